From an optimization exercise on the open Yosys and OpenROAD flow, aimed at small area and a short achievable clock period; shortcuts taken in it are not production practice.
In this exercise RTL edits were held to simulation tests only and were not proved equivalent to the original.
Order is by start time. A run may have started before the one above it ended, and the first run may already hold edits.
Some runs may be left out. An edit can pass the tests and still lose a function that they never use.

### design/flow/run.sh
#!/bin/bash
# synth_recipe.tcl (not shown) runs the flow's synth.tcl, then flattens the netlist and writes it again
# the make line also repeats each setting of config.mk as NAME=value (left out here)
make -C /OpenROAD-flow-scripts/flow DESIGN_CONFIG=/design/flow/config.mk WORK_HOME=/design/flow/orfs CLKGATE_MAP_FILE= SYNTH_SCRIPT=/design/flow/synth_recipe.tcl finish
### design/flow/config.mk
export PLATFORM = sky130hd
export DESIGN_NAME = mips
export DESIGN_NICKNAME = mips
export VERILOG_FILES = /design/flow/design.v
export SDC_FILE = /design/flow/constraint.sdc
export NUM_CORES = 4
export LEC_CHECK = 0
export CAP_MARGIN = 20
export CORE_MARGIN = 2
export CORE_UTILIZATION = 40
export SETUP_SLACK_MARGIN = 5
export SLEW_MARGIN = 20
### design/flow/constraint.sdc
create_clock -name core_clock -period 200.0 [get_ports {clk}]
set_input_delay 40.0000 -clock core_clock [delete_from_list [all_inputs] [get_ports {clk}]]
set_output_delay 40.0000 -clock core_clock [all_outputs]
set_load 0.01 [all_outputs]
### design/flow/design.v
`timescale 1ns / 1ps
`timescale 1ns / 1ps
 `timescale 1ns / 1ps
module ALU(
    input wire [31:0] SrcA,
    input wire [31:0] SrcB,
    input wire [3:0] ALUOp,
    output reg [31:0] ALURes,
    output reg overflow
    );
    integer i;
    reg [32:0] temp;
    always @(*)begin
      overflow = 1'b0;
      temp = 33'b0;
        case (ALUOp)
            4'b10:begin
                temp = {SrcA[31],SrcA} + {SrcB[31], SrcB};
                if (temp[32] != temp[31])begin  
                  overflow = 1'b1;
                  ALURes = 32'b0;
                end
                else begin
                  overflow = 1'b0;
                  ALURes = SrcA+SrcB;
                end
            end
            4'b110:begin
                temp = {SrcA[31], SrcA} - {SrcB[31], SrcB};
                if (temp[32] != temp[31])begin  
                  overflow = 1'b1;
                  ALURes = 32'b0;
                end
                else begin
                  overflow = 1'b0;
                  ALURes = SrcA-SrcB;
                end
            end
            4'b1:ALURes = SrcA | SrcB;
            4'b0:ALURes = SrcA & SrcB;
            4'b11:ALURes = SrcB << 16;  
            4'b101:ALURes = ($signed(SrcA) < $signed(SrcB)) ? $signed(32'b1) : $signed(32'b0);
            4'b111:ALURes = ($unsigned(SrcA) < $unsigned(SrcB)) ? $unsigned(32'b1) : $unsigned(32'b0);
            default:ALURes = 32'b0;
        endcase
    end
endmodule
`timescale 1ns / 1ps
module BRIDGE(
    input wire [31:0] PR_addr,
    input wire [31:0] PR_WD,
    input wire [3:0] PR_byteen,
    output wire [31:0] PR_RD,
    output wire [31:0] DEV_addr,
    input wire [31:0] DM_RD,
    input wire [31:0] TC0_RD,
    input wire [31:0] TC1_RD,
    output wire [3:0] DM_byteen,
    output wire TC0_enable,
    output wire TC1_enable,
    output wire [3:0] INT_byteen
);
    assign DEV_addr = PR_addr;
    assign DM_byteen = (PR_addr >= 32'h0000_0000 && PR_addr <= 32'h0000_2FFF) ? PR_byteen : 4'b0;
    assign TC0_enable = (PR_addr >= 32'h0000_7F00 && PR_addr <= 32'h0000_7f0B) ?  (|PR_byteen) : 1'b0;
    assign TC1_enable = (PR_addr >= 32'h0000_7F10 && PR_addr <= 32'h0000_7f1B) ?  (|PR_byteen) : 1'b0;
    assign INT_byteen = (PR_addr >= 32'h0000_7F20 && PR_addr <= 32'h0000_7f23) ? PR_byteen : 4'b0;
    assign PR_RD = (PR_addr >= 32'h0000_0000 && PR_addr <= 32'h0000_2FFF) ? DM_RD :
                   (PR_addr >= 32'h0000_7F00 && PR_addr <= 32'h0000_7f0B) ? TC0_RD :
                   (PR_addr >= 32'h0000_7F10 && PR_addr <= 32'h0000_7f1B) ? TC1_RD :
                    32'b0;
endmodule
`timescale 1ns / 1ps
 `timescale 1ns / 1ps
module CMP(
    input wire [31:0] A,
    input wire [31:0] B,
    input wire [3:0] CMPControl,
    output zero
    );
    reg [31:0] a_cnt;
    reg [31:0] b_cnt;
    integer i;
    always @(*)begin
        a_cnt = 0;
        b_cnt = 0;
        for (i=0;i<32;i=i+1)begin
            if (A[i] == 1)begin
                a_cnt = a_cnt + 1;
            end
            else begin
                a_cnt = a_cnt;
            end
            if (B[i] == 1)begin
                b_cnt = b_cnt + 1;
            end
            else begin
                b_cnt = b_cnt;
            end
        end
    end
    assign zero = (CMPControl == 4'b0000)  ? (A == B) :
                  (CMPControl == 4'b0001) ? (A >= 32'b0):
                  (CMPControl == 4'b0010) ? (A > 32'b0) :
                  (CMPControl == 4'b0011) ? (A <= 32'b0) :
                  (CMPControl == 4'b0100) ? (A < 32'b0) :
                  (CMPControl == 4'b0101)  ? (A != B) :
                  (CMPControl == 4'b1000) ? (a_cnt == b_cnt) : 
                  1'b0;
endmodule
module CP0(
    input wire clk,  
    input wire reset,  
    input wire enable,  
    input wire [4:0] CP0_addr,  
    input wire [31:0] CP0_in,  
    output wire [31:0] CP0_out,  
    input wire [31:0] VPC,  
    input wire BD_in,  
    input wire [4:0] ExcCode_in,  
    input wire [5:0] HW_Int,  
    input wire EXL_clr,  
    output wire [31:0] EPC_out,  
    output wire Req,  
    output wire [31:0] macroscopic_pc
);
    reg [31:0] SR;  
    reg [31:0] Cause;  
    reg [31:0] EPC;  
    always @(posedge clk)begin
        if (reset)begin
            SR <= 32'b0;
            Cause <= 32'b0;
            EPC <= 32'b0;
        end
        else begin
            Cause[15:10] <= HW_Int & SR[15:10];
            if (EXL_clr)begin
                SR[1] <= 1'b0;
            end
            if (Req)begin
                SR[1] <= 1'b1;
                Cause[31] <= BD_in;
                Cause[6:2] <= (IntReq) ? 5'd0 : ExcCode_in;
                EPC <= (BD_in == 1) ? (VPC - 32'D4) : VPC;
            end
            else if (enable)begin
                if (CP0_addr == 5'd12)begin
                    SR <= CP0_in;
                end
                else if (CP0_addr == 5'd14)begin
                    EPC <= CP0_in;
                end
                else begin
                end
            end
        end
    end
    wire ExcReq;
    wire IntReq;
    assign ExcReq = (SR[1] == 1'b0 && ExcCode_in != 5'b0) ? 1 : 0;
    assign IntReq = (SR[1] == 1'b0 && SR[0] == 1'b1 && (|(SR[15:10] & HW_Int))) ? 1 : 0;
    assign Req = (ExcReq || IntReq) ? 1 : 0;
    assign CP0_out = (CP0_addr == 5'd12) ? SR :
                     (CP0_addr == 5'd13) ? Cause :
                     (CP0_addr == 5'd14) ? EPC :
                     32'b0;
    assign EPC_out = EPC;
    assign macroscopic_pc = VPC;
endmodule
`timescale 1ns / 1ps
 `timescale 1ns / 1ps
module CTRL(
    input wire [31:0] instr,
    input wire zero,
    output wire Branch,
    output wire Jal,
    output Jr,
    output Eret,
    output ExtControl,
    output Sel_ID_WD,
    output [4:0] ID_A3,
    output [1:0] ID_A1_USE,
    output [1:0] ID_A2_USE,
    output [3:0] CMPControl,
    output ID_MD,
    output [3:0] ID_OP,
    output ri,
    output SYSCALL,
    output [3:0] ALUOp,
    output ALU_A_Sel,
    output ALU_B_Sel,
    output WD_Sel,
    output [1:0] EX_NEW,
    output [2:0] MULT_DIV_OP,
    output MULT_DIV_START,
    output MFLO,
    output MFHI,
    output MTHI,
    output MTLO,
    output MTC0,
    output wire LOAD,
    output wire STORE,
    output MEM_WE,  
    output MEM_Sel,  
    output CP0_Sel,  
    output [1:0] MEM_A2_NEW,
    output [1:0] MEM_PART,
    output [2:0] MEM_EXT_Control,
    output [4:0] mfc0_rd,
    output CP0_enable,
    output EXL_clr
    );
    wire [5:0] op;
    wire [5:0] funct;
    wire [4:0] rs;
    wire [4:0] rt;
    wire [4:0] rd;
    assign op = instr[31:26];
    assign funct = instr[5:0];
    assign rs = instr[25:21];
    assign rt = instr[20:16];
    assign rd = instr[15:11];
    wire R;
    wire COPO;
    wire add, sub, and_, or_, slt, sltu, nop;
    wire ori, lui, addi, andi;
    wire beq, bgez, bgtz, blez, bltz, bne, bnumeq;
    wire lw, sw, lh, sh, lb, sb;
    wire jal;
    wire jr;
    wire mult, multu, div, divu, mfhi, mflo, mthi, mtlo;
    wire mfc0, mtc0, eret, syscall; 
    assign R =   (op == 6'b0) ? 1 : 0;
    assign add = (R && funct == 6'b100000) ? 1 : 0;
    assign sub = (R && funct == 6'b100010) ? 1 : 0;
    assign jr =  (R && funct == 6'b001000) ? 1 : 0;
    assign nop = (R && funct == 6'b000000) ? 1 : 0;
    assign and_ = (R && funct == 6'b100100) ? 1 : 0;
    assign or_ = (R && funct == 6'b100101) ? 1 : 0;
    assign slt = (R && funct == 6'b101010) ? 1 : 0;
    assign sltu = (R && funct == 6'b101011) ? 1 : 0;
    assign ori = (op == 6'b001101) ? 1 : 0;
    assign lui = (op == 6'b001111) ? 1 : 0;
    assign addi = (op == 6'b001000) ? 1 : 0;
    assign andi = (op == 6'b001100) ? 1 : 0;
    assign mult = (R && funct == 6'b011000) ? 1 : 0;
    assign multu = (R && funct == 6'b011001) ? 1 : 0;
    assign div = (R && funct == 6'b011010) ? 1 : 0;
    assign divu = (R && funct == 6'b011011) ? 1 : 0;
    assign mfhi = (R && funct == 6'b010000) ? 1 : 0;
    assign mflo = (R && funct == 6'b010010) ? 1 : 0;
    assign mthi = (R && funct == 6'b010001) ? 1 : 0;
    assign mtlo = (R && funct == 6'b010011) ? 1 : 0;
    assign beq = (op == 6'b000100) ? 1 : 0;
    assign bgez = (op == 6'b000001 && rt == 5'b00001) ? 1 : 0;
    assign bgtz = (op == 6'b000111) ? 1 : 0;
    assign blez = (op == 6'b000110) ? 1 : 0;
    assign bltz = (op == 6'b000001 && rt == 5'b00000) ? 1 : 0;
    assign bne  = (op == 6'b000101) ? 1 : 0;
    assign bnumeq = (op == 6'b110110) ? 1 : 0;
    assign jal = (op == 6'b000011) ? 1 : 0;
    assign lw =  (op == 6'b100011) ? 1 : 0;
    assign sw =  (op == 6'b101011) ? 1 : 0;
    assign lh = (op == 6'b100001) ? 1 : 0;
    assign sh = (op == 6'b101001) ? 1 : 0;
    assign lb = (op == 6'b100000) ? 1 : 0;
    assign sb = (op == 6'b101000) ? 1 : 0;
    assign COPO = (op == 6'b010000) ? 1 : 0;
    assign eret = (COPO && funct == 6'b011000) ? 1 : 0;
    assign mfc0 = (COPO && rs == 5'b00000) ? 1 : 0;
    assign mtc0 = (COPO && rs == 5'b00100) ? 1 : 0;
    assign syscall = (R && funct == 6'b001100) ? 1 : 0;
    wire cal_r, cal_i, branch, cal_jal, cal_jr, load, store, cal_md, load_md, store_md;
    assign cal_r    = (add | sub | and_ | or_ | slt | sltu);
    assign cal_i    = (ori | lui | addi | andi);
    assign branch   = (beq | bne | bgez | bgtz | blez | bltz | bnumeq);
    assign cal_jal  = jal;
    assign cal_jr   = jr;
    assign load     = (lw | lh | lb);
    assign store    = (sw | sh | sb);
    assign cal_md   = (mult | multu | div | divu);
    assign load_md  = (mfhi | mflo);
    assign store_md = (mthi | mtlo);
    assign Branch = ((beq || bgez || bgtz || blez ||  bltz || bne || bnumeq) & zero)  ? 1 : 0;
    assign Sel_ID_WD = (jal) ? 1'b1 : 1'b0;
    assign Jal = jal ? 1 : 0;
    assign Jr = jr ? 1 : 0;
    assign Eret = eret ? 1 : 0;
    assign ExtControl = (lw || sw || beq || bnumeq || lui || bgez || bgtz || blez ||  
                        bltz || bne || lb || sb || lh || sh || addi) ? 1'b0 :
                        (ori || andi) ? 1'b1 :
                        1'b0;
    assign ID_A3 = (jal) ? 31 : 
                   (add || sub || and_ || or_ || slt || sltu || mflo || mfhi) ? rd : 
                   (lui || ori || lw || lb || lh || addi || andi || mfc0)? rt :
                   0;  
    assign ID_A1_USE = (branch || cal_jr) ? 2'd0 :  
                       (cal_r || cal_i || cal_md || store_md || load || store) ? 2'd1 :  
                       (load_md || cal_jal || eret || mfc0 || mtc0 || syscall) ? 2'd3 :   
                       2'd3; 
    assign ID_A2_USE = (branch) ? 2'd0 :  
                       (cal_r || cal_md) ? 2'd1 :  
                       (store || mtc0) ? 2'd2 :  
                       (cal_jal || cal_i || cal_jr || load_md || load || store_md || eret || mfc0 || syscall) ? 2'd3 :  
                       2'd3;
    assign CMPControl = (beq) ? 4'b0000 :
                        (bgez) ? 4'b0001 :
                        (bgtz) ? 4'b0010 :
                        (blez) ? 4'b0011 :
                        (bltz) ? 4'b0100 :
                        (bne) ? 4'b0101 : 
                        (bnumeq) ? 4'b1000:
                        4'b0;
    assign ID_MD = (mult || multu || div || divu || mfhi || mflo || mthi || mtlo) ? 1 : 0;
    assign ID_OP = (branch) ? 4'b0001 :
                   (jal) ? 4'b0010 :
                   (jr) ? 4'b0011 :
                   4'b0000;
    assign ri = ~(cal_r | cal_i | branch | cal_jal | cal_jr | load | store | cal_md | load_md | store_md | nop | COPO | syscall);
    assign SYSCALL = (syscall) ? 1 : 0;
    assign ALUOp = (add || lw || sw || lb || sb || lh || sh || addi) ? 4'b10 :  
                    (ori || or_) ? 4'b1 :  
                    (sub) ? 4'b110 :  
                    (lui) ? 4'b11 :  
                    (and_ || andi) ? 4'b0 :  
                    (slt) ? 4'b101 :  
                    (sltu) ? 4'b111 :  
                    4'b0;
    assign ALU_A_Sel = 0;
    assign ALU_B_Sel = (ori || lw || sw || lui || lb || sb || lh || sh || addi || andi) ? 1'b1 :
                       (add || sub || and_ || or_ || slt || sltu || mtc0) ?  1'b0 :
                        1'b0;
    assign WD_Sel = (jal) ? 1 : 0;
    assign EX_NEW = (cal_r || cal_i || load_md) ? 2'd1: 
                    (load || mfc0) ? 2'd2 :  
                    (store || cal_jal || cal_jr || cal_md || store_md || branch || syscall || mtc0 || eret) ? 2'd0 :  
                    2'd0;
    assign MULT_DIV_OP = (mult) ? 3'b0 :  
                         (div) ? 3'b1 :  
                         (multu) ? 3'b10 :  
                         (divu) ? 3'b11 :  
                         3'b0;
    assign MULT_DIV_START = (mult || div || multu || divu) ? 1 : 0;
    assign MTHI = (mthi == 1) ? 1 : 0;
    assign MTLO = (mtlo == 1) ? 1 : 0;
    assign MFHI = (mfhi == 1) ? 1 : 0;
    assign MFLO = (mflo == 1) ? 1 : 0;
    assign MTC0 = (mtc0 == 1) ? 1 : 0;
    assign LOAD = (load == 1) ? 1 : 0;
    assign STORE = (store == 1) ? 1 : 0;
    assign MEM_WE = (sw || sh || sb) ? 1 : 0;
    assign MEM_Sel = (lw || lh || lb) ? 1 : 0;
    assign MEM_A2_NEW = (load || mfc0) ? 2'd1 :   
                        (store || cal_r || cal_i || cal_jal || cal_jr || cal_md || load_md || store_md || branch || syscall || mtc0) ? 2'd0 :
                        2'd0;
    assign MEM_PART = (sw || lw) ? 2'b00 :
                      (sh || lh) ? 2'b01 :
                      (sb || lb) ? 2'b10 : 
                      2'b11;
    assign MEM_EXT_Control = (lw) ? 3'b000 :
                             (lh) ? 3'b100 :
                             (lb) ? 3'b010 :
                             3'b0;
    assign CP0_Sel = (mfc0) ? 1 : 0;
    assign mfc0_rd = (mfc0 || mtc0) ? rd : 5'b0;
    assign CP0_enable = (mtc0) ? 1 : 0;
    assign EXL_clr = (eret) ? 1 : 0;
endmodule
`timescale 1ns / 1ps
module EXT(
    input wire [15:0] imm16,
    input wire ExtControl,
    output wire [31:0] imm32
    );
    assign imm32 = (ExtControl == 1'b0) ? {{16{imm16[15]}}, imm16} :
                                          {{16{1'b0}}, imm16};
endmodule
`timescale 1ns / 1ps
 `timescale 1ns / 1ps
module EX(
    input wire clk,
    input wire reset,
    input wire req,
    input wire [31:0] EX_instr,
    input wire [31:0] EX_imm32,
    input wire [31:0] EX_WD,
    input wire [31:0] EX_RD1_forward,
    input wire [31:0] EX_RD2_forward,
    input wire [4:0] EX_ExcCode,
    output wire [31:0] EX_MEM_RES,
    output wire [31:0] EX_MEM_WD,
    output wire [31:0] EX_MEM_RD2,
    output wire [1:0] EX_NEW,
    output wire MULT_DIV_BUSY,
    output wire MULT_DIV_START,
    output wire [4:0] EX_MEM_ExcCode,
    output wire EX_MTC0
    );
    wire [3:0] ALUOp;
    wire ALU_A_Sel;
    wire ALU_B_Sel;
    wire WD_Sel;
    wire [2:0] MULT_DIV_OP;
    wire MTHI;
    wire MTLO;
    wire MFHI;
    wire MFLO;  
    wire MTC0;  
    wire LOAD;
    wire STORE;
    wire [1:0] MEM_PART;
    assign EX_MTC0 = MTC0;
    CTRL ex_control(
        .instr(EX_instr),
        .ALUOp(ALUOp),
        .ALU_A_Sel(ALU_A_Sel),
        .ALU_B_Sel(ALU_B_Sel),
        .WD_Sel(WD_Sel),
        .EX_NEW(EX_NEW),
        .MULT_DIV_OP(MULT_DIV_OP),
        .MULT_DIV_START(MULT_DIV_START),
        .MTHI(MTHI),       
        .MTLO(MTLO),
        .MFHI(MFHI),
        .MFLO(MFLO),
        .MTC0(MTC0),
        .LOAD(LOAD),
        .STORE(STORE),
        .MEM_PART(MEM_PART)
    );
    wire [31:0] SrcA;
    wire [31:0] SrcB;
    wire [31:0] ALURes;
    wire overflow;
    assign SrcA = (ALU_A_Sel == 1) ? EX_RD2_forward :   
                                    EX_RD1_forward;
    assign SrcB = (ALU_B_Sel == 1) ? EX_imm32 : 
                                    EX_RD2_forward;
    ALU alu(
        .SrcA(SrcA),
        .SrcB(SrcB),
        .ALUOp(ALUOp),
        .ALURes(ALURes),
        .overflow(overflow)
    );
    assign EX_MEM_RES = ALURes;
    assign EX_MEM_WD =  (MFHI == 1) ? HI :
                        (MFLO == 1) ? LO :
                        (WD_Sel == 1) ? EX_WD :
                        (MTC0 == 1) ? SrcB :
                        ALURes;
    assign EX_MEM_RD2 = EX_RD2_forward;
    wire busy;
    wire [31:0] HI;
    wire [31:0] LO;
    MULT_DIV mult_div(
        .clk(clk),
        .reset(reset),
        .req(req),
        .A(EX_RD1_forward),
        .B(EX_RD2_forward),
        .start(MULT_DIV_START),
        .MULT_DIV_OP(MULT_DIV_OP),
        .busy(busy),
        .HI(HI),
        .LO(LO),
        .MTHI(MTHI),
        .MTLO(MTLO) 
    );
    assign MULT_DIV_BUSY = busy;
    wire [31:0] addr = ALURes;
    wire NOT_ALIGN = (MEM_PART == 2'b00 && addr[1:0] != 2'b00)
                    || (MEM_PART == 2'b01 && addr[0] != 1'b0);
    wire AdEL =  
                (LOAD && NOT_ALIGN) || 
                (LOAD && (MEM_PART == 2'b01 || MEM_PART == 2'b10) && 
                    ((addr >= 32'h7f00 && addr <= 32'h7f0b) || (addr >= 32'h7f10 && addr <= 32'h7f1b))) ||
                (LOAD && !((addr >= 32'h0000 && addr <= 32'h2fff)
                        || (addr >= 32'h7f00 && addr <= 32'h7f0b) 
                        || (addr >= 32'h7f10 && addr <= 32'h7f1b)
                        || (addr >= 32'h7f20 && addr <= 32'h7f23)) )     ||
                (overflow && LOAD)           
                ? 1 : 0;
    wire AdES =  
                (STORE && NOT_ALIGN) ||
                (STORE && (MEM_PART == 2'b01 || MEM_PART == 2'b10) 
                    && ((addr >= 32'h7f00 && addr <= 32'h7f0b) || (addr >= 32'h7f10 && addr <= 32'h7f1b))) ||
                (STORE && (addr  == 32'h7f08 || addr == 32'h7f18)) ||
                (STORE && !((addr >= 32'h0000 && addr <= 32'h2fff) 
                         || (addr >= 32'h7f00 && addr <= 32'h7f0b) 
                         || (addr >= 32'h7f10 && addr <= 32'h7f1b)
                         || (addr >= 32'h7f20 && addr <= 32'h7f23)))  ||
                (overflow && STORE)
                ? 1 : 0;
    assign EX_MEM_ExcCode = (EX_ExcCode != 5'b0) ? EX_ExcCode :
                            AdEL ? 5'd4 :
                            AdES ? 5'd5 :
                            (overflow) ? 5'd12 :
                            5'd0;
endmodule
`timescale 1ns / 1ps
module EX_MEM(
    input wire clk,
    input wire reset,
    input wire req,
    input wire [31:0] EX_PC,
    input wire [31:0] EX_instr,
    input wire [4:0] EX_A3,
    input wire [31:0] EX_WD,
    input wire [31:0] EX_RES,
    input wire [31:0] EX_RD2,
    input wire EX_BD,
    input wire [4:0] EX_MEM_ExcCode,
    output reg [31:0] MEM_PC,
    output reg [31:0] MEM_instr,
    output reg [4:0] MEM_A3,
    output reg [31:0] MEM_WD,
    output reg [31:0] MEM_RES,
    output reg [31:0] MEM_RD2,
    output reg MEM_BD,
    output reg [4:0] MEM_ExcCode
    );
    always @(posedge clk)begin
        if (reset || req)begin
            MEM_PC <= (req == 1'b1) ?    32'h0000_4180 : 
                                        32'h3000;
            MEM_instr <= 32'b0;
            MEM_A3 <= 5'b0;
            MEM_WD <= 32'b0;
            MEM_RES <= 32'b0;
            MEM_RD2 <= 32'b0;
            MEM_BD <= 1'b0;
            MEM_ExcCode <= 5'b0;
        end
        else begin
            MEM_PC <= EX_PC;
            MEM_instr <= EX_instr;
            MEM_A3 <= EX_A3;
            MEM_WD <= EX_WD;
            MEM_RES <= EX_RES;
            MEM_RD2 <= EX_RD2;
            MEM_BD <= EX_BD;
            MEM_ExcCode <= EX_MEM_ExcCode;
        end
    end
endmodule
`timescale 1ns / 1ps
module GRF(
    input clk,
    input reset,
    input [4:0] A1,
    input [4:0] A2,
    input [4:0] A3,
    input [31:0] WD,
    input [31:0] PC,
    output [31:0] RD1,
    output [31:0] RD2
    );
    reg [31:0] grf[31:0];
    integer i;
    always @(posedge clk)begin
      if (reset)begin
        for (i = 0; i < 32; i=i+1)begin
          grf[i] <= 32'b0;
        end
      end
      else if (A3 != 5'b0)begin
        grf[A3] <= WD;
      end
    end
    assign RD1 = (A1 == A3 && A1 != 0 && !reset) ? WD : grf[A1]; 
    assign RD2 = (A2 == A3 && A2 != 0 && !reset) ? WD : grf[A2];
endmodule
`timescale 1ns / 1ps
module HAZARD_CTRL(
    input wire [31:0] ID_instr,
    input wire [4:0] ID_A1,
    input wire [4:0] ID_A2,
    input wire [31:0] ID_RD1,
    input wire [31:0] ID_RD2,
    input wire [1:0] ID_A1_USE,
    input wire [1:0] ID_A2_USE,
    input wire ID_MD,
    input wire ID_Eret,  
    input wire [31:0] EX_instr,
    input wire [4:0] EX_A1,
    input wire [4:0] EX_A2,
    input wire [31:0] EX_RD1,
    input wire [31:0] EX_RD2,
    input wire [1:0] EX_NEW,
    input wire [4:0] EX_A3,
    input wire [31:0] EX_WD,
    input wire MULT_DIV_BUSY,
    input wire MULT_DIV_START,
    input wire EX_MTC0,  
    input wire [31:0] MEM_instr,
    input wire [4:0] MEM_A2,
    input wire [31:0] MEM_RD2,
    input wire [1:0] MEM_A2_NEW,
    input wire [4:0] MEM_A3,
    input wire [31:0] MEM_WD,
    input wire MEM_MTC0,  
    input wire [4:0] WB_A3,
    input wire [31:0] WB_WD,
    output wire [31:0] ID_RD1_forward,
    output wire [31:0] ID_RD2_forward,
    output wire [31:0] EX_RD1_forward,
    output wire [31:0] EX_RD2_forward,
    output wire [31:0] MEM_RD2_forward,
    output wire Enable_PC,
    output wire Enable_IF_ID,
    output wire Enable_ID_EX,
    output wire Flush_ID_EX
    );
    wire STALL;
    assign STALL =  (ID_A1 == EX_A3 && ID_A1_USE < EX_NEW && EX_A3 != 0)  
                 || (ID_A2 == EX_A3 && ID_A2_USE < EX_NEW && EX_A3 != 0)
                 || (ID_A1 == MEM_A3 && ID_A1_USE < MEM_A2_NEW && MEM_A3 != 0)
                 || (ID_A2 == MEM_A3 && ID_A2_USE < MEM_A2_NEW && MEM_A3 != 0)
                 || (ID_MD && (MULT_DIV_BUSY || MULT_DIV_START))
                 || (ID_Eret && ((EX_MTC0 && EX_instr[15:11] == 5'D14) || (MEM_MTC0 && MEM_instr[15:11] == 5'd14))); 
    assign Enable_PC = !STALL;
    assign Enable_IF_ID = !STALL;
    assign Flush_ID_EX = STALL;
    assign Enable_ID_EX = 1'b1;
    reg [31:0] REG_A3;
    reg [31:0] REG_WD;
    assign ID_RD1_forward = (ID_A1 == 5'b0) ? 0 :
                            (ID_A1 == MEM_A3) ? MEM_WD :
                            (ID_A1 == WB_A3) ? WB_WD :
                            ID_RD1;
    assign ID_RD2_forward = (ID_A2 == 5'b0) ? 0:
                            (ID_A2 == MEM_A3) ? MEM_WD :
                            (ID_A2 == WB_A3) ? WB_WD :
                            ID_RD2;
    assign EX_RD1_forward = (EX_A1 == 5'b0) ? 0:
                            (EX_A1 == MEM_A3) ? MEM_WD :
                            (EX_A1 == WB_A3) ? WB_WD :
                            EX_RD1;
    assign EX_RD2_forward = (EX_A2 == 5'b0 ) ? 0:
                            (EX_A2 == MEM_A3) ? MEM_WD :
                            (EX_A2 == WB_A3) ? WB_WD : 
                            EX_RD2;
    assign MEM_RD2_forward = (MEM_A2 == 5'b0 ) ? 0 :
                            (MEM_A2 == WB_A3) ? WB_WD :
                            MEM_RD2;
endmodule
`timescale 1ns / 1ps
 `timescale 1ns / 1ps
module ID(
    input wire clk,
    input wire reset,
    input wire [31:0] IF_PC,  
    input wire [31:0] ID_PC,  
    input wire [31:0] ID_instr,  
    input wire [31:0] ID_RD1_forward,  
    input wire [31:0] ID_RD2_forward,  
    input wire [4:0] ID_ExcCode,  
    input wire [31:0] WB_WD,  
    input wire [4:0] WB_A3,  
    input wire [31:0] WB_PC,  
    input wire [31:0] EPC_out,  
    output wire [31:0] ID_EX_instr,
    output wire [31:0] ID_RD1,  
    output wire [31:0] ID_RD2,  
    output wire [31:0] ID_IMM32,   
    output wire [4:0] ID_A3,  
    output wire [31:0] ID_WD,  
    output wire [31:0] ID_NPC,  
    output wire [1:0] ID_A1_USE,  
    output wire [1:0] ID_A2_USE,  
    output wire ID_MD,  
    output wire [4:0] ID_EX_ExcCode,  
    output wire [3:0] ID_OP,
    output wire IF_ID_FLUSH,
    output wire ID_Eret  
    );
    wire [15:0] imm16;
    wire ExtControl;
    wire [31:0] imm32;
    assign imm16 = ID_instr[15:0];
    EXT ext(
        .imm16(imm16),
        .ExtControl(ExtControl),
        .imm32(imm32)
    );
    wire [31:0] A;
    wire [31:0] B;
    assign A = ID_RD1_forward;
    assign B = ID_RD2_forward;
    wire zero;
    wire [3:0] CMPControl;
    CMP cmp(
        .A(A),
        .B(B),
        .CMPControl(CMPControl),
        .zero(zero)
    );
    wire [25:0]ID_imm26;
    wire Branch;
    wire Jal;
    wire Jr;
    wire Eret;
    assign ID_Eret = Eret;
    assign ID_imm26 = ID_instr[25:0];
    NPC npc(
        .IF_PC(IF_PC),
        .ID_PC(ID_PC),
        .ID_imm26(ID_imm26),
        .imm32(imm32),
        .Jr_Reg_Data(ID_RD1_forward),  
        .EPC_out(EPC_out),
        .Branch(Branch),  
        .Jal(Jal),
        .Jr(Jr),
        .Eret(Eret),
        .NPC(ID_NPC)  
    );
    wire Sel_ID_WD;
    wire SYSCALL;
    wire ri;
    CTRL ID_CTRL(
        .instr(ID_instr),
        .Branch(Branch),
        .zero(zero),
        .Jal(Jal),
        .Jr(Jr),
        .Eret(Eret),
        .ExtControl(ExtControl),
        .Sel_ID_WD(Sel_ID_WD),
        .ID_A3(ID_A3),
        .ID_A1_USE(ID_A1_USE),
        .ID_A2_USE(ID_A2_USE),
        .CMPControl(CMPControl),
        .ID_MD(ID_MD),
        .ID_OP(ID_OP),
        .ri(ri),
        .SYSCALL(SYSCALL)
    );
    wire [4:0] A1;
    wire [4:0] A2;
    wire [4:0] A3;
    wire [31:0] WD;
    wire [31:0] PC;
    wire [31:0] RD1;
    wire [31:0] RD2;
    assign A1 = ID_instr[25:21];
    assign A2 = ID_instr[20:16];
    assign A3 = WB_A3;
    assign WD = WB_WD;
    assign PC = WB_PC;
    GRF grf(
        .clk(clk),
        .reset(reset),
        .A1(A1),
        .A2(A2),
        .A3(A3),
        .WD(WD),
        .PC(PC),
        .RD1(RD1),
        .RD2(RD2)
    );
    wire[31:0] PC_PLUS_EIGHT;
    assign ID_EX_instr = (ID_ExcCode == 5'b0) ? ID_instr : 32'b0;
    assign PC_PLUS_EIGHT = ID_PC + 32'd8;
    assign ID_RD1 = RD1;
    assign ID_RD2 = RD2;
    assign ID_IMM32 = imm32;
    assign ID_WD = Sel_ID_WD ? PC_PLUS_EIGHT : 32'b0;
    assign ID_EX_ExcCode =  (ID_ExcCode != 5'd0) ? ID_ExcCode : 
                            (ri) ? 5'd10 :
                            (SYSCALL) ? 5'd8 :
                            5'd0; 
    assign IF_ID_FLUSH = (Eret) ? 1 : 0;
endmodule
`timescale 1ns / 1ps
  module ID_EX(
    input wire clk,
    input wire reset,
    input wire enable,
    input wire req,
    input wire flush,  
    input wire [31:0] ID_PC,
    input wire [31:0] ID_instr,
    input wire [31:0] ID_RD1,
    input wire [31:0] ID_RD2,
    input wire [31:0] ID_imm32,
    input wire [4:0] ID_A3,
    input wire [31:0] ID_WD,
    input wire ID_BD,
    input wire [4:0] ID_EX_ExcCode,
    output reg [31:0] EX_PC,
    output reg [31:0] EX_instr,
    output reg [31:0] EX_RD1,
    output reg [31:0] EX_RD2,
    output reg [31:0] EX_imm32,
    output reg [4:0] EX_A3,
    output reg [31:0] EX_WD,
    output reg EX_BD,
    output reg [4:0] EX_ExcCode
    );
    always @(posedge clk)begin
      if (reset)begin
        EX_PC <= 32'h3000;
        EX_instr <= 32'b0;
        EX_RD1 <= 32'b0;
        EX_RD2 <= 32'b0;
        EX_imm32 <= 32'b0;
        EX_A3 <= 5'b0;
        EX_WD <= 32'b0;
        EX_BD <= 1'b0;
        EX_ExcCode <= 5'b0;
      end
      else if (req) begin
        EX_PC <= 32'h0000_4180;
        EX_instr <= 32'b0;
        EX_RD1 <= 32'b0;
        EX_RD2 <= 32'b0;
        EX_imm32 <= 32'b0;
        EX_A3 <= 5'b0;
        EX_WD <= 32'b0;
        EX_BD <= 1'b0;
        EX_ExcCode <= 5'b0;
      end
      else if (enable) begin
        if (flush)begin
          EX_PC <= ID_PC;
          EX_instr <= 32'b0;
          EX_RD1 <= 32'b0;
          EX_RD2 <= 32'b0;
          EX_imm32 <= 32'b0;
          EX_A3 <= 5'b0;
          EX_WD <= 32'b0;
          EX_BD <= ID_BD;
          EX_ExcCode <= 5'b0;    
        end
        else begin
          EX_PC <= ID_PC;
          EX_instr <= ID_instr;
          EX_RD1 <= ID_RD1;
          EX_RD2 <= ID_RD2;
          EX_imm32 <= ID_imm32;
          EX_A3 <= ID_A3;
          EX_WD <= ID_WD;
          EX_BD <= ID_BD;
          EX_ExcCode <= ID_EX_ExcCode;
        end
      end
    end
endmodule
`timescale 1ns / 1ps
 `timescale 1ns / 1ps
module IF(
    input wire clk,  
    input wire reset,    
    input wire req,  
    input wire enablePC,  
    input wire [31:0] NPC,  
    input wire [3:0] ID_OP,  
    output wire [31:0] IF_PC,  
    output wire IF_BD,  
    output wire [4:0] IF_ExcCode  
    );
    PC pc(
        .clk(clk),
        .reset(reset),
        .req(req),
        .enable(enablePC),
        .NPC(NPC),  
        .PC(IF_PC)  
    );
    assign IF_BD = (ID_OP != 4'b0000) ? 1 : 0;
    assign IF_ExcCode = (IF_PC[1:0] != 2'b00 || (IF_PC > 32'h6ffc || IF_PC < 32'h3000)) ? 5'd4 : 5'd0;
endmodule
`timescale 1ns / 1ps
module IF_ID(
    input wire clk,
    input wire reset,
    input wire enable,  
    input wire req,  
    input wire flush,  
    input wire [31:0] IF_PC,  
    input wire [31:0] IF_instr,  
    input wire [4:0] IF_ExcCode,  
    input wire IF_BD,  
    output reg [31:0] ID_PC,  
    output reg [31:0] ID_instr,  
    output reg [4:0] ID_ExcCode,  
    output reg ID_BD  
    );
    always @(posedge clk)begin
        if (reset)begin
            ID_PC <= 32'h3000;
            ID_instr <= 32'h0;
            ID_ExcCode <= 5'b0;
            ID_BD <= 1'b0;
        end
        else if (req)begin
            ID_PC <= 32'h4180;  
            ID_instr <= 32'b0;  
            ID_ExcCode <= 5'b0;
            ID_BD <= 1'b0;
        end
        else if (enable)begin
            if (flush)begin
                ID_PC <= ID_PC;
                ID_instr <= 32'h0;
                ID_ExcCode <= 5'b0;
                ID_BD <= 1'b0;
            end
            else begin
                ID_PC <= IF_PC;
                ID_instr <= IF_instr;
                ID_ExcCode <= IF_ExcCode;
                ID_BD <= IF_BD;
            end
        end
    end
endmodule
`timescale 1ns / 1ps
 `timescale 1ns / 1ps
module MEM(
    input wire clk,
    input wire reset,
    input wire req,
    input wire [31:0] MEM_PC,  
    input wire [31:0] MEM_instr,  
    input wire [31:0] MEM_WD,  
    input wire [31:0] MEM_RES,  
    input wire [31:0] MEM_RD2_forward,  
    input wire [4:0] MEM_A3,  
    input wire [31:0] RD,  
    input wire [4:0] MEM_ExcCode,
    input wire [31:0] CP0_out,  
    output [4:0] MEM_WB_A3,  
    output wire [31:0] MEM_WB_WD, 
    output wire [1:0] MEM_A2_NEW,  
    output wire [3:0] MEM_BYTE_EN,  
    output wire [31:0] MEM_WRITE_DATA,  
    output wire [31:0] MEM_DATA_ADDR,  
    output wire [31:0] MEM_INST_ADDR,  
    output wire [4:0] MEM_WB_ExcCode,
    output wire CP0_enable,
    output wire [4:0] mfc0_rd,
    output wire EXL_clr,
    output wire MEM_MTC0
    );
    wire WE;
    wire MEM_Sel;
    wire [1:0] MEM_PART;
    wire [2:0] MEM_EXT_Control;
    wire CP0_Sel;
    CTRL mem_ctrl(
        .instr(MEM_instr),
        .MEM_WE(WE),  
        .MEM_Sel(MEM_Sel),
        .MEM_A2_NEW(MEM_A2_NEW),
        .MEM_PART(MEM_PART),
        .MEM_EXT_Control(MEM_EXT_Control),
        .CP0_Sel(CP0_Sel),
        .mfc0_rd(mfc0_rd),
        .CP0_enable(CP0_enable),
        .EXL_clr(EXL_clr),
        .MTC0(MEM_MTC0)
    );
    assign MEM_WB_A3 = (req || CP0_enable) ? 5'd0 : MEM_A3;
    wire [31:0] LOAD_DATA;
    MEM_EXT mem_ext(
        .A(addr[1:0]),
        .Din(RD),
        .Op(MEM_EXT_Control),
        .Dout(LOAD_DATA)
    );
    assign MEM_WB_WD =  (CP0_Sel == 1) ? CP0_out :
                        (MEM_Sel == 1) ? LOAD_DATA : 
                        MEM_WD;  
    wire half;
    wire [1:0] byte_sel;
    wire [31:0] addr;
    assign addr = MEM_RES;    
    assign half = addr[1];
    assign byte_sel = addr[1:0];
    assign MEM_BYTE_EN =    (req) ? 4'b0000 :
                            (WE == 0) ? 4'b0000 :
                            (MEM_PART == 2'b00) ? 4'b1111 :
                            (MEM_PART == 2'b01 && half == 0) ? 4'b0011 :
                            (MEM_PART == 2'b01 && half == 1) ? 4'b1100 :
                            (MEM_PART == 2'b10 && byte_sel == 2'b00) ? 4'b0001 : 
                            (MEM_PART == 2'b10 && byte_sel == 2'b01) ? 4'b0010 : 
                            (MEM_PART == 2'b10 && byte_sel == 2'b10) ? 4'b0100 : 
                            (MEM_PART == 2'b10 && byte_sel == 2'b11) ? 4'b1000 :
                            4'b0000;
    assign MEM_WRITE_DATA = (WE== 0) ? 32'b0 :
                            (MEM_PART == 2'b00) ? MEM_RD2_forward:
                            (MEM_PART == 2'b01 && half == 0) ? MEM_RD2_forward :
                            (MEM_PART == 2'b01 && half == 1) ? {MEM_RD2_forward[15:0], 16'b0} :
                            (MEM_PART == 2'b10 && byte_sel == 2'b00) ? MEM_RD2_forward : 
                            (MEM_PART == 2'b10 && byte_sel == 2'b01) ? {16'b0, MEM_RD2_forward[7:0], 8'b0} : 
                            (MEM_PART == 2'b10 && byte_sel == 2'b10) ? {8'b0, MEM_RD2_forward[7:0], 16'b0} : 
                            (MEM_PART == 2'b10 && byte_sel == 2'b11) ? {MEM_RD2_forward[7:0], 24'b0} :
                            32'b0;
    assign MEM_DATA_ADDR = MEM_RES;
    assign MEM_INST_ADDR = MEM_PC;
    assign MEM_WB_ExcCode = MEM_ExcCode;
endmodule
`timescale 1ns / 1ps
 `timescale 1ns / 1ps
module MEM_EXT(
    input wire [1:0] A,
    input wire [31:0] Din,
    input wire [2:0] Op,
    output wire [31:0] Dout
);
    wire [1:0] byte_sel;
    wire half;
    assign byte_sel = A;
    assign half = A[1];
    assign Dout = (Op == 3'b000) ? Din :
                  (Op == 3'b001) ? {24'b0, Din[8*byte_sel+:8]} :
                  (Op == 3'b010) ? {{24{Din[8*byte_sel+7]}}, Din[8*byte_sel+:8]}:
                  (Op == 3'b011) ? {16'b0, Din[16*half+:16]} :
                  (Op == 3'b100) ? {{16{Din[16*half+15]}}, Din[16*half+:16]} :
                  32'b0;
endmodule
`timescale 1ns / 1ps
module MEM_WB(
    input wire clk,
    input wire reset,
    input wire req,
    input wire [31:0] MEM_PC,
    input wire [31:0] MEM_instr,
    input wire [4:0] MEM_A3,
    input wire [31:0] MEM_WD,
    output reg [31:0] WB_PC,
    output reg [31:0] WB_instr,
    output reg [4:0] WB_A3,
    output reg [31:0] WB_WD
    );
    always @(posedge clk)begin
        if (reset || req)begin
            WB_PC <= (req == 1) ? 32'h4180 : 32'h3000;
            WB_instr <= 32'b0;
            WB_A3 <= 5'b0;
            WB_WD <= 32'b0;
        end
        else begin
            WB_PC <= MEM_PC;
            WB_instr <= MEM_instr;
            WB_A3 <= MEM_A3;
            WB_WD <= MEM_WD;
        end
    end
endmodule
`timescale 1ns / 1ps
 `timescale 1ns / 1ps
module MULT_DIV(
    input wire clk,
    input wire reset,
    input wire req,
    input wire [31:0] A,
    input wire [31:0] B,
    input wire start,
    input wire [2:0] MULT_DIV_OP,  
    input wire MTHI,   
    input wire MTLO,       
    output reg busy,
    output reg [31:0] HI,
    output reg [31:0] LO
    );
    reg[31:0] hi;
    reg[31:0] lo;
    integer cnt;
    wire is_signed = (MULT_DIV_OP == 3'b0) || (MULT_DIV_OP == 3'b1);
    wire signed [32:0] mul_a = {is_signed & A[31], A};
    wire signed [32:0] mul_b = {is_signed & B[31], B};
    wire signed [65:0] mul_p = mul_a * mul_b;
    wire a_neg = is_signed & A[31];
    wire b_neg = is_signed & B[31];
    wire [31:0] div_n = a_neg ? (~A + 32'd1) : A;
    wire [31:0] div_d = b_neg ? (~B + 32'd1) : B;
    reg [32:0] div_r;
    reg [31:0] div_q;
    integer k;
    always @(*) begin
        div_r = 33'b0;
        div_q = div_n;
        for (k = 0; k < 32; k = k + 1) begin
            div_r = {div_r[31:0], div_q[31]};
            div_q = {div_q[30:0], 1'b0};
            if (div_r >= {1'b0, div_d}) begin
                div_r = div_r - {1'b0, div_d};
                div_q[0] = 1'b1;
            end
        end
    end
    wire [31:0] div_lo = (B == 32'b0) ? 32'hffffffff :
                         (a_neg ^ b_neg) ? (~div_q + 32'd1) : div_q;
    wire [31:0] div_hi = (B == 32'b0) ? A :
                         a_neg ? (~div_r[31:0] + 32'd1) : div_r[31:0];
    always @(posedge clk)begin
        if (reset)begin
            hi <= 32'b0;
            lo <= 32'b0;
            cnt <= 0;
            busy <= 0;
            HI <= 32'b0;
            LO <= 32'b0;
        end
        else if (cnt==0)begin
            if (MTHI == 1 && req == 0)begin
              HI <= A;
            end
            else if (MTLO == 1 && req == 0)begin
              LO <= A;
            end
            else if (start == 1 && req == 0)begin
                busy <= 1;
                if (MULT_DIV_OP == 3'b0 || MULT_DIV_OP == 3'b10)begin
                    {hi, lo} <= mul_p[63:0];
                    cnt <= 5;
                end
                else if (MULT_DIV_OP == 3'b1 || MULT_DIV_OP == 3'b11)begin
                    hi <= div_hi;
                    lo <= div_lo;
                    cnt <= 10;
                end
            end
        end
        else if (cnt == 1)begin
            HI <= hi;
            LO <= lo;
            cnt <= 0;
            busy <= 0;
        end
        else begin
            cnt <= cnt - 1;
        end
    end
endmodule
`timescale 1ns / 1ps
module NPC(
    input wire [31:0] IF_PC,
    input wire [31:0] ID_PC,
    input wire [25:0] ID_imm26,
    input wire [31:0] imm32,
    input wire [31:0] Jr_Reg_Data,
    input wire [31:0] EPC_out,
    input wire Branch,
    input wire Jal,
    input wire Jr,
    input wire Eret,
    output wire [31:0] NPC
    );
    wire [31:0] PC_PLUS_FOUR;
    assign PC_PLUS_FOUR = ID_PC + 4;
    assign NPC = (Branch == 1) ? PC_PLUS_FOUR + (imm32 << 2) :
                 (Jal == 1) ? {PC_PLUS_FOUR[31:28], ID_imm26, 2'b0} :
                 (Jr == 1) ? Jr_Reg_Data :
                 (Eret == 1) ? EPC_out : 
                 IF_PC + 4;
endmodule
`timescale 1ns / 1ps
module PC(
    input wire clk,
    input wire reset,
    input wire enable,
    input wire req,
    input wire [31:0] NPC,
    output wire [31:0] PC
    );
    reg [31:0] reg_pc;
    always @(posedge clk)begin
		if (reset) begin
			reg_pc<=32'h3000 ; 
		end
		else if (req)begin
			reg_pc <= 32'h4180;  
		end
		else if (enable) begin
			reg_pc<=NPC;
		end
    end
    assign PC = reg_pc;
endmodule
`timescale 1ns / 1ps
module TC(
    input wire clk,
    input wire reset,
    input wire [31:2] Addr,
    input wire WE,
    input wire [31:0] Din,
    output wire [31:0] Dout,
    output wire IRQ
    );
	reg [1:0] state;
	reg [31:0] mem [2:0];
	reg _IRQ;
	assign IRQ = mem[0][3] & _IRQ;
	assign Dout = mem[Addr[3:2]];
	wire [31:0] load = Addr[3:2] == 0 ? {28'h0, Din[3:0]} : Din;
	integer i;
	always @(posedge clk) begin
		if(reset) begin
			state <= 0; 
			for(i = 0; i < 3; i = i+1) mem[i] <= 0;
			_IRQ <= 0;
		end
		else if(WE) begin
			mem[Addr[3:2]] <= load;
		end
		else begin
			case(state)
				2'b00 : if(mem[0][0]) begin
					state <= 2'b01;
					_IRQ <= 1'b0;
				end
				2'b01 : begin
					mem[2] <= mem[1];
					state <= 2'b10;
				end
				2'b10  : 
					if(mem[0][0]) begin
						if(mem[2] > 1) mem[2] <= mem[2]-1;
						else begin
							mem[2] <= 0;
							state <= 2'b11;
							_IRQ <= 1'b1;
						end
					end
					else state <= 2'b00;
				default : begin
					if(mem[0][2:1] == 2'b00) mem[0][0] <= 1'b0;
					else _IRQ <= 1'b0;
					state <= 2'b00;
				end
			endcase
		end
	end
endmodule
module CPU(
    input wire clk,
    input wire reset,
    input wire [5:0] HW_Int,
    output wire [31:0] i_inst_addr,
    input wire [31:0] i_inst_rdata,
    output wire [31:0] m_data_addr,
    input wire [31:0] m_data_rdata,
    output wire [31:0] m_data_wdata,
    output wire [3:0] m_data_byteen,
    output wire [31:0] m_inst_addr,
    output wire w_grf_we,
    output wire [4:0] w_grf_addr,
    output wire [31:0] w_grf_wdata,
    output wire [31:0] w_inst_addr,  
    output wire [31:0] macroscopic_pc
);
    wire MEM_BD;
    wire EXL_clr;
    wire Enable_PC;
    wire [31:0] IF_instr;
    wire [31:0] IF_PC;
    wire [31:0] ID_NPC;  
    assign i_inst_addr = IF_PC;  
    assign IF_instr = i_inst_rdata;  
    wire IF_BD;
    wire [4:0] IF_ExcCode;
    wire [3:0] ID_OP;
    wire req;
    IF uvv1(
        .clk(clk),  
        .reset(reset),  
        .req(req),
        .enablePC(Enable_PC),  
        .NPC(ID_NPC),  
        .ID_OP(ID_OP),
        .IF_PC(IF_PC),  
        .IF_BD(IF_BD),
        .IF_ExcCode(IF_ExcCode)
    );
    wire [31:0] ID_PC;
    wire [31:0] ID_instr;
    wire Enable_IF_ID;
    wire ID_BD;
    wire [4:0] ID_ExcCode;
    wire IF_ID_FLUSH;
    IF_ID uvv2(
        .clk(clk),  
        .reset(reset),  
        .req(req),  
        .flush(IF_ID_FLUSH),
        .enable(Enable_IF_ID),  
        .IF_PC(IF_PC),   
        .IF_instr(IF_instr),  
        .IF_BD(IF_BD),
        .IF_ExcCode(IF_ExcCode),
        .ID_PC(ID_PC),  
        .ID_instr(ID_instr),  
        .ID_BD(ID_BD),
        .ID_ExcCode(ID_ExcCode)
    );
    wire [31:0] ID_RD1_forward;
    wire [31:0] ID_RD2_forward;
    wire [31:0] WB_WD;
    wire [4:0] WB_A3;
    wire [31:0] WB_PC;
    wire [31:0] ID_EX_instr;
    wire [31:0] ID_RD1;
    wire [31:0] ID_RD2;
    wire [31:0] ID_IMM32;
    wire [4:0] ID_A3; 
    wire [31:0] ID_WD;  
    wire [1:0] ID_A1_USE; 
    wire [1:0] ID_A2_USE; 
    wire ID_MD;
    wire [4:0] ID_EX_ExcCode;
    wire [31:0] EPC_out;
    wire ID_Eret;
    ID uvv3(
        .clk(clk),
        .reset(reset),
        .IF_PC(IF_PC),  
        .ID_PC(ID_PC),  
        .ID_instr(ID_instr),  
        .ID_RD1_forward(ID_RD1_forward),  
        .ID_RD2_forward(ID_RD2_forward),  
        .ID_ExcCode(ID_ExcCode),
        .WB_WD(WB_WD),  
        .WB_A3(WB_A3),  
        .WB_PC(WB_PC),  
        .EPC_out(EPC_out),
        .ID_EX_instr(ID_EX_instr),
        .ID_RD1(ID_RD1),  
        .ID_RD2(ID_RD2),  
        .ID_IMM32(ID_IMM32),  
        .ID_A3(ID_A3),  
        .ID_WD(ID_WD),  
        .ID_NPC(ID_NPC),  
        .ID_A1_USE(ID_A1_USE),  
        .ID_A2_USE(ID_A2_USE),  
        .ID_MD(ID_MD),
        .ID_EX_ExcCode(ID_EX_ExcCode),
        .ID_OP(ID_OP),
        .IF_ID_FLUSH(IF_ID_FLUSH),
        .ID_Eret(ID_Eret)
    );
    wire Enable_ID_EX;
    wire Flush_ID_EX;  
    wire [31:0] EX_PC;
    wire [31:0] EX_instr;
    wire [31:0] EX_RD1;
    wire [31:0] EX_RD2;
    wire [31:0] EX_imm32;
    wire [4:0] EX_A3;
    wire [31:0] EX_WD;
    wire EX_BD;
    wire [4:0] EX_ExcCode;
    ID_EX uvv4(
        .clk(clk),
        .reset(reset),
        .enable(Enable_ID_EX),
        .req(req),
        .flush(Flush_ID_EX),  
        .ID_PC(ID_PC),
        .ID_instr(ID_EX_instr),
        .ID_RD1(ID_RD1_forward),
        .ID_RD2(ID_RD2_forward),
        .ID_imm32(ID_IMM32),
        .ID_A3(ID_A3),
        .ID_WD(ID_WD),
        .ID_BD(ID_BD),
        .ID_EX_ExcCode(ID_EX_ExcCode),
        .EX_PC(EX_PC),
        .EX_instr(EX_instr),
        .EX_RD1(EX_RD1),
        .EX_RD2(EX_RD2),
        .EX_imm32(EX_imm32),
        .EX_A3(EX_A3),
        .EX_WD(EX_WD),
        .EX_BD(EX_BD),
        .EX_ExcCode(EX_ExcCode)
    );
    wire [31:0] EX_RD1_forward;
    wire [31:0] EX_RD2_forward;
    wire [31:0] EX_MEM_RES;
    wire [31:0] EX_MEM_WD;
    wire [31:0] EX_MEM_RD2;
    wire [1:0] EX_NEW;
    wire MULT_DIV_BUSY;
    wire MULT_DIV_START;
    wire [4:0] EX_MEM_ExcCode;
    wire EX_MTC0;
    EX uvv5(
        .clk(clk),
        .reset(reset),
        .req(req),
        .EX_instr(EX_instr),  
        .EX_imm32(EX_imm32),  
        .EX_WD(EX_WD),  
        .EX_RD1_forward(EX_RD1_forward),  
        .EX_RD2_forward(EX_RD2_forward),  
        .EX_ExcCode(EX_ExcCode),
        .EX_MEM_RES(EX_MEM_RES),  
        .EX_MEM_WD(EX_MEM_WD),  
        .EX_MEM_RD2(EX_MEM_RD2),  
        .EX_NEW(EX_NEW),  
        .MULT_DIV_BUSY(MULT_DIV_BUSY),
        .MULT_DIV_START(MULT_DIV_START),
        .EX_MEM_ExcCode(EX_MEM_ExcCode),
        .EX_MTC0(EX_MTC0)
    );
    wire [31:0] MEM_PC;
    wire [31:0] MEM_instr;
    wire [4:0] MEM_A3;
    wire [31:0] MEM_WD;
    wire [31:0] MEM_RES;
    wire [31:0] MEM_RD2;
    wire [4:0] MEM_ExcCode;
    EX_MEM uvv6(
        .clk(clk),
        .reset(reset),
        .req(req),
        .EX_PC(EX_PC),  
        .EX_instr(EX_instr),
        .EX_A3(EX_A3),
        .EX_RES(EX_MEM_RES),
        .EX_RD2(EX_MEM_RD2),
        .EX_WD(EX_MEM_WD),
        .EX_BD(EX_BD),
        .EX_MEM_ExcCode(EX_MEM_ExcCode),
        .MEM_PC(MEM_PC),
        .MEM_instr(MEM_instr),
        .MEM_A3(MEM_A3),
        .MEM_WD(MEM_WD),
        .MEM_RES(MEM_RES),
        .MEM_RD2(MEM_RD2),
        .MEM_BD(MEM_BD),
        .MEM_ExcCode(MEM_ExcCode)
    );
    wire [31:0] MEM_RD2_forward;
    wire [4:0] MEM_WB_A3;
    wire [31:0] MEM_WB_WD;
    wire [1:0] MEM_A2_NEW;
    wire [3:0] MEM_BYTE_EN;
    wire [4:0] MEM_WB_ExcCode;
    wire CP0_enable;
    wire [4:0] mfc0_rd;
    wire [31:0] CP0_out;
    wire MEM_MTC0;
    MEM uvv7(
        .clk(clk),
        .reset(reset),
        .req(req),
        .MEM_PC(MEM_PC),
        .MEM_instr(MEM_instr),
        .MEM_RES(MEM_RES),
        .MEM_RD2_forward(MEM_RD2_forward),
        .MEM_A3(MEM_A3),
        .RD(m_data_rdata),
        .MEM_ExcCode(MEM_ExcCode),
        .MEM_WD(MEM_WD),
        .CP0_out(CP0_out),
        .MEM_WB_A3(MEM_WB_A3),
        .MEM_WB_WD(MEM_WB_WD),
        .MEM_A2_NEW(MEM_A2_NEW),
        .MEM_BYTE_EN(m_data_byteen),
        .MEM_WRITE_DATA(m_data_wdata),
        .MEM_DATA_ADDR(m_data_addr),
        .MEM_INST_ADDR(m_inst_addr),
        .MEM_WB_ExcCode(MEM_WB_ExcCode),
        .mfc0_rd(mfc0_rd),
        .CP0_enable(CP0_enable),
        .EXL_clr(EXL_clr),
        .MEM_MTC0(MEM_MTC0)
    );
    wire [31:0] WB_instr;
    assign w_grf_we = 1;
    assign w_grf_addr = WB_A3;
    assign w_grf_wdata = WB_WD;
    assign w_inst_addr = WB_PC;
    MEM_WB uvv8(
        .clk(clk),
        .reset(reset),
        .req(req),
        .MEM_PC(MEM_PC),
        .MEM_instr(MEM_instr),
        .MEM_A3(MEM_WB_A3),
        .MEM_WD(MEM_WB_WD),
        .WB_PC(WB_PC),
        .WB_instr(WB_instr),
        .WB_A3(WB_A3),
        .WB_WD(WB_WD)
    );
    wire [4:0] ID_A1;
    wire [4:0] ID_A2;
    assign ID_A1 = ID_instr[25:21];
    assign ID_A2 = ID_instr[20:16];
    wire [4:0] EX_A1;
    wire [4:0] EX_A2;
    assign EX_A1 = EX_instr[25:21];
    assign EX_A2 = EX_instr[20:16];
    wire [4:0] MEM_A2;
    assign MEM_A2 = MEM_instr[20:16];
    HAZARD_CTRL uvv9(
        .ID_instr(ID_instr),
        .ID_A1(ID_A1),
        .ID_A2(ID_A2),
        .ID_RD1(ID_RD1),
        .ID_RD2(ID_RD2),
        .ID_A1_USE(ID_A1_USE),
        .ID_A2_USE(ID_A2_USE),
        .ID_MD(ID_MD),
        .ID_Eret(ID_Eret),
        .EX_instr(EX_instr),
        .EX_A1(EX_A1),
        .EX_A2(EX_A2),
        .EX_RD1(EX_RD1),
        .EX_RD2(EX_RD2),
        .EX_NEW(EX_NEW),
        .EX_A3(EX_A3),
        .EX_WD(EX_WD),
        .MULT_DIV_BUSY(MULT_DIV_BUSY),
        .MULT_DIV_START(MULT_DIV_START),
        .EX_MTC0(EX_MTC0),
        .MEM_instr(MEM_instr),
        .MEM_A2(MEM_A2),
        .MEM_RD2(MEM_RD2),
        .MEM_A2_NEW(MEM_A2_NEW),
        .MEM_A3(MEM_A3),
        .MEM_WD(MEM_WD),
        .MEM_MTC0(MEM_MTC0),
        .WB_A3(WB_A3),
        .WB_WD(WB_WD),
        .ID_RD1_forward(ID_RD1_forward),
        .ID_RD2_forward(ID_RD2_forward),
        .EX_RD1_forward(EX_RD1_forward),
        .EX_RD2_forward(EX_RD2_forward),
        .MEM_RD2_forward(MEM_RD2_forward),
        .Enable_PC(Enable_PC),
        .Enable_IF_ID(Enable_IF_ID),
        .Enable_ID_EX(Enable_ID_EX),
        .Flush_ID_EX(Flush_ID_EX)
    );
    CP0 cp0(
        .clk(clk),
        .reset(reset),
        .enable(CP0_enable),
        .CP0_addr(mfc0_rd),
        .CP0_in(MEM_RD2_forward),
        .CP0_out(CP0_out),  
        .VPC(MEM_PC),
        .BD_in(MEM_BD),
        .ExcCode_in(MEM_WB_ExcCode),
        .HW_Int(HW_Int),
        .EXL_clr(ID_Eret),
        .EPC_out(EPC_out),
        .Req(req),
        .macroscopic_pc(macroscopic_pc)
    );
endmodule
`timescale 1ns / 1ps
`default_nettype none
module mips(
    input wire clk,  
    input wire reset,  
    input wire interrupt,  
    output wire [31:0] macroscopic_pc,  
    output wire [31:0] i_inst_addr,  
    input wire [31:0] i_inst_rdata,  
    output wire [31:0] m_data_addr,  
    input wire [31:0] m_data_rdata,  
    output wire [31:0] m_data_wdata,  
    output wire [3 :0] m_data_byteen,  
    output wire [31:0] m_int_addr,  
    output wire [3:0] m_int_byteen,  
    output wire [31:0] m_inst_addr,  
    output wire w_grf_we,  
    output wire [4:0] w_grf_addr,  
    output wire [31:0] w_grf_wdata,  
    output wire [31:0] w_inst_addr  
    );
    wire [5:0] HW_Int;
    wire IRQ0;
    wire IRQ1;
    assign HW_Int = {3'b0, interrupt, IRQ1, IRQ0}; 
    wire [3:0] tmp_m_data_byteen;
    wire [31:0] PR_RD;
    CPU cpu(
        .clk(clk),
        .reset(reset),
        .HW_Int(HW_Int),
        .i_inst_addr(i_inst_addr),
        .i_inst_rdata(i_inst_rdata),
        .m_data_addr(m_data_addr),
        .m_data_rdata(PR_RD),
        .m_data_wdata(m_data_wdata),
        .m_data_byteen(tmp_m_data_byteen),
        .m_inst_addr(m_inst_addr),
        .w_grf_we(w_grf_we),
        .w_grf_addr(w_grf_addr),
        .w_grf_wdata(w_grf_wdata),
        .w_inst_addr(w_inst_addr),
        .macroscopic_pc(macroscopic_pc)
    );
    wire [31:0] DEV_addr;
    wire TC0_enable;
    wire TC1_enable;
    wire [31:0] TC0_RD;
    wire [31:0] TC1_RD;
    BRIDGE bridge(
        .PR_addr(m_data_addr),
        .PR_WD(m_data_wdata),
        .PR_byteen(tmp_m_data_byteen),
        .DEV_addr(DEV_addr),
        .DM_RD(m_data_rdata),
        .TC0_RD(TC0_RD),
        .TC1_RD(TC1_RD),
        .DM_byteen(m_data_byteen),
        .TC0_enable(TC0_enable),
        .TC1_enable(TC1_enable),
        .INT_byteen(m_int_byteen),
        .PR_RD(PR_RD)
    );
    TC tc0(
        .clk(clk),
        .reset(reset),
        .Addr(DEV_addr[31:2]),
        .WE(TC0_enable),
        .Din(m_data_wdata),
        .Dout(TC0_RD),
        .IRQ(IRQ0)
    );
    TC tc1(
        .clk(clk),
        .reset(reset),
        .Addr(DEV_addr[31:2]),
        .WE(TC1_enable),
        .Din(m_data_wdata),
        .Dout(TC1_RD),
        .IRQ(IRQ1)
    );
    assign m_int_addr = DEV_addr;
endmodule
==> results of run 1 <==
==> stage by stage <==
stage / hold slack, ps / utilization [%] / setup slack [ps]
final: 441.4 / 44.56 / 21870
after CTS: 439.2 / 44.30 / 8838
after detailed placement: 410.9 / 42.87 / 10050
after floorplan: 399.6 / - / 26590
after global routing: 455.3 / 44.53 / 4624
after global placement: 416.1 / 42.86 / 11420
==> logic make-up (layout without fill, tap and decap cells) <==
group | Yosys count | in the layout | synth area share (%)
flip-flops | 2037 | 2037 | 25.03
XOR/XNOR | 1330 | 1330 | 5.537
buffers and inverters | 3325 | 3441 | 6.061
AO/OA/AOI/OAI | 4547 | 4548 | 13.79
other | 2 | 217 | 0.003507
adder cells (fa/ha/maj) | 2573 | 2573 | 19.10
multiplexers | 1732 | 1732 | 12.56
AND/OR/NAND/NOR | 8198 | 8200 | 17.92
==> synthesized netlist by cell type, drive strengths merged (140+ instances only) <==
cell type	number	share of area, %
a211oi	278	0.99
dfxtp	757	7.1
nand4	267	0.78
nor2	2428	4.3
mux4	704	7.4
nand2b	170	0.50
inv	1951	3.4
nor2b	215	0.63
xor2	443	1.8
fa	1159	11
and2	1062	3.1
nor3	449	1.1
ha	1414	8.3
clkbuf	972	1.7
mux2	594	3.1
nand2	2557	4.5
o21ai	1109	2.6
nand3	308	0.72
o21bai	140	0.49
a21boi	305	1.1
mux2i	434	2.0
buf	395	0.92
xnor2	872	3.6
a21oi	1152	2.7
a21o	431	1.5
and3	244	0.71
edfxtp	1280	18
==> area by class of cell <==
type	count	area, µm²	share of cell area [%]
Multi-Input combinational cell	18536	150700	63.46
Sequential cell	2037	53680	22.61
Timing Repair Buffer	1068	9111	3.838
Tap cell	7020	8783	3.700
Inverter	1957	7377	3.107
Clock buffer	291	6256	2.635
Clock inverter	125	1386	0.5839
Antenna cell	64	160.2	0.06746
==> repair_timing <==
action,4_1_cts,5_1_grt
resized for setup,0,222
hold endpoints to repair,0,0
setup buffers,0,51
setup endpoints to repair,0,64
==> routing by layer <==
layer	up-vias	global-route usage [%]
met5	-	0
met4	50	25.25
met3	3215	7.714
met2	10957	54.03
met1	93414	41.23
li1	83238	-
==> run_results.csv, run 1 <==
group,metric,value,unit
outcome,status,"complete, no violations",
routing,routed_wirelength,960900,µm
clock_network,root_buffer,"clkbuf_16",
routing,drtAntennaViolNets,0,
synth,synth-main-ff-cell,"edfxtp_1",
final_layout,num-fill-cells,51417,
final_layout,num-nets-final,26466,
setup_path,critical_path_depth,889,
setup_path,crit_family,"compound AO/OA/AOI/OAI gates",
global_route,grt_use_total,34.31,%
placement,placed_cell_area,228400,µm²
clock_network,h-tree-depth,4,
synth,ys_seq_area_share,25.03,%
final_layout,regMostFlops,"cpu.uvv3.grf.grf",
final_layout,areaGrowthSynthToFinish,10.86,%
timing,max_freq,0.005614,GHz
clock_network,cts_tree,"yes",
timing,setup_viol,0,
routing,drt_iter0_markers,22324,
global_route,grt_pass1_vias,184354,
placement,routabilityCongestion,1.028,
routing,drc,0,
routing,via_count,190874,
routing,wl_met1,351800,µm
flow_run,drv_cap,0,
worst_hold_path,hold_path_class,"reg -> reg",
setup_path,arrival,178970,ps
floorplanning,start_util,40.19,%
timing,skew,84.85,ps
synth,syn-cell-area,214100,µm²
clock_network,clock_path_buffers,4,
timing,finalCriticalPeriod,178130,ps
final_layout,final_common_cell,"nand2_1",
final_layout,reg_top3,"cpu.uvv3.grf.grf (1024), tc0.mem (128), tc1.mem (128)",
final_layout,drive_gt1_share,12.26,%
setup_path,worst-setup-path-type,"reg -> reg",
setup_path,rrSetupSlack,21870,ps
routing,met3_length,94950,µm
synth,synth_warnings,11,
setup_path,timing.rr.end,"cpu.uvv5.mult_div.lo[28]$_SDFFE_PP0P_",
synth,ys_async_sr_fraction,0,%
synth,syn-instance-count,23744,
setup_path,crit_end,"cpu.uvv5.mult_div.lo[28]$_SDFFE_PP0P_",
setup_path,slowest_stage,"nor4_4",
worst_hold_path,min_to,"cpu.uvv6.MEM_PC[8]$_DFF_P_",
floorplanning,fp-row-count,268,
clock_network,clock_latency,990,ps
timing,hold_viol_final,0,
floorplanning,die_x,735.7,µm
timing,finalCritPeriodShare,89.07,%
setup_path,cp_max_fo,42,
synth,synth-edff-count,1280,
global_route,grt_pass1_wl,1347000,µm
placement,place_inst,30562,
routing,via_per_inst,6.138,
clock_network,clk_pin_slew,70,ps
routing,top_layer,"met5",
global_route,grt.overflow.total,0,
synth,synth-seq-cells,2037,
clock_network,cts_sinks,2037,
setup_path,worstPathRequired,200830,ps
setup_path,path_buf_inv,57,
synth,ys_types,131,
final_layout,final_cells,31098,
setup_path,endpoint_kind,"flop",
placement,port_buffers,335,
timing,fin_tns_setup,0,ps
worst_hold_path,worstHoldStart,"cpu.uvv4.EX_PC[8]$_SDFF_PP0_",
synth,synth.avg_cell_area,9.019,µm²
final_layout,final_area,237400,µm²
timing,worst-slew-pin-transition,1385,ps
setup_path,critPathLaunch,"cpu.uvv6.MEM_A3[1]$_SDFF_PN0_",
global_route,grt_max_degree,80,
floorplanning,ios,337,
final_layout,largest_reg_flops,1024,
timing,rsz0062_at_grt,"false",
floorplanning,coreArea,532800,µm²
timing,maxSlewViolCount,0,
timing,relSlewSlack,7.413,%
routing,dr.pass1.iters,7,
setup_path,r2r-start,"cpu.uvv6.MEM_A3[1]$_SDFF_PN0_",
worst_hold_path,min_delay_path_depth,1,
routing,routedWlPerCell,30.90,µm
setup_path,worstRegToRegCells,894,
routing,met2_wirelength,427900,µm
placement,dpl.hpwl,711300,µm
global_route,antenna_found_initial,93,
clock_network,cts_inserted_buffers,226,
final_layout,final_cell_mix,"nand2_1, nor2_1, inv_1",
floorplanning,die_h,735.7,µm
setup_path,cpMostUsedCell,"o21ai_0",
clock_network,cts_hold_buf,0,
setup_path,worst_setup_path_start_kind,"flop",
setup_path,max_stage_delay,690,ps
floorplanning,die_area,541200,µm²
Power of run 1 is not shown: the default activity estimate is doubtful for this run.
==> run 2, diff against run 1 <==
--- a/design/flow/design.v
+++ b/design/flow/design.v
@@ -1,6 +1,22 @@
 `timescale 1ns / 1ps
 `timescale 1ns / 1ps
  `timescale 1ns / 1ps
+module RCA #(parameter W = 32) (
+    input wire [W-1:0] a,
+    input wire [W-1:0] b,
+    input wire ci,
+    output wire [W-1:0] s,
+    output wire co
+    );
+    assign {co, s} = a + b + ci;
+endmodule
+module INC #(parameter W = 32) (
+    input wire [W-1:0] a,
+    input wire ci,
+    output wire [W-1:0] s
+    );
+    assign s = a + ci;
+endmodule
 module ALU(
     input wire [31:0] SrcA,
     input wire [31:0] SrcB,
@@ -8,40 +24,27 @@
     output reg [31:0] ALURes,
     output reg overflow
     );
-    integer i;
-    reg [32:0] temp;
-    always @(*)begin
-      overflow = 1'b0;
-      temp = 33'b0;
+    wire inv = (ALUOp == 4'b110) || (ALUOp == 4'b101) || (ALUOp == 4'b111);
+    wire [31:0] bx = SrcB ^ {32{inv}};
+    wire [31:0] sum;
+    wire co;
+    RCA #(32) add(.a(SrcA), .b(bx), .ci(inv), .s(sum), .co(co));
+    wire ov = (SrcA[31] == bx[31]) && (sum[31] != SrcA[31]);
+    wire lt = sum[31] ^ ov;    
+    wire ltu = ~co;            
+    always @(*) begin
+        overflow = 1'b0;
         case (ALUOp)
-            4'b10:begin
-                temp = {SrcA[31],SrcA} + {SrcB[31], SrcB};
-                if (temp[32] != temp[31])begin  
-                  overflow = 1'b1;
-                  ALURes = 32'b0;
-                end
-                else begin
-                  overflow = 1'b0;
-                  ALURes = SrcA+SrcB;
-                end
+            4'b10, 4'b110: begin
+                overflow = ov;
+                ALURes = ov ? 32'b0 : sum;
             end
-            4'b110:begin
-                temp = {SrcA[31], SrcA} - {SrcB[31], SrcB};
-                if (temp[32] != temp[31])begin  
-                  overflow = 1'b1;
-                  ALURes = 32'b0;
-                end
-                else begin
-                  overflow = 1'b0;
-                  ALURes = SrcA-SrcB;
-                end
-            end
-            4'b1:ALURes = SrcA | SrcB;
-            4'b0:ALURes = SrcA & SrcB;
-            4'b11:ALURes = SrcB << 16;  
-            4'b101:ALURes = ($signed(SrcA) < $signed(SrcB)) ? $signed(32'b1) : $signed(32'b0);
-            4'b111:ALURes = ($unsigned(SrcA) < $unsigned(SrcB)) ? $unsigned(32'b1) : $unsigned(32'b0);
-            default:ALURes = 32'b0;
+            4'b1:   ALURes = SrcA | SrcB;
+            4'b0:  ALURes = SrcA & SrcB;
+            4'b11:  ALURes = {SrcB[15:0], 16'b0};
+            4'b101:  ALURes = {31'b0, lt};
+            4'b111: ALURes = {31'b0, ltu};
+            default:  ALURes = 32'b0;
         endcase
     end
 endmodule
@@ -72,77 +75,97 @@
 endmodule
 `timescale 1ns / 1ps
  `timescale 1ns / 1ps
+module POPCNT32(
+    input wire [31:0] x,
+    output wire [5:0] n
+    );
+    wire [1:0] l1 [15:0];
+    wire [2:0] l2 [7:0];
+    wire [3:0] l3 [3:0];
+    wire [4:0] l4 [1:0];
+    genvar i;
+    generate
+        for (i = 0; i < 16; i = i + 1) begin : g1
+            assign l1[i] = {1'b0, x[2*i]} + {1'b0, x[2*i+1]};
+        end
+        for (i = 0; i < 8; i = i + 1) begin : g2
+            assign l2[i] = {1'b0, l1[2*i]} + {1'b0, l1[2*i+1]};
+        end
+        for (i = 0; i < 4; i = i + 1) begin : g3
+            assign l3[i] = {1'b0, l2[2*i]} + {1'b0, l2[2*i+1]};
+        end
+        for (i = 0; i < 2; i = i + 1) begin : g4
+            assign l4[i] = {1'b0, l3[2*i]} + {1'b0, l3[2*i+1]};
+        end
+    endgenerate
+    assign n = {1'b0, l4[0]} + {1'b0, l4[1]};
+endmodule
 module CMP(
     input wire [31:0] A,
     input wire [31:0] B,
     input wire [3:0] CMPControl,
     output zero
     );
-    reg [31:0] a_cnt;
-    reg [31:0] b_cnt;
-    integer i;
-    always @(*)begin
-        a_cnt = 0;
-        b_cnt = 0;
-        for (i=0;i<32;i=i+1)begin
-            if (A[i] == 1)begin
-                a_cnt = a_cnt + 1;
-            end
-            else begin
-                a_cnt = a_cnt;
-            end
-            if (B[i] == 1)begin
-                b_cnt = b_cnt + 1;
-            end
-            else begin
-                b_cnt = b_cnt;
-            end
-        end
-    end
-    assign zero = (CMPControl == 4'b0000)  ? (A == B) :
-                  (CMPControl == 4'b0001) ? (A >= 32'b0):
-                  (CMPControl == 4'b0010) ? (A > 32'b0) :
-                  (CMPControl == 4'b0011) ? (A <= 32'b0) :
-                  (CMPControl == 4'b0100) ? (A < 32'b0) :
-                  (CMPControl == 4'b0101)  ? (A != B) :
-                  (CMPControl == 4'b1000) ? (a_cnt == b_cnt) : 
+    wire [5:0] a_cnt, b_cnt;
+    POPCNT32 pa(.x(A), .n(a_cnt));
+    POPCNT32 pb(.x(B), .n(b_cnt));
+    wire eq = (A == B);
+    wire a_zero = (A == 32'b0);
+    assign zero = (CMPControl == 4'b0000)  ? eq :
+                  (CMPControl == 4'b0001) ? 1'b1 :
+                  (CMPControl == 4'b0010) ? ~a_zero :
+                  (CMPControl == 4'b0011) ? a_zero :
+                  (CMPControl == 4'b0100) ? 1'b0 :
+                  (CMPControl == 4'b0101)  ? ~eq :
+                  (CMPControl == 4'b1000)  ? (a_cnt == b_cnt) :
                   1'b0;
 endmodule
 module CP0(
-    input wire clk,  
-    input wire reset,  
-    input wire enable,  
-    input wire [4:0] CP0_addr,  
+    input wire clk, 
+    input wire reset, 
+    input wire enable, 
+    input wire [4:0] CP0_addr, 
     input wire [31:0] CP0_in,  
     output wire [31:0] CP0_out,  
     input wire [31:0] VPC,  
-    input wire BD_in,  
-    input wire [4:0] ExcCode_in,  
-    input wire [5:0] HW_Int,  
+    input wire BD_in, 
+    input wire [4:0] ExcCode_in, 
+    input wire [5:0] HW_Int, 
     input wire EXL_clr,  
     output wire [31:0] EPC_out,  
-    output wire Req,  
+    output wire Req, 
     output wire [31:0] macroscopic_pc
 );
     reg [31:0] SR;  
-    reg [31:0] Cause;  
+    reg BD;
+    reg [2:0] IP;
+    reg [4:0] ExcCode;
     reg [31:0] EPC;  
+    wire [31:0] Cause = {BD, 15'b0, 3'b0, IP, 3'b0, ExcCode, 2'b0};
+    wire [29:0] vpc_m4_hi;
+    wire [29:0] vpc_neg;
+    INC #(30) dec(.a(~VPC[31:2]), .ci(1'b1), .s(vpc_neg));
+    assign vpc_m4_hi = ~vpc_neg;
+    wire ExcReq;
+    wire IntReq;
     always @(posedge clk)begin
         if (reset)begin
             SR <= 32'b0;
-            Cause <= 32'b0;
+            BD <= 1'b0;
+            IP <= 3'b0;
+            ExcCode <= 5'b0;
             EPC <= 32'b0;
         end
         else begin
-            Cause[15:10] <= HW_Int & SR[15:10];
+            IP <= HW_Int[2:0] & SR[12:10];
             if (EXL_clr)begin
                 SR[1] <= 1'b0;
             end
             if (Req)begin
                 SR[1] <= 1'b1;
-                Cause[31] <= BD_in;
-                Cause[6:2] <= (IntReq) ? 5'd0 : ExcCode_in;
-                EPC <= (BD_in == 1) ? (VPC - 32'D4) : VPC;
+                BD <= BD_in;
+                ExcCode <= (IntReq) ? 5'd0 : ExcCode_in;
+                EPC <= (BD_in == 1) ? {vpc_m4_hi, VPC[1:0]} : VPC;
             end
             else if (enable)begin
                 if (CP0_addr == 5'd12)begin
@@ -151,13 +174,9 @@
                 else if (CP0_addr == 5'd14)begin
                     EPC <= CP0_in;
                 end
-                else begin
-                end
             end
         end
     end
-    wire ExcReq;
-    wire IntReq;
     assign ExcReq = (SR[1] == 1'b0 && ExcCode_in != 5'b0) ? 1 : 0;
     assign IntReq = (SR[1] == 1'b0 && SR[0] == 1'b1 && (|(SR[15:10] & HW_Int))) ? 1 : 0;
     assign Req = (ExcReq || IntReq) ? 1 : 0;
@@ -322,8 +341,8 @@
     assign ALUOp = (add || lw || sw || lb || sb || lh || sh || addi) ? 4'b10 :  
                     (ori || or_) ? 4'b1 :  
                     (sub) ? 4'b110 :  
-                    (lui) ? 4'b11 :  
-                    (and_ || andi) ? 4'b0 :  
+                    (lui) ? 4'b11 : 
+                    (and_ || andi) ? 4'b0 : 
                     (slt) ? 4'b101 :  
                     (sltu) ? 4'b111 :  
                     4'b0;
@@ -334,7 +353,7 @@
     assign WD_Sel = (jal) ? 1 : 0;
     assign EX_NEW = (cal_r || cal_i || load_md) ? 2'd1: 
                     (load || mfc0) ? 2'd2 :  
-                    (store || cal_jal || cal_jr || cal_md || store_md || branch || syscall || mtc0 || eret) ? 2'd0 :  
+                    (store || cal_jal || cal_jr || cal_md || store_md || branch || syscall || mtc0 || eret) ? 2'd0 : 
                     2'd0;
     assign MULT_DIV_OP = (mult) ? 3'b0 :  
                          (div) ? 3'b1 :  
@@ -383,13 +402,10 @@
     input wire reset,
     input wire req,
     input wire [31:0] EX_instr,
-    input wire [31:0] EX_imm32,
-    input wire [31:0] EX_WD,
     input wire [31:0] EX_RD1_forward,
     input wire [31:0] EX_RD2_forward,
     input wire [4:0] EX_ExcCode,
     output wire [31:0] EX_MEM_RES,
-    output wire [31:0] EX_MEM_WD,
     output wire [31:0] EX_MEM_RD2,
     output wire [1:0] EX_NEW,
     output wire MULT_DIV_BUSY,
@@ -401,6 +417,7 @@
     wire ALU_A_Sel;
     wire ALU_B_Sel;
     wire WD_Sel;
+    wire ExtControl;
     wire [2:0] MULT_DIV_OP;
     wire MTHI;
     wire MTLO;
@@ -417,6 +434,7 @@
         .ALU_A_Sel(ALU_A_Sel),
         .ALU_B_Sel(ALU_B_Sel),
         .WD_Sel(WD_Sel),
+        .ExtControl(ExtControl),
         .EX_NEW(EX_NEW),
         .MULT_DIV_OP(MULT_DIV_OP),
         .MULT_DIV_START(MULT_DIV_START),
@@ -429,6 +447,12 @@
         .STORE(STORE),
         .MEM_PART(MEM_PART)
     );
+    wire [31:0] EX_imm32;
+    EXT ext(
+        .imm16(EX_instr[15:0]),
+        .ExtControl(ExtControl),
+        .imm32(EX_imm32)
+    );
     wire [31:0] SrcA;
     wire [31:0] SrcB;
     wire [31:0] ALURes;
@@ -445,12 +469,9 @@
         .overflow(overflow)
     );
     assign EX_MEM_RES = ALURes;
-    assign EX_MEM_WD =  (MFHI == 1) ? HI :
+    assign EX_MEM_RD2 = (MFHI == 1) ? HI :
                         (MFLO == 1) ? LO :
-                        (WD_Sel == 1) ? EX_WD :
-                        (MTC0 == 1) ? SrcB :
-                        ALURes;
-    assign EX_MEM_RD2 = EX_RD2_forward;
+                        EX_RD2_forward;
     wire busy;
     wire [31:0] HI;
     wire [31:0] LO;
@@ -507,7 +528,6 @@
     input wire [31:0] EX_PC,
     input wire [31:0] EX_instr,
     input wire [4:0] EX_A3,
-    input wire [31:0] EX_WD,
     input wire [31:0] EX_RES,
     input wire [31:0] EX_RD2,
     input wire EX_BD,
@@ -515,21 +535,21 @@
     output reg [31:0] MEM_PC,
     output reg [31:0] MEM_instr,
     output reg [4:0] MEM_A3,
-    output reg [31:0] MEM_WD,
     output reg [31:0] MEM_RES,
     output reg [31:0] MEM_RD2,
     output reg MEM_BD,
     output reg [4:0] MEM_ExcCode
     );
+    always @(posedge clk) begin
+        MEM_RD2 <= EX_RD2;
+    end
     always @(posedge clk)begin
         if (reset || req)begin
             MEM_PC <= (req == 1'b1) ?    32'h0000_4180 : 
                                         32'h3000;
             MEM_instr <= 32'b0;
             MEM_A3 <= 5'b0;
-            MEM_WD <= 32'b0;
             MEM_RES <= 32'b0;
-            MEM_RD2 <= 32'b0;
             MEM_BD <= 1'b0;
             MEM_ExcCode <= 5'b0;
         end
@@ -537,9 +557,7 @@
             MEM_PC <= EX_PC;
             MEM_instr <= EX_instr;
             MEM_A3 <= EX_A3;
-            MEM_WD <= EX_WD;
             MEM_RES <= EX_RES;
-            MEM_RD2 <= EX_RD2;
             MEM_BD <= EX_BD;
             MEM_ExcCode <= EX_MEM_ExcCode;
         end
@@ -557,20 +575,26 @@
     output [31:0] RD1,
     output [31:0] RD2
     );
-    reg [31:0] grf[31:0];
+    wire [31:0] wd = reset ? 32'b0 : WD;
+    reg [32*32-1:32] grf;    
+    integer j;
+    always @(posedge clk) begin
+        for (j = 1; j < 32; j = j + 1)
+            if (reset || A3 == j)
+                grf[32*j +: 32] <= wd;
+    end
+    reg [31:0] rd1, rd2;
     integer i;
-    always @(posedge clk)begin
-      if (reset)begin
-        for (i = 0; i < 32; i=i+1)begin
-          grf[i] <= 32'b0;
+    always @(*) begin
+        rd1 = 32'b0;
+        rd2 = 32'b0;
+        for (i = 1; i < 32; i = i + 1) begin
+            rd1 = rd1 | (grf[32*i +: 32] & {32{A1 == i}});
+            rd2 = rd2 | (grf[32*i +: 32] & {32{A2 == i}});
         end
-      end
-      else if (A3 != 5'b0)begin
-        grf[A3] <= WD;
-      end
     end
-    assign RD1 = (A1 == A3 && A1 != 0 && !reset) ? WD : grf[A1]; 
-    assign RD2 = (A2 == A3 && A2 != 0 && !reset) ? WD : grf[A2];
+    assign RD1 = rd1;
+    assign RD2 = rd2;
 endmodule
 `timescale 1ns / 1ps
 module HAZARD_CTRL(
@@ -590,7 +614,6 @@
     input wire [31:0] EX_RD2,
     input wire [1:0] EX_NEW,
     input wire [4:0] EX_A3,
-    input wire [31:0] EX_WD,
     input wire MULT_DIV_BUSY,
     input wire MULT_DIV_START,
     input wire EX_MTC0,  
@@ -624,27 +647,23 @@
     assign Enable_IF_ID = !STALL;
     assign Flush_ID_EX = STALL;
     assign Enable_ID_EX = 1'b1;
-    reg [31:0] REG_A3;
-    reg [31:0] REG_WD;
-    assign ID_RD1_forward = (ID_A1 == 5'b0) ? 0 :
-                            (ID_A1 == MEM_A3) ? MEM_WD :
-                            (ID_A1 == WB_A3) ? WB_WD :
-                            ID_RD1;
-    assign ID_RD2_forward = (ID_A2 == 5'b0) ? 0:
-                            (ID_A2 == MEM_A3) ? MEM_WD :
-                            (ID_A2 == WB_A3) ? WB_WD :
-                            ID_RD2;
-    assign EX_RD1_forward = (EX_A1 == 5'b0) ? 0:
-                            (EX_A1 == MEM_A3) ? MEM_WD :
-                            (EX_A1 == WB_A3) ? WB_WD :
-                            EX_RD1;
-    assign EX_RD2_forward = (EX_A2 == 5'b0 ) ? 0:
-                            (EX_A2 == MEM_A3) ? MEM_WD :
-                            (EX_A2 == WB_A3) ? WB_WD : 
-                            EX_RD2;
-    assign MEM_RD2_forward = (MEM_A2 == 5'b0 ) ? 0 :
-                            (MEM_A2 == WB_A3) ? WB_WD :
-                            MEM_RD2;
+    wire id1_m = (ID_A1 != 5'b0) && (ID_A1 == MEM_A3);
+    wire id1_w = (ID_A1 != 5'b0) && (ID_A1 == WB_A3);
+    wire id2_m = (ID_A2 != 5'b0) && (ID_A2 == MEM_A3);
+    wire id2_w = (ID_A2 != 5'b0) && (ID_A2 == WB_A3);
+    wire ex1_z = (EX_A1 == 5'b0);
+    wire ex1_m = !ex1_z && (EX_A1 == MEM_A3);
+    wire ex1_w = !ex1_z && (EX_A1 == WB_A3);
+    wire ex2_z = (EX_A2 == 5'b0);
+    wire ex2_m = !ex2_z && (EX_A2 == MEM_A3);
+    wire ex2_w = !ex2_z && (EX_A2 == WB_A3);
+    wire mem2_z = (MEM_A2 == 5'b0);
+    wire mem2_w = !mem2_z && (MEM_A2 == WB_A3);
+    assign ID_RD1_forward = id1_m ? MEM_WD : id1_w ? WB_WD : ID_RD1;
+    assign ID_RD2_forward = id2_m ? MEM_WD : id2_w ? WB_WD : ID_RD2;
+    assign EX_RD1_forward = ex1_m ? MEM_WD : ex1_w ? WB_WD : (EX_RD1 & {32{!ex1_z}});
+    assign EX_RD2_forward = ex2_m ? MEM_WD : ex2_w ? WB_WD : (EX_RD2 & {32{!ex2_z}});
+    assign MEM_RD2_forward = mem2_w ? WB_WD : (MEM_RD2 & {32{!mem2_z}});
 endmodule
 `timescale 1ns / 1ps
  `timescale 1ns / 1ps
@@ -666,7 +685,6 @@
     output wire [31:0] ID_RD2,  
     output wire [31:0] ID_IMM32,   
     output wire [4:0] ID_A3,  
-    output wire [31:0] ID_WD,  
     output wire [31:0] ID_NPC,  
     output wire [1:0] ID_A1_USE,  
     output wire [1:0] ID_A2_USE,  
@@ -709,13 +727,13 @@
         .ID_PC(ID_PC),
         .ID_imm26(ID_imm26),
         .imm32(imm32),
-        .Jr_Reg_Data(ID_RD1_forward),  
+        .Jr_Reg_Data(ID_RD1_forward), 
         .EPC_out(EPC_out),
         .Branch(Branch),  
         .Jal(Jal),
         .Jr(Jr),
         .Eret(Eret),
-        .NPC(ID_NPC)  
+        .NPC(ID_NPC) 
     );
     wire Sel_ID_WD;
     wire SYSCALL;
@@ -761,13 +779,10 @@
         .RD1(RD1),
         .RD2(RD2)
     );
-    wire[31:0] PC_PLUS_EIGHT;
     assign ID_EX_instr = (ID_ExcCode == 5'b0) ? ID_instr : 32'b0;
-    assign PC_PLUS_EIGHT = ID_PC + 32'd8;
     assign ID_RD1 = RD1;
     assign ID_RD2 = RD2;
     assign ID_IMM32 = imm32;
-    assign ID_WD = Sel_ID_WD ? PC_PLUS_EIGHT : 32'b0;
     assign ID_EX_ExcCode =  (ID_ExcCode != 5'd0) ? ID_ExcCode : 
                             (ri) ? 5'd10 :
                             (SYSCALL) ? 5'd8 :
@@ -780,46 +795,38 @@
     input wire reset,
     input wire enable,
     input wire req,
-    input wire flush,  
+    input wire flush, 
     input wire [31:0] ID_PC,
     input wire [31:0] ID_instr,
     input wire [31:0] ID_RD1,
     input wire [31:0] ID_RD2,
-    input wire [31:0] ID_imm32,
     input wire [4:0] ID_A3,
-    input wire [31:0] ID_WD,
     input wire ID_BD,
     input wire [4:0] ID_EX_ExcCode,
     output reg [31:0] EX_PC,
     output reg [31:0] EX_instr,
     output reg [31:0] EX_RD1,
     output reg [31:0] EX_RD2,
-    output reg [31:0] EX_imm32,
     output reg [4:0] EX_A3,
-    output reg [31:0] EX_WD,
     output reg EX_BD,
     output reg [4:0] EX_ExcCode
     );
+    always @(posedge clk) begin
+      EX_RD1 <= ID_RD1;
+      EX_RD2 <= ID_RD2;
+    end
     always @(posedge clk)begin
       if (reset)begin
         EX_PC <= 32'h3000;
         EX_instr <= 32'b0;
-        EX_RD1 <= 32'b0;
-        EX_RD2 <= 32'b0;
-        EX_imm32 <= 32'b0;
         EX_A3 <= 5'b0;
-        EX_WD <= 32'b0;
         EX_BD <= 1'b0;
         EX_ExcCode <= 5'b0;
       end
       else if (req) begin
         EX_PC <= 32'h0000_4180;
         EX_instr <= 32'b0;
-        EX_RD1 <= 32'b0;
-        EX_RD2 <= 32'b0;
-        EX_imm32 <= 32'b0;
         EX_A3 <= 5'b0;
-        EX_WD <= 32'b0;
         EX_BD <= 1'b0;
         EX_ExcCode <= 5'b0;
       end
@@ -827,22 +834,14 @@
         if (flush)begin
           EX_PC <= ID_PC;
           EX_instr <= 32'b0;
-          EX_RD1 <= 32'b0;
-          EX_RD2 <= 32'b0;
-          EX_imm32 <= 32'b0;
           EX_A3 <= 5'b0;
-          EX_WD <= 32'b0;
           EX_BD <= ID_BD;
           EX_ExcCode <= 5'b0;    
         end
         else begin
           EX_PC <= ID_PC;
           EX_instr <= ID_instr;
-          EX_RD1 <= ID_RD1;
-          EX_RD2 <= ID_RD2;
-          EX_imm32 <= ID_imm32;
-          EX_A3 <= ID_A3;
-          EX_WD <= ID_WD;
+                    EX_A3 <= ID_A3;
           EX_BD <= ID_BD;
           EX_ExcCode <= ID_EX_ExcCode;
         end
@@ -852,9 +851,9 @@
 `timescale 1ns / 1ps
  `timescale 1ns / 1ps
 module IF(
-    input wire clk,  
-    input wire reset,    
-    input wire req,  
+    input wire clk, 
+    input wire reset,   
+    input wire req, 
     input wire enablePC,  
     input wire [31:0] NPC,  
     input wire [3:0] ID_OP,  
@@ -877,9 +876,9 @@
 module IF_ID(
     input wire clk,
     input wire reset,
-    input wire enable,  
-    input wire req,  
-    input wire flush,  
+    input wire enable, 
+    input wire req, 
+    input wire flush, 
     input wire [31:0] IF_PC,  
     input wire [31:0] IF_instr,  
     input wire [4:0] IF_ExcCode,  
@@ -897,7 +896,7 @@
             ID_BD <= 1'b0;
         end
         else if (req)begin
-            ID_PC <= 32'h4180;  
+            ID_PC <= 32'h4180; 
             ID_instr <= 32'b0;  
             ID_ExcCode <= 5'b0;
             ID_BD <= 1'b0;
@@ -926,7 +925,8 @@
     input wire req,
     input wire [31:0] MEM_PC,  
     input wire [31:0] MEM_instr,  
-    input wire [31:0] MEM_WD,  
+    input wire [31:0] MEM_RD2,  
+    output wire [31:0] MEM_WD,  
     input wire [31:0] MEM_RES,  
     input wire [31:0] MEM_RD2_forward,  
     input wire [4:0] MEM_A3,  
@@ -951,6 +951,7 @@
     wire [1:0] MEM_PART;
     wire [2:0] MEM_EXT_Control;
     wire CP0_Sel;
+    wire MFHI, MFLO, JAL;
     CTRL mem_ctrl(
         .instr(MEM_instr),
         .MEM_WE(WE),  
@@ -959,11 +960,19 @@
         .MEM_PART(MEM_PART),
         .MEM_EXT_Control(MEM_EXT_Control),
         .CP0_Sel(CP0_Sel),
+        .MFHI(MFHI),
+        .MFLO(MFLO),
+        .Jal(JAL),
         .mfc0_rd(mfc0_rd),
         .CP0_enable(CP0_enable),
         .EXL_clr(EXL_clr),
         .MTC0(MEM_MTC0)
     );
+    wire [28:0] pc8_hi;
+    INC #(29) pc8(.a(MEM_PC[31:3]), .ci(1'b1), .s(pc8_hi));
+    assign MEM_WD = (MFHI || MFLO || MEM_MTC0) ? MEM_RD2 :
+                    JAL ? {pc8_hi, MEM_PC[2:0]} :
+                    MEM_RES;
     assign MEM_WB_A3 = (req || CP0_enable) ? 5'd0 : MEM_A3;
     wire [31:0] LOAD_DATA;
     MEM_EXT mem_ext(
@@ -1061,80 +1070,132 @@
     input wire [31:0] A,
     input wire [31:0] B,
     input wire start,
-    input wire [2:0] MULT_DIV_OP,  
-    input wire MTHI,   
-    input wire MTLO,       
-    output reg busy,
+    input wire [2:0] MULT_DIV_OP,
+    input wire MTHI,
+    input wire MTLO,
+    output wire busy,
     output reg [31:0] HI,
     output reg [31:0] LO
     );
-    reg[31:0] hi;
-    reg[31:0] lo;
-    integer cnt;
+    reg [3:0] cnt;
+    reg is_div;
+    reg [32:0] M;      
+    reg [1:0] Hx;      
+    reg [7:0] Lx;      
+    reg q;             
+    reg negq, negr;    
+    assign busy = (cnt != 4'd0);
     wire is_signed = (MULT_DIV_OP == 3'b0) || (MULT_DIV_OP == 3'b1);
-    wire signed [32:0] mul_a = {is_signed & A[31], A};
-    wire signed [32:0] mul_b = {is_signed & B[31], B};
-    wire signed [65:0] mul_p = mul_a * mul_b;
+    wire op_div = (MULT_DIV_OP == 3'b1) || (MULT_DIV_OP == 3'b11);
     wire a_neg = is_signed & A[31];
     wire b_neg = is_signed & B[31];
-    wire [31:0] div_n = a_neg ? (~A + 32'd1) : A;
-    wire [31:0] div_d = b_neg ? (~B + 32'd1) : B;
-    reg [32:0] div_r;
-    reg [31:0] div_q;
-    integer k;
-    always @(*) begin
-        div_r = 33'b0;
-        div_q = div_n;
-        for (k = 0; k < 32; k = k + 1) begin
-            div_r = {div_r[31:0], div_q[31]};
-            div_q = {div_q[30:0], 1'b0};
-            if (div_r >= {1'b0, div_d}) begin
-                div_r = div_r - {1'b0, div_d};
-                div_q[0] = 1'b1;
-            end
+    wire [1:0] nsel = (cnt == 4'd0) ? 2'd0 : (cnt == 4'd2) ? 2'd1 : 2'd2;
+    wire [31:0] nin = (nsel == 2'd0) ? A : (nsel == 2'd1) ? LO : HI;
+    wire [31:0] nout;
+    INC #(32) neg(.a(~nin), .ci(1'b1), .s(nout));
+    wire [8:0] bw = {Lx, q};
+    wire [35:0] m1 = {{3{M[32]}}, M};
+    wire [35:0] m2 = {{2{M[32]}}, M, 1'b0};
+    wire [41:0] S0 = {{8{Hx[1]}}, Hx, HI};
+    wire [41:0] S1, S2, S3, S4;
+    genvar j;
+    generate
+        for (j = 0; j < 4; j = j + 1) begin : brow
+            wire b0 = bw[2*j], b1 = bw[2*j+1], b2 = bw[2*j+2];
+            wire sel1 = b1 ^ b0;
+            wire sel2 = (b2 & ~b1 & ~b0) | (~b2 & b1 & b0);
+            wire ng = b2 & ~(b1 & b0);
+            wire [35:0] p = (m1 & {36{sel1}}) | (m2 & {36{sel2}});
+            wire [41:0] sin = (j == 0) ? S0 : (j == 1) ? S1 : (j == 2) ? S2 : S3;
+            wire [35:0] sum;
+            wire co;
+            RCA #(36) add(.a(sin[2*j+35:2*j]), .b(p ^ {36{ng}}), .ci(ng), .s(sum), .co(co));
+            if (j == 0) begin : o0 assign S1 = {{6{sum[35]}}, sum}; end
+            if (j == 1) begin : o1 assign S2 = {{4{sum[35]}}, sum, S1[1:0]}; end
+            if (j == 2) begin : o2 assign S3 = {{2{sum[35]}}, sum, S2[3:0]}; end
+            if (j == 3) begin : o3 assign S4 = {sum, S3[5:0]}; end
         end
-    end
-    wire [31:0] div_lo = (B == 32'b0) ? 32'hffffffff :
-                         (a_neg ^ b_neg) ? (~div_q + 32'd1) : div_q;
-    wire [31:0] div_hi = (B == 32'b0) ? A :
-                         a_neg ? (~div_r[31:0] + 32'd1) : div_r[31:0];
-    always @(posedge clk)begin
-        if (reset)begin
-            hi <= 32'b0;
-            lo <= 32'b0;
-            cnt <= 0;
-            busy <= 0;
+    endgenerate
+    wire [41:0] S = S4;
+    wire [31:0] R0 = HI;
+    wire [31:0] R1, R2, R3, R4;
+    wire [3:0] qb;
+    genvar k;
+    generate
+        for (k = 0; k < 4; k = k + 1) begin : drow
+            wire [31:0] rin = (k == 0) ? R0 : (k == 1) ? R1 : (k == 2) ? R2 : R3;
+            wire [32:0] t = {rin, LO[31-k]};
+            wire [32:0] d;
+            wire co;
+            RCA #(33) sub(.a(t), .b(M), .ci(~q), .s(d), .co(co));
+            wire [31:0] rout = co ? d[31:0] : t[31:0];
+            assign qb[3-k] = co;
+            if (k == 0) begin : o0 assign R1 = rout; end
+            if (k == 1) begin : o1 assign R2 = rout; end
+            if (k == 2) begin : o2 assign R3 = rout; end
+            if (k == 3) begin : o3 assign R4 = rout; end
+        end
+    endgenerate
+    wire [31:0] r = R4;
+    wire [31:0] qv = {LO[27:0], qb};
+    always @(posedge clk) begin
+        if (reset) begin
+            cnt <= 4'd0;
             HI <= 32'b0;
             LO <= 32'b0;
         end
-        else if (cnt==0)begin
-            if (MTHI == 1 && req == 0)begin
-              HI <= A;
+        else if (cnt == 4'd0) begin
+            if (MTHI && !req) begin
+                HI <= A;
             end
-            else if (MTLO == 1 && req == 0)begin
-              LO <= A;
+            else if (MTLO && !req) begin
+                LO <= A;
             end
-            else if (start == 1 && req == 0)begin
-                busy <= 1;
-                if (MULT_DIV_OP == 3'b0 || MULT_DIV_OP == 3'b10)begin
-                    {hi, lo} <= mul_p[63:0];
-                    cnt <= 5;
+            else if (start && !req) begin
+                is_div <= op_div;
+                if (op_div) begin
+                    cnt <= 4'd10;
+                    HI <= 32'b0;
+                    LO <= a_neg ? nout : A;
+                    M <= {1'b1, b_neg ? B : ~B};
+                    q <= b_neg;
+                    negq <= (a_neg ^ b_neg) & (B != 32'b0);
+                    negr <= a_neg;
                 end
-                else if (MULT_DIV_OP == 3'b1 || MULT_DIV_OP == 3'b11)begin
-                    hi <= div_hi;
-                    lo <= div_lo;
-                    cnt <= 10;
+                else begin
+                    cnt <= 4'd5;
+                    HI <= 32'b0;
+                    Hx <= 2'b0;
+                    LO <= {{8{b_neg}}, B[31:8]};
+                    Lx <= B[7:0];
+                    q <= 1'b0;
+                    M <= {a_neg, A};
                 end
             end
         end
-        else if (cnt == 1)begin
-            HI <= hi;
-            LO <= lo;
-            cnt <= 0;
-            busy <= 0;
-        end
         else begin
-            cnt <= cnt - 1;
+            cnt <= cnt - 4'd1;
+            if (!is_div) begin
+                HI <= S[39:8];
+                Hx <= S[41:40];
+                LO <= {S[7:0], LO[31:8]};
+                Lx <= LO[7:0];
+                q <= Lx[7];
+                if (cnt == 4'd1) begin
+                    HI <= S[31:0];
+                    LO <= LO;
+                end
+            end
+            else if (cnt >= 4'd3) begin
+                HI <= r;
+                LO <= qv;
+            end
+            else if (cnt == 4'd2) begin
+                if (negq) LO <= nout;
+            end
+            else begin
+                if (negr) HI <= nout;
+            end
         end
     end
 endmodule
@@ -1152,13 +1213,17 @@
     input wire Eret,
     output wire [31:0] NPC
     );
-    wire [31:0] PC_PLUS_FOUR;
-    assign PC_PLUS_FOUR = ID_PC + 4;
-    assign NPC = (Branch == 1) ? PC_PLUS_FOUR + (imm32 << 2) :
-                 (Jal == 1) ? {PC_PLUS_FOUR[31:28], ID_imm26, 2'b0} :
+    wire [29:0] br_hi;
+    wire br_co;
+    RCA #(30) br(.a(ID_PC[31:2]), .b(imm32[29:0]), .ci(1'b1), .s(br_hi), .co(br_co));
+    wire [3:0] pc4_top = ID_PC[31:28] + {3'b0, &ID_PC[27:2]};
+    wire [29:0] seq_hi;
+    INC #(30) seq(.a(IF_PC[31:2]), .ci(1'b1), .s(seq_hi));
+    assign NPC = (Branch == 1) ? {br_hi, ID_PC[1:0]} :
+                 (Jal == 1) ? {pc4_top, ID_imm26, 2'b0} :
                  (Jr == 1) ? Jr_Reg_Data :
-                 (Eret == 1) ? EPC_out : 
-                 IF_PC + 4;
+                 (Eret == 1) ? EPC_out :
+                 {seq_hi, IF_PC[1:0]};
 endmodule
 `timescale 1ns / 1ps
 module PC(
@@ -1194,43 +1259,55 @@
     output wire IRQ
     );
 	reg [1:0] state;
-	reg [31:0] mem [2:0];
+	reg [3:0] ctrl;
+	reg [31:0] preset;
+	reg [31:0] count;
 	reg _IRQ;
-	assign IRQ = mem[0][3] & _IRQ;
-	assign Dout = mem[Addr[3:2]];
-	wire [31:0] load = Addr[3:2] == 0 ? {28'h0, Din[3:0]} : Din;
-	integer i;
+	assign IRQ = ctrl[3] & _IRQ;
+	assign Dout = Addr[3] ? count : Addr[2] ? preset : {28'h0, ctrl};
+	wire [31:0] count_m1;
+	wire [31:0] ncount;
+	INC #(32) dec(.a(~count), .ci(1'b1), .s(ncount));   
+	assign count_m1 = ~ncount;                           
+	wire count_gt1 = |count[31:1];
 	always @(posedge clk) begin
 		if(reset) begin
-			state <= 0; 
-			for(i = 0; i < 3; i = i+1) mem[i] <= 0;
+			state <= 0;
+			ctrl <= 4'b0;
+			preset <= 32'b0;
+			count <= 32'b0;
 			_IRQ <= 0;
 		end
 		else if(WE) begin
-			mem[Addr[3:2]] <= load;
+			case (Addr[3:2])
+				2'd0: ctrl <= Din[3:0];
+				2'd1: preset <= Din;
+				2'd2: count <= Din;
+				default: ;
+			endcase
 		end
 		else begin
 			case(state)
-				2'b00 : if(mem[0][0]) begin
+				2'b00 : if(ctrl[0]) begin
 					state <= 2'b01;
 					_IRQ <= 1'b0;
 				end
 				2'b01 : begin
-					mem[2] <= mem[1];
+					count <= preset;
 					state <= 2'b10;
 				end
-				2'b10  : 
-					if(mem[0][0]) begin
-						if(mem[2] > 1) mem[2] <= mem[2]-1;
+				2'b10  :
+					if(ctrl[0]) begin
+						if(count_gt1) count <= count_m1;
 						else begin
-							mem[2] <= 0;
+							count <= 0;
 							state <= 2'b11;
 							_IRQ <= 1'b1;
 						end
 					end
 					else state <= 2'b00;
 				default : begin
-					if(mem[0][2:1] == 2'b00) mem[0][0] <= 1'b0;
+					if(ctrl[2:1] == 2'b00) ctrl[0] <= 1'b0;
 					else _IRQ <= 1'b0;
 					state <= 2'b00;
 				end
@@ -1268,10 +1345,10 @@
     wire [3:0] ID_OP;
     wire req;
     IF uvv1(
-        .clk(clk),  
-        .reset(reset),  
+        .clk(clk), 
+        .reset(reset), 
         .req(req),
-        .enablePC(Enable_PC),  
+        .enablePC(Enable_PC), 
         .NPC(ID_NPC),  
         .ID_OP(ID_OP),
         .IF_PC(IF_PC),  
@@ -1285,11 +1362,11 @@
     wire [4:0] ID_ExcCode;
     wire IF_ID_FLUSH;
     IF_ID uvv2(
-        .clk(clk),  
-        .reset(reset),  
-        .req(req),  
+        .clk(clk), 
+        .reset(reset), 
+        .req(req), 
         .flush(IF_ID_FLUSH),
-        .enable(Enable_IF_ID),  
+        .enable(Enable_IF_ID), 
         .IF_PC(IF_PC),   
         .IF_instr(IF_instr),  
         .IF_BD(IF_BD),
@@ -1309,7 +1386,6 @@
     wire [31:0] ID_RD2;
     wire [31:0] ID_IMM32;
     wire [4:0] ID_A3; 
-    wire [31:0] ID_WD;  
     wire [1:0] ID_A1_USE; 
     wire [1:0] ID_A2_USE; 
     wire ID_MD;
@@ -1334,7 +1410,6 @@
         .ID_RD2(ID_RD2),  
         .ID_IMM32(ID_IMM32),  
         .ID_A3(ID_A3),  
-        .ID_WD(ID_WD),  
         .ID_NPC(ID_NPC),  
         .ID_A1_USE(ID_A1_USE),  
         .ID_A2_USE(ID_A2_USE),  
@@ -1345,14 +1420,12 @@
         .ID_Eret(ID_Eret)
     );
     wire Enable_ID_EX;
-    wire Flush_ID_EX;  
+    wire Flush_ID_EX; 
     wire [31:0] EX_PC;
     wire [31:0] EX_instr;
     wire [31:0] EX_RD1;
     wire [31:0] EX_RD2;
-    wire [31:0] EX_imm32;
     wire [4:0] EX_A3;
-    wire [31:0] EX_WD;
     wire EX_BD;
     wire [4:0] EX_ExcCode;
     ID_EX uvv4(
@@ -1360,30 +1433,25 @@
         .reset(reset),
         .enable(Enable_ID_EX),
         .req(req),
-        .flush(Flush_ID_EX),  
+        .flush(Flush_ID_EX), 
         .ID_PC(ID_PC),
         .ID_instr(ID_EX_instr),
         .ID_RD1(ID_RD1_forward),
         .ID_RD2(ID_RD2_forward),
-        .ID_imm32(ID_IMM32),
         .ID_A3(ID_A3),
-        .ID_WD(ID_WD),
         .ID_BD(ID_BD),
         .ID_EX_ExcCode(ID_EX_ExcCode),
         .EX_PC(EX_PC),
         .EX_instr(EX_instr),
         .EX_RD1(EX_RD1),
         .EX_RD2(EX_RD2),
-        .EX_imm32(EX_imm32),
         .EX_A3(EX_A3),
-        .EX_WD(EX_WD),
         .EX_BD(EX_BD),
         .EX_ExcCode(EX_ExcCode)
     );
     wire [31:0] EX_RD1_forward;
     wire [31:0] EX_RD2_forward;
     wire [31:0] EX_MEM_RES;
-    wire [31:0] EX_MEM_WD;
     wire [31:0] EX_MEM_RD2;
     wire [1:0] EX_NEW;
     wire MULT_DIV_BUSY;
@@ -1395,13 +1463,10 @@
         .reset(reset),
         .req(req),
         .EX_instr(EX_instr),  
-        .EX_imm32(EX_imm32),  
-        .EX_WD(EX_WD),  
         .EX_RD1_forward(EX_RD1_forward),  
         .EX_RD2_forward(EX_RD2_forward),  
         .EX_ExcCode(EX_ExcCode),
         .EX_MEM_RES(EX_MEM_RES),  
-        .EX_MEM_WD(EX_MEM_WD),  
         .EX_MEM_RD2(EX_MEM_RD2),  
         .EX_NEW(EX_NEW),  
         .MULT_DIV_BUSY(MULT_DIV_BUSY),
@@ -1425,13 +1490,11 @@
         .EX_A3(EX_A3),
         .EX_RES(EX_MEM_RES),
         .EX_RD2(EX_MEM_RD2),
-        .EX_WD(EX_MEM_WD),
         .EX_BD(EX_BD),
         .EX_MEM_ExcCode(EX_MEM_ExcCode),
         .MEM_PC(MEM_PC),
         .MEM_instr(MEM_instr),
         .MEM_A3(MEM_A3),
-        .MEM_WD(MEM_WD),
         .MEM_RES(MEM_RES),
         .MEM_RD2(MEM_RD2),
         .MEM_BD(MEM_BD),
@@ -1458,6 +1521,7 @@
         .MEM_A3(MEM_A3),
         .RD(m_data_rdata),
         .MEM_ExcCode(MEM_ExcCode),
+        .MEM_RD2(MEM_RD2),
         .MEM_WD(MEM_WD),
         .CP0_out(CP0_out),
         .MEM_WB_A3(MEM_WB_A3),
@@ -1518,7 +1582,6 @@
         .EX_RD2(EX_RD2),
         .EX_NEW(EX_NEW),
         .EX_A3(EX_A3),
-        .EX_WD(EX_WD),
         .MULT_DIV_BUSY(MULT_DIV_BUSY),
         .MULT_DIV_START(MULT_DIV_START),
         .EX_MTC0(EX_MTC0),
@@ -1561,13 +1624,13 @@
 `timescale 1ns / 1ps
 `default_nettype none
 module mips(
-    input wire clk,  
-    input wire reset,  
+    input wire clk, 
+    input wire reset, 
     input wire interrupt,  
     output wire [31:0] macroscopic_pc,  
     output wire [31:0] i_inst_addr,  
     input wire [31:0] i_inst_rdata,  
-    output wire [31:0] m_data_addr,  
+    output wire [31:0] m_data_addr, 
     input wire [31:0] m_data_rdata,  
     output wire [31:0] m_data_wdata,  
     output wire [3 :0] m_data_byteen,  
==> design/flow/flow/run.sh (new file) <==
#!/bin/bash
# Own layout flow: the standard ORFS flow (standard.sh) with two changes
# to synthesis, both in the combinational logic only (registers untouched):
#   - adders' carry chains ($lcu) mapped as ripple carry (flow/lcu_ripple.v)
#     instead of Kogge-Stone
#   - ABC maps with an area-oriented script (flow/abc_own.script)
# Everything after synthesis is the standard flow. Each tool's output goes to
# the ORFS logs under orfs/logs; this script's own output goes to own_flow.log.
set -euo pipefail
W=$(pwd)
F=$W/flow
exec > >(tee -a "$W/own_flow.log") 2>&1

{
  echo "set ::own_lcu {$F/lcu_ripple.v}"
  echo "set ::own_abc {$F/abc_own.script}"
  cat <<'EOT'
proc synth {args} {
  set a {}
  foreach x $args {
    if {[string match *lcu_kogge_stone.v $x]} { lappend a $::own_lcu } else { lappend a $x }
  }
  yosys synth -nofsm -noshare {*}$a
}
proc abc {args} {
  set i [lsearch -exact $args -script]
  if {$i >= 0} { lset args [expr {$i + 1}] $::own_abc }
  puts "own flow: abc [lrange $args 0 1]"
  yosys abc {*}$args
}
EOT
  # The standard flow's synthesis script without its first line (its own synth proc)
  tail -n +2 "$W/synth_recipe.tcl"
} > "$W/own_synth.tcl"

sed "s#SYNTH_SCRIPT=[^ ]*#SYNTH_SCRIPT=$W/own_synth.tcl#" "$W/standard.sh" > "$W/own_standard.sh"
grep -q "SYNTH_SCRIPT=$W/own_synth.tcl" "$W/own_standard.sh"
bash "$W/own_standard.sh"
==> design/flow/flow/abc_own.script (new file) <==
&get -n
&st
&synch2
&dch
&nf -R 1000
&put
topo
==> design/flow/flow/lcu_ripple.v (new file) <==
// Ripple-carry lookahead unit: maps Yosys's $lcu (the carry chain of every
// adder and comparator) as a plain carry chain instead of Kogge-Stone.
(* techmap_celltype = "$lcu" *)
module _80_lcu_ripple (P, G, CI, CO);
	parameter WIDTH = 2;

	(* force_downto *)
	input [WIDTH-1:0] P, G;
	input CI;

	(* force_downto *)
	output [WIDTH-1:0] CO;

	genvar i;
	generate
		for (i = 0; i < WIDTH; i = i + 1) begin : c
			if (i == 0) begin : f
				assign CO[i] = G[i] | (P[i] & CI);
			end else begin : n
				assign CO[i] = G[i] | (P[i] & CO[i-1]);
			end
		end
	endgenerate
endmodule
==> design/flow/standard.sh (new file) <==
#!/bin/bash
# synth_recipe.tcl (not shown) runs the flow's synth.tcl, then flattens the netlist and writes it again
# the make line also repeats each setting of config.mk as NAME=value (left out here)
make -C /OpenROAD-flow-scripts/flow DESIGN_CONFIG=/design/flow/config.mk WORK_HOME=/design/flow/orfs CLKGATE_MAP_FILE= SYNTH_SCRIPT=/design/flow/synth_recipe.tcl "${@:-finish}"
--- a/design/flow/config.mk
+++ b/design/flow/config.mk
@@ -5,6 +5,7 @@
 export SDC_FILE = /design/flow/constraint.sdc
 export NUM_CORES = 4
 export LEC_CHECK = 0
+export ABC_AREA = 1
 export CAP_MARGIN = 20
 export CORE_MARGIN = 2
 export CORE_UTILIZATION = 40
removed: design/flow/run.sh
==> run_results.csv, run 2 <==
group,metric,value,unit
outcome,status,"complete, no violations",
floorplanning,die_area,238700,µm²
floorplanning,coreArea,233000,µm²
setup_path,slowest_stage,"or2_2",
timing,fin_ws,116890,ps
final_layout,regMostFlops,"cpu.uvv3.grf.grf",
synth,synth_top_cells_by_area,"edfxtp_1, dfxtp_1, fa_1",
timing,skew,52.28,ps
clock_network,root_buffer,"clkbuf_16",
synth,ys_async_sr_fraction,0,%
final_layout,final_cell_mix,"edfxtp_1, nor2_1, dfxtp_1",
routing,routedWlPerCell,36.22,µm
global_route,grt_pass1_vias,82507,
setup_path,endpoint_kind,"output port",
routing,drt_iter0_markers,15381,
synth,syn-instance-count,8673,
setup_path,arrival,43110,ps
synth,synth.avg_cell_area,10.83,µm²
synth,synth_top_area_share,33.22,%
floorplanning,fp-row-count,177,
clock_network,cts_hold_buf,0,
synth,yosys.cell_count.top_type,"edfxtp_1",
floorplanning,die_h,488.6,µm
final_layout,num-nets-final,10169,
synth,synth-main-ff-cell,"edfxtp_1",
final_layout,areaGrowthSynthToFinish,18.37,%
synth,synth_warnings,11,
timing,fin_tns_setup,0,ps
final_layout,num-fill-cells,21507,
timing,holdWs,414.8,ps
clock_network,clock_latency,880,ps
timing,rsz0062_at_grt,"false",
synth,ys_types,68,
setup_path,crit_family,"simple AND/OR/NAND/NOR gates",
synth,synth-seq-cells,1757,
routing,via_per_inst,6.813,
timing,setup_viol,0,
routing,drc,0,
setup_path,cp_max_fo,34,
global_route,grt_use_total,37.75,%
clock_network,post_cts_buffers,0,
clock_network,clk_pin_slew,60,ps
clock_network,cts_resized,0,
global_route,grt.overflow.total,0,
clock_network,clock_path_buffers,3,
flow_run,drv_cap,0,
synth,yosys-top-cells-count,"edfxtp_1, nor2_1, dfxtp_1",
timing,relSlewSlack,12.72,%
clock_network,cts_sinks,1757,
setup_path,path_buf_inv,2,
floorplanning,ios,337,
timing,max_freq,0.01203,GHz
synth,ys_seq_area_share,48.52,%
placement,dpl_worst_slack,116900,ps
placement,dpl.hpwl,312200,µm
timing,hold_viol_final,0,
global_route,grt_pass1_wl,640400,µm
worst_hold_path,hold_path_class,"reg -> reg",
clock_network,cts_tree,"yes",
final_layout,largest_reg_flops,992,
final_layout,reg_top3,"cpu.uvv3.grf.grf (992), cpu.uvv5.mult_div.M (33)",
setup_path,worst_setup_path_start_kind,"input pin",
synth,synth-edff-count,1039,
floorplanning,start_util,40.32,%
floorplanning,die_x,488.6,µm
setup_path,worstPathRequired,160000,ps
final_layout,final_common_cell,"edfxtp_1",
clock_network,h-tree-depth,4,
global_route,grt_max_degree,90,
timing,finalCriticalPeriod,83110,ps
timing,maxSlewViolCount,0,
synth,synth_top_cell_by_area,"edfxtp_1",
routing,drtAntennaViolNets,0,
routing,dr.pass1.iters,13,
timing,worst-slew-pin-transition,1309,ps
final_layout,drive_gt1_share,8.779,%
routing,via_count,87317,
placement,routabilityCongestion,1.007,
timing,finalCritPeriodShare,41.56,%
clock_network,cts_inserted_buffers,185,
setup_path,crit_chain,"clkdlybuf4s50_1, nand2_1, a311oi_1, or2_2, nor2_1, o211ai_1, nor2_1, clkdlybuf4s50_1",
setup_path,worst-setup-path-type,"in -> out",
routing,routed_wirelength,464200,µm
global_route,antenna_found_initial,33,
placement,port_buffers,335,
synth,syn-cell-area,93930,µm²
setup_path,max_stage_delay,800,ps
run 2: changes by cell type after synthesis, sizes merged, moves of 423 or more:
cell	change
inv	-1951
nand2	-1897
nor2	-1417
ha	-1209
clkbuf	-972
and2	-932
xnor2	-789
fa	-780
mux4	-704
o21ai	-688
a21oi	-589
mux2	-557
a22oi	+423
run 2: metal layers:
metal	global-route usage (%)	up-vias	part of all wire [%]
met5	0	-	0.076
met4	24.01	48	7.8
met3	11.31	1828	13
met2	58.26	7081	44
met1	45.99	42734	35
li1	-	35626	-
run 2: path summary, 6_finish.rpt:
path,slack [ps],startpoint,cells after the start,to
max,116890,interrupt,8,m_int_byteen[2]
min,410,cpu.uvv4.EX_PC[6]$_SDFF_PN0_,1,cpu.uvv6.MEM_PC[6]$_SDFF_PN0_
max reg2reg,142260,cpu.uvv5.mult_div.LO[31]$_SDFFE_PP0P_,146,cpu.uvv5.mult_div.HI[0]$_SDFFE_PP0P_
min reg2reg,410,cpu.uvv4.EX_PC[6]$_SDFF_PN0_,1,cpu.uvv6.MEM_PC[6]$_SDFF_PN0_
run 2: cell type report:
| cell class | count | area (µm²) | area share, % |
|---|---|---|---|
| inverters | 412 | 1546 | 1.391 |
| clock inverters | 99 | 1210 | 1.088 |
| diodes | 14 | 35.03 | 0.03151 |
| flip-flops and latches | 1757 | 45580 | 40.99 |
| repair buffers | 723 | 6301 | 5.667 |
| well taps | 3132 | 3919 | 3.524 |
| clock buffers | 241 | 5086 | 4.574 |
| multi-input cells | 6439 | 47510 | 42.73 |
run 2: logic make-up (layout without fill, tap and decap cells):
logic type / Yosys count / in the layout / synth area share, %
compound gates: 2792 / 2792 / 21.07
other cells: 1 / 15 / 0.003992
mux: 192 / 192 / 2.095
xor+xnor: 292 / 292 / 2.723
simple gates: 2578 / 2578 / 12.61
flops: 1757 / 1757 / 48.52
fa+ha+maj: 584 / 584 / 10.81
buf+inv: 477 / 1475 / 2.166
run 2: through the flow:
stage	instance area [µm²]	std cells	util, %
after floorplan	93930	8673	-
after global placement	104800	12460	44.98
after detailed placement	104800	12461	44.98
after CTS	111100	12801	47.69
after global routing	111200	12806	47.71
final	111200	12817	47.72
Power of run 2 is not shown: the default activity estimate is doubtful for this run.
==> run 3, diff against run 2 <==
--- a/design/flow/design.v
+++ b/design/flow/design.v
@@ -1093,51 +1093,36 @@
     wire [31:0] nin = (nsel == 2'd0) ? A : (nsel == 2'd1) ? LO : HI;
     wire [31:0] nout;
     INC #(32) neg(.a(~nin), .ci(1'b1), .s(nout));
+    wire div_step = is_div && (cnt >= 4'd3);
     wire [8:0] bw = {Lx, q};
     wire [35:0] m1 = {{3{M[32]}}, M};
     wire [35:0] m2 = {{2{M[32]}}, M, 1'b0};
-    wire [41:0] S0 = {{8{Hx[1]}}, Hx, HI};
-    wire [41:0] S1, S2, S3, S4;
+    wire [35:0] sum0, sum1, sum2, sum3;
+    wire [3:0] qb;
     genvar j;
     generate
-        for (j = 0; j < 4; j = j + 1) begin : brow
+        for (j = 0; j < 4; j = j + 1) begin : row
+            wire [35:0] prev = (j == 0) ? 36'b0 : (j == 1) ? sum0 : (j == 2) ? sum1 : sum2;
+            wire rneg = (j == 0) ? Hx[0] : prev[35];
+            wire [35:0] x_mul = (j == 0) ? {{2{Hx[1]}}, Hx, HI} : {{2{prev[35]}}, prev[35:2]};
+            wire [35:0] x_div = (j == 0) ? {{2{Hx[0]}}, Hx[0], HI, LO[31]} : {{2{prev[32]}}, prev[32:0], LO[31-j]};
+            wire [35:0] x = div_step ? x_div : x_mul;
             wire b0 = bw[2*j], b1 = bw[2*j+1], b2 = bw[2*j+2];
-            wire sel1 = b1 ^ b0;
-            wire sel2 = (b2 & ~b1 & ~b0) | (~b2 & b1 & b0);
-            wire ng = b2 & ~(b1 & b0);
+            wire sel1 = !is_div ? (b1 ^ b0) : div_step ? 1'b1 : rneg;
+            wire sel2 = !is_div && ((b2 & ~b1 & ~b0) | (~b2 & b1 & b0));
+            wire ng = !is_div ? (b2 & ~(b1 & b0)) : div_step ? (rneg ^ ~q) : q;
             wire [35:0] p = (m1 & {36{sel1}}) | (m2 & {36{sel2}});
-            wire [41:0] sin = (j == 0) ? S0 : (j == 1) ? S1 : (j == 2) ? S2 : S3;
             wire [35:0] sum;
             wire co;
-            RCA #(36) add(.a(sin[2*j+35:2*j]), .b(p ^ {36{ng}}), .ci(ng), .s(sum), .co(co));
-            if (j == 0) begin : o0 assign S1 = {{6{sum[35]}}, sum}; end
-            if (j == 1) begin : o1 assign S2 = {{4{sum[35]}}, sum, S1[1:0]}; end
-            if (j == 2) begin : o2 assign S3 = {{2{sum[35]}}, sum, S2[3:0]}; end
-            if (j == 3) begin : o3 assign S4 = {sum, S3[5:0]}; end
+            RCA #(36) add(.a(x), .b(p ^ {36{ng}}), .ci(ng), .s(sum), .co(co));
+            assign qb[3-j] = ~sum[35];
+            if (j == 0) begin : o0 assign sum0 = sum; end
+            if (j == 1) begin : o1 assign sum1 = sum; end
+            if (j == 2) begin : o2 assign sum2 = sum; end
+            if (j == 3) begin : o3 assign sum3 = sum; end
         end
     endgenerate
-    wire [41:0] S = S4;
-    wire [31:0] R0 = HI;
-    wire [31:0] R1, R2, R3, R4;
-    wire [3:0] qb;
-    genvar k;
-    generate
-        for (k = 0; k < 4; k = k + 1) begin : drow
-            wire [31:0] rin = (k == 0) ? R0 : (k == 1) ? R1 : (k == 2) ? R2 : R3;
-            wire [32:0] t = {rin, LO[31-k]};
-            wire [32:0] d;
-            wire co;
-            RCA #(33) sub(.a(t), .b(M), .ci(~q), .s(d), .co(co));
-            wire [31:0] rout = co ? d[31:0] : t[31:0];
-            assign qb[3-k] = co;
-            if (k == 0) begin : o0 assign R1 = rout; end
-            if (k == 1) begin : o1 assign R2 = rout; end
-            if (k == 2) begin : o2 assign R3 = rout; end
-            if (k == 3) begin : o3 assign R4 = rout; end
-        end
-    endgenerate
-    wire [31:0] r = R4;
-    wire [31:0] qv = {LO[27:0], qb};
+    wire [41:0] S = {sum3, sum2[1:0], sum1[1:0], sum0[1:0]};
     always @(posedge clk) begin
         if (reset) begin
             cnt <= 4'd0;
@@ -1156,8 +1141,9 @@
                 if (op_div) begin
                     cnt <= 4'd10;
                     HI <= 32'b0;
+                    Hx <= 2'b0;
                     LO <= a_neg ? nout : A;
-                    M <= {1'b1, b_neg ? B : ~B};
+                    M <= {b_neg, B};
                     q <= b_neg;
                     negq <= (a_neg ^ b_neg) & (B != 32'b0);
                     negr <= a_neg;
@@ -1176,21 +1162,23 @@
         else begin
             cnt <= cnt - 4'd1;
             if (!is_div) begin
-                HI <= S[39:8];
-                Hx <= S[41:40];
-                LO <= {S[7:0], LO[31:8]};
-                Lx <= LO[7:0];
-                q <= Lx[7];
                 if (cnt == 4'd1) begin
                     HI <= S[31:0];
-                    LO <= LO;
+                end
+                else begin
+                    HI <= S[39:8];
+                    Hx <= S[41:40];
+                    LO <= {S[7:0], LO[31:8]};
+                    Lx <= LO[7:0];
+                    q <= Lx[7];
                 end
             end
             else if (cnt >= 4'd3) begin
-                HI <= r;
-                LO <= qv;
+                {Hx, HI} <= sum3[33:0];
+                LO <= {LO[27:0], qb};
             end
             else if (cnt == 4'd2) begin
+                HI <= sum0[31:0];
                 if (negq) LO <= nout;
             end
             else begin
--- a/design/flow/flow/run.sh
+++ b/design/flow/flow/run.sh
@@ -4,7 +4,9 @@
 #   - adders' carry chains ($lcu) mapped as ripple carry (flow/lcu_ripple.v)
 #     instead of Kogge-Stone
 #   - ABC maps with an area-oriented script (flow/abc_own.script)
-# Everything after synthesis is the standard flow. Each tool's output goes to
+# After synthesis it is the standard flow, except that the port buffers that
+# global placement puts on every input and output are buf_2 cells instead of
+# the delay buffer buffer_ports picks by default. Each tool's output goes to
 # the ORFS logs under orfs/logs; this script's own output goes to own_flow.log.
 set -euo pipefail
 W=$(pwd)
@@ -35,4 +37,4 @@
 
 sed "s#SYNTH_SCRIPT=[^ ]*#SYNTH_SCRIPT=$W/own_synth.tcl#" "$W/standard.sh" > "$W/own_standard.sh"
 grep -q "SYNTH_SCRIPT=$W/own_synth.tcl" "$W/own_standard.sh"
-bash "$W/own_standard.sh"
+bash "$W/own_standard.sh" "BUFFER_PORTS_ARGS=-buffer_cell sky130_fd_sc_hd__buf_2" "${@:-finish}"
--- a/design/flow/config.mk
+++ b/design/flow/config.mk
@@ -6,8 +6,10 @@
 export NUM_CORES = 4
 export LEC_CHECK = 0
 export ABC_AREA = 1
-export CAP_MARGIN = 20
+export CAP_MARGIN = 10
 export CORE_MARGIN = 2
-export CORE_UTILIZATION = 40
+export CORE_UTILIZATION = 30
+export CTS_BUF_LIST = sky130_fd_sc_hd__clkbuf_8
+export PLACE_DENSITY = 0.4
 export SETUP_SLACK_MARGIN = 5
-export SLEW_MARGIN = 20
+export SLEW_MARGIN = 10
==> run_results.csv, run 3 <==
group,metric,value,unit
global_route,use_met1,41.60,%
synth,ys_async_sr_fraction,0,%
setup_path,worst_setup_path_start_kind,"input pin",
synth,ys_seq_area_share,49.90,%
clock_network,clock_latency,1040,ps
synth,synth-seq-cells,1757,
final_layout,final_cell_mix,"edfxtp_1, nor2_1, dfxtp_1",
worst_hold_path,hold_path_class,"reg -> reg",
timing,worst-slew-pin-transition,1441,ps
synth,syn-instance-count,8517,
floorplanning,ios,337,
final_layout,drive_gt1_share,14.13,%
setup_path,arrival,41650,ps
timing,finalCritPeriodShare,40.83,%
synth,synth_top_family_by_area,"compound AO/OA/AOI/OAI gates",
floorplanning,start_util,30.16,%
synth,yosys-top-cells-count,"edfxtp_1, nor2_1, nand2_1",
clock_network,cts_inserted_buffers,331,
final_layout,multi_input_area,45420,µm²
clock_network,clk_pin_slew,60,ps
placement,place_inst,13187,
clock_network,cts_tree,"yes",
timing,relSlewSlack,2.926,%
synth,synth-simple-area-share,12.43,%
final_layout,areaGrowthSynthToFinish,18.58,%
final_layout,regMostFlops,"cpu.uvv3.grf.grf",
synth,synth_top_cells_by_area,"edfxtp_1, dfxtp_1, fa_1",
setup_path,rrSetupSlack,137100,ps
routing,drtAntennaViolNets,0,
synth,synth-edff-count,1039,
timing,hold_viol_final,0,
clock_network,cts_resized,0,
timing,fin_tns_setup,0,ps
setup_path,endpoint_kind,"output port",
setup_path,cp_max_fo,5,
clock_network,cts_hold_buf,0,
final_layout,final_common_cell,"edfxtp_1",
placement,dpl.hpwl,352500,µm
timing,skew,101.5,ps
synth,synth-main-ff-cell,"edfxtp_1",
setup_path,critPathLaunch,"interrupt",
final_layout,final_cells,13798,
routing,routed_wirelength,530700,µm
global_route,busiest_layer,"met2",
synth,synth_top_area_share,34.16,%
synth,synth_top_cell_by_area,"edfxtp_1",
final_layout,largest_reg_flops,992,
routing,routedWlPerCell,38.46,µm
flow_run,drv_cap,0,
global_route,grt.overflow.total,0,
clock_network,h-tree-depth,5,
synth,synth.avg_cell_area,10.72,µm²
synth,ys_types,62,
synth,syn-cell-area,91330,µm²
global_route,grt_use_total,33.14,%
floorplanning,coreArea,302800,µm²
setup_path,max_stage_delay,360,ps
global_route,grt_pass1_vias,82822,
global_route,gr-usage-met3,6.844,%
clock_network,clock_path_buffers,4,
setup_path,slowest_stage,"or2_2",
timing,setup_viol,0,
floorplanning,die_h,555.7,µm
worst_hold_path,worstHoldStart,"cpu.uvv4.EX_PC[12]$_SDFF_PP1_",
final_layout,reg_top3,"cpu.uvv3.grf.grf (992), cpu.uvv5.mult_div.M (33)",
floorplanning,die_area,308900,µm²
routing,drt_iter0_markers,12992,
final_layout,register_area,45580,µm²
synth,synth_warnings,11,
routing,dr.pass1.iters,11,
synth,synth_xor_area_share,2.618,%
routing,drc,0,
setup_path,path_buf_inv,2,
timing,maxSlewViolCount,0,
global_route,use_met2,52.89,%
setup_path,crit_chain,"buf_2, nand2_1, a311oi_1, or2_2, nor2_1, o211ai_1, nor2_1, buf_2",
floorplanning,fp-row-count,202,
synth,yosys.cell_count.top_type,"edfxtp_1",
routing,via_per_inst,6.272,
clock_network,post_cts_buffers,0,
placement,routabilityCongestion,0.9711,
clock_network,cts_sinks,1757,
clock_network,root_buffer,"clkbuf_8",
global_route,antenna_found_initial,47,
synth,synthMuxAreaShare,2.085,%
setup_path,r2r-start,"cpu.uvv5.mult_div.is_div$_DFFE_PP_",
placement,port_buffers,335,
global_route,grt_max_degree,133,
final_layout,num-nets-final,10061,
routing,via_count,86542,
setup_path,worstPathRequired,160000,ps
setup_path,crit_family,"simple AND/OR/NAND/NOR gates",
synth,synth_compound_area_share,22.99,%
timing,finalCriticalPeriod,81650,ps
global_route,grt_pass1_wl,714100,µm
synth,synth-adder-area-share,8.256,%
setup_path,worst-setup-path-type,"in -> out",
floorplanning,die_x,555.7,µm
timing,rsz0062_at_grt,"false",
outcome,status,"complete, no violations",
timing,max_freq,0.01225,GHz
final_layout,num-fill-cells,30676,
-- run 3: changes by cell type after synthesis, sizes merged, moves of 58 or more --
cell / delta
xor2: -60
fa: -128
a221oi: +171
nor2: -72
o22ai: -58
clkinv: -124
nand3: +67
nand2: +60
a22o: +134
a222oi: -161
and3: +61
and2: -86
-- run 3: path summary, 6_finish.rpt --
| path | end | depth (start not counted) |
|---|---|---|
| setup / recovery | m_int_byteen[2] | 8 |
| hold / removal | cpu.uvv6.MEM_PC[12]$_DFF_P_ | 2 |
| setup reg to reg | cpu.uvv5.mult_div.HI[31]$_SDFFE_PP0P_ | 168 |
| hold reg to reg | cpu.uvv6.MEM_PC[12]$_DFF_P_ | 2 |
-- run 3: cells by family (layout without fill, tap and decap cells) --
| group | Yosys count | in the layout |
|---|---|---|
| xor gates and xnor gates | 273 | 273 |
| muxes | 190 | 190 |
| adders and majority gates | 452 | 452 |
| buffers and inverters | 353 | 1634 |
| AOI/OAI and AO/OA | 2966 | 2966 |
| DFF | 1757 | 1757 |
| and+or+nand+nor | 2525 | 2525 |
| other | 1 | 23 |
-- run 3: worst register-to-register path, delay by kind of cell, from the launching register on --
family                   cells  cell delay, ps
multiplexers                 1             200
AND/OR/NAND/NOR              8            1200
buffers and inverters       11            3120
AO/OA/AOI/OAI                8            1250
XOR/XNOR                     5             920
adder cells (fa/ha/maj)    135           55840
flip-flops                   1             350
-- run 3: layout make-up --
type,count,area share (%)
Timing Repair Buffer,757,4.506
Tap cell,3978,4.596
Clock inverter,230,1.251
Clock buffer,359,4.563
Inverter,288,1.003
Sequential cell,1757,42.09
Antenna cell,22,0.05084
Multi-Input combinational cell,6407,41.94
-- run 3: routing by layer --
| layer | vias up | part of all wire, % |
|---|---|---|
| li1 | 35873 | - |
| met1 | 43453 | 39 |
| met2 | 5675 | 45 |
| met3 | 1521 | 9.3 |
| met4 | 20 | 6.6 |
| met5 | - | 0.025 |
-- run 3: per-stage QoR --
step,worst slack [ps],hold slack [ps],cell area [µm²],util (%)
2_1_floorplan,115980,403.6,91330,-
5_1_grt,118210,438.4,108200,35.75
6_report,118350,430.7,108300,35.77
4_1_cts,118340,420.5,108200,35.75
3_3_place_gp,118360,413.2,101900,33.67
3_5_place_dp,118340,415.9,101900,33.67
Power of run 3 is not shown: default switching activity piles up to over one toggle a cycle in this logic, so the estimate is an artifact.
==> run 4, diff against run 3 <==
--- a/design/flow/flow/run.sh
+++ b/design/flow/flow/run.sh
@@ -5,7 +5,7 @@
 #     instead of Kogge-Stone
 #   - ABC maps with an area-oriented script (flow/abc_own.script)
 # After synthesis it is the standard flow, except that the port buffers that
-# global placement puts on every input and output are buf_2 cells instead of
+# global placement puts on every input and output are buf_1 cells instead of
 # the delay buffer buffer_ports picks by default. Each tool's output goes to
 # the ORFS logs under orfs/logs; this script's own output goes to own_flow.log.
 set -euo pipefail
@@ -37,4 +37,4 @@
 
 sed "s#SYNTH_SCRIPT=[^ ]*#SYNTH_SCRIPT=$W/own_synth.tcl#" "$W/standard.sh" > "$W/own_standard.sh"
 grep -q "SYNTH_SCRIPT=$W/own_synth.tcl" "$W/own_standard.sh"
-bash "$W/own_standard.sh" "BUFFER_PORTS_ARGS=-buffer_cell sky130_fd_sc_hd__buf_2" "${@:-finish}"
+bash "$W/own_standard.sh" "BUFFER_PORTS_ARGS=-buffer_cell sky130_fd_sc_hd__buf_1" "${@:-finish}"
--- a/design/flow/config.mk
+++ b/design/flow/config.mk
@@ -7,9 +7,13 @@
 export LEC_CHECK = 0
 export ABC_AREA = 1
 export CAP_MARGIN = 10
+export CELL_PAD_IN_SITES_DETAIL_PLACEMENT = 1
+export CELL_PAD_IN_SITES_GLOBAL_PLACEMENT = 1
 export CORE_MARGIN = 2
-export CORE_UTILIZATION = 30
-export CTS_BUF_LIST = sky130_fd_sc_hd__clkbuf_8
-export PLACE_DENSITY = 0.4
+export CORE_UTILIZATION = 25
+export CTS_BUF_LIST = sky130_fd_sc_hd__clkbuf_16
+export CTS_CLUSTER_DIAMETER = 100
+export CTS_CLUSTER_SIZE = 16
+export PLACE_DENSITY = 0.5
 export SETUP_SLACK_MARGIN = 5
 export SLEW_MARGIN = 10
==> run_results.csv, run 4 <==
group,metric,value,unit
outcome,status,"complete, no violations",
routing,via_per_inst,6.105,
clock_network,cts_sinks,1757,
synth,ys_types,62,
synth,synth_top_area_share,34.16,%
timing,fin_tns_setup,0,ps
global_route,grt_pass1_vias,85929,
timing,rsz0062_at_grt,"false",
worst_hold_path,hold_path_class,"reg -> reg",
setup_path,path_buf_inv,2,
final_layout,num-nets-final,9874,
final_layout,regMostFlops,"cpu.uvv3.grf.grf",
floorplanning,fp-row-count,221,
setup_path,cp_max_fo,5,
timing,relSlewSlack,8.048,%
global_route,grt.overflow.total,0,
timing,finalCriticalPeriod,81790,ps
synth,yosys.cell_count.top_type,"edfxtp_1",
final_layout,final_util,29.38,%
placement,place_inst,14004,
placement,routabilityCongestion,0.9537,
final_layout,largest_reg_flops,992,
final_layout,drive_gt1_share,8.230,%
setup_path,critical_path_depth,8,
clock_network,post_cts_buffers,0,
floorplanning,die_x,608.4,µm
clock_network,clock_latency,890,ps
timing,skew,90.10,ps
floorplanning,start_util,25.15,%
worst_hold_path,min_delay_path_depth,2,
synth,synth-edff-count,1039,
synth,ys_async_sr_fraction,0,%
synth,synth.avg_cell_area,10.72,µm²
setup_path,max_stage_delay,380,ps
floorplanning,coreArea,363100,µm²
clock_network,h-tree-depth,4,
setup_path,crit_chain,"buf_1, nand2_1, a311oi_1, or2_2, nor2_1, o211ai_1, nor2_1, buf_1",
routing,drc,0,
clock_network,cts_tree,"yes",
global_route,antenna_found_initial,41,
synth,syn-cell-area,91330,µm²
clock_network,cts_inserted_buffers,142,
setup_path,endpoint_kind,"output port",
setup_path,worst_setup_path_start_kind,"input pin",
timing,holdWs,438.6,ps
global_route,grt_use_total,28.17,%
routing,routedWlPerCell,38.24,µm
floorplanning,die_h,608.4,µm
synth,yosys-top-cells-count,"edfxtp_1, nor2_1, nand2_1",
floorplanning,ios,337,
timing,maxSlewViolCount,0,
final_layout,final_cell_mix,"edfxtp_1, nor2_1, dfxtp_1",
clock_network,cts_resized,0,
global_route,grt_max_degree,141,
final_layout,final_common_cell,"edfxtp_1",
synth,ys_seq_area_share,49.90,%
routing,via_count,86765,
setup_path,worstRegToRegCells,168,
final_layout,final_cells,14211,
routing,dr.pass1.iters,10,
clock_network,root_buffer,"clkbuf_16",
setup_path,crit_family,"simple AND/OR/NAND/NOR gates",
setup_path,worst-setup-path-type,"in -> out",
synth,synth_warnings,11,
synth,syn-instance-count,8517,
timing,hold_viol_final,0,
timing,max_freq,0.01223,GHz
timing,setup_viol,0,
clock_network,clk_pin_slew,70,ps
clock_network,cts_hold_buf,0,
synth,synth_top_cells_by_area,"edfxtp_1, dfxtp_1, fa_1",
routing,drt_iter0_markers,12059,
setup_path,slowest_stage,"or2_2",
placement,port_buffers,335,
flow_run,drv_cap,0,
setup_path,arrival,41790,ps
final_layout,reg_top3,"cpu.uvv3.grf.grf (992), cpu.uvv5.mult_div.M (33)",
synth,synth_top_cell_by_area,"edfxtp_1",
global_route,grt_pass1_wl,736800,µm
routing,routed_wirelength,543400,µm
placement,dpl.hpwl,364300,µm
routing,drtAntennaViolNets,0,
timing,finalCritPeriodShare,40.89,%
floorplanning,die_area,370200,µm²
final_layout,areaGrowthSynthToFinish,16.82,%
timing,worst-slew-pin-transition,1379,ps
synth,synth-seq-cells,1757,
setup_path,worstPathRequired,160000,ps
synth,synth-main-ff-cell,"edfxtp_1",
clock_network,clock_path_buffers,4,
==> run 4: cell counts after synthesis <==
Identical to the previous run, type by type.
==> run 4: final cells by class <==
class                      count  area (µm²)
inverter                     288        1086
sequential                  1757       45580
antenna                       12       30.03
timing repair buffer         759        4519
tap                         4794        5998
fill                       40693      256400
clock buffer                 147        3679
clock inverter                47       360.3
multi-input combinational   6407       45430
==> run 4: kinds of logic after synthesis <==
group | after synthesis | share of synthesized area, %
xor gates and xnor gates | 273 | 2.618
other | 1 | 0.004106
AOI/OAI and AO/OA | 2966 | 22.99
buffers and inverters | 353 | 1.718
and+or+nand+nor | 2525 | 12.43
adders and majority gates | 452 | 8.256
DFF | 1757 | 49.90
muxes | 190 | 2.085
==> run 4: per-stage QoR <==
step	setup WS (ps)	area (µm²)
6_report	118220	106700
3_5_place_dp	118210	102600
3_3_place_gp	118260	102600
2_1_floorplan	115980	91330
4_1_cts	118210	106600
5_1_grt	118110	106700
==> run 4: path summary, 6_finish.rpt <==
path                                      startpoint                               endpoint  slack [ps]
setup / recovery                           interrupt                       m_data_byteen[2]      118220
hold / removal         cpu.uvv4.EX_PC[12]$_SDFF_PP1_            cpu.uvv6.MEM_PC[12]$_DFF_P_         440
setup reg to reg  cpu.uvv5.mult_div.is_div$_DFFE_PP_  cpu.uvv5.mult_div.HI[31]$_SDFFE_PP0P_      136800
hold reg to reg        cpu.uvv4.EX_PC[12]$_SDFF_PP1_            cpu.uvv6.MEM_PC[12]$_DFF_P_         440
==> run 4: tightest hold or removal path, stage by stage, from the launching register on <==
cell	delay, ps
dfxtp_1	310
nor2_1	30
nor2_1	60
==> run 4: metal layers <==
layer  GRT usage [%]  part of all wire, %
met4           13.98                  6.1
met5               0                0.017
met3           4.919                  8.7
met1           35.88                   39
met2           45.93                   46
Power of run 4 is left out for the same reason.
==> run 5, diff against run 4 <==
==> design/flow/config.mk (replaced) <==
export PLATFORM = sky130hd
export DESIGN_NAME = mips
export DESIGN_NICKNAME = mips
export VERILOG_FILES = /design/flow/design.v
export SDC_FILE = /design/flow/constraint.sdc
export NUM_CORES = 4
export LEC_CHECK = 0
export ABC_AREA = 1
export CAP_MARGIN = 5
export CELL_PAD_IN_SITES_DETAIL_PLACEMENT = 1
export CELL_PAD_IN_SITES_GLOBAL_PLACEMENT = 1
export CORE_MARGIN = 2
export CORE_UTILIZATION = 25
export CTS_BUF_LIST = sky130_fd_sc_hd__clkbuf_8
export CTS_CLUSTER_DIAMETER = 100
export CTS_CLUSTER_SIZE = 12
export PLACE_DENSITY = 0.5
export SETUP_SLACK_MARGIN = 5
export SLEW_MARGIN = 5
==> run_results.csv, run 5 <==
group,metric,value,unit
routing,drt_iter0_markers,12165,
placement,dpl.hpwl,364300,µm
timing,worst-slew-pin-transition,1350,ps
setup_path,worst_setup_path_start_kind,"input pin",
setup_path,worstPathRequired,160000,ps
routing,drtAntennaViolNets,0,
clock_network,clock_latency,1070,ps
clock_network,post_cts_buffers,0,
routing,drc,0,
floorplanning,fp-row-count,221,
clock_network,root_buffer,"clkbuf_8",
timing,relSlewSlack,9.175,%
timing,skew,124.8,ps
routing,routed_wirelength,544300,µm
placement,routabilityCongestion,0.9537,
final_layout,reg_top3,"cpu.uvv3.grf.grf (992), cpu.uvv5.mult_div.M (33)",
floorplanning,start_util,25.15,%
setup_path,cp_max_fo,5,
routing,routedWlPerCell,38.18,µm
synth,ys_async_sr_fraction,0,%
timing,rsz0062_at_grt,"false",
setup_path,worst-setup-path-type,"in -> out",
placement,place_inst,14004,
synth,yosys.cell_count.top_type,"edfxtp_1",
placement,dpl_worst_slack,118210,ps
clock_network,cts_resized,0,
timing,fin_tns_setup,0,ps
setup_path,endpoint_kind,"output port",
timing,finalCritPeriodShare,40.90,%
synth,synth-main-ff-cell,"edfxtp_1",
timing,finalCriticalPeriod,81810,ps
floorplanning,die_area,370200,µm²
global_route,grt_pass1_wl,737800,µm
synth,synth.avg_cell_area,10.72,µm²
global_route,grt_use_total,28.21,%
final_layout,final_cell_mix,"edfxtp_1, nor2_1, dfxtp_1",
synth,syn-cell-area,91330,µm²
synth,synth-edff-count,1039,
final_layout,areaGrowthSynthToFinish,15.45,%
timing,maxSlewViolCount,0,
final_layout,drive_gt1_share,8.510,%
floorplanning,coreArea,363100,µm²
routing,via_count,86839,
timing,fin_ws,118190,ps
synth,yosys-top-cells-count,"edfxtp_1, nor2_1, nand2_1",
final_layout,num-nets-final,9908,
clock_network,clk_pin_slew,100,ps
global_route,grt_max_degree,141,
routing,via_per_inst,6.091,
synth,syn-instance-count,8517,
clock_network,clock_path_buffers,4,
timing,max_freq,0.01222,GHz
synth,synth-seq-cells,1757,
clock_network,h-tree-depth,4,
final_layout,num-fill-cells,40870,
placement,placed_cell_area,102600,µm²
flow_run,drv_cap,0,
placement,port_buffers,335,
routing,dr.pass1.iters,7,
timing,hold_viol_final,0,
synth,synth_top_cells_by_area,"edfxtp_1, dfxtp_1, fa_1",
clock_network,cts_tree,"yes",
synth,ys_seq_area_share,49.90,%
synth,synth_top_cell_by_area,"edfxtp_1",
global_route,grt.overflow.total,0,
synth,synth_top_area_share,34.16,%
final_layout,largest_reg_flops,992,
final_layout,final_cells,14258,
final_layout,final_area,105400,µm²
synth,ys_types,62,
floorplanning,ios,337,
floorplanning,die_h,608.4,µm
clock_network,cts_inserted_buffers,177,
setup_path,arrival,41810,ps
global_route,grt_pass1_vias,86352,
timing,setup_viol,0,
floorplanning,die_x,608.4,µm
clock_network,cts_hold_buf,0,
worst_hold_path,hold_path_class,"reg -> reg",
global_route,antenna_found_initial,37,
clock_network,cts_sinks,1757,
synth,synth_warnings,11,
outcome,status,"complete, no violations",
final_layout,regMostFlops,"cpu.uvv3.grf.grf",
final_layout,final_common_cell,"edfxtp_1",
run 5: final timing paths:
path,to,slack (ps),cells past startpoint,from
worst max register to register,cpu.uvv5.mult_div.HI[31]$_SDFFE_PP0P_,136810,168,cpu.uvv5.mult_div.is_div$_DFFE_PP_
worst max-delay path,m_data_byteen[2],118190,8,interrupt
worst min register to register,cpu.uvv6.MEM_PC[13]$_DFF_P_,440,2,cpu.uvv4.EX_PC[13]$_SDFF_PP1_
worst min-delay path,cpu.uvv6.MEM_PC[13]$_DFF_P_,440,2,cpu.uvv4.EX_PC[13]$_SDFF_PP1_
run 5: worst max-delay path, stage by stage:
cell      delay (ps)
buf_1            130
nand2_1          120
a311oi_1         180
or2_2            380
nor2_1           380
o211ai_1         230
nor2_1           190
buf_1            180
run 5: kinds of logic after synthesis:
group / count (synthesis) / share of synthesized area (%)
xor gates and xnor gates: 273 / 2.618
AOI/OAI and AO/OA: 2966 / 22.99
and+or+nand+nor: 2525 / 12.43
buffers and inverters: 353 / 1.718
muxes: 190 / 2.085
DFF: 1757 / 49.90
adders and majority gates: 452 / 8.256
other: 1 / 0.004106
run 5: final cells by class:
type / count / area [µm²] / share of cell area [%]
antenna: 16 / 40.04 / 0.03797
clock buffer: 181 / 2491 / 2.363
clock inverter: 57 / 301.5 / 0.2860
inverter: 288 / 1086 / 1.030
multi-input combinational: 6407 / 45430 / 43.09
sequential: 1757 / 45580 / 43.23
tap: 4794 / 5998 / 5.689
timing repair buffer: 758 / 4512 / 4.279
run 5: per-stage QoR:
step / utilization, % / hold WS, ps
finish: 29.04 / 443.1
CTS: 29.03 / 440.3
global placement: 28.26 / 420.0
floorplan: - / 403.6
detailed placement: 28.26 / 417.0
global route: 29.03 / 461.3
run 5: layer usage:
metal  share of wire, %  up-vias  global-route usage, %  wire length, µm
met5              0.026        -                      0              139
met2                 46     5107                  45.87           250100
li1                   -    35326                      -                -
met1                 40    45015                  35.88           215500
met3                8.5     1375                  5.087            46340
met4                5.9       16                  14.08            32240
Power of run 5 is left out for the same reason.

==> afterwards: timing with drivers on the ports <==
No port has a modelled driver above. Below, the same layouts with a new extraction and two added sets of constraints. Step 1 sets driving cells, clkbuf_16 on the clock port and buf_2 on the other inputs (assumed; they add their load-dependent delay and slew). Step 2, shift: input delay + t, output delay - t, t = (earliest + latest rising clock arrival at the registers) / 2. This alone moves slack from input paths to output paths. Slacks: ideal ports / drivers / drivers and shift; pairs: ideal ports / drivers.
run	t (ns)	setup slack, ns	clock arrival spread, ns
run 1	1.064	21.866 / 21.866 / 21.866	0.088 / 0.088
run 2	0.953	116.886 / 116.846 / 116.846	0.075 / 0.074
run 3	1.085	118.346 / 118.321 / 118.321	0.120 / 0.121
run 4	0.948	118.215 / 118.189 / 118.189	0.090 / 0.091
run 5	1.110	118.192 / 118.166 / 118.166	0.127 / 0.127
After both steps every run listed still meets setup and hold. For run 2, which loses most, drivers alone change the setup slack by -0.040 ns; drivers and shift together by -0.040 ns.
